From an optimization exercise on the open Yosys and OpenROAD flow, aimed at small area; shortcuts taken in it are not production practice. RTL that was checked went through simulation tests only; none was proved equivalent to the original. Order is by start time. A run may have started before the one above it ended, and the first run may already hold edits. Not every run is shown, and edits may drop behaviour that the tests do not exercise. Function not checked in runs 3 and 15: the RTL went through the layout flow alone. Power is estimated from default activity; no workload was simulated.

===== flow/design.v =====
`timescale 1ns/10ps
module CannyEdge(dAddrRegRow, dAddrRegCol, bWE, bCE, InData, OutData,
	OPMode, bOPEnable, dReadReg, dWriteReg,	clk, rst_b);
	input 	[2:0]						dAddrRegRow, dAddrRegCol;  
	input									bWE, bCE;  
	input 	[8-1:0] 	InData;
	output 	[8-1:0] 	OutData;
	reg     	[8-1:0] 	OutData;
	input 	[2:0]						OPMode;   
	input 								bOPEnable;  
	input 	[3:0]						dReadReg, dWriteReg;
	input									clk, rst_b;
	reg   [8-1:0]			regX[0:24];	 
	reg 	[8-1:0]			regY[0:24];	 
	reg 	[8-1:0]			regZ[0:24];	 
	wire 	[8-1:0]			gf[0:24];	 
	wire signed [31:0]	sobelX[0:8]; 
	wire signed [31:0]	sobelY[0:8]; 
	reg 	[8-1:0]			Out_gf, Out_gradient, Out_direction, Out_bThres;
	parameter 							dThresHigh = 15;
	parameter							dThresLow = 10;
	reg 		[31:0]					tpSum, Sum;
	reg		[1:0]						IntSignal;
	reg signed	 	[31:0] 			Gx, Gy, fGx, fGy, Gxadd, Gyadd, Gxyadd, fGx_t;
	reg signed	[1:0]					dx, dy;
	integer 								i, j, k;
	assign gf[0] =1;  assign gf[1] =3;  assign gf[2]=4;   assign gf[3]=3;   assign gf[4]=1;
	assign gf[5] =3;  assign gf[6] =7;  assign gf[7]=10;  assign gf[8]=7;   assign gf[9]=3;
	assign gf[10]=4;  assign gf[11]=10; assign gf[12]=16; assign gf[13]=10; assign gf[14]=4;
	assign gf[15]=3;  assign gf[16]=7;  assign gf[17]=10; assign gf[18]=7;  assign gf[19]=3;
	assign gf[20]=1;  assign gf[21]=3;  assign gf[22]=4;  assign gf[23]=3;  assign gf[24]=1;
	assign sobelX[0]=-1;	assign sobelX[1]=0; assign sobelX[2]=1;
	assign sobelX[3]=-2;	assign sobelX[4]=0; assign sobelX[5]=2;
	assign sobelX[6]=-1;	assign sobelX[7]=0; assign sobelX[8]=1;
	assign sobelY[0]=1;	assign sobelY[1]=2; assign sobelY[2]=1;
	assign sobelY[3]=0;	assign sobelY[4]=0; assign sobelY[5]=0;
	assign sobelY[6]=-1;	assign sobelY[7]=-2; assign sobelY[8]=-1;
	always @(posedge clk or negedge rst_b)
		begin
			if(!rst_b)
				IntSignal <= 2'b00;
			else if(bCE==1'b0)
				IntSignal <= IntSignal;
			else if(bOPEnable==1'b1)
				IntSignal <= 2'b00;
			else if(OPMode == 0)
				IntSignal <= (IntSignal == 2'b00) ? 2'b01 : (IntSignal == 2'b01) ? 2'b00 : IntSignal;
			else if(OPMode == 1)
				IntSignal <= IntSignal + 2'b01;
			else if(OPMode == 2 || OPMode == 3)
				IntSignal <= (IntSignal == 2'b00) ? 2'b01 : (IntSignal == 2'b01) ? 2'b00 : IntSignal;
			else
				IntSignal <= IntSignal;
		end
	always @(posedge clk)
		begin
			if(!rst_b) 
				begin
				end
			else if(bCE==1'b0 && bWE==1'b0) 
				begin
					if(dWriteReg == 0)
						regX[dAddrRegRow*5+dAddrRegCol] <= InData;
					else if(dWriteReg == 1)
						regY[dAddrRegRow*5+dAddrRegCol] <= InData;
					else if(dWriteReg == 2)
						regZ[dAddrRegRow*5+dAddrRegCol] <= InData;
				end
			else if(bCE==1'b0 && bWE==1'b1)
				begin
					if(dReadReg == 0)
						OutData <= Out_gf;
					else if(dReadReg == 1)
						OutData <= Out_gradient;
					else if(dReadReg == 2)
						OutData <= Out_direction;
					else if(dReadReg == 3)
						OutData <= regX[dAddrRegRow*5+dAddrRegCol];
					else if(dReadReg == 4)
						OutData <= Out_bThres;
				end
			else
				begin
					if(bOPEnable==1'b0)
						begin
							if(OPMode == 0)
								begin
									if(IntSignal == 2'b00)	
										begin
											tpSum = 0;
											for(i=0; i<25; i=i+1)
												begin
													Sum = regX[i]*gf[i];
													tpSum = tpSum + Sum;
												end
										end
									else if(IntSignal == 2'b01) 
										begin
										 Out_gf <= (tpSum>>7);
										end
									else 
										begin
											Out_gf <= Out_gf;
										end
								end
							else if(OPMode == 1)
								begin
									if(IntSignal == 2'b00)	
										begin
											Gx = 0;
											Gy = 0;
											for (j=0; j<3; j=j+1)
												for (k=0; k<3; k=k+1)
													begin
														Gxadd = regX[j*5+k]*sobelX[j*3+k];
														Gx = Gx + Gxadd;
														Gyadd = regX[j*5+k]*sobelY[j*3+k];
														Gy = Gy + Gyadd;
													end 
										end
									else if(IntSignal == 2'b01) 
										begin
											if(Gx<0 && Gy<0)
												begin
													Gxyadd = (-Gx) + (-Gy);
												end
											else if(Gx>0 && Gy<0)
												begin
													Gxyadd = Gx + (-Gy);
												end
											else if(Gx<0 && Gy>0)
												begin
													Gxyadd = (-Gx) + Gy;
												end
											else 
												begin
													Gxyadd = Gx + Gy;
												end
											if(Gxyadd < 0)	Gxyadd = -Gxyadd;
											Out_gradient <= (Gxyadd>>3);
										end	
									else if(IntSignal == 2'b10) 
										begin
											if(Gy < 0)
												begin
													fGx <= -Gx;
													fGy <= -Gy;
												end
											else
												begin
													fGx <= Gx;
													fGy <= Gy;
												end
										end
									else if(IntSignal == 2'b11) 
										begin
											if(fGx >= 0)
												begin
													fGx_t = (5*fGx)>>1;
													if(fGx_t < 0) fGx_t = -fGx_t;
													if(fGy <= (fGx>>1))
														begin
															Out_direction <= 0;
														end
													else if(fGy <= fGx_t)
														begin
															Out_direction <= 45;
														end
													else
														begin
															Out_direction <= 90;
														end
												end
											else  
												begin
													fGx_t = ((-5)*fGx)>>1;
													if(fGx_t < 0) fGx_t = -fGx_t;
													if(fGy <= ((-fGx)>>1))
														begin
															Out_direction <= 0;
														end
													else if(fGy <= fGx_t)
														begin
															Out_direction <= 135;
														end
													else
														begin
															Out_direction <= 90;
														end
												end
										end
								end
							else if(OPMode == 2)
								begin
									if(IntSignal == 2'b00) 
										begin
											if(regY[6] == 0)
												begin
													dx <= 1;
													dy <= 0;
												end
											else if(regY[6] == 45)
												begin
													dx <= 1;
													dy <= -1;
												end
											else if(regY[6] == 90)
												begin
													dx <= 0;
													dy <= -1;
												end
											else 
												begin
													dx <= -1;
													dy <= -1;
												end
										end
									else if(IntSignal == 2'b01) 
										begin
											if(regX[6]>=regX[(1+dy)*5+dx+1] && regX[6]>=regX[(1-dy)*5-dx+1])
												begin
													regX[(1+dy)*5+dx+1] <= 0;
													regX[(1-dy)*5-dx+1] <= 0;
												end
											else
												begin
													regX[6] <= 0;
												end
										end
								end
							else if(OPMode == 3)
								begin
									if(IntSignal == 2'b00) 
										begin
											if(regY[6] == 0)
												begin
													dx <= 0;
													dy <= -1;
												end
											else if(regY[6] == 45)
												begin
													dx <= -1;
													dy <= -1;
												end
											else if(regY[6] == 90)
												begin
													dx <= 1;
													dy <= 0;
												end
											else 
												begin
													dx <= 1;
													dy <= -1;
												end
										end	
									else if(IntSignal == 2'b01) 
										begin
											if(regX[6] >= dThresHigh)		 
												Out_bThres <= 1;
											else if(regX[6] <= dThresLow)		 
												Out_bThres <= 0;
											else					 
												begin
													if(regX[6-5*dy-dx] >= dThresHigh || regX[6+5*dy+dx] >= dThresHigh)
														Out_bThres <= 1;
													else if(regZ[6-5*dy-dx] == 1 || regZ[6+5*dy+dx] == 1)
														Out_bThres <= 1;
													else
														Out_bThres <= 0;
												end
										end
								end
						end	
				end  
		end
endmodule

===== flow/config.mk =====
export PLATFORM = sky130hd
export DESIGN_NAME = CannyEdge
export DESIGN_NICKNAME = CannyEdge
export VERILOG_FILES = /design/flow/design.v
export SDC_FILE = /design/flow/constraint.sdc
export NUM_CORES = 4
export LEC_CHECK = 0
export CAP_MARGIN = 20
export CORE_MARGIN = 2
export CORE_UTILIZATION = 40
export PLACE_DENSITY = 0.6
export SLEW_MARGIN = 20

===== flow/constraint.sdc =====
create_clock -name core_clock -period 12.0 [get_ports {clk}]
set_input_delay 2.4000 -clock core_clock [delete_from_list [all_inputs] [get_ports {clk}]]
set_output_delay 2.4000 -clock core_clock [all_outputs]
set_load 0.01 [all_outputs]

===== flow/run.sh =====
#!/bin/bash
# synth_recipe.tcl (not shown) runs the flow's synth.tcl, then flattens the netlist and writes it again
# the make line also repeats each setting of config.mk as NAME=value (left out here)
make -C /OpenROAD-flow-scripts/flow DESIGN_CONFIG=/design/flow/config.mk WORK_HOME=/design/flow/orfs CLKGATE_MAP_FILE= SYNTH_SCRIPT=/design/flow/synth_recipe.tcl finish

==> results.yml, run 1 <==
outcome:
  run_status: "finished clean"
critical_path:
  regToRegSetupSlack_ns: 1.32
  worst_r2r_end: "Gy[30]"
  r2r_start: "regX[10][2]"
  critPathBufInv: 9
  crit_type: "reg2reg"
  timing.critical_path.slowest_stage_cell: "sky130_fd_sc_hd__fa_1"
  setup.worst_path.end_class: "flip-flop"
  critPathTopFamily: "adder cells"
  worstPathRequired_ns: 12.39
  critical_path.max_stage_delay_ns: 0.67
  worst_setup_path_start_kind: "flip-flop"
  timing.critical_path.arrival_ns: 11.07
  register_to_register_path_depth: 39
  path_max_fanout: 7
synthesis:
  synth_most_common_cell: "sky130_fd_sc_hd__inv_1"
  synthDistinctLibCells: 92
  synth_top_cell_by_area: "sky130_fd_sc_hd__fa_1"
  synth_top_family_by_area: "adder cells"
  synthXorXnorAreaFrac: 0.0518
  avgSynthCellArea_um2: 10.3
  synth_common_cells: "sky130_fd_sc_hd__inv_1, sky130_fd_sc_hd__fa_1, sky130_fd_sc_hd__ha_1"
  synth-edff-count: 378
  synthMuxAreaShare: 0.0833
  fraction_of_the_mapped_netlist_area_in_compound_gates: 0.0895
  synth_warnings: 1
  adder_and_majority_cell_fraction_of_the_synthesized_area: 0.357
  synth-seq-area-share: 0.245
  yosys.area.top_type_share: 0.222
  syn_inst: 6536
  yosys_most_used_dff: "sky130_fd_sc_hd__edfxtp_1"
  synth.top_cells.by_area: "sky130_fd_sc_hd__fa_1, sky130_fd_sc_hd__edfxtp_1, sky130_fd_sc_hd__ha_1, sky130_fd_sc_hd__dfxtp_1, sky130_fd_sc_hd__inv_1"
  synth-simple-area-share: 0.0972
  ys_seq_elements: 636
  postSynth.asyncResetShare: 0.00314
  syn_area_mm2: 0.0674
drt:
  vias_per_cell: 5.56
  first_iter_violations: 4441
  drtPass1Iterations: 6
  dr_total_vias: 49000
  ant_nets: 0
  drt_wl_total_um: 213000
  drt_drc_violations_left: 0
  average_wire_per_cell_in_the_routed_design_um: 24.2
floorplanning:
  start_util: 0.403
  floorplan.core_area_mm2: 0.167
  die_h_um: 415
  floorplan.die.width_um: 415
  floorplan.die_area_mm2: 0.172
  pin_count: 38
  num_rows: 150
cts:
  ctsHtreeMaxLevel: 3
  tritoncts_num_sinks: 636
  path_clk_slew_ns: 0.06
  clk_path_buf_depth: 3
  postCtsSetupRepairBufs: 0
  clk_latency_ns: 0.71
  ctsHoldBuffers: 0
  cts_resized: 0
  tritoncts: "yes"
  clk_root_buffer_cell: "sky130_fd_sc_hd__clkbuf_16"
  cts_buffers: 72
hold_path:
  hold_path.startpoint: "tpSum[11]"
  hold-path-endpoint: "Out_gf[4]"
  worstHoldPathType: "reg2reg"
  whs_path_depth: 0
placed_design:
  hpwl_dp_um: 171000
  number_of_buffers_inserted_by_port_buffering: 37
  gpl.final_weighted_congestion: 0.980
global_route:
  grt_start_max_net_pins: 72
  grtUsageTotal: 0.249
  antenna_violations_before_repair: 18
  grt_pass1_vias: 50000
  grt.overflow.total: 0
  global_route_wire_length_before_repair_um: 322000
timing:
  period_needed_ns: 10.68
  clock-skew-final_ns: 0.0623
  achievable-frequency_mhz: 93.7
  grt_setup_unrepaired: "no"
  setup_failing_eps_final: 0
  timing.final.crit_share: 0.890
  worst-slew-pin-transition_ns: 1.31
  maxSlewViolCount: 0
  totalNegativeSetupSlack_ns: 0
  worst_hold_slack_ns: 0.418
  relSlewSlack: 0.128
  hold_fails_final_rpt: 0
final_layout:
  design.final.nets: 8053
  layout-drive-gt1-share: 0.0592
  syn_to_final_growth_pct: 8.25
job:
  maxCapViolCount: 0
-- state kept, by name, summed over array words and instances, names as in the netlist --
register       count
regX             256
regZ             200
Gx                32
Gy                32
fGx               32
fGy               32
OutData            8
Out_gf             8
Out_gradient       8
regY               8
tpSum              8
Out_direction      6
IntSignal          2
dx                 2
Out_bThres         1
dy                 1
-- layout make-up --
class	instances	area (um2)
Fill cell	15800	94200
Multi-Input combinational cell	4545	45900
Sequential cell	636	16500
Inverter	1180	4430
Tap cell	2204	2760
Clock buffer	94	1960
Timing Repair Buffer	111	926
Clock inverter	35	452
Antenna cell	6	15.0
-- per-stage QoR --
stage                     worst slack [ns]   util  area (um2)  instances
after CTS                             1.41  0.436       73000       8804
after floorplan                       2.26      -       67400       6536
final                                 1.32  0.437       73000       8811
after detailed placement              1.50  0.422       70600       8675
after global routing                 0.568  0.436       73000       8806
after global placement                1.55  0.422       70600       8675
-- cells in the final DEF, fill, tap and decap left out, types with 37 or more instances in the layout --
cell type	instances
sky130_fd_sc_hd__inv_1	1176
sky130_fd_sc_hd__fa_1	747
sky130_fd_sc_hd__ha_1	724
sky130_fd_sc_hd__edfxtp_1	378
sky130_fd_sc_hd__nand2_1	332
sky130_fd_sc_hd__o21ai_0	315
sky130_fd_sc_hd__xnor2_1	285
sky130_fd_sc_hd__nor2_1	278
sky130_fd_sc_hd__dfxtp_1	256
sky130_fd_sc_hd__a21oi_1	226
sky130_fd_sc_hd__mux2i_1	217
sky130_fd_sc_hd__nand3_1	210
sky130_fd_sc_hd__mux4_2	151
sky130_fd_sc_hd__a21o_1	127
sky130_fd_sc_hd__xor2_1	110
sky130_fd_sc_hd__nor3_1	92
sky130_fd_sc_hd__buf_4	74
sky130_fd_sc_hd__clkbuf_16	73
sky130_fd_sc_hd__nor4_1	59
sky130_fd_sc_hd__or3_1	54
sky130_fd_sc_hd__nand2b_1	53
sky130_fd_sc_hd__nor2b_1	52
sky130_fd_sc_hd__nand4_1	52
sky130_fd_sc_hd__o21bai_1	45
sky130_fd_sc_hd__o21a_1	40
sky130_fd_sc_hd__o31ai_1	37
sky130_fd_sc_hd__clkdlybuf4s50_1	37
-- kinds of logic (layout without fill, tap and decap cells) --
| logic type | Yosys count | in the layout |
|---|---|---|
| other | 0 | 6 |
| muxes | 372 | 372 |
| adders and majority gates | 1477 | 1477 |
| AOI/OAI and AO/OA | 973 | 973 |
| xor gates and xnor gates | 399 | 399 |
| DFF | 636 | 636 |
| and+or+nand+nor | 1324 | 1324 |
| buffers and inverters | 1355 | 1420 |
-- metal layers --
metal | GRT usage | part of all wire
met4 | 0.0936 | 0.042
met1 | 0.338 | 0.43
met2 | 0.396 | 0.45
met3 | 0.0450 | 0.075
met5 | 0 | 0.00024
-- worst max-delay path by stage --
stage	startpoint	to	slack (ns)	depth (start not counted)
after CTS	regX[10][2]	Gy[30]	1.41	39
after detailed placement	regX[10][2]	Gy[30]	1.50	37
after floorplan	regX[10][2]	Gy[30]	2.26	40
after global routing	regX[10][2]	Gy[30]	0.57	39
after global placement	regX[10][2]	Gy[30]	1.55	39
final	regX[10][2]	Gy[30]	1.32	39
Power of run 1 is left out: the tool's default activity adds up to more than one toggle a clock period on the data nets, which glitch-free logic cannot reach.
==> run 2: changes to the inputs <==
==> flow/design.v (replaced) <==
`timescale 1ns/10ps
module CannyEdge(dAddrRegRow, dAddrRegCol, bWE, bCE, InData, OutData,
	OPMode, bOPEnable, dReadReg, dWriteReg, clk, rst_b);
	input      [2:0] dAddrRegRow, dAddrRegCol;
	input            bWE, bCE;
	input      [7:0] InData;
	output reg [7:0] OutData;
	input      [2:0] OPMode;
	input            bOPEnable;
	input      [3:0] dReadReg, dWriteReg;
	input            clk, rst_b;
	wire wr    = ~bCE & ~bWE;
	wire rd    = ~bCE &  bWE;
	wire run   =  bCE & ~bOPEnable;
	wire run_g = run & (OPMode == 3'd0);
	wire run_s = run & (OPMode == 3'd1);
	wire run_n = run & (OPMode == 3'd2);
	wire run_h = run & (OPMode == 3'd3);
	wire wr_x  = wr & (dWriteReg == 4'd0);
	wire wr_y  = wr & (dWriteReg == 4'd1);
	wire wr_z  = wr & (dWriteReg == 4'd2);
	reg  [7:0]  X [0:24];
	reg  [1:0]  yc;           
	reg  [7:0]  z1;           
	reg  [14:0] accG;         
	reg  [10:0] accX, accY;   
	reg  [7:0]  Out_gf, Out_gradient;
	reg  [1:0]  Out_dir;      
	reg         Out_bThres;
	wire [1:0] p = {yc[1] ^ run_h, yc[0]};
	reg  [7:0] nA, nB;
	reg        zA, zB;
	reg  [2:0] aR, aC, bR, bC;
	always @* begin
		case (p)
			2'd0: begin nA = X[7];  nB = X[5];  zA = z1[4]; zB = z1[3]; aR = 1; aC = 2; bR = 1; bC = 0; end
			2'd1: begin nA = X[2];  nB = X[10]; zA = z1[2]; zB = z1[5]; aR = 0; aC = 2; bR = 2; bC = 0; end
			2'd2: begin nA = X[1];  nB = X[11]; zA = z1[1]; zB = z1[6]; aR = 0; aC = 1; bR = 2; bC = 1; end
			default: begin nA = X[0]; nB = X[12]; zA = z1[0]; zB = z1[7]; aR = 0; aC = 0; bR = 2; bC = 2; end
		endcase
	end
	wire [7:0] cen = X[6];
	wire keep = (cen >= nA) && (cen >= nB);
	wire selA = (nA != 8'd0);
	wire [2:0] nR = keep ? (selA ? aR : bR) : 3'd1;
	wire [2:0] nC = keep ? (selA ? aC : bC) : 3'd1;
	wire [2:0] cr = run_n ? nR : dAddrRegRow;
	wire [2:0] cc = run_n ? nC : dAddrRegCol;
	wire [4:0] ci = cr * 3'd5 + cc;
	wire [7:0] old = X[ci];
	wire [7:0] nv  = InData & {8{~bCE}};    
	wire       chg = wr_x | run_n;
	wire signed [8:0] d = {1'b0, nv} - {1'b0, old};
	reg [1:0] gp, gq;    
	reg [2:0] sx, sy;    
	always @* begin
		gp = 2'd0; gq = 2'd0; sx = 3'd0; sy = 3'd0;
		case ({cr, cc})
			{3'd0,3'd0}: begin gp = 0; gq = 0; sx = 5; sy = 1; end
			{3'd0,3'd1}: begin gp = 1; gq = 1;         sy = 2; end
			{3'd0,3'd2}: begin gp = 1; gq = 0; sx = 1; sy = 1; end
			{3'd0,3'd3}: begin gp = 1; gq = 1; end
			{3'd0,3'd4}: begin gp = 0; gq = 0; end
			{3'd1,3'd0}: begin gp = 1; gq = 1; sx = 6; end
			{3'd1,3'd1}: begin gp = 2; gq = 1; end
			{3'd1,3'd2}: begin gp = 2; gq = 2; sx = 2; end
			{3'd1,3'd3}: begin gp = 2; gq = 1; end
			{3'd1,3'd4}: begin gp = 1; gq = 1; end
			{3'd2,3'd0}: begin gp = 1; gq = 0; sx = 5; sy = 5; end
			{3'd2,3'd1}: begin gp = 2; gq = 2;         sy = 6; end
			{3'd2,3'd2}: begin gp = 3; gq = 0; sx = 1; sy = 5; end
			{3'd2,3'd3}: begin gp = 2; gq = 2; end
			{3'd2,3'd4}: begin gp = 1; gq = 0; end
			{3'd3,3'd0}: begin gp = 1; gq = 1; end
			{3'd3,3'd1}: begin gp = 2; gq = 1; end
			{3'd3,3'd2}: begin gp = 2; gq = 2; end
			{3'd3,3'd3}: begin gp = 2; gq = 1; end
			{3'd3,3'd4}: begin gp = 1; gq = 1; end
			{3'd4,3'd0}: begin gp = 0; gq = 0; end
			{3'd4,3'd1}: begin gp = 1; gq = 1; end
			{3'd4,3'd2}: begin gp = 1; gq = 0; end
			{3'd4,3'd3}: begin gp = 1; gq = 1; end
			{3'd4,3'd4}: begin gp = 0; gq = 0; end
			default: ;
		endcase
	end
	wire signed [14:0] de = {{6{d[8]}}, d};
	wire signed [14:0] gP = ~chg ? 15'sd0 :
	                        (gp == 2'd0) ? de :
	                        (gp == 2'd1) ? (de <<< 2) :
	                        (gp == 2'd2) ? (de <<< 3) : (de <<< 4);
	wire signed [14:0] gQ = (~chg || gq == 2'd0) ? 15'sd0 :
	                        (gq == 2'd1) ? -de : (de <<< 1);
	wire signed [10:0] d11 = {{2{d[8]}}, d};
	wire signed [10:0] tX = (~chg || sx[1:0] == 2'd0) ? 11'sd0 :
	                        (sx[1:0] == 2'd1) ? (sx[2] ? -d11 : d11) :
	                                            (sx[2] ? -(d11 <<< 1) : (d11 <<< 1));
	wire signed [10:0] tY = (~chg || sy[1:0] == 2'd0) ? 11'sd0 :
	                        (sy[1:0] == 2'd1) ? (sy[2] ? -d11 : d11) :
	                                            (sy[2] ? -(d11 <<< 1) : (d11 <<< 1));
	wire        sgx = accX[10], sgy = accY[10];
	wire [9:0]  ax = sgx ? -accX[9:0] : accX[9:0];
	wire [9:0]  ay = sgy ? -accY[9:0] : accY[9:0];
	wire [10:0] gsum = ax + ay;
	wire [11:0] a52 = {ax, 1'b0} + (ax >> 1);
	wire [1:0]  dir = (ay <= (ax >> 1)) ? 2'd0 :
	                  ({2'b0, ay} <= a52) ? ((sgx == sgy) ? 2'd1 : 2'd3) : 2'd2;
	wire bth = (cen >= 8'd15) ||
	           ((cen > 8'd10) && ((nA >= 8'd15) || (nB >= 8'd15) || zA || zB));
	integer i;
	always @(posedge clk or negedge rst_b) begin
		if (!rst_b) begin
			for (i = 0; i < 25; i = i + 1) X[i] <= 8'd0;
			accG <= 15'd0;
			accX <= 11'd0;
			accY <= 11'd0;
		end else begin
			if (chg) X[ci] <= nv;
			accG <= accG + gP + gQ;
			accX <= accX + tX;
			accY <= accY + tY;
		end
	end
	always @(posedge clk) begin
		if (wr_y && dAddrRegRow == 3'd1 && dAddrRegCol == 3'd1)
			yc <= (InData == 8'd0)  ? 2'd0 :
			      (InData == 8'd45) ? 2'd1 :
			      (InData == 8'd90) ? 2'd2 : 2'd3;
		if (wr_z)
			case ({dAddrRegRow, dAddrRegCol})
				{3'd0,3'd0}: z1[0] <= (InData == 8'd1);
				{3'd0,3'd1}: z1[1] <= (InData == 8'd1);
				{3'd0,3'd2}: z1[2] <= (InData == 8'd1);
				{3'd1,3'd0}: z1[3] <= (InData == 8'd1);
				{3'd1,3'd2}: z1[4] <= (InData == 8'd1);
				{3'd2,3'd0}: z1[5] <= (InData == 8'd1);
				{3'd2,3'd1}: z1[6] <= (InData == 8'd1);
				{3'd2,3'd2}: z1[7] <= (InData == 8'd1);
				default: ;
			endcase
		if (run_g) Out_gf <= accG[14:7];
		if (run_s) begin
			Out_gradient <= gsum[10:3];
			Out_dir <= dir;
		end
		if (run_h) Out_bThres <= bth;
		if (rd)
			case (dReadReg)
				4'd0: OutData <= Out_gf;
				4'd1: OutData <= Out_gradient;
				4'd2: OutData <= (Out_dir == 2'd0) ? 8'd0 :
				                 (Out_dir == 2'd1) ? 8'd45 :
				                 (Out_dir == 2'd2) ? 8'd90 : 8'd135;
				4'd3: OutData <= old;
				4'd4: OutData <= {7'd0, Out_bThres};
				default: ;
			endcase
	end
endmodule
--- a/flow/config.mk
+++ b/flow/config.mk
@@ -6,4 +6,5 @@
 export NUM_CORES = 4
 export LEC_CHECK = 0
+export ABC_AREA = 1
 export CAP_MARGIN = 20
 export CORE_MARGIN = 2
==> run 2 against run 1 <==
Net effect: largest cell class unchanged; highest routed layer is now met4; critical path depth up 22; via count down 67%; synthesized cell count down 67%; critical endpoint is now accG[13]; hold slack better by 0.066 ns; global-route usage up 0.90 points.
==> results.yml, run 2 <==
outcome:
  run_status: "finished clean"
timing:
  clock-skew-final_ns: 0.0260
  setup_failing_eps_final: 0
  worst-slew-pin-transition_ns: 1.09
  fin_ws_ns: 0.472
  period_needed_ns: 11.53
  hold_fails_final_rpt: 0
  worst_hold_slack_ns: 0.484
  timing.final.crit_share: 0.961
  achievable-frequency_mhz: 86.7
  relSlewSlack: 0.275
  maxSlewViolCount: 0
floorplanning:
  floorplan.die.width_um: 212
  die_h_um: 212
  floorplan.core_area_mm2: 0.0430
  num_rows: 76
  floorplan.die_area_mm2: 0.0451
  start_util: 0.404
  pin_count: 38
drt:
  dr_total_vias: 16200
  ant_nets: 0
  vias_per_cell: 5.33
  drt_drc_violations_left: 0
  drt_wl_total_um: 57500
  average_wire_per_cell_in_the_routed_design_um: 18.9
  first_iter_violations: 1331
  drtPass1Iterations: 7
power_and_ir_drop:
  total_power_uw: 4690
  worst_ir_drop_vdd_mv: 0.157
  power_leakage_uw: 0.0106
  power_density_mw_per_mm2: 211
final_layout:
  mostFrequentLayoutCell: "sky130_fd_sc_hd__nand2_1"
  nFillCells: 4157
  layout_common_cells: "sky130_fd_sc_hd__nand2_1, sky130_fd_sc_hd__o21ai_0, sky130_fd_sc_hd__buf_4, sky130_fd_sc_hd__dfrtp_1, sky130_fd_sc_hd__inv_1"
  largest_register_ff_count: 200
  stdcell_area_mm2: 0.0222
  multi_input_comb_area_mm2: 0.00982
  layout-drive-gt1-share: 0.215
  seqCellArea_mm2: 0.00704
  design.final.nets: 2592
  antenna_cells_inserted: 0
  register_ranked_first_by_flip_flop_count: "X"
  instances_no_fill: 3044
  syn_to_final_growth_pct: 28.1
  reg.largest.list: "X x200, accG x15"
placed_design:
  gpl.final_weighted_congestion: 0.976
  detailedPlace.worstSlack_ns: -1.04
  hpwl_dp_um: 43400
  placed_area_mm2: 0.0202
  number_of_buffers_inserted_by_port_buffering: 37
  place.detailed.instances: 2969
critical_path:
  worstSetupPathDepth: 61
  crit_type: "in2reg"
  setup.worst_path.end_class: "flip-flop"
  worst_r2r_end: "accG[13]"
  timing.critical_path.slowest_stage_cell: "sky130_fd_sc_hd__fa_2"
  register_to_register_path_depth: 56
  r2r_start: "yc[0]"
  critical_path.max_stage_delay_ns: 0.66
  timing.critical_path.from: "bOPEnable"
  critPathTopFamily: "adder cells"
  timing.critical_path.arrival_ns: 12.00
  worstPathRequired_ns: 12.47
  critPathBufInv: 17
  critical-path-top-cell-by-count: "sky130_fd_sc_hd__inv_1"
  path_max_fanout: 7
  crit_end: "accG[13]"
  worst_setup_path_start_kind: "input port"
  regToRegSetupSlack_ns: 2.14
job:
  maxCapViolCount: 0
cts:
  tritoncts: "yes"
  clk_root_buffer_cell: "sky130_fd_sc_hd__clkbuf_16"
  cts_buffers: 34
  clk_latency_ns: 0.57
  ctsHtreeMaxLevel: 2
  path_clk_slew_ns: 0.05
  tritoncts_num_sinks: 274
  clk_path_buf_depth: 3
synthesis:
  synth_warnings: 2
  ys_seq_elements: 274
  yosys.area.top_type_share: 0.342
  synth.top_cells.by_area: "sky130_fd_sc_hd__dfrtp_1, sky130_fd_sc_hd__nand2_1, sky130_fd_sc_hd__ha_1, sky130_fd_sc_hd__o21ai_0, sky130_fd_sc_hd__edfxtp_1"
  avgSynthCellArea_um2: 8.07
  synthDistinctLibCells: 66
  synth_common_cells: "sky130_fd_sc_hd__nand2_1, sky130_fd_sc_hd__o21ai_0, sky130_fd_sc_hd__dfrtp_1"
  syn_inst: 2151
  yosys_most_used_dff: "sky130_fd_sc_hd__dfrtp_1"
  synth-seq-area-share: 0.406
  syn_area_mm2: 0.0174
  synth-edff-count: 37
  postSynth.asyncResetShare: 0.865
  synth_most_common_cell: "sky130_fd_sc_hd__nand2_1"
  synth_top_cell_by_area: "sky130_fd_sc_hd__dfrtp_1"
global_route:
  grt_pass1_vias: 15700
  grt.overflow.total: 0
  antenna_violations_before_repair: 0
  global_route_wire_length_before_repair_um: 89200
  grt_start_max_net_pins: 106
  grtUsageTotal: 0.258
hold_path:
  worstHoldPathType: "reg2reg"
  whs_path_depth: 0
## run 2: cell type report
class,instances,area share
Sequential cell,274,0.317
Clock buffer,42,0.0410
Timing Repair Buffer,306,0.113
Inverter,251,0.0430
Tap cell,585,0.0329
Multi-Input combinational cell,1567,0.442
Clock inverter,19,0.0116
## run 2: timing repair
item	4_1_cts	5_1_grt
resized for setup	21	164
setup endpoints to repair	3	13
pin swaps	5	72
setup buffers	2	10
hold buffers	0	0
cloned	0	1
## run 2: metrics by stage
step | utilization | setup TNS, ns
after floorplan | - | 0
after global routing | 0.517 | -0.170
after global placement | 0.468 | -2.41
after CTS | 0.499 | 0
final | 0.517 | 0
after detailed placement | 0.470 | -3.94
## run 2: layer usage
metal / global-route usage / up-vias / wire, um
li1: - / 7818 / -
met1: 0.376 / 7819 / 26800
met2: 0.401 / 506 / 25400
met3: 0.0405 / 85 / 3980
met4: 0.0646 / 0 / 1320
met5: 0 / - / 0
## run 2: where the power goes
group          switching, uW  total [uW]  internal, uW
Combinational           1360        2440          1080
Sequential              83.4        1150          1070
Clock                    437        1090           655
## run 2: worst min path at each step
stage                  start        end  slack, ns
CTS                 accG[11]  Out_gf[4]       0.48
finish              accG[11]  Out_gf[4]       0.48
floorplan            accG[8]  Out_gf[1]       0.42
global placement    accG[11]  Out_gf[4]       0.46
detailed placement  accG[11]  Out_gf[4]       0.47
global route        accG[11]  Out_gf[4]       0.50
## run 2: worst reg2reg max path, delay by kind of cell (launching register included)
kind,cells,cell delay [ns]
compound gates,17,2.44
xor+xnor,2,0.41
fa+ha+maj,9,2.90
buf+inv,14,1.51
flops,1,0.76
simple gates,14,1.75
## run 2: cell families (layout without fill, tap and decap cells)
group	after synthesis	count (layout)	share of synthesized area
adders and majority gates	128	128	0.101
and+or+nand+nor	859	859	0.217
xor gates and xnor gates	68	68	0.0343
buffers and inverters	310	618	0.0703
AOI/OAI and AO/OA	512	512	0.172
DFF	274	274	0.406
==> run 3: changes to the inputs <==
--- a/flow/design.v
+++ b/flow/design.v
@@ -10,4 +10,29 @@
 	input      [3:0] dReadReg, dWriteReg;
 	input            clk, rst_b;
+	function [16:0] rca;
+		input [15:0] a, b;
+		input        ci;
+		integer k;
+		reg c;
+		begin
+			c = ci;
+			for (k = 0; k < 16; k = k + 1) begin
+				rca[k] = a[k] ^ b[k] ^ c;
+				c = (a[k] & b[k]) | (c & (a[k] ^ b[k]));
+			end
+			rca[16] = c;
+		end
+	endfunction
+	function geq;
+		input [15:0] a, b;
+		integer k;
+		reg c;
+		begin
+			c = 1'b1;
+			for (k = 0; k < 16; k = k + 1)
+				c = (a[k] & ~b[k]) | (c & ~(a[k] ^ b[k]));
+			geq = c;
+		end
+	endfunction
 	wire wr    = ~bCE & ~bWE;
 	wire rd    = ~bCE &  bWE;
@@ -41,5 +66,5 @@
 	end
 	wire [7:0] cen = X[6];
-	wire keep = (cen >= nA) && (cen >= nB);
+	wire keep = geq({8'd0, cen}, {8'd0, nA}) & geq({8'd0, cen}, {8'd0, nB});
 	wire selA = (nA != 8'd0);
 	wire [2:0] nR = keep ? (selA ? aR : bR) : 3'd1;
@@ -51,5 +76,6 @@
 	wire [7:0] nv  = InData & {8{~bCE}};    
 	wire       chg = wr_x | run_n;
-	wire signed [8:0] d = {1'b0, nv} - {1'b0, old};
+	wire [16:0] dsum = rca({8'd0, nv}, {8'hff, ~old}, 1'b1);
+	wire [8:0]  d = dsum[8:0];
 	reg [1:0] gp, gq;    
 	reg [2:0] sx, sy;    
@@ -85,25 +111,29 @@
 		endcase
 	end
-	wire signed [14:0] de = {{6{d[8]}}, d};
-	wire signed [14:0] gP = ~chg ? 15'sd0 :
-	                        (gp == 2'd0) ? de :
-	                        (gp == 2'd1) ? (de <<< 2) :
-	                        (gp == 2'd2) ? (de <<< 3) : (de <<< 4);
-	wire signed [14:0] gQ = (~chg || gq == 2'd0) ? 15'sd0 :
-	                        (gq == 2'd1) ? -de : (de <<< 1);
-	wire signed [10:0] d11 = {{2{d[8]}}, d};
-	wire signed [10:0] tX = (~chg || sx[1:0] == 2'd0) ? 11'sd0 :
-	                        (sx[1:0] == 2'd1) ? (sx[2] ? -d11 : d11) :
-	                                            (sx[2] ? -(d11 <<< 1) : (d11 <<< 1));
-	wire signed [10:0] tY = (~chg || sy[1:0] == 2'd0) ? 11'sd0 :
-	                        (sy[1:0] == 2'd1) ? (sy[2] ? -d11 : d11) :
-	                                            (sy[2] ? -(d11 <<< 1) : (d11 <<< 1));
+	wire [14:0] de = {{6{d[8]}}, d};
+	wire [14:0] gP = ~chg ? 15'd0 :
+	                 (gp == 2'd0) ? de :
+	                 (gp == 2'd1) ? {de[12:0], 2'b0} :
+	                 (gp == 2'd2) ? {de[11:0], 3'b0} : {de[10:0], 4'b0};
+	wire        gN = chg & (gq == 2'd1);
+	wire [14:0] gQ = ((~chg || gq == 2'd0) ? 15'd0 : (gq == 2'd1) ? de : {de[13:0], 1'b0}) ^ {15{gN}};
+	wire [16:0] gT = rca({1'b0, gP}, {1'b0, gQ}, gN);
+	wire [16:0] gS = rca({1'b0, accG}, {1'b0, gT[14:0]}, 1'b0);
+	wire [10:0] d11 = {{2{d[8]}}, d};
+	wire        nX = chg & sx[2];
+	wire        nY = chg & sy[2];
+	wire [10:0] tX = ((~chg || sx[1:0] == 2'd0) ? 11'd0 : (sx[1:0] == 2'd1) ? d11 : {d11[9:0], 1'b0}) ^ {11{nX}};
+	wire [10:0] tY = ((~chg || sy[1:0] == 2'd0) ? 11'd0 : (sy[1:0] == 2'd1) ? d11 : {d11[9:0], 1'b0}) ^ {11{nY}};
+	wire [16:0] xS = rca({5'd0, accX}, {5'd0, tX}, nX);
+	wire [16:0] yS = rca({5'd0, accY}, {5'd0, tY}, nY);
 	wire        sgx = accX[10], sgy = accY[10];
-	wire [9:0]  ax = sgx ? -accX[9:0] : accX[9:0];
-	wire [9:0]  ay = sgy ? -accY[9:0] : accY[9:0];
-	wire [10:0] gsum = ax + ay;
-	wire [11:0] a52 = {ax, 1'b0} + (ax >> 1);
-	wire [1:0]  dir = (ay <= (ax >> 1)) ? 2'd0 :
-	                  ({2'b0, ay} <= a52) ? ((sgx == sgy) ? 2'd1 : 2'd3) : 2'd2;
+	wire [16:0] axs = rca({6'd0, accX[9:0] ^ {10{sgx}}}, 16'd0, sgx);
+	wire [16:0] ays = rca({6'd0, accY[9:0] ^ {10{sgy}}}, 16'd0, sgy);
+	wire [9:0]  ax = axs[9:0], ay = ays[9:0];
+	wire [16:0] gsum = rca({6'd0, ax}, {6'd0, ay}, 1'b0);
+	wire [16:0] a5 = rca({4'd0, ax, 2'b0}, {6'd0, ax}, 1'b0);      
+	wire        c1 = geq({6'd0, ax}, {5'd0, ay, 1'b0});              
+	wire        c2 = geq({3'd0, a5[12:0]}, {5'd0, ay, 1'b0});        
+	wire [1:0]  dir = c1 ? 2'd0 : c2 ? ((sgx == sgy) ? 2'd1 : 2'd3) : 2'd2;
 	wire bth = (cen >= 8'd15) ||
 	           ((cen > 8'd10) && ((nA >= 8'd15) || (nB >= 8'd15) || zA || zB));
@@ -117,7 +147,7 @@
 		end else begin
 			if (chg) X[ci] <= nv;
-			accG <= accG + gP + gQ;
-			accX <= accX + tX;
-			accY <= accY + tY;
+			accG <= gS[14:0];
+			accX <= xS[10:0];
+			accY <= yS[10:0];
 		end
 	end
--- a/flow/config.mk
+++ b/flow/config.mk
@@ -6,8 +6,8 @@
 export NUM_CORES = 4
 export LEC_CHECK = 0
-export ABC_AREA = 1
 export CAP_MARGIN = 20
 export CORE_MARGIN = 2
-export CORE_UTILIZATION = 40
-export PLACE_DENSITY = 0.6
+export CORE_UTILIZATION = 50
+export GPL_TIMING_DRIVEN = 0
+export PLACE_DENSITY = 0.65
 export SLEW_MARGIN = 20
==> run 3 against run 2 <==
Net effect: the layout now fails its checks (negative setup slack); sequential power is 3% higher; utilization grew 9.5 points; cell count is 25% lower; clock skew grew 0.0011 ns; sequential share of layout area is 4.0 points higher; routed wire length is 4.7% higher; critical path depth down 12; power shrank 15%; combinational power decreased by 28%; critical endpoint is now accG[14]; global-route usage increased by 11 points; die area shrank 25%; synthesized cell count shrank 22%.
==> results.yml, run 3 <==
cts:
  clk_root_buffer_cell: "sky130_fd_sc_hd__clkbuf_16"
  clk_latency_ns: 0.54
  cts_buffers: 34
  clk_path_buf_depth: 3
  tritoncts: "yes"
  ctsHtreeMaxLevel: 2
  path_clk_slew_ns: 0.05
  tritoncts_num_sinks: 274
timing:
  hold_fails_final_rpt: 0
  period_needed_ns: 14.93
  relSlewSlack: 0.272
  maxSlewViolCount: 0
  setup_failing_eps_final: 17
  timing.final.crit_share: 1.24
  worst-slew-pin-transition_ns: 1.08
  achievable-frequency_mhz: 67.0
  totalNegativeSetupSlack_ns: -19.53
  grt_setup_unrepaired: "yes"
  clock-skew-final_ns: 0.0272
  fin_ws_ns: -2.93
power_and_ir_drop:
  sequential_power_share: 0.298
  power_density_mw_per_mm2: 202
  total_power_uw: 3990
  switching_share: 0.378
  power_report.internal_total_uw: 2480
  power_leakage_uw: 0.00827
  pwr-share-comb: 0.439
  power_frac_clock: 0.263
  worst_ir_drop_vdd_mv: 0.241
  switchingPower_uw: 1510
synthesis:
  synthDistinctLibCells: 88
  ys_seq_elements: 274
  synth_common_cells: "sky130_fd_sc_hd__nand2_1, sky130_fd_sc_hd__dfrtp_1, sky130_fd_sc_hd__o21ai_0"
  synth-seq-area-share: 0.433
  avgSynthCellArea_um2: 9.69
  yosys_most_used_dff: "sky130_fd_sc_hd__dfrtp_1"
  synth-edff-count: 37
  synth_warnings: 2
  syn_inst: 1676
  synth.top_cells.by_area: "sky130_fd_sc_hd__dfrtp_1, sky130_fd_sc_hd__fa_1, sky130_fd_sc_hd__nand2_1, sky130_fd_sc_hd__o21ai_0, sky130_fd_sc_hd__edfxtp_1"
  synth_most_common_cell: "sky130_fd_sc_hd__nand2_1"
  synth_top_cell_by_area: "sky130_fd_sc_hd__dfrtp_1"
  syn_area_mm2: 0.0162
  yosys.area.top_type_share: 0.365
  postSynth.asyncResetShare: 0.865
outcome:
  layout.failed_checks: "negative setup slack"
  run_status: "failed layout checks"
placed_design:
  place.detailed.instances: 2155
  number_of_buffers_inserted_by_port_buffering: 34
  gpl.final_weighted_congestion: 1.04
  hpwl_dp_um: 44700
  placed_area_mm2: 0.0176
drt:
  average_wire_per_cell_in_the_routed_design_um: 26.2
  ant_nets: 0
  dr_total_vias: 14100
  drt_drc_violations_left: 0
  drtPass1Iterations: 6
  drt_wl_total_um: 60100
  vias_per_cell: 6.13
  first_iter_violations: 1772
final_layout:
  instances_no_fill: 2294
  syn_to_final_growth_pct: 21.7
  register_ranked_first_by_flip_flop_count: "X"
  design.final.nets: 1990
  reg.largest.list: "X x200, accG x15"
  layout_common_cells: "sky130_fd_sc_hd__nand2_1, sky130_fd_sc_hd__dfrtp_1, sky130_fd_sc_hd__o21ai_0, sky130_fd_sc_hd__inv_1, sky130_fd_sc_hd__buf_4"
  largest_register_ff_count: 200
  nFillCells: 2728
  mostFrequentLayoutCell: "sky130_fd_sc_hd__nand2_1"
  layout-drive-gt1-share: 0.176
  stdcell_area_mm2: 0.0198
floorplanning:
  num_rows: 66
  die_h_um: 184
  start_util: 0.503
  floorplan.core_area_mm2: 0.0323
  pin_count: 38
  floorplan.die_area_mm2: 0.0340
  floorplan.die.width_um: 184
job:
  maxCapViolCount: 0
critical_path:
  register_to_register_path_depth: 46
  path_max_fanout: 9
  critical_path.max_stage_delay_ns: 0.61
  setup.worst_path.end_class: "flip-flop"
  worst_setup_path_start_kind: "input port"
  crit_type: "in2reg"
  timing.critical_path.slowest_stage_cell: "sky130_fd_sc_hd__a2111oi_4"
  worstPathRequired_ns: 12.40
  timing.critical_path.arrival_ns: 15.33
  critical-path-top-cell-by-count: "sky130_fd_sc_hd__fa_2"
global_route:
  antenna_violations_before_repair: 0
  grt_start_max_net_pins: 93
  global_route_wire_length_before_repair_um: 88800
  grtUsageTotal: 0.364
  grt_pass1_vias: 13500
  grt.overflow.total: 0
hold_path:
  worstHoldPathType: "reg2reg"
  whs_path_depth: 0
-- run 3: worst paths after layout --
check	endpoint	start	slack [ns]
setup / recovery	accG[14]	OPMode[2]	-2.93
hold / removal	Out_gf[2]	accG[9]	0.45
setup reg to reg	accG[14]	yc[0]	-1.75
hold reg to reg	Out_gf[2]	accG[9]	0.45
max in group asynchronous	accY[10]	rst_b	9.24
min in group asynchronous	X[6][5]	rst_b	1.85
-- run 3: cell type report --
cell class / instances / area [um2] / area share
antenna: 1 / 2.50 / 0.000127
buffer: 73 / 354 / 0.0179
clock buffer: 51 / 1060 / 0.0536
clock inverter: 11 / 85.1 / 0.00430
inverter: 142 / 538 / 0.0272
multi-input combinational: 1183 / 9060 / 0.458
sequential: 274 / 7040 / 0.356
tap: 442 / 553 / 0.0280
timing repair buffer: 117 / 1070 / 0.0543
-- run 3: stage by stage --
stage | setup slack [ns] | utilization | hold slack [ns]
after floorplan | -2.76 | - | 0.425
after global placement | -5.74 | 0.543 | 0.435
after detailed placement | -5.77 | 0.545 | 0.436
after CTS | -3.18 | 0.601 | 0.449
after global routing | -3.21 | 0.612 | 0.451
final | -2.93 | 0.612 | 0.450
-- run 3: per-layer routing --
metal | vias up | track usage | wire [um]
met1 | 6935 | 0.528 | 25800
li1 | 6184 | - | -
met5 | - | 0 | 0
met3 | 133 | 0.119 | 7500
met4 | 0 | 0.143 | 2630
met2 | 816 | 0.504 | 24200
-- run 3: repair_timing --
action | 4_1_cts | 5_1_grt
resized for setup | 99 | 38
setup buffers | 47 | 33
pin swaps | 61 | 67
hold buffers | 0 | 0
setup endpoints to repair | 33 | 21
gates cloned | 0 | 1
hold endpoints to repair | 0 | 0
-- run 3: cell families after synthesis --
| group | synth area share |
|---|---|
| and+or+nand+nor | 0.152 |
| DFF | 0.433 |
| buffers and inverters | 0.0523 |
| xor gates and xnor gates | 0.0271 |
| muxes | 0.0333 |
| adders and majority gates | 0.135 |
| AOI/OAI and AO/OA | 0.167 |
-- run 3: power by group through the flow --
stage | sequential [uW] | combinational, uW | clock (uW)
2_1_floorplan | 1160 | 1160 | 0
5_1_grt | 1200 | 2020 | 1100
3_3_place_gp | 1200 | 1550 | 0
4_1_cts | 1180 | 1720 | 1050
3_5_place_dp | 1200 | 1620 | 0
6_report | 1190 | 1750 | 1050
-- run 3: critical path: cells and delay by family --
kind / cells / cell delay (ns)
muxes: 1 / 0.36
buffers and inverters: 11 / 1.27
xor gates and xnor gates: 2 / 0.27
and+or+nand+nor: 9 / 2.53
adders and majority gates: 19 / 6.96
AOI/OAI and AO/OA: 7 / 1.52
==> run 4: changes to the inputs <==
--- a/flow/design.v
+++ b/flow/design.v
@@ -31,6 +31,18 @@
 			c = 1'b1;
 			for (k = 0; k < 16; k = k + 1)
-				c = (a[k] & ~b[k]) | (c & ~(a[k] ^ b[k]));
+				c = (a[k] & ~b[k]) | (c & (a[k] | ~b[k]));
 			geq = c;
+		end
+	endfunction
+	function [9:0] mag;
+		input [10:0] v;
+		integer k;
+		reg o;
+		begin
+			o = 1'b0;
+			for (k = 0; k < 10; k = k + 1) begin
+				mag[k] = v[k] ^ (v[10] & o);
+				o = o | v[k];
+			end
 		end
 	endfunction
@@ -46,4 +58,5 @@
 	wire wr_z  = wr & (dWriteReg == 4'd2);
 	reg  [7:0]  X [0:24];
+	reg  [24:0] xv;           
 	reg  [1:0]  yc;           
 	reg  [7:0]  z1;           
@@ -56,5 +69,5 @@
 	reg  [7:0] nA, nB;
 	reg        zA, zB;
-	reg  [2:0] aR, aC, bR, bC;
+	reg  [1:0] aR, aC, bR, bC;
 	always @* begin
 		case (p)
@@ -68,14 +81,36 @@
 	wire keep = geq({8'd0, cen}, {8'd0, nA}) & geq({8'd0, cen}, {8'd0, nB});
 	wire selA = (nA != 8'd0);
-	wire [2:0] nR = keep ? (selA ? aR : bR) : 3'd1;
-	wire [2:0] nC = keep ? (selA ? aC : bC) : 3'd1;
-	wire [2:0] cr = run_n ? nR : dAddrRegRow;
-	wire [2:0] cc = run_n ? nC : dAddrRegCol;
-	wire [4:0] ci = cr * 3'd5 + cc;
-	wire [7:0] old = X[ci];
+	wire [1:0] nR = keep ? (selA ? aR : bR) : 2'd1;
+	wire [1:0] nC = keep ? (selA ? aC : bC) : 2'd1;
+	wire [2:0] cr = run_n ? {1'b0, nR} : dAddrRegRow;
+	wire [2:0] cc = run_n ? {1'b0, nC} : dAddrRegCol;
+	wire [4:0] rs, cs;
+	genvar g;
+	generate
+		for (g = 0; g < 5; g = g + 1) begin : dec
+			assign rs[g] = (cr == g);
+			assign cs[g] = (cc == g);
+		end
+	endgenerate
+	reg [7:0] ov;
+	reg       of;
+	integer i, j;
+	always @* begin
+		ov = 8'd0;
+		of = 1'b0;
+		for (i = 0; i < 5; i = i + 1)
+			for (j = 0; j < 5; j = j + 1) begin
+				ov = ov | (X[i*5+j] & {8{rs[i] & cs[j]}});
+				of = of | (xv[i*5+j] & rs[i] & cs[j]);
+			end
+	end
+	wire [7:0] old = ov & {8{of}};
 	wire [7:0] nv  = InData & {8{~bCE}};    
 	wire       chg = wr_x | run_n;
 	wire [16:0] dsum = rca({8'd0, nv}, {8'hff, ~old}, 1'b1);
-	wire [8:0]  d = dsum[8:0];
+	reg        pc;           
+	reg [8:0]  d;            
+	reg [1:0]  qgp, qgq;     
+	reg [2:0]  qsx, qsy;
 	reg [1:0] gp, gq;    
 	reg [2:0] sx, sy;    
@@ -112,39 +147,41 @@
 	end
 	wire [14:0] de = {{6{d[8]}}, d};
-	wire [14:0] gP = ~chg ? 15'd0 :
-	                 (gp == 2'd0) ? de :
-	                 (gp == 2'd1) ? {de[12:0], 2'b0} :
-	                 (gp == 2'd2) ? {de[11:0], 3'b0} : {de[10:0], 4'b0};
-	wire        gN = chg & (gq == 2'd1);
-	wire [14:0] gQ = ((~chg || gq == 2'd0) ? 15'd0 : (gq == 2'd1) ? de : {de[13:0], 1'b0}) ^ {15{gN}};
-	wire [16:0] gT = rca({1'b0, gP}, {1'b0, gQ}, gN);
-	wire [16:0] gS = rca({1'b0, accG}, {1'b0, gT[14:0]}, 1'b0);
+	wire [14:0] gP = ~pc ? 15'd0 :
+	                 (qgp == 2'd0) ? de :
+	                 (qgp == 2'd1) ? {de[12:0], 2'b0} :
+	                 (qgp == 2'd2) ? {de[11:0], 3'b0} : {de[10:0], 4'b0};
+	wire        gN = pc & (qgq == 2'd1);
+	wire [14:0] gQ = ((~pc || qgq == 2'd0) ? 15'd0 : (qgq == 2'd1) ? de : {de[13:0], 1'b0}) ^ {15{gN}};
+	wire [14:0] gs = accG ^ gP ^ gQ;
+	wire [14:0] gc = (accG & gP) | (accG & gQ) | (gP & gQ);
+	wire [16:0] gS = rca({1'b0, gs}, {gc, 1'b0}, gN);
 	wire [10:0] d11 = {{2{d[8]}}, d};
-	wire        nX = chg & sx[2];
-	wire        nY = chg & sy[2];
-	wire [10:0] tX = ((~chg || sx[1:0] == 2'd0) ? 11'd0 : (sx[1:0] == 2'd1) ? d11 : {d11[9:0], 1'b0}) ^ {11{nX}};
-	wire [10:0] tY = ((~chg || sy[1:0] == 2'd0) ? 11'd0 : (sy[1:0] == 2'd1) ? d11 : {d11[9:0], 1'b0}) ^ {11{nY}};
+	wire        nX = pc & qsx[2];
+	wire        nY = pc & qsy[2];
+	wire [10:0] tX = ((~pc || qsx[1:0] == 2'd0) ? 11'd0 : (qsx[1:0] == 2'd1) ? d11 : {d11[9:0], 1'b0}) ^ {11{nX}};
+	wire [10:0] tY = ((~pc || qsy[1:0] == 2'd0) ? 11'd0 : (qsy[1:0] == 2'd1) ? d11 : {d11[9:0], 1'b0}) ^ {11{nY}};
 	wire [16:0] xS = rca({5'd0, accX}, {5'd0, tX}, nX);
 	wire [16:0] yS = rca({5'd0, accY}, {5'd0, tY}, nY);
 	wire        sgx = accX[10], sgy = accY[10];
-	wire [16:0] axs = rca({6'd0, accX[9:0] ^ {10{sgx}}}, 16'd0, sgx);
-	wire [16:0] ays = rca({6'd0, accY[9:0] ^ {10{sgy}}}, 16'd0, sgy);
-	wire [9:0]  ax = axs[9:0], ay = ays[9:0];
+	wire [9:0]  ax = mag(accX), ay = mag(accY);
 	wire [16:0] gsum = rca({6'd0, ax}, {6'd0, ay}, 1'b0);
-	wire [16:0] a5 = rca({4'd0, ax, 2'b0}, {6'd0, ax}, 1'b0);      
-	wire        c1 = geq({6'd0, ax}, {5'd0, ay, 1'b0});              
-	wire        c2 = geq({3'd0, a5[12:0]}, {5'd0, ay, 1'b0});        
+	wire [16:0] ws = rca({4'd0, 1'b0, ay, 1'b0}, {4'd0, ~{2'b0, ax}}, 1'b0);
+	wire        c1 = ws[11];
+	wire        c2 = ~geq({6'd0, ws[11:2]}, {6'd0, ax});
 	wire [1:0]  dir = c1 ? 2'd0 : c2 ? ((sgx == sgy) ? 2'd1 : 2'd3) : 2'd2;
 	wire bth = (cen >= 8'd15) ||
 	           ((cen > 8'd10) && ((nA >= 8'd15) || (nB >= 8'd15) || zA || zB));
-	integer i;
 	always @(posedge clk or negedge rst_b) begin
 		if (!rst_b) begin
-			for (i = 0; i < 25; i = i + 1) X[i] <= 8'd0;
+			xv   <= 25'd0;
+			pc   <= 1'b0;
 			accG <= 15'd0;
 			accX <= 11'd0;
 			accY <= 11'd0;
 		end else begin
-			if (chg) X[ci] <= nv;
+			for (i = 0; i < 5; i = i + 1)
+				for (j = 0; j < 5; j = j + 1)
+					if (chg & rs[i] & cs[j]) xv[i*5+j] <= 1'b1;
+			pc   <= chg;
 			accG <= gS[14:0];
 			accX <= xS[10:0];
@@ -153,4 +190,12 @@
 	end
 	always @(posedge clk) begin
+		d   <= dsum[8:0];
+		qgp <= gp;
+		qgq <= gq;
+		qsx <= sx;
+		qsy <= sy;
+		for (i = 0; i < 5; i = i + 1)
+			for (j = 0; j < 5; j = j + 1)
+				if (chg & rs[i] & cs[j]) X[i*5+j] <= nv;
 		if (wr_y && dAddrRegRow == 3'd1 && dAddrRegCol == 3'd1)
 			yc <= (InData == 8'd0)  ? 2'd0 :
@@ -182,5 +227,5 @@
 				                 (Out_dir == 2'd1) ? 8'd45 :
 				                 (Out_dir == 2'd2) ? 8'd90 : 8'd135;
-				4'd3: OutData <= old;
+				4'd3: OutData <= ov;
 				4'd4: OutData <= {7'd0, Out_bThres};
 				default: ;
--- a/flow/config.mk
+++ b/flow/config.mk
@@ -6,8 +6,10 @@
 export NUM_CORES = 4
 export LEC_CHECK = 0
+export ABC_AREA = 1
 export CAP_MARGIN = 20
 export CORE_MARGIN = 2
-export CORE_UTILIZATION = 50
+export CORE_UTILIZATION = 60
+export CTS_BUF_LIST = sky130_fd_sc_hd__clkbuf_4
 export GPL_TIMING_DRIVEN = 0
-export PLACE_DENSITY = 0.65
+export PLACE_DENSITY = 0.75
 export SLEW_MARGIN = 20
==> run 4 against run 3 <==
Net effect: the run now finishes clean; clock skew is 0.054 ns higher; hold slack about the same; clock-buffer cell count rose by 83; clock power is 7% lower.
==> results.yml, run 4 <==
outcome:
  run_status: "finished clean"
drt:
  vias_per_cell: 5.53
  drt_wl_total_um: 44900
  drtPass1Iterations: 8
  first_iter_violations: 1484
  average_wire_per_cell_in_the_routed_design_um: 19.8
  drt_drc_violations_left: 0
  dr_total_vias: 12600
  ant_nets: 0
power_and_ir_drop:
  sequential_power_share: 0.442
  worst_ir_drop_vdd_mv: 0.101
  switchingPower_uw: 940
  power_report.internal_total_uw: 2060
  power_leakage_uw: 0.00809
  power_density_mw_per_mm2: 159
  switching_share: 0.313
  power_frac_clock: 0.325
  pwr-share-comb: 0.233
hold_path:
  worstHoldPathType: "reg2reg"
  whs_path_depth: 0
timing:
  totalNegativeSetupSlack_ns: 0
  clock-skew-final_ns: 0.0810
  timing.final.crit_share: 0.768
  hold_fails_final_rpt: 0
  worst-slew-pin-transition_ns: 1.04
  relSlewSlack: 0.307
  setup_failing_eps_final: 0
  achievable-frequency_mhz: 109
  period_needed_ns: 9.22
  grt_setup_unrepaired: "no"
  maxSlewViolCount: 0
critical_path:
  critical_path.max_stage_delay_ns: 0.56
  timing.critical_path.arrival_ns: 9.81
  register_to_register_path_depth: 26
  path_max_fanout: 10
  worst_setup_path_start_kind: "input port"
  worstPathRequired_ns: 12.60
  timing.critical_path.slowest_stage_cell: "sky130_fd_sc_hd__clkdlybuf4s50_1"
  setup.worst_path.end_class: "flip-flop"
  crit_type: "in2reg"
floorplanning:
  floorplan.die.width_um: 171
  pin_count: 38
  start_util: 0.614
  floorplan.die_area_mm2: 0.0291
  num_rows: 60
  die_h_um: 171
  floorplan.core_area_mm2: 0.0271
cts:
  clk_latency_ns: 0.76
  clk_path_buf_depth: 3
  tritoncts_num_sinks: 318
  ctsHoldBuffers: 0
  tritoncts: "yes"
  cts_resized: 0
  ctsHtreeMaxLevel: 3
  path_clk_slew_ns: 0.07
  postCtsSetupRepairBufs: 0
  cts_buffers: 82
  clk_root_buffer_cell: "sky130_fd_sc_hd__clkbuf_4"
global_route:
  antenna_violations_before_repair: 1
  grt_pass1_vias: 12200
  grt_start_max_net_pins: 40
  grt.overflow.total: 0
  global_route_wire_length_before_repair_um: 68500
  grtUsageTotal: 0.320
synthesis:
  synth-seq-area-share: 0.544
  avgSynthCellArea_um2: 9.78
  syn_area_mm2: 0.0166
  ys_seq_elements: 318
  yosys_most_used_dff: "sky130_fd_sc_hd__edfxtp_1"
  synth.top_cells.by_area: "sky130_fd_sc_hd__edfxtp_1, sky130_fd_sc_hd__nand2_1, sky130_fd_sc_hd__dfrtp_1, sky130_fd_sc_hd__fa_1, sky130_fd_sc_hd__inv_1"
  yosys.area.top_type_share: 0.428
  synth_most_common_cell: "sky130_fd_sc_hd__nand2_1"
  synth-edff-count: 237
  postSynth.asyncResetShare: 0.198
  synthDistinctLibCells: 59
  synth_top_cell_by_area: "sky130_fd_sc_hd__edfxtp_1"
  synth_warnings: 2
  synth_common_cells: "sky130_fd_sc_hd__nand2_1, sky130_fd_sc_hd__inv_1, sky130_fd_sc_hd__edfxtp_1"
  syn_inst: 1701
final_layout:
  register_ranked_first_by_flip_flop_count: "X"
  nFillCells: 2084
  syn_to_final_growth_pct: 13.2
  reg.largest.list: "X x200, xv x25, accG x15"
  multi_input_comb_area_mm2: 0.00661
  layout_common_cells: "sky130_fd_sc_hd__nand2_1, sky130_fd_sc_hd__inv_1, sky130_fd_sc_hd__edfxtp_1, sky130_fd_sc_hd__nor2_1, sky130_fd_sc_hd__clkbuf_4"
  design.final.nets: 1937
  mostFrequentLayoutCell: "sky130_fd_sc_hd__nand2_1"
  largest_register_ff_count: 200
  layout-drive-gt1-share: 0.148
  final_core_util: 0.695
  seqCellArea_mm2: 0.00905
placed_design:
  gpl.final_weighted_congestion: 0.945
  number_of_buffers_inserted_by_port_buffering: 36
  hpwl_dp_um: 33300
job:
  maxCapViolCount: 0
[run 4: cell count changes in the layout (fill, tap and decap cells not counted), moves of 48 or more]
cell and change:
sky130_fd_sc_hd__fa_1 +49, sky130_fd_sc_hd__inv_1 +120, sky130_fd_sc_hd__o21ai_0 -152, sky130_fd_sc_hd__clkbuf_4 +132, sky130_fd_sc_hd__buf_4 -66, sky130_fd_sc_hd__edfxtp_1 +200, sky130_fd_sc_hd__clkbuf_1 -57, sky130_fd_sc_hd__nor2_1 +94
sky130_fd_sc_hd__nand2_1 +168, sky130_fd_sc_hd__ha_1 -48, sky130_fd_sc_hd__dfrtp_1 -174
[run 4: layout make-up]
class | instances | share of cell area
Antenna cell | 1 | 0.000133
Tap cell | 372 | 0.0247
Multi-Input combinational cell | 1103 | 0.351
Buffer | 16 | 0.00485
Inverter | 264 | 0.0529
Timing Repair Buffer | 44 | 0.0263
Clock buffer | 134 | 0.0534
Sequential cell | 318 | 0.481
Clock inverter | 18 | 0.00624
[run 4: per-layer routing]
layer	wire length (um)	track usage
met5	0	0
met4	1680	0.127
met3	5020	0.0712
met2	19700	0.478
met1	18500	0.462
[run 4: path summary, 6_finish.rpt]
| path | startpoint | endpoint | slack, ns |
|---|---|---|---|
| max | OPMode[0] | d[7] | 2.78 |
| min | accG[12] | Out_gf[5] | 0.45 |
| max reg2reg | qgq[1] | accG[14] | 3.94 |
| min reg2reg | accG[12] | Out_gf[5] | 0.45 |
| max in group asynchronous | rst_b | accY[6] | 9.76 |
| min in group asynchronous | rst_b | xv[15] | 1.57 |
[run 4: cell families after synthesis]
group / after synthesis / synth area share
buf+inv: 280 / 0.0654
flops: 318 / 0.544
compound gates: 177 / 0.0601
xor+xnor: 48 / 0.0253
fa+ha+maj: 78 / 0.0889
simple gates: 800 / 0.216
[run 4: worst max-delay path, delay by kind of cell]
kind	cells	cell delay, ns
buffers and inverters	6	1.02
adder cells (fa/ha/maj)	8	2.97
AND/OR/NAND/NOR	25	3.23
AO/OA/AOI/OAI	2	0.18
[run 4: stage by stage]
step | area (um2) | total power, uW | setup slack, ns | cells | hold WS [ns]
global route | 18800 | 3170 | 2.51 | 2270 | 0.472
CTS | 18800 | 3010 | 2.93 | 2269 | 0.449
global placement | 17500 | 1990 | 2.26 | 2109 | 0.434
detailed placement | 17700 | 2050 | 2.22 | 2117 | 0.445
finish | 18800 | 3000 | 2.78 | 2270 | 0.450
floorplan | 16600 | 1850 | 3.90 | 1701 | 0.419
[run 4: power by group through the flow]
stage | clock (uW) | sequential [uW] | combinational (uW)
final | 975 | 1330 | 697
after global routing | 1030 | 1330 | 804
after CTS | 985 | 1320 | 702
after detailed placement | 0 | 1350 | 699
after global placement | 0 | 1350 | 645
after floorplan | 0 | 1330 | 513
==> run 5: changes to the inputs <==
--- a/flow/config.mk
+++ b/flow/config.mk
@@ -6,9 +6,9 @@
 export NUM_CORES = 4
 export LEC_CHECK = 0
-export ABC_AREA = 1
 export CAP_MARGIN = 20
 export CORE_MARGIN = 2
 export CORE_UTILIZATION = 60
-export CTS_BUF_LIST = sky130_fd_sc_hd__clkbuf_4
+export CTS_BUF_LIST = sky130_fd_sc_hd__clkbuf_8
+export CTS_CLUSTER_SIZE = 20
 export GPL_TIMING_DRIVEN = 0
 export PLACE_DENSITY = 0.75
==> run 5 against run 4 <==
Net effect: cell count down 15%; combinational power is 51% lower; via count fell by 1.7%; clock skew shrank 0.047 ns; setup slack lost 1.3 ns; routed wire length up 10%; global-route usage grew 2.7 points; clock power fell by 3.5%.
==> results.yml, run 5 <==
drt:
  average_wire_per_cell_in_the_routed_design_um: 25.7
  first_iter_violations: 1910
  dr_total_vias: 12400
  vias_per_cell: 6.43
  drtPass1Iterations: 8
  drt_drc_violations_left: 0
  drt_wl_total_um: 49400
  ant_nets: 0
final_layout:
  mostFrequentLayoutCell: "sky130_fd_sc_hd__edfxtp_1"
  instances_no_fill: 1922
  layout_common_cells: "sky130_fd_sc_hd__edfxtp_1, sky130_fd_sc_hd__inv_1, sky130_fd_sc_hd__nand2_1, sky130_fd_sc_hd__nor2_1, sky130_fd_sc_hd__o21ai_0"
  layout-drive-gt1-share: 0.117
  register_ranked_first_by_flip_flop_count: "X"
  syn_to_final_growth_pct: 12.1
  design.final.nets: 1615
  largest_register_ff_count: 200
  reg.largest.list: "X x200, xv x25, accG x15"
  stdcell_area_mm2: 0.0186
outcome:
  run_status: "finished clean"
power_and_ir_drop:
  power_leakage_uw: 0.00707
  power_density_mw_per_mm2: 137
  total_power_uw: 2550
  worst_ir_drop_vdd_mv: 0.119
synthesis:
  synth_top_cell_by_area: "sky130_fd_sc_hd__edfxtp_1"
  syn_area_mm2: 0.0166
  synth_common_cells: "sky130_fd_sc_hd__edfxtp_1, sky130_fd_sc_hd__nand2_1, sky130_fd_sc_hd__inv_1"
  yosys_most_used_dff: "sky130_fd_sc_hd__edfxtp_1"
  postSynth.asyncResetShare: 0.198
  avgSynthCellArea_um2: 11.8
  synthDistinctLibCells: 89
  synth-edff-count: 237
  synth-seq-area-share: 0.545
  syn_inst: 1413
  synth_most_common_cell: "sky130_fd_sc_hd__edfxtp_1"
  synth_warnings: 2
  yosys.area.top_type_share: 0.428
  synth.top_cells.by_area: "sky130_fd_sc_hd__edfxtp_1, sky130_fd_sc_hd__dfrtp_1, sky130_fd_sc_hd__fa_1, sky130_fd_sc_hd__nand2_1, sky130_fd_sc_hd__inv_1"
  ys_seq_elements: 318
critical_path:
  critPathBufInv: 6
  timing.critical_path.slowest_stage_cell: "sky130_fd_sc_hd__a221oi_1"
  register_to_register_path_depth: 25
  critical-path-top-cell-by-count: "sky130_fd_sc_hd__fa_1"
  critical_path.max_stage_delay_ns: 0.73
  timing.critical_path.arrival_ns: 10.98
  setup.worst_path.end_class: "flip-flop"
  worstPathRequired_ns: 12.49
  crit_type: "in2reg"
  worstSetupPathDepth: 27
  path_max_fanout: 10
  worst_setup_path_start_kind: "input port"
  critPathTopFamily: "adder cells"
timing:
  relSlewSlack: 0.190
  worst-slew-pin-transition_ns: 1.21
  totalNegativeSetupSlack_ns: 0
  hold_fails_final_rpt: 0
  timing.final.crit_share: 0.875
  setup_failing_eps_final: 0
  maxSlewViolCount: 0
  clock-skew-final_ns: 0.0337
  achievable-frequency_mhz: 95.3
  period_needed_ns: 10.50
  grt_setup_unrepaired: "no"
global_route:
  antenna_violations_before_repair: 1
  grt.overflow.total: 0
  global_route_wire_length_before_repair_um: 73200
  grt_pass1_vias: 11900
  grtUsageTotal: 0.348
  grt_start_max_net_pins: 42
cts:
  cts_resized: 0
  postCtsSetupRepairBufs: 0
  ctsHoldBuffers: 0
  path_clk_slew_ns: 0.06
  clk_root_buffer_cell: "sky130_fd_sc_hd__clkbuf_8"
  tritoncts_num_sinks: 318
  tritoncts: "yes"
  clk_latency_ns: 0.61
  ctsHtreeMaxLevel: 2
  cts_buffers: 51
  clk_path_buf_depth: 3
floorplanning:
  floorplan.die.width_um: 170
  pin_count: 38
  num_rows: 60
  floorplan.core_area_mm2: 0.0271
  floorplan.die_area_mm2: 0.0291
  start_util: 0.613
  die_h_um: 170
hold_path:
  worstHoldPathType: "reg2reg"
  whs_path_depth: 1
placed_design:
  number_of_buffers_inserted_by_port_buffering: 33
  placed_area_mm2: 0.0176
  place.detailed.instances: 1826
  hpwl_dp_um: 36000
  gpl.final_weighted_congestion: 1.01
job:
  maxCapViolCount: 0
==> run 5: worst paths after layout <==
check,slack (ns),to,start
worst max register to register,3.59,d[7],yc[1]
worst min-delay path,0.47,xv[12],xv[12]
max in group asynchronous,9.68,accY[10],rst_b
min in group asynchronous,1.71,xv[21],rst_b
worst max-delay path,1.50,d[7],OPMode[1]
worst min register to register,0.47,xv[12],xv[12]
==> run 5: cells by family after synthesis <==
family | share of synthesized area
compound gates | 0.116
xor+xnor | 0.0248
fa+ha+maj | 0.0944
buf+inv | 0.0468
flops | 0.545
mux | 0.0413
simple gates | 0.132
==> run 5: final cells by class <==
type	count	area, um2
tap	372	465
sequential	318	9050
clock buffer	56	771
multi-input combinational	894	6900
buffer	64	264
inverter	137	514
timing repair buffer	41	418
antenna	1	2.50
clock inverter	39	256
fill	1995	8460
==> run 5: routing by layer <==
metal	vias up	global-route usage	part of all wire	wire [um]
met5	-	0	0	0
met4	0	0.118	0.035	1750
met3	138	0.0884	0.14	6800
met2	900	0.500	0.42	20900
met1	5993	0.520	0.40	19900
li1	5322	-	-	-
==> run 5: metrics by stage <==
step | worst slack [ns] | hold WS (ns) | util
global route | 1.28 | 0.479 | 0.688
finish | 1.50 | 0.468 | 0.688
global placement | 1.31 | 0.446 | 0.643
CTS | 1.84 | 0.467 | 0.687
floorplan | 3.24 | 0.425 | -
detailed placement | 1.21 | 0.453 | 0.649
==> run 5: worst reg2reg max path, cell delays in order, from the launching register on <==
cell	delay, ns
sky130_fd_sc_hd__edfxtp_1	0.52
sky130_fd_sc_hd__a21boi_2	0.27
sky130_fd_sc_hd__nor2_4	0.40
sky130_fd_sc_hd__mux4_2	0.66
sky130_fd_sc_hd__o21ai_0	0.35
sky130_fd_sc_hd__o311ai_1	0.22
sky130_fd_sc_hd__o21ai_1	0.34
sky130_fd_sc_hd__buf_2	0.28
sky130_fd_sc_hd__a31oi_1	0.33
sky130_fd_sc_hd__a221oi_1	0.73
sky130_fd_sc_hd__nand2_1	0.23
sky130_fd_sc_hd__a21oi_1	0.15
sky130_fd_sc_hd__nor4bb_1	0.33
sky130_fd_sc_hd__buf_2	0.25
sky130_fd_sc_hd__nor2_1	0.06
sky130_fd_sc_hd__ha_1	0.19
sky130_fd_sc_hd__fa_1	0.41
sky130_fd_sc_hd__fa_1	0.43
sky130_fd_sc_hd__fa_1	0.44
sky130_fd_sc_hd__fa_1	0.40
sky130_fd_sc_hd__inv_1	0.09
sky130_fd_sc_hd__fa_1	0.16
sky130_fd_sc_hd__inv_1	0.05
sky130_fd_sc_hd__fa_1	0.41
sky130_fd_sc_hd__fa_1	0.55
sky130_fd_sc_hd__inv_1	0.04
==> run 5: where the power goes <==
group	switching, uW	internal (uW)	total (uW)	leakage (uW)
Combinational	220	124	344	0.00348
Sequential	34.5	1230	1270	0.00299
Clock	443	498	941	0.000601
Total	697	1860	2550	0.00707
==> run 6: changes to the inputs <==
--- a/flow/config.mk
+++ b/flow/config.mk
@@ -8,8 +8,9 @@
 export CAP_MARGIN = 20
 export CORE_MARGIN = 2
-export CORE_UTILIZATION = 60
-export CTS_BUF_LIST = sky130_fd_sc_hd__clkbuf_8
-export CTS_CLUSTER_SIZE = 20
+export CORE_UTILIZATION = 70
+export CTS_BUF_LIST = sky130_fd_sc_hd__clkbuf_16
+export CTS_CLUSTER_DIAMETER = 100
+export CTS_CLUSTER_SIZE = 25
 export GPL_TIMING_DRIVEN = 0
-export PLACE_DENSITY = 0.75
+export PLACE_DENSITY = 0.8
 export SLEW_MARGIN = 20
==> run 6 against run 5 <==
Net effect: critical endpoint unchanged; setup slack lost 0.21 ns; cell area decreased by 3.3%; synthesized cell count stayed put; critical path type unchanged; sequential power is essentially flat; hold slack about the same; die area fell by 14%.
==> results.yml, run 6 <==
synthesis:
  synth_warnings: 2
  ys_seq_elements: 318
  synth.top_cells.by_area: "sky130_fd_sc_hd__edfxtp_1, sky130_fd_sc_hd__dfrtp_1, sky130_fd_sc_hd__fa_1, sky130_fd_sc_hd__nand2_1, sky130_fd_sc_hd__inv_1"
  synth-seq-area-share: 0.545
  yosys.area.top_type_share: 0.428
  syn_inst: 1413
  avgSynthCellArea_um2: 11.8
  synthDistinctLibCells: 89
  synth-edff-count: 237
  postSynth.asyncResetShare: 0.198
  syn_area_mm2: 0.0166
  yosys_most_used_dff: "sky130_fd_sc_hd__edfxtp_1"
  synth_most_common_cell: "sky130_fd_sc_hd__edfxtp_1"
  synth_common_cells: "sky130_fd_sc_hd__edfxtp_1, sky130_fd_sc_hd__nand2_1, sky130_fd_sc_hd__inv_1"
  synth_top_cell_by_area: "sky130_fd_sc_hd__edfxtp_1"
global_route:
  antenna_violations_before_repair: 0
  global_route_wire_length_before_repair_um: 72900
  grt_start_max_net_pins: 37
  grt.overflow.total: 0
  grt_pass1_vias: 11800
  grtUsageTotal: 0.407
job:
  maxCapViolCount: 0
drt:
  dr_total_vias: 12400
  ant_nets: 0
  drtPass1Iterations: 7
  drt_wl_total_um: 49800
  vias_per_cell: 6.91
  first_iter_violations: 2017
  average_wire_per_cell_in_the_routed_design_um: 27.7
  drt_drc_violations_left: 0
floorplanning:
  num_rows: 56
  floorplan.core_area_mm2: 0.0234
  floorplan.die_area_mm2: 0.0250
  pin_count: 38
  die_h_um: 158
  floorplan.die.width_um: 158
  start_util: 0.710
power_and_ir_drop:
  worst_ir_drop_vdd_mv: 0.172
  power_density_mw_per_mm2: 125
  power_leakage_uw: 0.00675
  total_power_uw: 2250
cts:
  postCtsSetupRepairBufs: 0
  clk_latency_ns: 0.53
  cts_buffers: 16
  cts_resized: 0
  clk_path_buf_depth: 3
  tritoncts: "yes"
  path_clk_slew_ns: 0.10
  ctsHtreeMaxLevel: 1
  ctsHoldBuffers: 0
  tritoncts_num_sinks: 318
  clk_root_buffer_cell: "sky130_fd_sc_hd__clkbuf_16"
timing:
  maxSlewViolCount: 0
  achievable-frequency_mhz: 93.4
  period_needed_ns: 10.71
  grt_setup_unrepaired: "no"
  relSlewSlack: 0.233
  setup_failing_eps_final: 0
  totalNegativeSetupSlack_ns: 0
  fin_ws_ns: 1.29
  hold_fails_final_rpt: 0
  clock-skew-final_ns: 0.0195
  timing.final.crit_share: 0.892
  worst-slew-pin-transition_ns: 1.15
final_layout:
  nFillCells: 1538
  multi_input_comb_area_mm2: 0.00690
  layout-drive-gt1-share: 0.0878
  mostFrequentLayoutCell: "sky130_fd_sc_hd__edfxtp_1"
  antenna_cells_inserted: 0
  register_ranked_first_by_flip_flop_count: "X"
  stdcell_area_mm2: 0.0180
  layout_common_cells: "sky130_fd_sc_hd__edfxtp_1, sky130_fd_sc_hd__inv_1, sky130_fd_sc_hd__nand2_1, sky130_fd_sc_hd__nor2_1, sky130_fd_sc_hd__o21ai_0"
  seqCellArea_mm2: 0.00905
  design.final.nets: 1579
  final_core_util: 0.771
  reg.largest.list: "X x200, xv x25, accG x15"
  syn_to_final_growth_pct: 8.49
  largest_register_ff_count: 200
outcome:
  run_status: "finished clean"
placed_design:
  number_of_buffers_inserted_by_port_buffering: 33
  hpwl_dp_um: 36500
  detailedPlace.worstSlack_ns: 1.08
  gpl.final_weighted_congestion: 1.06
  placed_area_mm2: 0.0175
critical_path:
  worst_setup_path_start_kind: "input port"
  register_to_register_path_depth: 25
  path_max_fanout: 10
  critical_path.max_stage_delay_ns: 0.82
  timing.critical_path.arrival_ns: 11.12
  setup.worst_path.end_class: "flip-flop"
  worstPathRequired_ns: 12.42
  worstSetupPathDepth: 26
  critical-path-top-cell-by-count: "sky130_fd_sc_hd__fa_1"
  critPathBufInv: 8
  crit_type: "in2reg"
  critPathTopFamily: "adder cells"
  timing.critical_path.slowest_stage_cell: "sky130_fd_sc_hd__nor4_1"
hold_path:
  whs_path_depth: 0
  worstHoldPathType: "reg2reg"
==> run 6: final timing paths <==
kind	start	to	slack, ns
max reg2reg	yc[0]	d[7]	3.50
max in group asynchronous	rst_b	accY[8]	9.61
min in group asynchronous	rst_b	xv[20]	1.80
min	accG[13]	Out_gf[6]	0.47
min reg2reg	accG[13]	Out_gf[6]	0.47
max	OPMode[0]	d[7]	1.29
==> run 6: layout make-up <==
class                      count  area share
clock buffer                  18      0.0250
clock inverter                10     0.00215
buffer                        64      0.0146
timing repair buffer          40      0.0230
tap                          319      0.0221
sequential                   318       0.502
multi-input combinational    894       0.383
inverter                     137      0.0285
==> run 6: logic make-up (layout without fill, tap and decap cells) <==
group / Yosys count / count (layout) / synth area share
compound gates: 277 / 277 / 0.116
xor+xnor: 47 / 47 / 0.0248
fa+ha+maj: 87 / 87 / 0.0944
buf+inv: 201 / 269 / 0.0468
flops: 318 / 318 / 0.545
mux: 47 / 47 / 0.0413
simple gates: 436 / 436 / 0.132
==> run 6: stage by stage <==
stage	hold slack (ns)	std cells
2_1_floorplan	0.425	1413
3_3_place_gp	0.431	1765
3_5_place_dp	0.447	1772
4_1_cts	0.469	1800
5_1_grt	0.482	1800
6_report	0.468	1800
==> run 6: metal layers <==
metal / vias to the layer above / routed length [um] / GRT usage
met5: - / 0 / 0
met4: 0 / 2190 / 0.146
met3: 168 / 7720 / 0.129
met2: 1037 / 21300 / 0.596
met1: 6004 / 18600 / 0.583
li1: 5222 / - / -
==> run 6: worst register-to-register path: stages, from the launching register on <==
cell,delay [ns]
sky130_fd_sc_hd__edfxtp_1,0.33
sky130_fd_sc_hd__buf_2,0.24
sky130_fd_sc_hd__buf_2,0.29
sky130_fd_sc_hd__buf_2,0.35
sky130_fd_sc_hd__mux2i_1,0.21
sky130_fd_sc_hd__a2111oi_0,0.44
sky130_fd_sc_hd__a211oi_1,0.10
sky130_fd_sc_hd__o311ai_1,0.45
sky130_fd_sc_hd__o21ai_1,0.26
sky130_fd_sc_hd__buf_2,0.24
sky130_fd_sc_hd__nand3_1,0.28
sky130_fd_sc_hd__nand2_1,0.40
sky130_fd_sc_hd__clkbuf_1,0.43
sky130_fd_sc_hd__a32o_1,0.36
sky130_fd_sc_hd__nor4_1,0.82
sky130_fd_sc_hd__nor2_1,0.17
sky130_fd_sc_hd__fa_1,0.43
sky130_fd_sc_hd__fa_1,0.42
sky130_fd_sc_hd__fa_1,0.43
sky130_fd_sc_hd__fa_1,0.40
sky130_fd_sc_hd__inv_1,0.08
sky130_fd_sc_hd__fa_1,0.16
sky130_fd_sc_hd__inv_1,0.06
sky130_fd_sc_hd__fa_1,0.41
sky130_fd_sc_hd__fa_1,0.56
sky130_fd_sc_hd__inv_1,0.06
==> run 6: power by group <==
group          internal, uW  switching [uW]
logic                   129             230
registers              1230            36.7
clock network           273             352
total                  1630             619
==> run 7: changes to the inputs <==
--- a/flow/config.mk
+++ b/flow/config.mk
@@ -9,7 +9,7 @@
 export CORE_MARGIN = 2
 export CORE_UTILIZATION = 70
-export CTS_BUF_LIST = sky130_fd_sc_hd__clkbuf_16
-export CTS_CLUSTER_DIAMETER = 100
-export CTS_CLUSTER_SIZE = 25
+export CTS_BUF_LIST = sky130_fd_sc_hd__clkbuf_8
+export CTS_CLUSTER_DIAMETER = 80
+export CTS_CLUSTER_SIZE = 16
 export GPL_TIMING_DRIVEN = 0
 export PLACE_DENSITY = 0.8
==> run 7 against run 6 <==
Net effect: sequential share of layout area up 0.25 points; still clean; cell area down 0.50%; via count down 0.14%; clock-buffer cell count up 6; maximum frequency up 0.88%; power down 3.8%; synthesized area unchanged; critical path depth unchanged; cell count up 0.78%; highest routed layer unchanged; clock power down 14%; setup slack better by 0.093 ns; die area unchanged.
==> results.yml, run 7 <==
critical_path:
  worst_setup_path_start_kind: "input port"
  worstPathRequired_ns: 12.51
  crit_type: "in2reg"
  timing.critical_path.arrival_ns: 11.13
  timing.critical_path.slowest_stage_cell: "sky130_fd_sc_hd__nor4_1"
  critical_path.max_stage_delay_ns: 0.83
  setup.worst_path.end_class: "flip-flop"
  path_max_fanout: 10
  critical-path-top-cell-by-count: "sky130_fd_sc_hd__fa_1"
synthesis:
  synth_warnings: 2
  yosys.area.top_type_share: 0.428
  syn_inst: 1413
  postSynth.asyncResetShare: 0.198
  syn_area_mm2: 0.0166
  synth_common_cells: "sky130_fd_sc_hd__edfxtp_1, sky130_fd_sc_hd__nand2_1, sky130_fd_sc_hd__inv_1"
  synth-edff-count: 237
  synth_top_cell_by_area: "sky130_fd_sc_hd__edfxtp_1"
  ys_seq_elements: 318
  synthDistinctLibCells: 89
  synth_most_common_cell: "sky130_fd_sc_hd__edfxtp_1"
  synth.top_cells.by_area: "sky130_fd_sc_hd__edfxtp_1, sky130_fd_sc_hd__dfrtp_1, sky130_fd_sc_hd__fa_1, sky130_fd_sc_hd__nand2_1, sky130_fd_sc_hd__inv_1"
  yosys_most_used_dff: "sky130_fd_sc_hd__edfxtp_1"
  avgSynthCellArea_um2: 11.8
  synth-seq-area-share: 0.545
drt:
  wl_met3_um: 7750
  wl_met2_um: 21600
  first_iter_violations: 1965
  drt_wl_total_um: 49900
  ant_nets: 0
  topRoutingLayerUsed: "met4"
  drtPass1Iterations: 6
  drt_drc_violations_left: 0
  vias_per_cell: 6.84
  average_wire_per_cell_in_the_routed_design_um: 27.5
  dr_total_vias: 12400
  m1WireLength_um: 18400
job:
  maxCapViolCount: 0
timing:
  period_needed_ns: 10.61
  setup_failing_eps_final: 0
  fin_ws_ns: 1.39
  relSlewSlack: 0.187
  achievable-frequency_mhz: 94.2
  worst-slew-pin-transition_ns: 1.21
  hold_fails_final_rpt: 0
  timing.final.crit_share: 0.884
  grt_setup_unrepaired: "no"
  clock-skew-final_ns: 0.0392
  worst_hold_slack_ns: 0.466
  maxSlewViolCount: 0
  totalNegativeSetupSlack_ns: 0
final_layout:
  design.final.nets: 1586
  instances_no_fill: 1814
  reg.largest.list: "X x200, xv x25, accG x15"
  register_ranked_first_by_flip_flop_count: "X"
  layout_common_cells: "sky130_fd_sc_hd__edfxtp_1, sky130_fd_sc_hd__inv_1, sky130_fd_sc_hd__nand2_1, sky130_fd_sc_hd__nor2_1, sky130_fd_sc_hd__o21ai_0"
  largest_register_ff_count: 200
  syn_to_final_growth_pct: 7.95
  mostFrequentLayoutCell: "sky130_fd_sc_hd__edfxtp_1"
  layout-drive-gt1-share: 0.0903
  antenna_cells_inserted: 0
  final_core_util: 0.767
cts:
  cts_buffers: 23
  tritoncts_num_sinks: 318
  tritoncts: "yes"
  clk_root_buffer_cell: "sky130_fd_sc_hd__clkbuf_8"
  cts_resized: 0
  clk_path_buf_depth: 3
  clk_latency_ns: 0.61
  postCtsSetupRepairBufs: 0
  ctsHoldBuffers: 0
  path_clk_slew_ns: 0.11
  ctsHtreeMaxLevel: 1
placed_design:
  number_of_buffers_inserted_by_port_buffering: 33
  gpl.final_weighted_congestion: 1.06
  detailedPlace.worstSlack_ns: 1.08
  hpwl_dp_um: 36500
  place.detailed.instances: 1772
floorplanning:
  num_rows: 56
  floorplan.die_area_mm2: 0.0250
  floorplan.core_area_mm2: 0.0234
  pin_count: 38
  die_h_um: 158
  start_util: 0.710
  floorplan.die.width_um: 158
global_route:
  grt_pass1_vias: 11900
  grt.overflow.total: 0
  grt_start_max_net_pins: 37
  global_route_wire_length_before_repair_um: 73400
  grtUsageTotal: 0.410
  antenna_violations_before_repair: 0
power_and_ir_drop:
  worst_ir_drop_vdd_mv: 0.136
  power_leakage_uw: 0.00674
  power_density_mw_per_mm2: 121
outcome:
  run_status: "finished clean"
hold_path:
  worstHoldPathType: "reg2reg"
run 7: worst max-delay path, delay by kind of cell:
family,cells,cell delay [ns]
buf+inv,8,2.03
compound gates,6,1.91
simple gates,5,1.96
fa+ha+maj,7,2.82
run 7: through the flow:
step                      cell area, um2  total power, uW
after detailed placement           17500             1640
after floorplan                    16600             1510
after global placement             17400             1610
final                              17900             2170
after CTS                          17900             2150
after global routing               17900             2230
run 7: where the power goes:
| part | internal, uW | total, uW | switching (uW) |
|---|---|---|---|
| sequential | 1230 | 1270 | 35.7 |
| clock | 187 | 540 | 353 |
| combinational | 128 | 358 | 230 |
| total | 1550 | 2170 | 619 |
run 7: worst paths after layout:
kind / from / endpoint / slack [ns] / cells after the start
max reg2reg: yc[0] / d[7] / 3.53 / 25
min: accG[13] / Out_gf[6] / 0.47 / 0
min reg2reg: accG[13] / Out_gf[6] / 0.47 / 0
max: OPMode[0] / d[7] / 1.39 / 26
max in group asynchronous: rst_b / accY[2] / 9.68 / 2
min in group asynchronous: rst_b / xv[15] / 1.72 / 1
run 7: layout make-up:
type	instances	area, um2
Buffer	64	264
Clock buffer	24	330
Clock inverter	18	71.3
Fill cell	1552	5460
Inverter	137	514
Multi-Input combinational cell	894	6900
Sequential cell	318	9050
Tap cell	319	399
Timing Repair Buffer	40	414
run 7: per-layer routing:
layer | up-vias | GRT usage
met4 | 0 | 0.150
met5 | - | 0
met1 | 6049 | 0.581
met3 | 159 | 0.135
met2 | 980 | 0.601
li1 | 5226 | -
run 7: kinds of logic (layout without fill, tap and decap cells):
| logic type | count (synthesis) | count (layout) | synth area share |
|---|---|---|---|
| adder cells (fa/ha/maj) | 87 | 87 | 0.0944 |
| AO/OA/AOI/OAI | 277 | 277 | 0.116 |
| flip-flops | 318 | 318 | 0.545 |
| multiplexers | 47 | 47 | 0.0413 |
| XOR/XNOR | 47 | 47 | 0.0248 |
| buffers and inverters | 201 | 283 | 0.0468 |
| AND/OR/NAND/NOR | 436 | 436 | 0.132 |
==> run 8: changes to the inputs <==
--- a/flow/config.mk
+++ b/flow/config.mk
@@ -12,5 +12,5 @@
 export CTS_CLUSTER_DIAMETER = 80
 export CTS_CLUSTER_SIZE = 16
-export GPL_TIMING_DRIVEN = 0
+export GPL_TIMING_DRIVEN = 1
 export PLACE_DENSITY = 0.8
 export SLEW_MARGIN = 20
==> run 8 against run 7 <==
Net effect: still clean; non-clock buffer count fell by 36; sequential share of layout area grew 0.48 points; setup slack improved by 0.31 ns; synthesized cell count did not move; die area unchanged; global-route usage is 1.9 points higher; maximum frequency is 3.0% higher; critical endpoint unchanged; largest cell class unchanged; highest routed layer unchanged.
==> results.yml, run 8 <==
timing:
  setup_failing_eps_final: 0
  timing.final.crit_share: 0.859
  worst-slew-pin-transition_ns: 1.24
  fin_ws_ns: 1.70
  worst_hold_slack_ns: 0.456
  totalNegativeSetupSlack_ns: 0
  maxSlewViolCount: 0
  grt_setup_unrepaired: "no"
  achievable-frequency_mhz: 97.1
  hold_fails_final_rpt: 0
  clock-skew-final_ns: 0.0372
  relSlewSlack: 0.168
  period_needed_ns: 10.30
synthesis:
  ys_seq_elements: 318
  avgSynthCellArea_um2: 11.8
  synth_common_cells: "sky130_fd_sc_hd__edfxtp_1, sky130_fd_sc_hd__nand2_1, sky130_fd_sc_hd__inv_1"
  postSynth.asyncResetShare: 0.198
  synth_top_cell_by_area: "sky130_fd_sc_hd__edfxtp_1"
  synth-edff-count: 237
  yosys_most_used_dff: "sky130_fd_sc_hd__edfxtp_1"
  synth_most_common_cell: "sky130_fd_sc_hd__edfxtp_1"
  syn_area_mm2: 0.0166
  yosys.area.top_type_share: 0.428
  synth-seq-area-share: 0.545
  synth_warnings: 2
  syn_inst: 1413
  synth.top_cells.by_area: "sky130_fd_sc_hd__edfxtp_1, sky130_fd_sc_hd__dfrtp_1, sky130_fd_sc_hd__fa_1, sky130_fd_sc_hd__nand2_1, sky130_fd_sc_hd__inv_1"
  synthDistinctLibCells: 89
hold_path:
  hold-path-endpoint: "Out_gf[1]"
  hold_path.startpoint: "accG[8]"
  whs_path_depth: 0
  worstHoldPathType: "reg2reg"
critical_path:
  crit_type: "in2reg"
  critical-path-top-cell-by-count: "sky130_fd_sc_hd__fa_1"
  worstSetupPathDepth: 26
  regToRegSetupSlack_ns: 3.92
  worst_r2r_end: "d[7]"
  critical_path.max_stage_delay_ns: 0.78
  timing.critical_path.arrival_ns: 10.80
  critPathTopFamily: "adder cells"
  timing.critical_path.slowest_stage_cell: "sky130_fd_sc_hd__o21ai_1"
  r2r_start: "yc[1]"
  critPathBufInv: 5
  setup.worst_path.end_class: "flip-flop"
  worstPathRequired_ns: 12.50
  path_max_fanout: 14
  register_to_register_path_depth: 24
  worst_setup_path_start_kind: "input port"
global_route:
  grt_start_max_net_pins: 64
  grtUsageTotal: 0.429
  global_route_wire_length_before_repair_um: 76400
  antenna_violations_before_repair: 0
  grt_pass1_vias: 12000
  grt.overflow.total: 0
final_layout:
  layout-drive-gt1-share: 0.0892
  mostFrequentLayoutCell: "sky130_fd_sc_hd__edfxtp_1"
  syn_to_final_growth_pct: 6.92
  register_ranked_first_by_flip_flop_count: "X"
  layout_common_cells: "sky130_fd_sc_hd__edfxtp_1, sky130_fd_sc_hd__inv_1, sky130_fd_sc_hd__nand2_1, sky130_fd_sc_hd__nor2_1, sky130_fd_sc_hd__o21ai_0"
  antenna_cells_inserted: 0
  design.final.nets: 1550
  final_core_util: 0.760
  nFillCells: 1474
  largest_register_ff_count: 200
  reg.largest.list: "X x200, xv x25, accG x15"
power_and_ir_drop:
  pwr-share-comb: 0.167
  sequential_power_share: 0.585
  switching_share: 0.285
  power_leakage_uw: 0.00673
  power_report.internal_total_uw: 1550
  power_density_mw_per_mm2: 122
  power_frac_clock: 0.248
  switchingPower_uw: 619
  worst_ir_drop_vdd_mv: 0.118
drt:
  vias_per_cell: 7.04
  ant_nets: 0
  drt_wl_total_um: 51800
  drt_drc_violations_left: 0
  average_wire_per_cell_in_the_routed_design_um: 29.1
  drtPass1Iterations: 6
  first_iter_violations: 2012
  dr_total_vias: 12500
cts:
  clk_latency_ns: 0.61
  clk_root_buffer_cell: "sky130_fd_sc_hd__clkbuf_8"
  clk_path_buf_depth: 3
  ctsHtreeMaxLevel: 1
  tritoncts: "yes"
  postCtsSetupRepairBufs: 0
  ctsHoldBuffers: 0
  cts_buffers: 23
  path_clk_slew_ns: 0.11
  tritoncts_num_sinks: 318
  cts_resized: 0
floorplanning:
  floorplan.die.width_um: 158
  floorplan.core_area_mm2: 0.0234
  pin_count: 38
  die_h_um: 158
  start_util: 0.710
  num_rows: 56
  floorplan.die_area_mm2: 0.0250
placed_design:
  detailedPlace.worstSlack_ns: 1.16
  number_of_buffers_inserted_by_port_buffering: 37
  gpl.final_weighted_congestion: 1.02
  hpwl_dp_um: 37700
outcome:
  run_status: "finished clean"
job:
  maxCapViolCount: 0
[run 8: cell families (layout without fill, tap and decap cells)]
kind of cell | count (synthesis) | count (layout) | synth area share
flip-flops | 318 | 318 | 0.545
XOR/XNOR | 47 | 47 | 0.0248
adder cells (fa/ha/maj) | 87 | 87 | 0.0944
buffers and inverters | 201 | 246 | 0.0468
AND/OR/NAND/NOR | 436 | 436 | 0.132
AO/OA/AOI/OAI | 277 | 277 | 0.116
multiplexers | 47 | 47 | 0.0413
[run 8: power by group through the flow]
stage	combinational [uW]	clock [uW]	sequential (uW)
final	363	538	1270
after global routing	398	567	1270
after CTS	356	530	1270
after detailed placement	351	0	1290
after global placement	329	0	1290
after floorplan	234	0	1270
[run 8: area by class of cell]
type	instances	area [um2]	share of cell area
flip-flops and latches	318	9050	0.509
repair buffers	68	598	0.0336
clock inverters	17	63.8	0.00359
multi-input cells	894	6820	0.383
clock buffers	24	330	0.0186
well taps	319	399	0.0225
inverters	137	514	0.0289
[run 8: worst max path at each step]
stage / startpoint / slack (ns) / endpoint
6_report: bCE / 1.70 / d[7]
5_1_grt: bCE / 1.25 / d[7]
4_1_cts: bCE / 1.78 / d[7]
3_5_place_dp: bCE / 1.16 / d[7]
3_3_place_gp: bCE / 1.38 / d[7]
2_1_floorplan: OPMode[2] / 3.24 / d[7]
[run 8: through the flow]
| stage | power [uW] | cells | instance area [um2] |
|---|---|---|---|
| floorplan | 1510 | 1413 | 16600 |
| global placement | 1620 | 1736 | 17400 |
| detailed placement | 1640 | 1736 | 17400 |
| CTS | 2150 | 1777 | 17800 |
| global route | 2240 | 1777 | 17800 |
| finish | 2170 | 1777 | 17800 |
[run 8: layer usage]
metal | track usage | share of wire | vias up | wire length, um
met1 | 0.626 | 0.37 | 6090 | 19000
met4 | 0.159 | 0.046 | 0 | 2380
met2 | 0.623 | 0.43 | 1062 | 22500
met3 | 0.123 | 0.15 | 193 | 7880
met5 | 0 | 0 | - | 0
li1 | - | - | 5157 | -
==> run 9: changes to the inputs <==
==> flow/flow/run.sh (new file) <==
#!/bin/bash
# Layout flow: the standard synthesis unchanged, then the standard ORFS
# layout with two changes:
#  - the buffers ABC inserted are removed at floorplan (REMOVE_ABC_BUFFERS);
#    placement repair adds back any that slew, capacitance or timing need;
#  - every input and output port still gets a buffer, but a buf_1 instead of
#    the default clkdlybuf4s50_1.
set -euo pipefail
bash standard.sh synth > synth.log 2>&1
bash standard.sh REMOVE_ABC_BUFFERS=1 "BUFFER_PORTS_ARGS=-buffer_cell sky130_fd_sc_hd__buf_1" finish > layout.log 2>&1
==> flow/standard.sh (new file) <==
#!/bin/bash
# synth_recipe.tcl (not shown) runs the flow's synth.tcl, then flattens the netlist and writes it again
# the make line also repeats each setting of config.mk as NAME=value (left out here)
make -C /OpenROAD-flow-scripts/flow DESIGN_CONFIG=/design/flow/config.mk WORK_HOME=/design/flow/orfs CLKGATE_MAP_FILE= SYNTH_SCRIPT=/design/flow/synth_recipe.tcl "${@:-finish}"
--- a/flow/config.mk
+++ b/flow/config.mk
@@ -12,5 +12,5 @@
 export CTS_CLUSTER_DIAMETER = 80
 export CTS_CLUSTER_SIZE = 16
-export GPL_TIMING_DRIVEN = 1
+export GPL_TIMING_DRIVEN = 0
 export PLACE_DENSITY = 0.8
 export SLEW_MARGIN = 20
removed: flow/run.sh
==> run 9 against run 8 <==
Net effect: still clean on timing, DRC and antenna; power fell by 2.7%; cell count decreased by 1.0%; register-to-register slack lost 1.3 ns; sequential share of layout area up 0.63 points; non-clock buffer count is 19 lower; cell area down 1.2%; setup slack lost 1.2 ns; critical endpoint unchanged.
==> results.yml, run 9 <==
drt:
  drt_drc_violations_left: 0
  dr_total_vias: 11800
  drt_wl_total_um: 46300
  average_wire_per_cell_in_the_routed_design_um: 26.3
  ant_nets: 0
  vias_per_cell: 6.72
  drtPass1Iterations: 6
  first_iter_violations: 1540
placed_design:
  hpwl_dp_um: 34100
  placed_area_mm2: 0.0172
  gpl.final_weighted_congestion: 1.03
  number_of_buffers_inserted_by_port_buffering: 37
  place.detailed.instances: 1717
critical_path:
  critical-path-top-cell-by-count: "sky130_fd_sc_hd__fa_1"
  regToRegSetupSlack_ns: 2.59
  worst_setup_path_start_kind: "input port"
  critPathTopFamily: "adder cells"
  critical_path.max_stage_delay_ns: 0.91
  worstPathRequired_ns: 12.48
  path_max_fanout: 14
  timing.critical_path.slowest_stage_cell: "sky130_fd_sc_hd__nor4bb_2"
  crit_type: "in2reg"
  timing.critical_path.arrival_ns: 11.95
  setup.worst_path.end_class: "flip-flop"
  critPathBufInv: 4
  timing.critical_path.from: "bCE"
  r2r_start: "yc[1]"
global_route:
  grt.overflow.total: 0
  antenna_violations_before_repair: 1
  global_route_wire_length_before_repair_um: 69500
  grt_pass1_vias: 11600
  grt_start_max_net_pins: 39
  grtUsageTotal: 0.386
final_layout:
  syn_to_final_growth_pct: 5.64
  seqCellArea_mm2: 0.00905
  register_ranked_first_by_flip_flop_count: "X"
  stdcell_area_mm2: 0.0176
  mostFrequentLayoutCell: "sky130_fd_sc_hd__edfxtp_1"
  largest_register_ff_count: 200
  layout-drive-gt1-share: 0.0910
  instances_no_fill: 1759
  multi_input_comb_area_mm2: 0.00691
  nFillCells: 1606
  layout_common_cells: "sky130_fd_sc_hd__edfxtp_1, sky130_fd_sc_hd__inv_1, sky130_fd_sc_hd__nand2_1, sky130_fd_sc_hd__nor2_1, sky130_fd_sc_hd__o21ai_0"
  reg.largest.list: "X x200, xv x25, accG x15"
  design.final.nets: 1531
floorplanning:
  floorplan.core_area_mm2: 0.0234
  start_util: 0.710
  num_rows: 56
  floorplan.die_area_mm2: 0.0250
  floorplan.die.width_um: 158
  pin_count: 38
  die_h_um: 158
timing:
  relSlewSlack: 0.234
  hold_fails_final_rpt: 0
  worst-slew-pin-transition_ns: 1.15
  achievable-frequency_mhz: 87.1
  grt_setup_unrepaired: "no"
  period_needed_ns: 11.48
  worst_hold_slack_ns: 0.457
  clock-skew-final_ns: 0.0284
  setup_failing_eps_final: 0
  timing.final.crit_share: 0.957
  maxSlewViolCount: 0
cts:
  clk_latency_ns: 0.59
  ctsHoldBuffers: 0
  postCtsSetupRepairBufs: 0
  clk_path_buf_depth: 3
  ctsHtreeMaxLevel: 1
  clk_root_buffer_cell: "sky130_fd_sc_hd__clkbuf_8"
  cts_resized: 0
  path_clk_slew_ns: 0.10
  tritoncts: "yes"
  cts_buffers: 23
  tritoncts_num_sinks: 318
synthesis:
  yosys_most_used_dff: "sky130_fd_sc_hd__edfxtp_1"
  fraction_of_the_mapped_netlist_area_in_compound_gates: 0.116
  adder_and_majority_cell_fraction_of_the_synthesized_area: 0.0944
  synthDistinctLibCells: 89
  synth-edff-count: 237
  synth_top_family_by_area: "simple AND/OR/NAND/NOR gates"
  synthXorXnorAreaFrac: 0.0248
  synth_top_cell_by_area: "sky130_fd_sc_hd__edfxtp_1"
  synth.top_cells.by_area: "sky130_fd_sc_hd__edfxtp_1, sky130_fd_sc_hd__dfrtp_1, sky130_fd_sc_hd__fa_1, sky130_fd_sc_hd__nand2_1, sky130_fd_sc_hd__inv_1"
  synthMuxAreaShare: 0.0413
  ys_seq_elements: 318
  postSynth.asyncResetShare: 0.198
  syn_inst: 1413
  yosys.area.top_type_share: 0.428
  synth_common_cells: "sky130_fd_sc_hd__edfxtp_1, sky130_fd_sc_hd__nand2_1, sky130_fd_sc_hd__inv_1"
  synth_warnings: 2
  avgSynthCellArea_um2: 11.8
  synth-simple-area-share: 0.132
  synth_most_common_cell: "sky130_fd_sc_hd__edfxtp_1"
  syn_area_mm2: 0.0166
  synth-seq-area-share: 0.545
power_and_ir_drop:
  power_report.internal_total_uw: 1530
  power_density_mw_per_mm2: 120
  switchingPower_uw: 584
  total_power_uw: 2110
  power_leakage_uw: 0.00656
  pwr-share-comb: 0.154
  switching_share: 0.276
  worst_ir_drop_vdd_mv: 0.125
  power_frac_clock: 0.246
  sequential_power_share: 0.600
outcome:
  run_status: "finished clean"
job:
  maxCapViolCount: 0
hold_path:
  worstHoldPathType: "reg2reg"
  hold_path.startpoint: "accG[12]"
## run 9: cell counts after synthesis
Identical to the previous run, type by type.
## run 9: routing by layer
metal  up-vias  part of all wire  global-route usage
met4         0             0.060               0.191
li1       5120                 -                   -
met1      5734              0.36               0.501
met5         -                 0                   0
met3       176              0.12              0.0969
met2       786              0.47               0.614
## run 9: path summary, 6_finish.rpt
check / to / cells after the start
min in group asynchronous: accX[8] / 1
hold reg to reg: Out_gf[5] / 0
max in group asynchronous: xv[14] / 2
setup reg to reg: d[7] / 23
hold / removal: Out_gf[5] / 0
setup / recovery: d[7] / 25
## run 9: logic make-up (layout without fill, tap and decap cells)
family	after synthesis	after routing
AND/OR/NAND/NOR	436	436
flip-flops	318	318
AO/OA/AOI/OAI	277	277
buffers and inverters	201	227
adder cells (fa/ha/maj)	87	87
XOR/XNOR	47	47
multiplexers	47	47
other	0	1
## run 9: layout make-up
type                    instances  area share
multi-input cells             894       0.394
clock inverters                18     0.00385
flip-flops and latches        318       0.516
inverters                     137      0.0293
well taps                     319      0.0227
clock buffers                  23      0.0180
diodes                          1    0.000143
repair buffers                 49      0.0166
## run 9: power groups by stage
| stage | sequential (uW) | combinational [uW] | clock [uW] |
|---|---|---|---|
| finish | 1270 | 325 | 519 |
| global route | 1270 | 371 | 552 |
| CTS | 1270 | 325 | 517 |
| detailed placement | 1290 | 322 | 0 |
| global placement | 1290 | 300 | 0 |
| floorplan | 1280 | 221 | 0 |
## run 9: worst register-to-register path, cell delays in order, from the launching register on
cell and delay (ns):
sky130_fd_sc_hd__edfxtp_1 0.53, sky130_fd_sc_hd__or3_1 0.48, sky130_fd_sc_hd__nand2_1 0.62, sky130_fd_sc_hd__mux4_2 0.43, sky130_fd_sc_hd__o21ai_0 0.34, sky130_fd_sc_hd__o311ai_1 0.20
sky130_fd_sc_hd__o21ai_1 0.76, sky130_fd_sc_hd__a31oi_1 0.50, sky130_fd_sc_hd__a221oi_1 0.80, sky130_fd_sc_hd__nand2_1 0.25, sky130_fd_sc_hd__a21oi_1 0.18, sky130_fd_sc_hd__nor4bb_2 0.91
sky130_fd_sc_hd__nor2_1 0.09, sky130_fd_sc_hd__ha_1 0.24, sky130_fd_sc_hd__fa_1 0.42, sky130_fd_sc_hd__fa_1 0.44, sky130_fd_sc_hd__fa_1 0.43, sky130_fd_sc_hd__fa_1 0.40
sky130_fd_sc_hd__inv_1 0.08, sky130_fd_sc_hd__fa_1 0.16, sky130_fd_sc_hd__inv_1 0.05, sky130_fd_sc_hd__fa_1 0.42, sky130_fd_sc_hd__fa_1 0.53, sky130_fd_sc_hd__inv_1 0.04
## run 9: stage by stage
stage | setup slack (ns) | TNS, ns | util
after global routing | 0.254 | 0 | 0.750
final | 0.521 | 0 | 0.750
after CTS | 0.789 | 0 | 0.750
after global placement | -0.0539 | -0.0539 | 0.722
after detailed placement | 0.209 | 0 | 0.733
after floorplan | 2.45 | 0 | -
==> run 10: changes to the inputs <==
==> flow/flow/run.sh (replaced) <==
#!/bin/bash
# Layout flow: the standard synthesis unchanged, then the standard ORFS
# layout with these changes:
#  - the buffers ABC inserted are removed at floorplan (REMOVE_ABC_BUFFERS);
#    placement repair adds back any that slew, capacitance or timing need;
#  - every input and output port still gets a buffer, but a buf_1 instead of
#    the default clkdlybuf4s50_1;
#  - clock tree: no dummy loads;
#  - after global routing, cells on paths with slack are downsized
#    (RECOVER_POWER).
set -euo pipefail
bash standard.sh synth > synth.log 2>&1
bash standard.sh REMOVE_ABC_BUFFERS=1 \
  "BUFFER_PORTS_ARGS=-buffer_cell sky130_fd_sc_hd__buf_1" \
  "CTS_ARGS=-sink_clustering_enable -repair_clock_nets -sink_clustering_size 16 -sink_clustering_max_diameter 80 -buf_list sky130_fd_sc_hd__clkbuf_8 -dont_use_dummy_load" \
  RECOVER_POWER=100 \
  finish > layout.log 2>&1
==> run 10 against run 9 <==
Net effect: the layout now fails its checks (max-capacitance violations, max-slew violations); clock power decreased by 4.4%; critical path depth increased by 1; sequential share of layout area increased by 0.73 points; routed wire length increased by 0.17%; die area unchanged; synthesized area unchanged; cell count decreased by 0.97%.
==> results.yml, run 10 <==
synthesis:
  synth_top_family_by_area: "simple AND/OR/NAND/NOR gates"
  synth-edff-count: 237
  synthXorXnorAreaFrac: 0.0248
  synth-seq-area-share: 0.545
  ys_seq_elements: 318
  synth_common_cells: "sky130_fd_sc_hd__edfxtp_1, sky130_fd_sc_hd__nand2_1, sky130_fd_sc_hd__inv_1"
  yosys.area.top_type_share: 0.428
  synth-simple-area-share: 0.132
  adder_and_majority_cell_fraction_of_the_synthesized_area: 0.0944
  avgSynthCellArea_um2: 11.8
  synthDistinctLibCells: 89
  synth.top_cells.by_area: "sky130_fd_sc_hd__edfxtp_1, sky130_fd_sc_hd__dfrtp_1, sky130_fd_sc_hd__fa_1, sky130_fd_sc_hd__nand2_1, sky130_fd_sc_hd__inv_1"
  synth_most_common_cell: "sky130_fd_sc_hd__edfxtp_1"
  postSynth.asyncResetShare: 0.198
  yosys_most_used_dff: "sky130_fd_sc_hd__edfxtp_1"
  synth_warnings: 2
  syn_inst: 1413
  syn_area_mm2: 0.0166
  synth_top_cell_by_area: "sky130_fd_sc_hd__edfxtp_1"
  synthMuxAreaShare: 0.0413
  fraction_of_the_mapped_netlist_area_in_compound_gates: 0.116
timing:
  fin_ws_ns: 0.510
  maxSlewViolCount: 95
  achievable-frequency_mhz: 87.0
  worst_hold_slack_ns: 0.456
  clock-skew-final_ns: 0.0250
  timing.final.crit_share: 0.957
  grt_setup_unrepaired: "no"
  worst-slew-pin-transition_ns: 2.62
  setup_failing_eps_final: 0
  hold_fails_final_rpt: 0
  period_needed_ns: 11.49
  relSlewSlack: -0.749
final_layout:
  seqCellArea_mm2: 0.00905
  syn_to_final_growth_pct: 4.14
  nFillCells: 1644
  instances_no_fill: 1742
  mostFrequentLayoutCell: "sky130_fd_sc_hd__edfxtp_1"
  reg.largest.list: "X x200, xv x25, accG x15"
  multi_input_comb_area_mm2: 0.00678
  stdcell_area_mm2: 0.0173
  largest_register_ff_count: 200
  layout_common_cells: "sky130_fd_sc_hd__edfxtp_1, sky130_fd_sc_hd__nand2_1, sky130_fd_sc_hd__inv_1, sky130_fd_sc_hd__nor2_1, sky130_fd_sc_hd__o21ai_0"
  design.final.nets: 1531
  layout-drive-gt1-share: 0.0683
  register_ranked_first_by_flip_flop_count: "X"
power_and_ir_drop:
  power_report.internal_total_uw: 1520
  pwr-share-comb: 0.154
  sequential_power_share: 0.608
  total_power_uw: 2080
  switching_share: 0.272
  worst_ir_drop_vdd_mv: 0.123
  power_frac_clock: 0.238
  power_leakage_uw: 0.00640
  switchingPower_uw: 567
  power_density_mw_per_mm2: 120
cts:
  tritoncts: "yes"
  ctsHtreeMaxLevel: 1
  ctsHoldBuffers: 0
  path_clk_slew_ns: 0.09
  clk_latency_ns: 0.58
  postCtsSetupRepairBufs: 0
  cts_buffers: 23
  clk_path_buf_depth: 3
  cts_resized: 0
  tritoncts_num_sinks: 318
  clk_root_buffer_cell: "sky130_fd_sc_hd__clkbuf_8"
drt:
  average_wire_per_cell_in_the_routed_design_um: 26.6
  vias_per_cell: 6.77
  drt_drc_violations_left: 0
  drt_wl_total_um: 46400
  dr_total_vias: 11800
  ant_nets: 0
  first_iter_violations: 1437
  drtPass1Iterations: 7
floorplanning:
  floorplan.die.width_um: 158
  start_util: 0.710
  floorplan.die_area_mm2: 0.0250
  pin_count: 38
  num_rows: 56
  floorplan.core_area_mm2: 0.0234
  die_h_um: 158
outcome:
  layout.failed_checks: "max-capacitance violations, max-slew violations"
  run_status: "failed layout checks"
critical_path:
  worstPathRequired_ns: 12.47
  worst_r2r_end: "d[7]"
  worst_setup_path_start_kind: "input port"
  register_to_register_path_depth: 24
  path_max_fanout: 15
  setup.worst_path.end_class: "flip-flop"
  crit_type: "in2reg"
  regToRegSetupSlack_ns: 2.49
  timing.critical_path.arrival_ns: 11.96
  r2r_start: "yc[1]"
placed_design:
  detailedPlace.worstSlack_ns: 0.209
  gpl.final_weighted_congestion: 1.03
  placed_area_mm2: 0.0172
  hpwl_dp_um: 34100
  place.detailed.instances: 1717
  number_of_buffers_inserted_by_port_buffering: 37
hold_path:
  hold_path.startpoint: "accG[12]"
  worstHoldPathType: "reg2reg"
  hold-path-endpoint: "Out_gf[5]"
  whs_path_depth: 0
global_route:
  global_route_wire_length_before_repair_um: 69700
  most_crowded_layer_after_global_routing: "met2"
  grtUsageMet3: 0.0917
  grt_pass1_vias: 11600
  grt.overflow.total: 0
  grt_use_met1: 0.506
  globalRouteMet2Util: 0.614
  grt_start_max_net_pins: 39
  antenna_violations_before_repair: 1
  grtUsageTotal: 0.387
job:
  maxCapViolCount: 4
run 10: cell types whose count changed in the layout (fill, tap and decap cells not counted), sizes merged:
cell    previous run  this run
buf               49        38
clkbuf            23        34
diode              1         2
inv              154       136
run 10: final cells by class:
type	count	area share
Antenna cell	2	0.000289
Clock buffer	23	0.0183
Inverter	137	0.0297
Multi-Input combinational cell	894	0.392
Sequential cell	318	0.523
Tap cell	319	0.0231
Timing Repair Buffer	49	0.0139
run 10: worst max path at each step:
stage	startpoint	to	slack (ns)	cells past startpoint
after detailed placement	bCE	d[7]	0.21	25
after global routing	bCE	d[7]	0.23	25
after floorplan	OPMode[2]	d[7]	2.45	24
final	bCE	d[7]	0.51	26
after CTS	bCE	d[7]	0.79	25
after global placement	bCE	d[7]	-0.05	25
run 10: per-layer routing:
metal	up-vias	wire (um)
met2	777	21700
li1	5104	-
met3	180	5490
met1	5741	16400
met5	-	0
met4	0	2780
run 10: power by group through the flow:
stage	sequential, uW	combinational, uW	clock, uW
final	1270	321	496
after global placement	1290	300	0
after CTS	1270	326	496
after floorplan	1280	221	0
after global routing	1270	368	528
after detailed placement	1290	322	0
run 10: kinds of logic after synthesis:
kind of cell,after synthesis
AND/OR/NAND/NOR,436
buffers and inverters,201
multiplexers,47
AO/OA/AOI/OAI,277
flip-flops,318
adder cells (fa/ha/maj),87
XOR/XNOR,47
run 10: stage by stage:
step	utilization	TNS [ns]
floorplan	-	0
global placement	0.722	-0.0539
detailed placement	0.733	0
CTS	0.747	0
global route	0.740	0
finish	0.740	0
run 10: critical path: stages:
cell                        delay, ns
sky130_fd_sc_hd__clkbuf_1        0.47
sky130_fd_sc_hd__nand4bb_4       0.24
sky130_fd_sc_hd__or3_1           0.45
sky130_fd_sc_hd__nand2_1         0.65
sky130_fd_sc_hd__mux4_2          0.41
sky130_fd_sc_hd__maj3_1          0.40
sky130_fd_sc_hd__o221ai_1        0.39
sky130_fd_sc_hd__o21ai_0         0.51
sky130_fd_sc_hd__nand3_1         0.77
sky130_fd_sc_hd__a21oi_2         0.23
sky130_fd_sc_hd__buf_8           0.23
sky130_fd_sc_hd__and2_0          0.20
sky130_fd_sc_hd__a221oi_1        0.39
sky130_fd_sc_hd__nor4bb_2        0.88
sky130_fd_sc_hd__nor2_1          0.09
sky130_fd_sc_hd__ha_1            0.24
sky130_fd_sc_hd__fa_1            0.42
sky130_fd_sc_hd__fa_1            0.44
sky130_fd_sc_hd__fa_1            0.43
sky130_fd_sc_hd__fa_1            0.40
sky130_fd_sc_hd__inv_1           0.08
sky130_fd_sc_hd__fa_1            0.16
sky130_fd_sc_hd__inv_1           0.06
sky130_fd_sc_hd__fa_1            0.42
sky130_fd_sc_hd__fa_1            0.53
sky130_fd_sc_hd__inv_1           0.04
==> run 11: changes to the inputs <==
--- a/flow/flow/run.sh
+++ b/flow/flow/run.sh
@@ -7,11 +7,12 @@
 #    the default clkdlybuf4s50_1;
 #  - clock tree: no dummy loads;
-#  - after global routing, cells on paths with slack are downsized
-#    (RECOVER_POWER).
+#  - before global routing, cells on paths with slack are downsized and the
+#    slew and capacitance repair is run again (flow/pre_grt.tcl).
 set -euo pipefail
+here=$(pwd)
 bash standard.sh synth > synth.log 2>&1
 bash standard.sh REMOVE_ABC_BUFFERS=1 \
   "BUFFER_PORTS_ARGS=-buffer_cell sky130_fd_sc_hd__buf_1" \
   "CTS_ARGS=-sink_clustering_enable -repair_clock_nets -sink_clustering_size 16 -sink_clustering_max_diameter 80 -buf_list sky130_fd_sc_hd__clkbuf_8 -dont_use_dummy_load" \
-  RECOVER_POWER=100 \
+  "PRE_GLOBAL_ROUTE_TCL=$here/flow/pre_grt.tcl" \
   finish > layout.log 2>&1
==> flow/flow/pre_grt.tcl (new file) <==
# Before global routing: downsize cells on paths with slack, then repair
# any slew or capacitance that the downsizing broke, and legalize.
puts "pre_grt hook: power recovery"
estimate_parasitics -placement
report_wns
repair_timing -recover_power 100 -verbose
repair_design -slew_margin $::env(SLEW_MARGIN) -cap_margin $::env(CAP_MARGIN) -verbose
set_placement_padding -global \
  -left $::env(CELL_PAD_IN_SITES_DETAIL_PLACEMENT) \
  -right $::env(CELL_PAD_IN_SITES_DETAIL_PLACEMENT)
detailed_placement
check_placement -verbose
estimate_parasitics -placement
report_wns
==> run 11 against run 10 <==
Net effect: now clean on timing, DRC and antenna; utilization increased by 0.53 points; clock-buffer cell count is the same; combinational power up 1%; critical path depth up 1; largest cell class unchanged; hold slack about the same; setup slack improved by 0.0053 ns; sequential power is essentially flat; highest routed layer unchanged; clock skew increased by 0.0024 ns; critical endpoint unchanged; synthesized area unchanged; synthesized cell count stayed put; power grew 0.25%.
==> results.yml, run 11 <==
drt:
  ant_nets: 0
  drt_wl_total_um: 46500
  drtPass1Iterations: 6
  drt_drc_violations_left: 0
  dr_total_vias: 11800
  average_wire_per_cell_in_the_routed_design_um: 26.6
  vias_per_cell: 6.75
  first_iter_violations: 1582
cts:
  clk_latency_ns: 0.57
  cts_buffers: 23
  path_clk_slew_ns: 0.09
  tritoncts_num_sinks: 318
  clk_root_buffer_cell: "sky130_fd_sc_hd__clkbuf_8"
  tritoncts: "yes"
  postCtsSetupRepairBufs: 0
  ctsHtreeMaxLevel: 1
  clk_path_buf_depth: 3
synthesis:
  avgSynthCellArea_um2: 11.8
  synth_most_common_cell: "sky130_fd_sc_hd__edfxtp_1"
  yosys_most_used_dff: "sky130_fd_sc_hd__edfxtp_1"
  synth-edff-count: 237
  synthDistinctLibCells: 89
  synth_top_cell_by_area: "sky130_fd_sc_hd__edfxtp_1"
  synth-seq-area-share: 0.545
  syn_area_mm2: 0.0166
  postSynth.asyncResetShare: 0.198
  synth_warnings: 2
  synth.top_cells.by_area: "sky130_fd_sc_hd__edfxtp_1, sky130_fd_sc_hd__dfrtp_1, sky130_fd_sc_hd__fa_1, sky130_fd_sc_hd__nand2_1, sky130_fd_sc_hd__inv_1"
  ys_seq_elements: 318
  syn_inst: 1413
  synth_common_cells: "sky130_fd_sc_hd__edfxtp_1, sky130_fd_sc_hd__nand2_1, sky130_fd_sc_hd__inv_1"
  yosys.area.top_type_share: 0.428
critical_path:
  timing.critical_path.arrival_ns: 11.96
  critical_path.max_stage_delay_ns: 0.61
  worstPathRequired_ns: 12.47
  crit_type: "in2reg"
  setup.worst_path.end_class: "flip-flop"
  timing.critical_path.slowest_stage_cell: "sky130_fd_sc_hd__nand2_1"
  path_max_fanout: 15
  critical-path-top-cell-by-count: "sky130_fd_sc_hd__fa_1"
  worst_setup_path_start_kind: "input port"
timing:
  period_needed_ns: 11.48
  hold_fails_final_rpt: 0
  timing.final.crit_share: 0.957
  totalNegativeSetupSlack_ns: 0
  grt_setup_unrepaired: "no"
  maxSlewViolCount: 0
  relSlewSlack: 0.236
  achievable-frequency_mhz: 87.1
  clock-skew-final_ns: 0.0273
  setup_failing_eps_final: 0
  worst-slew-pin-transition_ns: 1.14
  fin_ws_ns: 0.516
final_layout:
  design.final.nets: 1536
  layout_common_cells: "sky130_fd_sc_hd__edfxtp_1, sky130_fd_sc_hd__nand2_1, sky130_fd_sc_hd__inv_1, sky130_fd_sc_hd__nor2_1, sky130_fd_sc_hd__o21ai_0"
  mostFrequentLayoutCell: "sky130_fd_sc_hd__edfxtp_1"
  layout-drive-gt1-share: 0.0806
  register_ranked_first_by_flip_flop_count: "X"
  nFillCells: 1618
  largest_register_ff_count: 200
  reg.largest.list: "X x200, xv x25, accG x15"
  syn_to_final_growth_pct: 4.89
floorplanning:
  floorplan.die.width_um: 158
  die_h_um: 158
  floorplan.core_area_mm2: 0.0234
  floorplan.die_area_mm2: 0.0250
  pin_count: 38
  num_rows: 56
  start_util: 0.710
power_and_ir_drop:
  worst_ir_drop_vdd_mv: 0.122
  power_leakage_uw: 0.00645
  power_density_mw_per_mm2: 120
placed_design:
  gpl.final_weighted_congestion: 1.03
  detailedPlace.worstSlack_ns: 0.209
  hpwl_dp_um: 34100
  number_of_buffers_inserted_by_port_buffering: 37
global_route:
  global_route_wire_length_before_repair_um: 69700
  antenna_violations_before_repair: 1
  grtUsageTotal: 0.387
  grt_pass1_vias: 11600
  grt.overflow.total: 0
  grt_start_max_net_pins: 39
job:
  maxCapViolCount: 0
outcome:
  run_status: "finished clean"
hold_path:
  worstHoldPathType: "reg2reg"
run 11: metal layers:
metal	GRT usage	wire [um]
met1	0.504	16800
met2	0.616	21700
met3	0.0923	5160
met4	0.193	2830
met5	0	0
run 11: kinds of logic (layout without fill, tap and decap cells):
kind of cell | Yosys count | count (layout) | synth area share
DFF | 318 | 318 | 0.545
adders and majority gates | 87 | 87 | 0.0944
xor gates and xnor gates | 47 | 47 | 0.0248
muxes | 47 | 47 | 0.0413
other | 0 | 1 | 0
and+or+nand+nor | 436 | 436 | 0.132
buffers and inverters | 201 | 214 | 0.0468
AOI/OAI and AO/OA | 277 | 277 | 0.116
run 11: where the power goes:
| part | switching (uW) | internal, uW |
|---|---|---|
| logic | 209 | 116 |
| clock network | 325 | 172 |
| registers | 35.4 | 1230 |
run 11: what timing repair did:
item | 4_1_cts | 5_1_grt
gates resized for setup | 0 | 1
endpoints found under the setup margin | 0 | 1
hold buffers | 0 | 0
run 11: layout make-up:
cell class,instances,area (um2),share of cell area
Antenna cell,1,2.50,0.000144
Clock buffer,23,317,0.0182
Inverter,137,514,0.0295
Multi-Input combinational cell,894,6830,0.392
Sequential cell,318,9050,0.519
Tap cell,319,399,0.0229
Timing Repair Buffer,54,317,0.0182
run 11: path summary, 6_finish.rpt:
| kind | slack (ns) | to | depth (start not counted) | start |
|---|---|---|---|---|
| worst max-delay path | 0.52 | d[7] | 27 | bCE |
| worst min-delay path | 0.46 | Out_gf[5] | 0 | accG[12] |
| worst max register to register | 2.79 | d[7] | 25 | yc[1] |
| worst min register to register | 0.46 | Out_gf[5] | 0 | accG[12] |
| max in group asynchronous | 9.46 | xv[5] | 3 | rst_b |
| min in group asynchronous | 1.76 | accX[8] | 1 | rst_b |
run 11: metrics by stage:
| stage | util | area [um2] | hold WS, ns | cells | power [uW] |
|---|---|---|---|---|---|
| 6_report | 0.745 | 17400 | 0.456 | 1746 | 2090 |
| 5_1_grt | 0.745 | 17400 | 0.474 | 1745 | 2170 |
| 4_1_cts | 0.747 | 17500 | 0.459 | 1740 | 2090 |
| 3_5_place_dp | 0.733 | 17200 | 0.436 | 1717 | 1610 |
| 3_3_place_gp | 0.722 | 16900 | 0.430 | 1705 | 1590 |
| 2_1_floorplan | - | 16400 | 0.425 | 1349 | 1500 |
run 11: worst max-delay path: cells and delay by family:
kind,cells,cell delay (ns)
AOI/OAI and AO/OA,4,1.51
and+or+nand+nor,7,3.00
muxes,1,0.41
adders and majority gates,9,3.42
buffers and inverters,6,1.19
==> run 12: changes to the inputs <==
--- a/flow/flow/run.sh
+++ b/flow/flow/run.sh
@@ -14,5 +14,5 @@
 bash standard.sh REMOVE_ABC_BUFFERS=1 \
   "BUFFER_PORTS_ARGS=-buffer_cell sky130_fd_sc_hd__buf_1" \
-  "CTS_ARGS=-sink_clustering_enable -repair_clock_nets -sink_clustering_size 16 -sink_clustering_max_diameter 80 -buf_list sky130_fd_sc_hd__clkbuf_8 -dont_use_dummy_load" \
+  "CTS_ARGS=-sink_clustering_enable -repair_clock_nets -sink_clustering_size 10 -sink_clustering_max_diameter 60 -buf_list sky130_fd_sc_hd__clkbuf_4 -dont_use_dummy_load" \
   "PRE_GLOBAL_ROUTE_TCL=$here/flow/pre_grt.tcl" \
   finish > layout.log 2>&1
==> run 12 against run 11 <==
Net effect: sequential power about the same; clock-buffer cell count rose by 15; routed wire length is 0.19% lower; via count up 1.2%; power fell by 1.1%; setup slack better by 0.13 ns; synthesized area stayed put; non-clock buffer count decreased by 2.
==> results.yml, run 12 <==
timing:
  period_needed_ns: 11.36
  clock-skew-final_ns: 0.111
  grt_setup_unrepaired: "no"
  setup_failing_eps_final: 0
  hold_fails_final_rpt: 0
  totalNegativeSetupSlack_ns: 0
  relSlewSlack: 0.235
  worst-slew-pin-transition_ns: 1.15
  achievable-frequency_mhz: 88.1
  maxSlewViolCount: 0
  timing.final.crit_share: 0.946
synthesis:
  synth.top_cells.by_area: "sky130_fd_sc_hd__edfxtp_1, sky130_fd_sc_hd__dfrtp_1, sky130_fd_sc_hd__fa_1, sky130_fd_sc_hd__nand2_1, sky130_fd_sc_hd__inv_1"
  ys_seq_elements: 318
  synth-edff-count: 237
  synthDistinctLibCells: 89
  postSynth.asyncResetShare: 0.198
  syn_area_mm2: 0.0166
  synth_warnings: 2
  synth_top_cell_by_area: "sky130_fd_sc_hd__edfxtp_1"
  avgSynthCellArea_um2: 11.8
  synth_most_common_cell: "sky130_fd_sc_hd__edfxtp_1"
  synth-seq-area-share: 0.545
  yosys.area.top_type_share: 0.428
  syn_inst: 1413
  synth_common_cells: "sky130_fd_sc_hd__edfxtp_1, sky130_fd_sc_hd__nand2_1, sky130_fd_sc_hd__inv_1"
  yosys_most_used_dff: "sky130_fd_sc_hd__edfxtp_1"
critical_path:
  timing.critical_path.slowest_stage_cell: "sky130_fd_sc_hd__nand3_1"
  crit_type: "in2reg"
  worstPathRequired_ns: 12.53
  critPathBufInv: 5
  worst_setup_path_start_kind: "input port"
  path_max_fanout: 15
  critPathTopFamily: "adder cells"
  timing.critical_path.arrival_ns: 11.89
  setup.worst_path.end_class: "flip-flop"
  critical-path-top-cell-by-count: "sky130_fd_sc_hd__fa_1"
  regToRegSetupSlack_ns: 2.86
  critical_path.max_stage_delay_ns: 0.68
outcome:
  run_status: "finished clean"
global_route:
  grt_pass1_vias: 11600
  global_route_wire_length_before_repair_um: 69600
  grt_start_max_net_pins: 39
  antenna_violations_before_repair: 4
  grtUsageTotal: 0.388
  grt.overflow.total: 0
drt:
  average_wire_per_cell_in_the_routed_design_um: 26.4
  drt_wl_total_um: 46400
  drt_drc_violations_left: 0
  dr_total_vias: 11900
  drtPass1Iterations: 8
  vias_per_cell: 6.77
  first_iter_violations: 1621
  ant_nets: 0
cts:
  clk_root_buffer_cell: "sky130_fd_sc_hd__clkbuf_4"
  path_clk_slew_ns: 0.10
  cts_resized: 0
  ctsHtreeMaxLevel: 2
  ctsHoldBuffers: 0
  tritoncts_num_sinks: 318
  cts_buffers: 38
  postCtsSetupRepairBufs: 0
  clk_path_buf_depth: 3
  clk_latency_ns: 0.70
  tritoncts: "yes"
job:
  maxCapViolCount: 0
final_layout:
  seqCellArea_mm2: 0.00905
  largest_register_ff_count: 200
  design.final.nets: 1549
  layout-drive-gt1-share: 0.0883
  reg.largest.list: "X x200, xv x25, accG x15"
  nFillCells: 1625
  layout_common_cells: "sky130_fd_sc_hd__edfxtp_1, sky130_fd_sc_hd__nand2_1, sky130_fd_sc_hd__inv_1, sky130_fd_sc_hd__nor2_1, sky130_fd_sc_hd__o21ai_0"
  stdcell_area_mm2: 0.0174
  syn_to_final_growth_pct: 4.63
  multi_input_comb_area_mm2: 0.00683
  register_ranked_first_by_flip_flop_count: "X"
  mostFrequentLayoutCell: "sky130_fd_sc_hd__edfxtp_1"
power_and_ir_drop:
  power_leakage_uw: 0.00645
  worst_ir_drop_vdd_mv: 0.120
  power_density_mw_per_mm2: 119
floorplanning:
  floorplan.die_area_mm2: 0.0250
  pin_count: 38
  num_rows: 56
  floorplan.core_area_mm2: 0.0234
  start_util: 0.710
  die_h_um: 158
  floorplan.die.width_um: 158
placed_design:
  placed_area_mm2: 0.0172
  gpl.final_weighted_congestion: 1.03
  number_of_buffers_inserted_by_port_buffering: 37
  hpwl_dp_um: 34100
hold_path:
  worstHoldPathType: "reg2reg"
-- run 12: cell counts after synthesis --
No cell type changed its count.
-- run 12: final timing paths --
path	endpoint	start	cells past startpoint
max in group asynchronous	xv[16]	rst_b	3
setup / recovery	d[7]	bCE	26
min in group asynchronous	accX[2]	rst_b	1
setup reg to reg	d[7]	yc[1]	24
hold / removal	Out_gf[5]	accG[12]	0
hold reg to reg	Out_gf[5]	accG[12]	0
-- run 12: power breakdown --
part | leakage [uW] | switching [uW] | internal [uW]
logic | 0.00329 | 206 | 115
registers | 0.00299 | 34.7 | 1230
clock network | 0.000175 | 333 | 146
-- run 12: cells by family (layout without fill, tap and decap cells) --
| kind of cell | count (synthesis) | count (layout) | synth area share |
|---|---|---|---|
| muxes | 47 | 47 | 0.0413 |
| xor gates and xnor gates | 47 | 47 | 0.0248 |
| buffers and inverters | 201 | 227 | 0.0468 |
| AOI/OAI and AO/OA | 277 | 277 | 0.116 |
| adders and majority gates | 87 | 87 | 0.0944 |
| other | 0 | 2 | 0 |
| DFF | 318 | 318 | 0.545 |
| and+or+nand+nor | 436 | 436 | 0.132 |
-- run 12: area by class of cell --
type                       instances  share of cell area
sequential                       318               0.521
multi-input combinational        894               0.393
inverter                         137              0.0296
tap                              319              0.0229
timing repair buffer              52              0.0175
clock buffer                      38              0.0164
antenna                            2            0.000288
-- run 12: per-stage QoR --
stage | cells | hold slack [ns] | utilization | power [uW] | setup WS [ns]
floorplan | 1349 | 0.425 | - | 1500 | 2.45
global placement | 1705 | 0.430 | 0.722 | 1590 | -0.0539
detailed placement | 1717 | 0.436 | 0.733 | 1610 | 0.209
CTS | 1755 | 0.461 | 0.746 | 2070 | 0.865
global route | 1760 | 0.479 | 0.743 | 2160 | 0.278
finish | 1760 | 0.460 | 0.743 | 2070 | 0.644
-- run 12: metal layers --
layer / GRT usage / routed length [um]
met1: 0.499 / 16400
met3: 0.108 / 5650
met4: 0.203 / 2990
met2: 0.611 / 21400
met5: 0 / 13
==> run 13: changes to the inputs <==
--- a/flow/flow/run.sh
+++ b/flow/flow/run.sh
@@ -14,5 +14,5 @@
 bash standard.sh REMOVE_ABC_BUFFERS=1 \
   "BUFFER_PORTS_ARGS=-buffer_cell sky130_fd_sc_hd__buf_1" \
-  "CTS_ARGS=-sink_clustering_enable -repair_clock_nets -sink_clustering_size 10 -sink_clustering_max_diameter 60 -buf_list sky130_fd_sc_hd__clkbuf_4 -dont_use_dummy_load" \
+  "CTS_ARGS=-sink_clustering_enable -repair_clock_nets -sink_clustering_size 16 -sink_clustering_max_diameter 80 -buf_list sky130_fd_sc_hd__clkbuf_8 -dont_use_dummy_load" \
   "PRE_GLOBAL_ROUTE_TCL=$here/flow/pre_grt.tcl" \
   finish > layout.log 2>&1
--- a/flow/config.mk
+++ b/flow/config.mk
@@ -6,4 +6,5 @@
 export NUM_CORES = 4
 export LEC_CHECK = 0
+export ABC_AREA = 1
 export CAP_MARGIN = 20
 export CORE_MARGIN = 2
==> run 13 against run 12 <==
Net effect: global-route usage is 2.4 points lower; routed wire length down 5.8%; hold slack better by 0.0032 ns; combinational power up 110%; still clean on timing, DRC and antenna; die area about the same; power increased by 22%; largest power group unchanged.
==> results.yml, run 13 <==
outcome:
  run_status: "finished clean"
floorplanning:
  num_rows: 56
  die_h_um: 158
  floorplan.die.width_um: 158
  pin_count: 38
  start_util: 0.711
  floorplan.core_area_mm2: 0.0234
  floorplan.die_area_mm2: 0.0250
critical_path:
  worstPathRequired_ns: 12.50
  setup.worst_path.end_class: "flip-flop"
  path_max_fanout: 13
  timing.critical_path.arrival_ns: 11.86
  crit_type: "in2reg"
  critical_path.max_stage_delay_ns: 0.97
  worst_setup_path_start_kind: "input port"
  critical-path-top-cell-by-count: "sky130_fd_sc_hd__nand2_1"
  timing.critical_path.from: "bCE"
  timing.critical_path.slowest_stage_cell: "sky130_fd_sc_hd__nor2_1"
  r2r_start: "yc[1]"
synthesis:
  synth_warnings: 2
  synth-seq-area-share: 0.544
  synth-edff-count: 237
  yosys_most_used_dff: "sky130_fd_sc_hd__edfxtp_1"
  yosys.area.top_type_share: 0.428
  synth.top_cells.by_area: "sky130_fd_sc_hd__edfxtp_1, sky130_fd_sc_hd__nand2_1, sky130_fd_sc_hd__dfrtp_1, sky130_fd_sc_hd__fa_1, sky130_fd_sc_hd__inv_1"
  postSynth.asyncResetShare: 0.198
  syn_area_mm2: 0.0166
  synthDistinctLibCells: 59
  syn_inst: 1701
  ys_seq_elements: 318
  avgSynthCellArea_um2: 9.78
  synth_common_cells: "sky130_fd_sc_hd__nand2_1, sky130_fd_sc_hd__inv_1, sky130_fd_sc_hd__edfxtp_1"
  synth_most_common_cell: "sky130_fd_sc_hd__nand2_1"
  synth_top_cell_by_area: "sky130_fd_sc_hd__edfxtp_1"
final_layout:
  largest_register_ff_count: 200
  instances_no_fill: 2076
  syn_to_final_growth_pct: 4.49
  register_ranked_first_by_flip_flop_count: "X"
  reg.largest.list: "X x200, xv x25, accG x15"
  antenna_cells_inserted: 0
  layout-drive-gt1-share: 0.0603
  design.final.nets: 1867
  nFillCells: 1761
  layout_common_cells: "sky130_fd_sc_hd__nand2_1, sky130_fd_sc_hd__inv_1, sky130_fd_sc_hd__edfxtp_1, sky130_fd_sc_hd__nor2_1, sky130_fd_sc_hd__o21ai_0"
  mostFrequentLayoutCell: "sky130_fd_sc_hd__nand2_1"
global_route:
  grt.overflow.total: 0
  grt_use_met1: 0.553
  globalRouteMet2Util: 0.534
  most_crowded_layer_after_global_routing: "met1"
  grt_start_max_net_pins: 29
  grtUsageMet3: 0.0892
  grtUsageTotal: 0.365
  grt_pass1_vias: 11600
  global_route_wire_length_before_repair_um: 66500
  antenna_violations_before_repair: 0
cts:
  ctsHtreeMaxLevel: 1
  cts_resized: 0
  ctsHoldBuffers: 0
  clk_path_buf_depth: 3
  cts_buffers: 23
  postCtsSetupRepairBufs: 0
  tritoncts: "yes"
  path_clk_slew_ns: 0.12
  clk_latency_ns: 0.59
  tritoncts_num_sinks: 318
  clk_root_buffer_cell: "sky130_fd_sc_hd__clkbuf_8"
drt:
  first_iter_violations: 1824
  drt_drc_violations_left: 0
  dr_total_vias: 12300
  ant_nets: 0
  average_wire_per_cell_in_the_routed_design_um: 21.1
  drt_wl_total_um: 43700
  vias_per_cell: 5.92
  drtPass1Iterations: 7
power_and_ir_drop:
  worst_ir_drop_vdd_mv: 0.112
  total_power_uw: 2520
  power_leakage_uw: 0.00739
  power_density_mw_per_mm2: 145
timing:
  achievable-frequency_mhz: 88.0
  period_needed_ns: 11.36
  setup_failing_eps_final: 0
  fin_ws_ns: 0.641
  timing.final.crit_share: 0.947
  relSlewSlack: 0.275
  worst-slew-pin-transition_ns: 1.08
  grt_setup_unrepaired: "no"
  maxSlewViolCount: 0
  worst_hold_slack_ns: 0.464
  clock-skew-final_ns: 0.0345
  hold_fails_final_rpt: 0
  totalNegativeSetupSlack_ns: 0
placed_design:
  hpwl_dp_um: 32700
  number_of_buffers_inserted_by_port_buffering: 37
  gpl.final_weighted_congestion: 0.917
  detailedPlace.worstSlack_ns: 1.93
  place.detailed.instances: 2050
hold_path:
  hold_path.startpoint: "xv[0]"
  worstHoldPathType: "reg2reg"
job:
  maxCapViolCount: 0
==> run 13: cell count changes after synthesis, moves of 26 or more <==
cell	delta
sky130_fd_sc_hd__clkbuf_1	-41
sky130_fd_sc_hd__inv_1	+112
sky130_fd_sc_hd__nand2_1	+321
sky130_fd_sc_hd__nand3_1	+26
sky130_fd_sc_hd__nor2_1	+67
sky130_fd_sc_hd__xor2_1	+26
==> run 13: path summary, 6_finish.rpt <==
path                           end  slack, ns  cells past startpoint
setup / recovery              d[7]       0.64                     43
hold / removal               xv[0]       0.46                      2
setup reg to reg              d[7]       3.30                     40
hold reg to reg              xv[0]       0.46                      2
max in group asynchronous  accX[4]       8.94                      5
min in group asynchronous    xv[8]       1.76                      1
==> run 13: final cells by class <==
type / instances / area [um2] / area share
Sequential cell: 318 / 9050 / 0.521
Multi-Input combinational cell: 1103 / 6370 / 0.366
Inverter: 264 / 995 / 0.0572
Tap cell: 319 / 399 / 0.0230
Clock buffer: 23 / 317 / 0.0182
Timing Repair Buffer: 49 / 251 / 0.0145
==> run 13: kinds of logic (layout without fill, tap and decap cells) <==
group	Yosys count	count (layout)	synth area share
buf+inv	280	336	0.0654
fa+ha+maj	78	78	0.0889
compound gates	177	177	0.0601
xor+xnor	48	48	0.0253
flops	318	318	0.544
simple gates	800	800	0.216
==> run 13: layer usage <==
metal | share of wire | vias up
li1 | - | 5588
met1 | 0.40 | 5777
met2 | 0.43 | 822
met3 | 0.14 | 96
met4 | 0.029 | 0
met5 | 0 | -
==> run 13: worst max-delay path: cells and delay by family <==
family / cells / cell delay, ns
AO/OA/AOI/OAI: 2 / 0.16
adder cells (fa/ha/maj): 8 / 2.99
buffers and inverters: 8 / 1.69
AND/OR/NAND/NOR: 25 / 4.61
==> run 13: stage by stage <==
stage	utilization	area, um2
final	0.743	17400
after global routing	0.743	17400
after CTS	0.753	17600
after detailed placement	0.740	17300
after global placement	0.730	17100
after floorplan	-	16500
==> run 13: power breakdown <==
part           leakage [uW]  internal [uW]  total, uW  switching (uW)
Clock              0.000165            172        503             330
Sequential          0.00295           1280       1330            54.3
Combinational       0.00427            251        684             433
Total               0.00739           1700       2520             817
==> run 14: changes to the inputs <==
--- a/flow/flow/run.sh
+++ b/flow/flow/run.sh
@@ -14,5 +14,5 @@
 bash standard.sh REMOVE_ABC_BUFFERS=1 \
   "BUFFER_PORTS_ARGS=-buffer_cell sky130_fd_sc_hd__buf_1" \
-  "CTS_ARGS=-sink_clustering_enable -repair_clock_nets -sink_clustering_size 16 -sink_clustering_max_diameter 80 -buf_list sky130_fd_sc_hd__clkbuf_8 -dont_use_dummy_load" \
+  "CTS_ARGS=-sink_clustering_enable -repair_clock_nets -sink_clustering_size 10 -sink_clustering_max_diameter 60 -buf_list sky130_fd_sc_hd__clkbuf_4 -dont_use_dummy_load" \
   "PRE_GLOBAL_ROUTE_TCL=$here/flow/pre_grt.tcl" \
   finish > layout.log 2>&1
==> run 14 against run 13 <==
Net effect: utilization about the same; first-iteration DRC count grew 9.4%; clock skew grew 0.031 ns; synthesized area did not move; critical path type unchanged; critical endpoint unchanged; largest power group unchanged.
==> results.yml, run 14 <==
timing:
  timing.final.crit_share: 0.949
  worst-slew-pin-transition_ns: 1.10
  setup_failing_eps_final: 0
  relSlewSlack: 0.264
  maxSlewViolCount: 0
  totalNegativeSetupSlack_ns: 0
  period_needed_ns: 11.38
  achievable-frequency_mhz: 87.8
  hold_fails_final_rpt: 0
  grt_setup_unrepaired: "no"
  clock-skew-final_ns: 0.0650
synthesis:
  adder_and_majority_cell_fraction_of_the_synthesized_area: 0.0889
  fraction_of_the_mapped_netlist_area_in_compound_gates: 0.0601
  synth_most_common_cell: "sky130_fd_sc_hd__nand2_1"
  synth-edff-count: 237
  synth_top_cell_by_area: "sky130_fd_sc_hd__edfxtp_1"
  avgSynthCellArea_um2: 9.78
  syn_area_mm2: 0.0166
  synth-seq-area-share: 0.544
  synth_top_family_by_area: "simple AND/OR/NAND/NOR gates"
  synth_common_cells: "sky130_fd_sc_hd__nand2_1, sky130_fd_sc_hd__inv_1, sky130_fd_sc_hd__edfxtp_1"
  synth-simple-area-share: 0.216
  postSynth.asyncResetShare: 0.198
  synth.top_cells.by_area: "sky130_fd_sc_hd__edfxtp_1, sky130_fd_sc_hd__nand2_1, sky130_fd_sc_hd__dfrtp_1, sky130_fd_sc_hd__fa_1, sky130_fd_sc_hd__inv_1"
  synth_warnings: 2
  syn_inst: 1701
  synthMuxAreaShare: 0
  ys_seq_elements: 318
  yosys_most_used_dff: "sky130_fd_sc_hd__edfxtp_1"
  synthDistinctLibCells: 59
  yosys.area.top_type_share: 0.428
  synthXorXnorAreaFrac: 0.0253
drt:
  ant_nets: 0
  drt_drc_violations_left: 0
  first_iter_violations: 1996
  average_wire_per_cell_in_the_routed_design_um: 21.1
  drtPass1Iterations: 8
  drt_wl_total_um: 44100
  vias_per_cell: 5.92
  dr_total_vias: 12400
critical_path:
  setup.worst_path.end_class: "flip-flop"
  timing.critical_path.arrival_ns: 11.97
  critical-path-top-cell-by-count: "sky130_fd_sc_hd__nand2_1"
  worstPathRequired_ns: 12.58
  path_max_fanout: 13
  critical_path.max_stage_delay_ns: 0.98
  worst_r2r_end: "d[7]"
  r2r_start: "yc[1]"
  crit_type: "in2reg"
  register_to_register_path_depth: 40
  regToRegSetupSlack_ns: 3.21
  timing.critical_path.slowest_stage_cell: "sky130_fd_sc_hd__nor2_1"
  worst_setup_path_start_kind: "input port"
final_layout:
  design.final.nets: 1883
  register_ranked_first_by_flip_flop_count: "X"
  reg.largest.list: "X x200, xv x25, accG x15"
  largest_register_ff_count: 200
  multi_input_comb_area_mm2: 0.00639
  layout_common_cells: "sky130_fd_sc_hd__nand2_1, sky130_fd_sc_hd__inv_1, sky130_fd_sc_hd__edfxtp_1, sky130_fd_sc_hd__nor2_1, sky130_fd_sc_hd__o21ai_0"
  nFillCells: 1767
  layout-drive-gt1-share: 0.0716
  final_core_util: 0.743
  mostFrequentLayoutCell: "sky130_fd_sc_hd__nand2_1"
  syn_to_final_growth_pct: 4.50
  seqCellArea_mm2: 0.00905
cts:
  tritoncts: "yes"
  ctsHoldBuffers: 0
  postCtsSetupRepairBufs: 0
  clk_root_buffer_cell: "sky130_fd_sc_hd__clkbuf_4"
  tritoncts_num_sinks: 318
  path_clk_slew_ns: 0.11
  cts_buffers: 39
  cts_resized: 0
  ctsHtreeMaxLevel: 2
  clk_path_buf_depth: 3
  clk_latency_ns: 0.70
floorplanning:
  floorplan.die.width_um: 158
  start_util: 0.711
  num_rows: 56
  floorplan.core_area_mm2: 0.0234
  floorplan.die_area_mm2: 0.0250
  die_h_um: 158
  pin_count: 38
global_route:
  antenna_violations_before_repair: 1
  grt_start_max_net_pins: 29
  global_route_wire_length_before_repair_um: 67300
  grtUsageTotal: 0.370
  grt.overflow.total: 0
  grt_pass1_vias: 11800
hold_path:
  hold_path.startpoint: "xv[0]"
  whs_path_depth: 2
  worstHoldPathType: "reg2reg"
  hold-path-endpoint: "xv[0]"
power_and_ir_drop:
  worst_ir_drop_vdd_mv: 0.128
  power_leakage_uw: 0.00740
  total_power_uw: 2510
  power_density_mw_per_mm2: 145
placed_design:
  gpl.final_weighted_congestion: 0.917
  hpwl_dp_um: 32700
  number_of_buffers_inserted_by_port_buffering: 37
outcome:
  run_status: "finished clean"
job:
  maxCapViolCount: 0
-- run 14: cell counts after synthesis --
Identical to the previous run, type by type.
-- run 14: worst max-delay path by stage --
stage	startpoint	end	slack, ns	cells after the start
2_1_floorplan	OPMode[1]	d[7]	3.90	41
3_3_place_gp	bCE	d[7]	2.42	43
3_5_place_dp	bCE	d[7]	1.93	43
4_1_cts	bCE	d[7]	2.62	43
5_1_grt	bCE	d[7]	0.19	43
6_report	bCE	d[7]	0.62	43
-- run 14: layout make-up --
class,count,share of cell area
sequential,318,0.521
multi-input combinational,1103,0.368
tap,319,0.0230
clock buffer,39,0.0168
inverter,264,0.0572
antenna,1,0.000144
timing repair buffer,49,0.0145
-- run 14: report_power, final --
group | total (uW) | leakage (uW) | internal (uW) | switching (uW)
sequential | 1340 | 0.00295 | 1280 | 55.5
combinational | 685 | 0.00428 | 250 | 435
clock | 493 | 0.000179 | 150 | 343
total | 2510 | 0.00740 | 1680 | 833
-- run 14: through the flow --
stage | area, um2 | std cells | hold slack (ns) | setup slack [ns]
3_5_place_dp | 17300 | 2050 | 0.440 | 1.93
6_report | 17400 | 2093 | 0.459 | 0.616
3_3_place_gp | 17100 | 2041 | 0.433 | 2.42
4_1_cts | 17600 | 2089 | 0.462 | 2.62
2_1_floorplan | 16500 | 1685 | 0.419 | 3.90
5_1_grt | 17400 | 2093 | 0.486 | 0.191
-- run 14: critical path: cells and delay by family --
kind                     cells  cell delay (ns)
AND/OR/NAND/NOR             26             4.80
adder cells (fa/ha/maj)      8             2.99
buffers and inverters        8             1.66
AO/OA/AOI/OAI                1             0.08
-- run 14: logic make-up (layout without fill, tap and decap cells) --
| logic type | after synthesis | in the layout |
|---|---|---|
| flops | 318 | 318 |
| compound gates | 177 | 177 |
| simple gates | 800 | 800 |
| other cells | 0 | 1 |
| xor+xnor | 48 | 48 |
| buf+inv | 280 | 352 |
| fa+ha+maj | 78 | 78 |
-- run 14: metal layers --
| layer | GRT usage | up-vias | wire (um) |
|---|---|---|---|
| li1 | - | 5624 | - |
| met1 | 0.561 | 5789 | 17700 |
| met2 | 0.532 | 863 | 18600 |
| met3 | 0.0914 | 123 | 6230 |
| met4 | 0.120 | 0 | 1550 |
| met5 | 0 | - | 0 |
==> run 15: changes to the inputs <==
--- a/flow/design.v
+++ b/flow/design.v
@@ -164,7 +164,8 @@
 	wire [16:0] yS = rca({5'd0, accY}, {5'd0, tY}, nY);
 	wire        sgx = accX[10], sgy = accY[10];
-	wire [9:0]  ax = mag(accX), ay = mag(accY);
-	wire [16:0] gsum = rca({6'd0, ax}, {6'd0, ay}, 1'b0);
-	wire [16:0] ws = rca({4'd0, 1'b0, ay, 1'b0}, {4'd0, ~{2'b0, ax}}, 1'b0);
+	wire [9:0]  ax = mag(accX);
+	wire [9:0]  oy = accY[9:0] ^ {10{sgy}};
+	wire [16:0] gsum = rca({6'd0, ax}, {6'd0, oy}, sgy);
+	wire [16:0] ws = rca({4'd0, 1'b0, oy, sgy}, {4'd0, ~{2'b0, ax}}, sgy);
 	wire        c1 = ws[11];
 	wire        c2 = ~geq({6'd0, ws[11:2]}, {6'd0, ax});
--- a/flow/flow/run.sh
+++ b/flow/flow/run.sh
@@ -14,5 +14,5 @@
 bash standard.sh REMOVE_ABC_BUFFERS=1 \
   "BUFFER_PORTS_ARGS=-buffer_cell sky130_fd_sc_hd__buf_1" \
-  "CTS_ARGS=-sink_clustering_enable -repair_clock_nets -sink_clustering_size 10 -sink_clustering_max_diameter 60 -buf_list sky130_fd_sc_hd__clkbuf_4 -dont_use_dummy_load" \
+  "CTS_ARGS=-sink_clustering_enable -repair_clock_nets -sink_clustering_size 16 -sink_clustering_max_diameter 80 -buf_list sky130_fd_sc_hd__clkbuf_8 -dont_use_dummy_load" \
   "PRE_GLOBAL_ROUTE_TCL=$here/flow/pre_grt.tcl" \
   finish > layout.log 2>&1
==> run 15 against run 14 <==
Net effect: die area rose by 0.32%; power fell by 1.4%; hold slack got worse by 0.0024 ns; largest power group unchanged.
==> results.yml, run 15 <==
final_layout:
  largest_register_ff_count: 200
  mostFrequentLayoutCell: "sky130_fd_sc_hd__nand2_1"
  register_ranked_first_by_flip_flop_count: "X"
  reg.largest.list: "X x200, xv x25, accG x15"
  layout_common_cells: "sky130_fd_sc_hd__nand2_1, sky130_fd_sc_hd__inv_1, sky130_fd_sc_hd__edfxtp_1, sky130_fd_sc_hd__nor2_1, sky130_fd_sc_hd__o21ai_0"
  layout-drive-gt1-share: 0.0541
  antenna_cells_inserted: 0
  nFillCells: 1702
  syn_to_final_growth_pct: 4.24
  design.final.nets: 1885
global_route:
  grt_pass1_vias: 11500
  grt.overflow.total: 0
  global_route_wire_length_before_repair_um: 64600
  grt_start_max_net_pins: 30
  grtUsageTotal: 0.352
  antenna_violations_before_repair: 0
timing:
  clock-skew-final_ns: 0.0700
  setup_failing_eps_final: 0
  worst-slew-pin-transition_ns: 1.16
  totalNegativeSetupSlack_ns: 0
  relSlewSlack: 0.222
  achievable-frequency_mhz: 90.7
  hold_fails_final_rpt: 0
  period_needed_ns: 11.03
  grt_setup_unrepaired: "no"
  timing.final.crit_share: 0.919
  maxSlewViolCount: 0
hold_path:
  worstHoldPathType: "reg2reg"
  whs_path_depth: 0
synthesis:
  syn_area_mm2: 0.0167
  yosys.area.top_type_share: 0.426
  synthDistinctLibCells: 55
  synth.top_cells.by_area: "sky130_fd_sc_hd__edfxtp_1, sky130_fd_sc_hd__nand2_1, sky130_fd_sc_hd__dfrtp_1, sky130_fd_sc_hd__fa_1, sky130_fd_sc_hd__inv_1"
  synth_common_cells: "sky130_fd_sc_hd__nand2_1, sky130_fd_sc_hd__edfxtp_1, sky130_fd_sc_hd__inv_1"
  avgSynthCellArea_um2: 9.70
  synth_warnings: 2
  syn_inst: 1721
  synth_top_cell_by_area: "sky130_fd_sc_hd__edfxtp_1"
  synth_most_common_cell: "sky130_fd_sc_hd__nand2_1"
  synth-seq-area-share: 0.542
  synth-edff-count: 237
  yosys_most_used_dff: "sky130_fd_sc_hd__edfxtp_1"
  postSynth.asyncResetShare: 0.198
  ys_seq_elements: 318
drt:
  average_wire_per_cell_in_the_routed_design_um: 20.5
  dr_total_vias: 12300
  first_iter_violations: 1725
  ant_nets: 0
  drt_wl_total_um: 42800
  drt_drc_violations_left: 0
  vias_per_cell: 5.89
  drtPass1Iterations: 6
cts:
  postCtsSetupRepairBufs: 0
  clk_path_buf_depth: 3
  tritoncts: "yes"
  cts_buffers: 23
  clk_latency_ns: 0.59
  cts_resized: 0
  clk_root_buffer_cell: "sky130_fd_sc_hd__clkbuf_8"
  ctsHtreeMaxLevel: 1
  ctsHoldBuffers: 0
  path_clk_slew_ns: 0.10
  tritoncts_num_sinks: 318
power_and_ir_drop:
  power_leakage_uw: 0.00758
  worst_ir_drop_vdd_mv: 0.109
  total_power_uw: 2480
  power_density_mw_per_mm2: 142
critical_path:
  crit_type: "in2reg"
  register_to_register_path_depth: 38
  worst_setup_path_start_kind: "input port"
  critical_path.max_stage_delay_ns: 0.95
  timing.critical_path.slowest_stage_cell: "sky130_fd_sc_hd__nor2_1"
  setup.worst_path.end_class: "flip-flop"
  worstPathRequired_ns: 12.49
  timing.critical_path.arrival_ns: 11.52
  critical-path-top-cell-by-count: "sky130_fd_sc_hd__nand2_1"
  path_max_fanout: 12
floorplanning:
  start_util: 0.711
  pin_count: 38
  floorplan.die.width_um: 158
  die_h_um: 158
  floorplan.core_area_mm2: 0.0235
  num_rows: 56
  floorplan.die_area_mm2: 0.0251
placed_design:
  gpl.final_weighted_congestion: 0.951
  number_of_buffers_inserted_by_port_buffering: 37
  hpwl_dp_um: 32500
job:
  maxCapViolCount: 0
outcome:
  run_status: "finished clean"
run 15: worst max-delay path: cells and delay by family:
kind                       cells  cell delay [ns]
buffers and inverters          9             0.93
AOI/OAI and AO/OA              2             0.35
and+or+nand+nor               22             4.85
adders and majority gates      8             2.98
run 15: area by class of cell:
class | instances | area [um2] | area share
multi-input cells | 1129 | 6420 | 0.369
inverters | 255 | 957 | 0.0550
repair buffers | 49 | 255 | 0.0147
flip-flops and latches | 318 | 9050 | 0.520
clock buffers | 23 | 317 | 0.0182
well taps | 319 | 399 | 0.0229
run 15: logic make-up (layout without fill, tap and decap cells):
logic type                 Yosys count  after routing  share of synthesized area
DFF                                318            318                      0.542
AOI/OAI and AO/OA                  180            180                     0.0605
xor gates and xnor gates            47             47                     0.0247
buffers and inverters              274            327                     0.0633
adders and majority gates           79             79                     0.0894
and+or+nand+nor                    823            823                      0.220
run 15: through the flow:
stage	instance area [um2]	utilization	hold slack, ns	std cells	worst slack (ns)
6_report	17400	0.741	0.457	2093	0.972
5_1_grt	17400	0.741	0.482	2093	0.597
4_1_cts	17700	0.755	0.455	2090	2.64
3_5_place_dp	17400	0.742	0.435	2067	2.04
3_3_place_gp	17100	0.730	0.435	2058	2.64
2_1_floorplan	16600	-	0.425	1702	3.96
run 15: metal layers:
metal,routed length [um],share of wire,GRT usage
met5,0,0,0
met3,5740,0.13,0.0819
met2,18000,0.42,0.512
met4,1360,0.032,0.0982
met1,17800,0.41,0.541
run 15: path summary, 6_finish.rpt:
kind | startpoint | end | slack [ns]
min | accG[12] | Out_gf[5] | 0.46
min in group asynchronous | rst_b | xv[7] | 1.83
max reg2reg | yc[1] | d[7] | 3.34
max | bCE | d[7] | 0.97
min reg2reg | accG[12] | Out_gf[5] | 0.46
max in group asynchronous | rst_b | accX[0] | 8.42
run 15: report_power, final:
| part | switching (uW) | leakage, uW | total (uW) | internal (uW) |
|---|---|---|---|---|
| sequential | 60.0 | 0.00291 | 1340 | 1280 |
| clock | 315 | 0.000165 | 487 | 172 |
| combinational | 407 | 0.00450 | 652 | 245 |
| total | 781 | 0.00758 | 2480 | 1700 |
==> run 16: changes to the inputs <==
--- a/flow/design.v
+++ b/flow/design.v
@@ -164,8 +164,7 @@
 	wire [16:0] yS = rca({5'd0, accY}, {5'd0, tY}, nY);
 	wire        sgx = accX[10], sgy = accY[10];
-	wire [9:0]  ax = mag(accX);
-	wire [9:0]  oy = accY[9:0] ^ {10{sgy}};
-	wire [16:0] gsum = rca({6'd0, ax}, {6'd0, oy}, sgy);
-	wire [16:0] ws = rca({4'd0, 1'b0, oy, sgy}, {4'd0, ~{2'b0, ax}}, sgy);
+	wire [9:0]  ax = mag(accX), ay = mag(accY);
+	wire [16:0] gsum = rca({6'd0, ax}, {6'd0, ay}, 1'b0);
+	wire [16:0] ws = rca({4'd0, 1'b0, ay, 1'b0}, {4'd0, ~{2'b0, ax}}, 1'b0);
 	wire        c1 = ws[11];
 	wire        c2 = ~geq({6'd0, ws[11:2]}, {6'd0, ax});
--- a/flow/flow/pre_grt.tcl
+++ b/flow/flow/pre_grt.tcl
@@ -2,4 +2,5 @@
 # any slew or capacitance that the downsizing broke, and legalize.
 puts "pre_grt hook: power recovery"
+set_dont_use $::env(DONT_USE_CELLS)
 estimate_parasitics -placement
 report_wns
==> run 16 against run 15 <==
Net effect: still clean; cell area about the same; maximum frequency decreased by 2.9%; register-to-register slack got worse by 0.04 ns; sequential power about the same; critical endpoint unchanged.
==> results.yml, run 16 <==
cts:
  clk_latency_ns: 0.59
  clk_root_buffer_cell: "sky130_fd_sc_hd__clkbuf_8"
  ctsHtreeMaxLevel: 1
  tritoncts: "yes"
  cts_buffers: 23
  ctsHoldBuffers: 0
  cts_resized: 0
  path_clk_slew_ns: 0.12
  clk_path_buf_depth: 3
  postCtsSetupRepairBufs: 0
  tritoncts_num_sinks: 318
global_route:
  grtUsageTotal: 0.365
  antenna_violations_before_repair: 0
  grt_start_max_net_pins: 29
  global_route_wire_length_before_repair_um: 66500
  grt.overflow.total: 0
  grt_pass1_vias: 11600
final_layout:
  mostFrequentLayoutCell: "sky130_fd_sc_hd__nand2_1"
  design.final.nets: 1867
  antenna_cells_inserted: 0
  layout-drive-gt1-share: 0.0603
  syn_to_final_growth_pct: 4.49
  final_core_util: 0.743
  reg.largest.list: "X x200, xv x25, accG x15"
  largest_register_ff_count: 200
  nFillCells: 1761
  layout_common_cells: "sky130_fd_sc_hd__nand2_1, sky130_fd_sc_hd__inv_1, sky130_fd_sc_hd__edfxtp_1, sky130_fd_sc_hd__nor2_1, sky130_fd_sc_hd__o21ai_0"
  instances_no_fill: 2076
  register_ranked_first_by_flip_flop_count: "X"
floorplanning:
  pin_count: 38
  die_h_um: 158
  floorplan.die_area_mm2: 0.0250
  floorplan.core_area_mm2: 0.0234
  start_util: 0.711
  num_rows: 56
  floorplan.die.width_um: 158
hold_path:
  worstHoldPathType: "reg2reg"
  hold_path.startpoint: "xv[0]"
drt:
  ant_nets: 0
  dr_total_vias: 12300
  average_wire_per_cell_in_the_routed_design_um: 21.1
  drt_drc_violations_left: 0
  drt_wl_total_um: 43700
  first_iter_violations: 1824
  drtPass1Iterations: 7
  vias_per_cell: 5.92
synthesis:
  avgSynthCellArea_um2: 9.78
  syn_inst: 1701
  ys_seq_elements: 318
  synth-seq-area-share: 0.544
  postSynth.asyncResetShare: 0.198
  synth_warnings: 2
  yosys.area.top_type_share: 0.428
  synth.top_cells.by_area: "sky130_fd_sc_hd__edfxtp_1, sky130_fd_sc_hd__nand2_1, sky130_fd_sc_hd__dfrtp_1, sky130_fd_sc_hd__fa_1, sky130_fd_sc_hd__inv_1"
  yosys_most_used_dff: "sky130_fd_sc_hd__edfxtp_1"
  synth_common_cells: "sky130_fd_sc_hd__nand2_1, sky130_fd_sc_hd__inv_1, sky130_fd_sc_hd__edfxtp_1"
  syn_area_mm2: 0.0166
  synth-edff-count: 237
  synth_top_cell_by_area: "sky130_fd_sc_hd__edfxtp_1"
  synthDistinctLibCells: 59
  synth_most_common_cell: "sky130_fd_sc_hd__nand2_1"
critical_path:
  r2r_start: "yc[1]"
  path_max_fanout: 13
  setup.worst_path.end_class: "flip-flop"
  regToRegSetupSlack_ns: 3.30
  worst_setup_path_start_kind: "input port"
  timing.critical_path.slowest_stage_cell: "sky130_fd_sc_hd__nor2_1"
  crit_type: "in2reg"
  timing.critical_path.arrival_ns: 11.86
  worstPathRequired_ns: 12.50
  timing.critical_path.from: "bCE"
  critical_path.max_stage_delay_ns: 0.97
  critical-path-top-cell-by-count: "sky130_fd_sc_hd__nand2_1"
timing:
  maxSlewViolCount: 0
  period_needed_ns: 11.36
  relSlewSlack: 0.275
  hold_fails_final_rpt: 0
  worst-slew-pin-transition_ns: 1.08
  grt_setup_unrepaired: "no"
  totalNegativeSetupSlack_ns: 0
  achievable-frequency_mhz: 88.0
  timing.final.crit_share: 0.947
  clock-skew-final_ns: 0.0345
  setup_failing_eps_final: 0
power_and_ir_drop:
  power_density_mw_per_mm2: 145
  worst_ir_drop_vdd_mv: 0.112
  total_power_uw: 2520
  power_leakage_uw: 0.00739
placed_design:
  hpwl_dp_um: 32700
  place.detailed.instances: 2050
  gpl.final_weighted_congestion: 0.917
  number_of_buffers_inserted_by_port_buffering: 37
outcome:
  run_status: "finished clean"
job:
  maxCapViolCount: 0
[run 16: changes by cell type after synthesis, moves of 6 or more]
cell,change
sky130_fd_sc_hd__nand2_1,-23
sky130_fd_sc_hd__inv_1,+14
sky130_fd_sc_hd__nand4_1,+11
sky130_fd_sc_hd__nand3_1,-8
sky130_fd_sc_hd__nor2_1,-8
sky130_fd_sc_hd__inv_2,-6
[run 16: through the flow]
step / setup slack, ns / area, um2 / hold WS, ns
floorplan: 3.90 / 16500 / 0.419
global placement: 2.42 / 17100 / 0.433
global route: 0.163 / 17400 / 0.475
CTS: 2.51 / 17600 / 0.461
detailed placement: 1.93 / 17300 / 0.440
finish: 0.641 / 17400 / 0.464
[run 16: logic make-up (layout without fill, tap and decap cells)]
group | after synthesis | after routing | share of synthesized area
adder cells (fa/ha/maj) | 78 | 78 | 0.0889
XOR/XNOR | 48 | 48 | 0.0253
AND/OR/NAND/NOR | 800 | 800 | 0.216
flip-flops | 318 | 318 | 0.544
AO/OA/AOI/OAI | 177 | 177 | 0.0601
buffers and inverters | 280 | 336 | 0.0654
[run 16: routing by layer]
metal / track usage / up-vias / wire length (um)
met5: 0 / - / 0
met3: 0.0892 / 96 / 6140
met4: 0.0991 / 0 / 1270
met1: 0.553 / 5777 / 17400
li1: - / 5588 / -
met2: 0.534 / 822 / 18900
[run 16: where the power goes]
part | total (uW) | leakage, uW | internal, uW | switching (uW)
sequential | 1330 | 0.00295 | 1280 | 54.3
clock | 503 | 0.000165 | 172 | 330
combinational | 684 | 0.00427 | 251 | 433
total | 2520 | 0.00739 | 1700 | 817
[run 16: worst max-delay path: cells and delay by family]
| family | cells | cell delay, ns |
|---|---|---|
| compound gates | 2 | 0.16 |
| fa+ha+maj | 8 | 2.99 |
| buf+inv | 8 | 1.69 |
| simple gates | 25 | 4.61 |
[run 16: path summary, 6_finish.rpt]
| kind | end | depth (start not counted) |
|---|---|---|
| min reg2reg | xv[0] | 2 |
| min in group asynchronous | xv[8] | 1 |
| max reg2reg | d[7] | 40 |
| max | d[7] | 43 |
| max in group asynchronous | accX[4] | 5 |
| min | xv[0] | 2 |
[run 16: area by class of cell]
type	instances	area (um2)	share of cell area
Inverter	264	995	0.0572
Multi-Input combinational cell	1103	6370	0.366
Sequential cell	318	9050	0.521
Clock buffer	23	317	0.0182
Tap cell	319	399	0.0230
Timing Repair Buffer	49	251	0.0145

## afterwards: timing with drivers on the ports
Ports are ideal in the flow. The routed layouts listed here were re-timed in OpenROAD.
Step 1 assumes that a clkbuf_16 drives the clock port and a buf_2 every other input.
Step 2, shift: input delay + t, output delay - t, t = (earliest + latest rising clock arrival at the registers) / 2. This alone moves slack from input paths to output paths.
Slacks: no drivers / after step 1 / after step 2; pairs: no drivers / after step 1.
run	t, ns	setup slack, ns	hold slack, ns	slew at the worst register clock pin (ns)
run 1	0.741	1.322 / 1.322 / 1.322	0.418 / 0.418 / 0.418	0.07 / 0.07
run 2	0.611	0.472 / 0.494 / -0.117	0.484 / 0.484 / 0.484	0.07 / 0.07
run 3	0.583	-2.931 / -2.913 / -3.496	0.450 / 0.450 / 0.450	0.07 / 0.07
run 4	0.764	2.784 / 2.771 / 2.007	0.450 / 0.450 / 0.450	0.08 / 0.08
run 5	0.640	1.504 / 1.525 / 0.885	0.468 / 0.468 / 0.468	0.07 / 0.07
run 6	0.568	1.294 / 1.320 / 0.752	0.468 / 0.468 / 0.468	0.11 / 0.11
run 7	0.637	1.388 / 1.407 / 0.770	0.466 / 0.466 / 0.466	0.12 / 0.12
run 8	0.638	1.697 / 1.720 / 1.082	0.456 / 0.456 / 0.456	0.12 / 0.12
run 9	0.619	0.521 / 0.544 / -0.075	0.457 / 0.457 / 0.457	0.12 / 0.12
run 10	0.613	0.510 / 0.536 / -0.078	0.456 / 0.456 / 0.456	0.11 / 0.11
run 11	0.609	0.516 / 0.540 / -0.069	0.456 / 0.456 / 0.456	0.11 / 0.11
run 12	0.691	0.644 / 0.666 / -0.025	0.460 / 0.460 / 0.460	0.12 / 0.12
run 13	0.615	0.641 / 0.655 / 0.041	0.464 / 0.464 / 0.464	0.12 / 0.12
run 14	0.702	0.616 / 0.633 / -0.068	0.459 / 0.459 / 0.459	0.12 / 0.12
run 15	0.607	0.972 / 0.991 / 0.384	0.457 / 0.457 / 0.457	0.11 / 0.11
run 16	0.615	0.641 / 0.655 / 0.041	0.464 / 0.464 / 0.464	0.12 / 0.12
The setup slack of run 4, which loses most, moves by -0.013 ns with the drivers and by -0.777 ns with both steps.
